This is an optimization exercise on Yosys and OpenROAD, whose aim is small area, a short achievable clock period and few clock cycles, not a production implementation. Only simulation tests tie the RTL to the original design; equivalence was not proved. Order is by start time. A run may have started before the one above it ended, and the first run may already hold edits. Not every run is shown, and edits may drop behaviour that the tests do not exercise.

==> design/flow/design.v <==
module add2(out, a, b);
	input  [31:0] a, b;
	output [31:0] out;
	assign out = a + b;
endmodule
module ror(out, in);
	parameter N = 1;
	input  [31:0] in;
	output [31:0] out;
	assign out = {in[N-1:0], in[31:N]};
endmodule
module lsigma(out, in);
	parameter SHIFT_BITS  	= 1;
	parameter ROTATE_BITS_0 = 1;
	parameter ROTATE_BITS_1 = 1;
	input  [31:0] in;
	output [31:0] out;
	wire [31:0] net [2:0];	 
	assign net[0] = in >> SHIFT_BITS;
	ror #(ROTATE_BITS_0) u1(net[1], in);
	ror #(ROTATE_BITS_1) u2(net[2], in);
	assign out = net[0] ^ net[1] ^ net[2];
endmodule
module usigma(out, in);
	parameter ROTATE_BITS_0 = 1;
	parameter ROTATE_BITS_1 = 1;
	parameter ROTATE_BITS_2 = 1;
	input  [31:0] in;
	output [31:0] out;
	wire [31:0] net [2:0];	 
	ror #(ROTATE_BITS_0) u0(net[0], in);
	ror #(ROTATE_BITS_1) u1(net[1], in);
	ror #(ROTATE_BITS_2) u2(net[2], in);
	assign out = net[0] ^ net[1] ^ net[2];
endmodule
module choice(out, a, b, c);
	input  [31:0] a, b, c;
	output [31:0] out;
	assign out = (a & b) | (~a & c);
endmodule
module majority(out, a, b, c);
	input  [31:0] a, b, c;
	output [31:0] out;
	assign out = (a & b) | (a & c) | (b & c);
endmodule
module constants(out, addr);
	input  [5:0]  addr;
	output [31:0] out;
	reg [31:0] cnst;
	always @* begin
		case(addr)
			00 : cnst = 32'h 428a2f98;
			01 : cnst = 32'h 71374491;
			02 : cnst = 32'h b5c0fbcf;
			03 : cnst = 32'h e9b5dba5;
			04 : cnst = 32'h 3956c25b;
			05 : cnst = 32'h 59f111f1;
			06 : cnst = 32'h 923f82a4;
			07 : cnst = 32'h ab1c5ed5;
			08 : cnst = 32'h d807aa98;
			09 : cnst = 32'h 12835b01;
			10 : cnst = 32'h 243185be;
			11 : cnst = 32'h 550c7dc3;
			12 : cnst = 32'h 72be5d74;
			13 : cnst = 32'h 80deb1fe;
			14 : cnst = 32'h 9bdc06a7;
			15 : cnst = 32'h c19bf174;
			16 : cnst = 32'h e49b69c1;
			17 : cnst = 32'h efbe4786;
			18 : cnst = 32'h 0fc19dc6;
			19 : cnst = 32'h 240ca1cc;
			20 : cnst = 32'h 2de92c6f;
			21 : cnst = 32'h 4a7484aa;
			22 : cnst = 32'h 5cb0a9dc;
			23 : cnst = 32'h 76f988da;
			24 : cnst = 32'h 983e5152;
			25 : cnst = 32'h a831c66d;
			26 : cnst = 32'h b00327c8;
			27 : cnst = 32'h bf597fc7;
			28 : cnst = 32'h c6e00bf3;
			29 : cnst = 32'h d5a79147;
			30 : cnst = 32'h 06ca6351;
			31 : cnst = 32'h 14292967;
			32 : cnst = 32'h 27b70a85;
			33 : cnst = 32'h 2e1b2138;
			34 : cnst = 32'h 4d2c6dfc;
			35 : cnst = 32'h 53380d13;
			36 : cnst = 32'h 650a7354;
			37 : cnst = 32'h 766a0abb;
			38 : cnst = 32'h 81c2c92e;
			39 : cnst = 32'h 92722c85;
			40 : cnst = 32'h a2bfe8a1;
			41 : cnst = 32'h a81a664b;
			42 : cnst = 32'h c24b8b70;
			43 : cnst = 32'h c76c51a3;
			44 : cnst = 32'h d192e819;
			45 : cnst = 32'h d6990624;
			46 : cnst = 32'h f40e3585;
			47 : cnst = 32'h 106aa070;
			48 : cnst = 32'h 19a4c116;
			49 : cnst = 32'h 1e376c08;
			50 : cnst = 32'h 2748774c;
			51 : cnst = 32'h 34b0bcb5;
			52 : cnst = 32'h 391c0cb3;
			53 : cnst = 32'h 4ed8aa4a;
			54 : cnst = 32'h 5b9cca4f;
			55 : cnst = 32'h 682e6ff3;
			56 : cnst = 32'h 748f82ee;
			57 : cnst = 32'h 78a5636f;
			58 : cnst = 32'h 84c87814;
			59 : cnst = 32'h 8cc70208;
			60 : cnst = 32'h 90befffa;
			61 : cnst = 32'h a4506ceb;
			62 : cnst = 32'h bef9a3f7;
			63 : cnst = 32'h c67178f2;
		endcase
	end
	assign out = cnst;
endmodule
module counter(addr, eoc, clk, soc_n, rd);
	input  clk, soc_n, rd;
	output eoc;
	output [5:0] addr;
	reg  Q0, Q1, Q2, Q3, Q4, Q5, Q6;
	wire dQ0, dQ1, dQ2, dQ3, dQ4, dQ5, dQ6;
	wire wQ0, wQ1, wQ2, wQ3, wQ4, wQ5, wQ6, eoc_n;
	always @(posedge clk) begin
		Q0 <= dQ0;
		Q1 <= dQ1;
		Q2 <= dQ2;
		Q3 <= dQ3;
		Q4 <= dQ4;
		Q5 <= dQ5;
		Q6 <= dQ6;
	end
	assign eoc_n = ~Q6;
	assign wQ0 = eoc_n | rd; 
	assign dQ0 = (wQ0 ^ Q0) & soc_n;
	assign wQ1 = wQ0 & Q0;
	assign dQ1 = (wQ1 ^ Q1) & soc_n;
	assign wQ2 = wQ1 & Q1;
	assign dQ2 = (wQ2 ^ Q2) & soc_n;
	assign wQ3 = wQ2 & Q2 & eoc_n;
	assign dQ3 = (wQ3 ^ Q3) & soc_n;
	assign wQ4 = wQ3 & Q3;
	assign dQ4 = (wQ4 ^ Q4) & soc_n;
	assign wQ5 = wQ4 & Q4;
	assign dQ5 = (wQ5 ^ Q5) & soc_n;
	assign wQ6 = wQ5 & Q5;
	assign dQ6 = (wQ6 ^ Q6) & soc_n;
	assign eoc  = Q6;
	assign addr = {Q5, Q4, Q3, Q2, Q1, Q0};
endmodule
module wvar(H_out, X_out, in, H0, clk, rst_n, soc, eoc);
	input  clk, rst_n, soc, eoc;
	input  [31:0] in, H0;
	output [31:0] H_out, X_out;
	reg  [31:0] A, A0;
	wire [31:0] dA, dA0, add_out;
	always @(posedge clk) begin
		A  <= dA;
		A0 <= dA0;
	end
	add2 u0(add_out, A, A0);
	assign dA0 = (~rst_n) ? H0 : (soc) ? add_out : A0;
	assign dA  = (~rst_n) ? 32'd 0 : (soc) ? add_out : (eoc) ? A : in;
	assign X_out = A;
	assign H_out = add_out;
endmodule
module expansion(out, in, clk, sel);
	input  clk, sel;
	input  [31:0] in;
	output [31:0] out;
	reg  [31:0] mem [0:15];
	wire [31:0] a00, a01, a09, a14;
	wire [31:0] mux_out, add_out, lsigma0_out, lsigma1_out;
	always @(posedge clk) begin
		mem[0]  <=  mem[1]; 
		mem[1]  <=  mem[2]; 
		mem[2]  <=  mem[3];
		mem[3]  <=  mem[4];
		mem[4]  <=  mem[5];
		mem[5]  <=  mem[6];
		mem[6]  <=  mem[7];
		mem[7]  <=  mem[8];
		mem[8]  <=  mem[9];
		mem[9]  <=  mem[10];
		mem[10] <=  mem[11];
		mem[11] <=  mem[12];
		mem[12] <=  mem[13];
		mem[13] <=  mem[14];
		mem[14] <=  mem[15];
		mem[15] <=  mux_out;
	end
	assign a00 = mem[0];
	assign a01 = mem[1];
	assign a09 = mem[9];
	assign a14 = mem[14];
	lsigma #(3,  7,  18) u0(lsigma0_out, a01);
	lsigma #(10, 17, 19) u1(lsigma1_out, a14);
	assign add_out = a00 + lsigma0_out + a09 + lsigma1_out;
	assign mux_out = (sel) ? add_out : in;
	assign out = mux_out;
endmodule
module compression(hash, msg, k, clk, rst_n, soc, eoc);
	localparam Ha_0 = 32'h6a09e667;
	localparam Hb_0 = 32'hbb67ae85;
	localparam Hc_0 = 32'h3c6ef372;
	localparam Hd_0 = 32'ha54ff53a;
	localparam He_0 = 32'h510e527f;
	localparam Hf_0 = 32'h9b05688c;
	localparam Hg_0 = 32'h1f83d9ab;
	localparam Hh_0 = 32'h5be0cd19;
	input  clk, rst_n, soc, eoc;
	input  [31:0]  msg, k;
	output [255:0] hash;
	wire [31:0] A, B, C, D, E, F, G, H;
	wire [31:0] Ha, Hb, Hc, Hd, He, Hf, Hg, Hh;
	wire [31:0] addMsg, addE, addA;
	wire [31:0] us0, us1, maj, ch;
	wvar 	 uA(Ha, A, addA, Ha_0, clk, rst_n, soc, eoc);
	wvar 	 uB(Hb, B,    A, Hb_0, clk, rst_n, soc, eoc);
	wvar 	 uC(Hc, C,    B, Hc_0, clk, rst_n, soc, eoc);
	wvar 	 uD(Hd, D,    C, Hd_0, clk, rst_n, soc, eoc);
	wvar 	 uE(He, E, addE, He_0, clk, rst_n, soc, eoc);
	wvar 	 uF(Hf, F,    E, Hf_0, clk, rst_n, soc, eoc);
	wvar 	 uG(Hg, G,    F, Hg_0, clk, rst_n, soc, eoc);
	wvar 	 uH(Hh, H,    G, Hh_0, clk, rst_n, soc, eoc);
	usigma #(6, 11, 25)  u0(us1, E);
	choice	 u1(ch, E, F, G);
	assign addMsg = msg + k + us1 + ch + H;
	assign addE = addMsg + D;
	usigma #(2, 13, 22)	 u4(us0, A);
	majority u5(maj, A, B, C);
	assign addA = us0 + maj + addMsg;	
	assign hash = {Ha, Hb, Hc, Hd, He, Hf, Hg, Hh};
endmodule
module SHA256(idata, odata, eoc, clk, rst, soc, rd, hash);
	input  clk, rst, soc, rd;
	input  [31:0] idata;
	output  [31:0] odata;
	output eoc;
	wire rst_n, soc_n;
	wire ieoc, ird;
	assign rst_n = ~rst;
	assign soc_n = ~soc;
	assign ird = rd & ieoc;
	wire sel;
	wire [5:0] addr;
	counter u0(addr, ieoc, clk, soc_n, ird);
	assign sel = ieoc | addr[5] | addr[4];
	assign eoc = ieoc;
	wire [31:0] k;
	constants u1(k, addr);
	wire [31:0] msg;
	expansion u2(msg, idata, clk, sel);
	output wire [255:0] hash;
	compression u3(hash, msg, k, clk, rst_n, soc, ieoc);
	wire [2:0]  abc;
	reg  [31:0] mux_out;
	assign abc = {addr[2], addr[1], addr[0]};
	always @(abc, hash) begin
		case(abc)
			0 : mux_out = hash[255:224];
			1 : mux_out = hash[223:192];
			2 : mux_out = hash[191:160];
			3 : mux_out = hash[159:128];
			4 : mux_out = hash[127:96];
			5 : mux_out = hash[95:64];
			6 : mux_out = hash[63:32];
			7 : mux_out = hash[31:0];
		endcase
	end
	assign odata = (ird) ? mux_out : 32'd0;
endmodule
==> design/flow/run.sh <==
#!/bin/bash
# synth_recipe.tcl (not shown) runs the flow's synth.tcl, then flattens the netlist and writes it again
# the make line also repeats each setting of config.mk as NAME=value (left out here)
make -C /OpenROAD-flow-scripts/flow DESIGN_CONFIG=/design/flow/config.mk WORK_HOME=/design/flow/orfs CLKGATE_MAP_FILE= SYNTH_SCRIPT=/design/flow/synth_recipe.tcl finish
==> design/flow/config.mk <==
export PLATFORM = sky130hd
export DESIGN_NAME = SHA256
export DESIGN_NICKNAME = SHA256
export VERILOG_FILES = /design/flow/design.v
export SDC_FILE = /design/flow/constraint.sdc
export NUM_CORES = 4
export LEC_CHECK = 0
export CAP_MARGIN = 20
export CORE_MARGIN = 2
export CORE_UTILIZATION = 40
export SLEW_MARGIN = 20
==> design/flow/constraint.sdc <==
create_clock -name core_clock -period 11.0 [get_ports {clk}]
set_input_delay 2.2000 -clock core_clock [delete_from_list [all_inputs] [get_ports {clk}]]
set_output_delay 2.2000 -clock core_clock [all_outputs]
set_load 0.01 [all_outputs]
==> results of run 1 <==
==> per-stage QoR <==
stage / area, µm² / hold slack (ns) / worst slack (ns)
6_report: 71600 / 0.276 / 0.867
5_1_grt: 71600 / 0.313 / 0.178
4_1_cts: 71600 / 0.285 / 0.875
3_5_place_dp: 67500 / 0.312 / 0.987
3_3_place_gp: 67500 / 0.310 / 0.936
2_1_floorplan: 61900 / 0.310 / 2.21
==> layout make-up <==
type                    count  share of cell area, %
clock buffers             156                   4.57
inverters                 426                   2.25
clock inverters            63                   1.17
repair buffers            471                   6.10
well taps                2044                   3.57
multi-input cells        5184                   52.6
diodes                      7                 0.0244
flip-flops and latches   1063                   29.7
==> layout by cell type, fill, tap and decap left out, drive strengths merged, types with 156 or more instances in the layout <==
cell	count
a211oi	163
a21o	175
a21oi	597
clkbuf	156
clkdlybuf4s50	322
dfxtp	1063
fa	195
ha	394
inv	428
mux2i	226
nand2	594
nor2	636
o21ai	440
xnor2	394
xor2	183
==> logic make-up after synthesis <==
group	after synthesis	synth area share, %
adder cells (fa/ha/maj)	607	14.6
AO/OA/AOI/OAI	1928	19.9
flip-flops	1063	34.4
buffers and inverters	790	4.79
XOR/XNOR	578	8.21
multiplexers	328	5.73
AND/OR/NAND/NOR	1743	12.4
==> path summary, 6_finish.rpt <==
kind / startpoint / to / slack, ns
worst min-delay path: u2.mem[5][17]$_DFF_P_ / u2.mem[4][17]$_DFF_P_ / 0.28
worst max-delay path: u2.mem[14][21]$_DFF_P_ / u3.uA.A[31]$_SDFFE_PP0P_ / 0.87
worst max register to register: u2.mem[14][21]$_DFF_P_ / u3.uA.A[31]$_SDFFE_PP0P_ / 0.87
worst min register to register: u2.mem[5][17]$_DFF_P_ / u2.mem[4][17]$_DFF_P_ / 0.28
==> worst max-delay path, delay by kind of cell, from the launching register on <==
family          cells  cell delay, ns
xor+xnor            6            1.41
flops               1            0.35
compound gates     15            3.91
simple gates        8            1.24
buf+inv             1            0.06
fa+ha+maj           7            3.02
==> metal layers <==
metal | GRT usage [%] | up-vias | part of all wire [%] | routed length, µm
met5 | 0 | - | 0.040 | 109
met4 | 15.9 | 16 | 5.6 | 15500
met3 | 7.60 | 609 | 10 | 28100
met2 | 50.4 | 2983 | 42 | 116000
met1 | 46.3 | 27100 | 42 | 116000
li1 | - | 25000 | - | -
==> key figures, run 1 <==
Worst setup path
  • Crit path max fanout: 5
  • Slowest stage delay, CP: 0.66 ns
  • Worst reg2reg path depth: 37
  • Worst setup EP type: register
  • Critical Path RT: 11.65 ns
  • Worst EP arrival: 10.79 ns
  • Critical-path top delay cell: o21ai_0
  • Crit path kind: reg2reg
  • Startpoint Class: register

Logic synthesis
  • Syn_nets: 7662
  • Asr flop ratio synth: 0%
  • Post-synthesis cell area: 0.0619 mm²
  • Post-synthesis sequential area ratio: 34.4%
  • Synth top area cells: dfxtp_1 (34%), ha_1 (8.0%), fa_1 (6.3%)
  • Synth Instances: 7037
  • Avg Synthesized Cell Area: 8.80 µm²
  • Synth Flop Type: dfxtp_1
  • YS warnings: 10
  • EDFF count, synth: 0
  • Top cells by count, synth: dfxtp_1 (1063), nor2_1 (635), a21oi_1 (595)
  • Share of Yosys cell area claimed by the top area cell type: 34.4%
  • Synth Register Bits: 1063
  • Leading area contributor after synthesis: dfxtp_1
  • Top-count cell post-synth: dfxtp_1
  • Yosys cell types: 101

Finish
  • Max reg flops: 512
  • Fillcell total: 15000
  • Final Core Density: 46.6%
  • Biggest register: u2.mem
  • FF/Latch Area: 0.0213 mm²
  • Synthesis-to-finish area growth: 15.7%
  • Nets: 7889
  • Non-Filler Instances: 9414
  • Share of cells above drive strength 1: 7.23%
  • Multi-input logic area: 0.0377 mm²

Floorplanning
  • Core Area: 0.154 mm²
  • Die area: 0.158 mm²
  • Die W: 397 µm
  • Io pins: 325
  • Die Span Y: 397 µm
  • # rows: 144
  • Starting Density: 40.2%

STA
  • Max Clock Freq: 98.7 MHz
  • Slew @ Worst Pin: 1.26 ns
  • Part of the cycle the worst path needs: 92.1%
  • Post-route minimum period: 10.13 ns
  • Clock skew: 0.0692 ns
  • Max-slew violations: 0
  • Final setup viols: 0
  • Slew HR: 15.9%
  • Setup_tns: 0 ns
  • RSZ-0062 raised after global routing: no
  • Final hold violations: 0

Clock tree
  • # clock sinks: 1063
  • Worst-skew pair later-pin latency: 0.80 ns
  • Clk slew on worst S/H paths: 0.06 ns
  • Hold_buf cts: 0
  • Post-CTS Resized: 0
  • Clk root buf: clkbuf_16
  • H-tree levels: 3
  • CTS tree: built
  • CTS Buf Count: 118
  • Post-CTS Setup Inserts: 0
  • Clk buf depth: 3

Route
  • DR DRC count: 0
  • Number of vias per cell: 5.92
  • Initial DRC Count: 6976
  • Drt pass-1 iters: 8
  • Final wirelength: 276000 µm
  • Total number of vias: 55700
  • Wire per inst: 29.3 µm
  • Post-DRT Antenna Nets: 0

Global routing
  • First-pass GRT wire length: 386000 µm
  • Initial antenna violation count: 12
  • Gr ovfl total: 0
  • Largest net degree at the start of global routing: 164
  • Vias in the first global route: 51800
  • Total Routing Usage GR: 33.9%

Placed design
  • Port bufs: 324
  • Placed cell count: 9188
  • Detail Placement HPWL: 215000 µm
  • RePlAce Congestion: 1.02

Flow run
  • Max-Cap Viols: 0

Worst hold path
  • Class of the worst hold path: reg2reg
  • Hold-critical path depth: 0

Run status
  • Status: no timing/DRC/antenna violations
Testbench counts, summed over its fixed seeds: cycles 19,338.
Power of run 1 is not shown: default switching activity piles up to over one toggle a cycle in this logic, so the estimate is an artifact.
==> run 2: changes to the inputs <==
--- a/design/flow/design.v
+++ b/design/flow/design.v
@@ -240,36 +240,134 @@
 	input  [31:0] idata;
-	output  [31:0] odata;
+	output [31:0] odata;
 	output eoc;
-	wire rst_n, soc_n;
-	wire ieoc, ird;
-	assign rst_n = ~rst;
-	assign soc_n = ~soc;
-	assign ird = rd & ieoc;
-	wire sel;
-	wire [5:0] addr;
-	counter u0(addr, ieoc, clk, soc_n, ird);
-	assign sel = ieoc | addr[5] | addr[4];
-	assign eoc = ieoc;
-	wire [31:0] k;
-	constants u1(k, addr);
-	wire [31:0] msg;
-	expansion u2(msg, idata, clk, sel);
-	output wire [255:0] hash;
-	compression u3(hash, msg, k, clk, rst_n, soc, ieoc);
-	wire [2:0]  abc;
-	reg  [31:0] mux_out;
-	assign abc = {addr[2], addr[1], addr[0]};
-	always @(abc, hash) begin
-		case(abc)
-			0 : mux_out = hash[255:224];
-			1 : mux_out = hash[223:192];
-			2 : mux_out = hash[191:160];
-			3 : mux_out = hash[159:128];
-			4 : mux_out = hash[127:96];
-			5 : mux_out = hash[95:64];
-			6 : mux_out = hash[63:32];
-			7 : mux_out = hash[31:0];
+	output [255:0] hash;
+	localparam [255:0] IV = {32'h6a09e667, 32'hbb67ae85, 32'h3c6ef372, 32'ha54ff53a,
+	                         32'h510e527f, 32'h9b05688c, 32'h1f83d9ab, 32'h5be0cd19};
+	reg        soc_r, rst_r;
+	reg  [6:0] cnt;
+	reg  [2:0] ptr;
+	wire sat    = cnt[6] & cnt[0];                
+	wire active = (|cnt) & ~sat;                   
+	wire last   = cnt[6] & ~cnt[0];                
+	wire ff     = (cnt == 7'd62) | (cnt == 7'd63);  
+	wire load   = (cnt[6:3] == 4'd0) & (cnt[2:0] != 3'd0) & (cnt[2:0] <= 3'd4);  
+	wire wsel   = |cnt[6:4];                       
+	assign eoc = sat;
+	always @(posedge clk) begin
+		soc_r <= soc;
+		rst_r <= rst;
+		if (soc)
+			cnt <= 7'd0;
+		else if (!sat)
+			cnt <= cnt + 7'd1;
+		if (soc)
+			ptr <= 3'd0;
+		else if (rd & sat)
+			ptr <= ptr + 3'd1;
+	end
+	reg  [31:0] w [0:15];
+	wire [31:0] w1 = w[1], w14 = w[14];
+	wire [31:0] ls0 = {w1[6:0], w1[31:7]} ^ {w1[17:0], w1[31:18]} ^ (w1 >> 3);
+	wire [31:0] ls1 = {w14[16:0], w14[31:17]} ^ {w14[18:0], w14[31:19]} ^ (w14 >> 10);
+	wire [31:0] wexp = w[0] + ls0 + w[9] + ls1;
+	integer i;
+	always @(posedge clk) begin
+		for (i = 0; i < 15; i = i + 1)
+			w[i] <= w[i+1];
+		w[15] <= wsel ? wexp : idata;
+	end
+	reg [31:0] k;
+	always @* begin
+		case (cnt[5:0])
+			6'd0 : k = 32'h428a2f98;  6'd1 : k = 32'h71374491;  6'd2 : k = 32'hb5c0fbcf;  6'd3 : k = 32'he9b5dba5;
+			6'd4 : k = 32'h3956c25b;  6'd5 : k = 32'h59f111f1;  6'd6 : k = 32'h923f82a4;  6'd7 : k = 32'hab1c5ed5;
+			6'd8 : k = 32'hd807aa98;  6'd9 : k = 32'h12835b01;  6'd10: k = 32'h243185be;  6'd11: k = 32'h550c7dc3;
+			6'd12: k = 32'h72be5d74;  6'd13: k = 32'h80deb1fe;  6'd14: k = 32'h9bdc06a7;  6'd15: k = 32'hc19bf174;
+			6'd16: k = 32'he49b69c1;  6'd17: k = 32'hefbe4786;  6'd18: k = 32'h0fc19dc6;  6'd19: k = 32'h240ca1cc;
+			6'd20: k = 32'h2de92c6f;  6'd21: k = 32'h4a7484aa;  6'd22: k = 32'h5cb0a9dc;  6'd23: k = 32'h76f988da;
+			6'd24: k = 32'h983e5152;  6'd25: k = 32'ha831c66d;  6'd26: k = 32'hb00327c8;  6'd27: k = 32'hbf597fc7;
+			6'd28: k = 32'hc6e00bf3;  6'd29: k = 32'hd5a79147;  6'd30: k = 32'h06ca6351;  6'd31: k = 32'h14292967;
+			6'd32: k = 32'h27b70a85;  6'd33: k = 32'h2e1b2138;  6'd34: k = 32'h4d2c6dfc;  6'd35: k = 32'h53380d13;
+			6'd36: k = 32'h650a7354;  6'd37: k = 32'h766a0abb;  6'd38: k = 32'h81c2c92e;  6'd39: k = 32'h92722c85;
+			6'd40: k = 32'ha2bfe8a1;  6'd41: k = 32'ha81a664b;  6'd42: k = 32'hc24b8b70;  6'd43: k = 32'hc76c51a3;
+			6'd44: k = 32'hd192e819;  6'd45: k = 32'hd6990624;  6'd46: k = 32'hf40e3585;  6'd47: k = 32'h106aa070;
+			6'd48: k = 32'h19a4c116;  6'd49: k = 32'h1e376c08;  6'd50: k = 32'h2748774c;  6'd51: k = 32'h34b0bcb5;
+			6'd52: k = 32'h391c0cb3;  6'd53: k = 32'h4ed8aa4a;  6'd54: k = 32'h5b9cca4f;  6'd55: k = 32'h682e6ff3;
+			6'd56: k = 32'h748f82ee;  6'd57: k = 32'h78a5636f;  6'd58: k = 32'h84c87814;  6'd59: k = 32'h8cc70208;
+			6'd60: k = 32'h90befffa;  6'd61: k = 32'ha4506ceb;  6'd62: k = 32'hbef9a3f7;  default: k = 32'hc67178f2;
+		endcase
+	end
+	reg  [31:0] A, B, C, D, E, F, G, H;
+	reg  [31:0] hk;
+	always @(posedge clk)
+		hk <= (soc_r ? H : G) + k;
+	reg  [31:0] X0, X1, X2, X3, Y0, Y1, Y2, Y3;
+	wire [31:0] xs = X3 + A;
+	wire [31:0] ys = Y3 + E;
+	always @(posedge clk) begin
+		X0 <= X1;
+		X1 <= X2;
+		X2 <= ff ? xs : X3;
+		X3 <= load ? D : X0;
+		Y0 <= Y1;
+		Y1 <= Y2;
+		Y2 <= ff ? ys : Y3;
+		Y3 <= load ? H : Y0;
+	end
+	wire [31:0] wt  = w[15];
+	wire [31:0] S1  = {E[5:0], E[31:6]} ^ {E[10:0], E[31:11]} ^ {E[24:0], E[31:25]};
+	wire [31:0] S0  = {A[1:0], A[31:2]} ^ {A[12:0], A[31:13]} ^ {A[21:0], A[31:22]};
+	wire [31:0] ch  = (E & F) | (~E & G);
+	wire [31:0] mj  = (A & B) | (A & C) | (B & C);
+	wire [31:0] ga  = last ? X0 : 32'd0;
+	wire [31:0] ge  = last ? Y0 : 32'd0;
+	wire [31:0] a1s = hk ^ wt ^ ga;
+	wire [31:0] a1c = {(hk[30:0] & wt[30:0]) | (hk[30:0] & ga[30:0]) | (wt[30:0] & ga[30:0]), 1'b0};
+	wire [31:0] a2s = ch ^ mj ^ a1s;
+	wire [31:0] a2c = {(ch[30:0] & mj[30:0]) | (ch[30:0] & a1s[30:0]) | (mj[30:0] & a1s[30:0]), 1'b0};
+	wire [31:0] a3s = a1c ^ S1 ^ S0;
+	wire [31:0] a3c = {(a1c[30:0] & S1[30:0]) | (a1c[30:0] & S0[30:0]) | (S1[30:0] & S0[30:0]), 1'b0};
+	wire [31:0] a4s = a2s ^ a2c ^ a3s;
+	wire [31:0] a4c = {(a2s[30:0] & a2c[30:0]) | (a2s[30:0] & a3s[30:0]) | (a2c[30:0] & a3s[30:0]), 1'b0};
+	wire [31:0] a5s = a4s ^ a4c ^ a3c;
+	wire [31:0] a5c = {(a4s[30:0] & a4c[30:0]) | (a4s[30:0] & a3c[30:0]) | (a4c[30:0] & a3c[30:0]), 1'b0};
+	wire [31:0] an  = a5s + a5c;
+	wire [31:0] e1s = hk ^ wt ^ D;
+	wire [31:0] e1c = {(hk[30:0] & wt[30:0]) | (hk[30:0] & D[30:0]) | (wt[30:0] & D[30:0]), 1'b0};
+	wire [31:0] e2s = ge ^ ch ^ S1;
+	wire [31:0] e2c = {(ge[30:0] & ch[30:0]) | (ge[30:0] & S1[30:0]) | (ch[30:0] & S1[30:0]), 1'b0};
+	wire [31:0] e3s = e1s ^ e1c ^ e2s;
+	wire [31:0] e3c = {(e1s[30:0] & e1c[30:0]) | (e1s[30:0] & e2s[30:0]) | (e1c[30:0] & e2s[30:0]), 1'b0};
+	wire [31:0] e4s = e3s ^ e3c ^ e2c;
+	wire [31:0] e4c = {(e3s[30:0] & e3c[30:0]) | (e3s[30:0] & e2c[30:0]) | (e3c[30:0] & e2c[30:0]), 1'b0};
+	wire [31:0] en  = e4s + e4c;
+	always @(posedge clk) begin
+		if (rst_r) begin
+			{A, B, C, D, E, F, G, H} <= IV;
+		end else if (active) begin
+			A <= an;
+			B <= last ? xs : A;
+			C <= last ? X2 : B;
+			D <= last ? X1 : C;
+			E <= en;
+			F <= last ? ys : E;
+			G <= last ? Y2 : F;
+			H <= last ? Y1 : G;
+		end
+	end
+	assign hash = {A, B, C, D, E, F, G, H};
+	reg [31:0] mux_out;
+	always @* begin
+		case (ptr)
+			3'd0: mux_out = A;
+			3'd1: mux_out = B;
+			3'd2: mux_out = C;
+			3'd3: mux_out = D;
+			3'd4: mux_out = E;
+			3'd5: mux_out = F;
+			3'd6: mux_out = G;
+			default: mux_out = H;
 		endcase
 	end
-	assign odata = (ird) ? mux_out : 32'd0;
+	assign odata = mux_out;
 endmodule
==> run 2 against run 1 <==
Effect of this change: via count decreased by 22%; sequential cell count increased by 37; die area decreased by 13%; clock skew decreased by 0.042 ns; first-iteration DRC count decreased by 35%; synthesized cell count decreased by 20%; register-to-register slack improved by 3.4 ns; area after synthesis decreased by 13%; worst hold slack improved by 0.046 ns; critical path type is now reg2out.
==> key figures, run 2 <==
Run status
  • Status: no timing/DRC/antenna violations

Logic synthesis
  • Syn_nets: 6243
  • Synth Instances: 5657
  • Share of Yosys cell area claimed by the top area cell type: 40.8%
  • Synth Flop Type: dfxtp_1
  • Post-synthesis cell area: 0.0540 mm²
  • Top cells by count, synth: dfxtp_1 (1100), nand2_1 (688), inv_1 (447)
  • Leading area contributor after synthesis: dfxtp_1
  • Avg Synthesized Cell Area: 9.55 µm²
  • Asr flop ratio synth: 0%
  • Synth top area cells: dfxtp_1 (41%), fa_1 (13%), ha_1 (4.8%)
  • Synth Register Bits: 1100
  • Yosys cell types: 85
  • EDFF count, synth: 0
  • YS warnings: 2
  • Top-count cell post-synth: dfxtp_1
  • Post-synthesis sequential area ratio: 40.8%

STA
  • Clock skew: 0.0267 ns
  • Final setup viols: 0
  • Setup_tns: 0 ns
  • Max Clock Freq: 143 MHz
  • Final hold violations: 0
  • Slew @ Worst Pin: 1.17 ns
  • Post-route minimum period: 6.99 ns
  • Part of the cycle the worst path needs: 63.5%
  • RSZ-0062 raised after global routing: no
  • Slew HR: 21.7%
  • Max-slew violations: 0

Floorplanning
  • Core Area: 0.134 mm²
  • Die Span Y: 372 µm
  • # rows: 134
  • Die area: 0.138 mm²
  • Starting Density: 40.4%
  • Die W: 372 µm
  • Io pins: 325

Clock tree
  • CTS Buf Count: 115
  • Worst-skew pair later-pin latency: 0.75 ns
  • Post-CTS Resized: 0
  • Clk root buf: clkbuf_16
  • CTS tree: built
  • H-tree levels: 3
  • Post-CTS Setup Inserts: 0
  • Hold_buf cts: 0
  • # clock sinks: 1100
  • Clk slew on worst S/H paths: 0.06 ns
  • Clk buf depth: 3

Global routing
  • Gr ovfl total: 0
  • Vias in the first global route: 42100
  • Largest net degree at the start of global routing: 203
  • First-pass GRT wire length: 303000 µm
  • Initial antenna violation count: 11
  • Total Routing Usage GR: 30.4%

Finish
  • Commonest non-fill, non-tap cells in the layout: dfxtp_1 (1096), nand2_1 (687), inv_1 (446)
  • Synthesis-to-finish area growth: 16.5%
  • Share of cells above drive strength 1: 6.94%
  • Nets: 6428
  • Max reg flops: 512
  • Biggest register: w
  • Final Core Density: 47.1%
  • Commonest non-fill, non-tap cell in the layout: dfxtp_1

Placed design
  • Detail Placement HPWL: 160000 µm
  • RePlAce Congestion: 1.02
  • Port bufs: 324

Route
  • Post-DRT Antenna Nets: 0
  • DR DRC count: 0
  • Initial DRC Count: 4548
  • Final wirelength: 213000 µm
  • Total number of vias: 43600
  • Drt pass-1 iters: 12
  • Number of vias per cell: 5.66
  • Wire per inst: 27.6 µm

Worst setup path
  • Crit path max fanout: 37
  • CP delay by family, top: buffers and inverters
  • Startpoint Class: register
  • FF-to-FF End: A[28]$_SDFFE_PP0P_
  • Critical-path top delay cell: nor2b_2
  • Crit path kind: reg2out
  • Cell mode on critical path: buf_4
  • CP Cell Sequence: inv_1, ha_2, buf_4, nor2b_2, buf_4, a22oi_1, o2111ai_1, o21a_1, clkdlybuf4s50_1
  • Worst setup EP type: output port
  • Slowest stage delay, CP: 0.93 ns
  • RR Startpoint: cnt[0]$_SDFFE_PP0N_
  • Worst reg2reg path depth: 22
  • Crit path buf inv count: 4
  • Worst R2R Setup Slack: 4.22 ns
  • Worst EP arrival: 4.79 ns
  • Critical Path RT: 8.80 ns

Worst hold path
  • Hold worst-path end: w[2][29]$_DFF_P_
  • HP Start: w[3][29]$_DFF_P_
  • Hold-critical path depth: 0
  • Class of the worst hold path: reg2reg

Flow run
  • Max-Cap Viols: 0
## run 2: cell types whose count changed after synthesis, sizes merged, moves of 77 or more
cell	change
o21ai	-158
a21o	-82
a211oi	-128
fa	+146
a21oi	-288
nand2	+94
o311ai	+77
nor2	-240
xnor2	-106
ha	-185
mux2i	-183
## run 2: worst max-delay path by stage
stage	from	endpoint	cells after the start
after floorplan	cnt[6]$_SDFFE_PP0N_	A[28]$_SDFFE_PP0P_	25
after global placement	ptr[2]$_SDFFE_PP0P_	odata[16]	7
after detailed placement	cnt[0]$_SDFFE_PP0N_	A[28]$_SDFFE_PP0P_	22
after CTS	ptr[2]$_SDFFE_PP0P_	odata[16]	7
after global routing	cnt[0]$_SDFFE_PP0N_	A[28]$_SDFFE_PP0P_	22
final	ptr[0]$_SDFFE_PP0P_	odata[13]	9
## run 2: metal layers
layer / wire length (µm) / vias up / track usage [%]
li1: - / 19500 / -
met5: 16 / - / 0
met3: 21400 / 423 / 7.44
met1: 87200 / 21500 / 40.3
met2: 94700 / 2200 / 47.2
met4: 9700 / 2 / 12.5
## run 2: kinds of logic (layout without fill, tap and decap cells)
| logic type | Yosys count | count (layout) | share of synthesized area, % |
|---|---|---|---|
| and+or+nand+nor | 1364 | 1364 | 10.6 |
| AOI/OAI and AO/OA | 1310 | 1310 | 16.4 |
| DFF | 1100 | 1100 | 40.8 |
| buffers and inverters | 787 | 1067 | 5.50 |
| adders and majority gates | 553 | 553 | 17.5 |
| xor gates and xnor gates | 425 | 425 | 6.89 |
| muxes | 118 | 118 | 2.36 |
| other | 0 | 5 | 0 |
## run 2: per-stage QoR
step | cell area [µm²] | setup slack (ns) | std cells | hold WS (ns)
global route | 62900 | 4.00 | 7708 | 0.325
CTS | 62900 | 4.05 | 7705 | 0.325
finish | 63000 | 4.01 | 7710 | 0.322
global placement | 58900 | 4.43 | 7493 | 0.310
floorplan | 54000 | 4.71 | 5657 | 0.310
detailed placement | 58900 | 4.35 | 7493 | 0.312
## run 2: cell type report
type / count / area [µm²]
Sequential cell: 1100 / 22000
Multi-Input combinational cell: 3770 / 29100
Tap cell: 1768 / 2210
Clock buffer: 157 / 3340
Timing Repair Buffer: 405 / 3880
Clock inverter: 55 / 669
Inverter: 450 / 1690
Fill cell: 12600 / 70800
Antenna cell: 5 / 12.5
## run 2: worst register-to-register path: cells and delay by family (launching register included)
family                   cells  cell delay [ns]
adder cells (fa/ha/maj)      6             2.39
AND/OR/NAND/NOR              4             1.33
AO/OA/AOI/OAI                8             1.63
buffers and inverters        3             0.73
flip-flops                   1             0.42
XOR/XNOR                     1             0.16
Testbench counts for the RTL of run 2, summed over its fixed seeds: cycles 19,620.
Power of run 2 is left out for the same reason.
==> run 3: changes to the inputs <==
--- a/design/flow/design.v
+++ b/design/flow/design.v
@@ -1,5 +1,121 @@
-module add2(out, a, b);
-	input  [31:0] a, b;
-	output [31:0] out;
-	assign out = a + b;
+module add32_bk(a, b, s);
+	input [31:0] a, b;
+	output [31:0] s;
+	wire [31:0] p0 = a ^ b;
+	wire [31:0] g0 = a & b;
+	wire g_b0_1 = g0[1] | (p0[1] & g0[0]);
+	wire p_b0_1 = p0[1] & p0[0];
+	wire g_b0_3 = g0[3] | (p0[3] & g0[2]);
+	wire p_b0_3 = p0[3] & p0[2];
+	wire g_b0_5 = g0[5] | (p0[5] & g0[4]);
+	wire p_b0_5 = p0[5] & p0[4];
+	wire g_b0_7 = g0[7] | (p0[7] & g0[6]);
+	wire p_b0_7 = p0[7] & p0[6];
+	wire g_b0_9 = g0[9] | (p0[9] & g0[8]);
+	wire p_b0_9 = p0[9] & p0[8];
+	wire g_b0_11 = g0[11] | (p0[11] & g0[10]);
+	wire p_b0_11 = p0[11] & p0[10];
+	wire g_b0_13 = g0[13] | (p0[13] & g0[12]);
+	wire p_b0_13 = p0[13] & p0[12];
+	wire g_b0_15 = g0[15] | (p0[15] & g0[14]);
+	wire p_b0_15 = p0[15] & p0[14];
+	wire g_b0_17 = g0[17] | (p0[17] & g0[16]);
+	wire p_b0_17 = p0[17] & p0[16];
+	wire g_b0_19 = g0[19] | (p0[19] & g0[18]);
+	wire p_b0_19 = p0[19] & p0[18];
+	wire g_b0_21 = g0[21] | (p0[21] & g0[20]);
+	wire p_b0_21 = p0[21] & p0[20];
+	wire g_b0_23 = g0[23] | (p0[23] & g0[22]);
+	wire p_b0_23 = p0[23] & p0[22];
+	wire g_b0_25 = g0[25] | (p0[25] & g0[24]);
+	wire p_b0_25 = p0[25] & p0[24];
+	wire g_b0_27 = g0[27] | (p0[27] & g0[26]);
+	wire p_b0_27 = p0[27] & p0[26];
+	wire g_b0_29 = g0[29] | (p0[29] & g0[28]);
+	wire p_b0_29 = p0[29] & p0[28];
+	wire g_b0_31 = g0[31] | (p0[31] & g0[30]);
+	wire p_b0_31 = p0[31] & p0[30];
+	wire g_b1_3 = g_b0_3 | (p_b0_3 & g_b0_1);
+	wire p_b1_3 = p_b0_3 & p_b0_1;
+	wire g_b1_7 = g_b0_7 | (p_b0_7 & g_b0_5);
+	wire p_b1_7 = p_b0_7 & p_b0_5;
+	wire g_b1_11 = g_b0_11 | (p_b0_11 & g_b0_9);
+	wire p_b1_11 = p_b0_11 & p_b0_9;
+	wire g_b1_15 = g_b0_15 | (p_b0_15 & g_b0_13);
+	wire p_b1_15 = p_b0_15 & p_b0_13;
+	wire g_b1_19 = g_b0_19 | (p_b0_19 & g_b0_17);
+	wire p_b1_19 = p_b0_19 & p_b0_17;
+	wire g_b1_23 = g_b0_23 | (p_b0_23 & g_b0_21);
+	wire p_b1_23 = p_b0_23 & p_b0_21;
+	wire g_b1_27 = g_b0_27 | (p_b0_27 & g_b0_25);
+	wire p_b1_27 = p_b0_27 & p_b0_25;
+	wire g_b1_31 = g_b0_31 | (p_b0_31 & g_b0_29);
+	wire p_b1_31 = p_b0_31 & p_b0_29;
+	wire g_b2_7 = g_b1_7 | (p_b1_7 & g_b1_3);
+	wire p_b2_7 = p_b1_7 & p_b1_3;
+	wire g_b2_15 = g_b1_15 | (p_b1_15 & g_b1_11);
+	wire p_b2_15 = p_b1_15 & p_b1_11;
+	wire g_b2_23 = g_b1_23 | (p_b1_23 & g_b1_19);
+	wire p_b2_23 = p_b1_23 & p_b1_19;
+	wire g_b2_31 = g_b1_31 | (p_b1_31 & g_b1_27);
+	wire p_b2_31 = p_b1_31 & p_b1_27;
+	wire g_b3_15 = g_b2_15 | (p_b2_15 & g_b2_7);
+	wire p_b3_15 = p_b2_15 & p_b2_7;
+	wire g_b3_31 = g_b2_31 | (p_b2_31 & g_b2_23);
+	wire p_b3_31 = p_b2_31 & p_b2_23;
+	wire g_b4_31 = g_b3_31 | (p_b3_31 & g_b3_15);
+	wire p_b4_31 = p_b3_31 & p_b3_15;
+	wire g_r6_23 = g_b2_23 | (p_b2_23 & g_b3_15);
+	wire p_r6_23 = p_b2_23 & p_b3_15;
+	wire g_r7_11 = g_b1_11 | (p_b1_11 & g_b2_7);
+	wire p_r7_11 = p_b1_11 & p_b2_7;
+	wire g_r7_19 = g_b1_19 | (p_b1_19 & g_b3_15);
+	wire p_r7_19 = p_b1_19 & p_b3_15;
+	wire g_r7_27 = g_b1_27 | (p_b1_27 & g_r6_23);
+	wire p_r7_27 = p_b1_27 & p_r6_23;
+	wire g_r8_5 = g_b0_5 | (p_b0_5 & g_b1_3);
+	wire p_r8_5 = p_b0_5 & p_b1_3;
+	wire g_r8_9 = g_b0_9 | (p_b0_9 & g_b2_7);
+	wire p_r8_9 = p_b0_9 & p_b2_7;
+	wire g_r8_13 = g_b0_13 | (p_b0_13 & g_r7_11);
+	wire p_r8_13 = p_b0_13 & p_r7_11;
+	wire g_r8_17 = g_b0_17 | (p_b0_17 & g_b3_15);
+	wire p_r8_17 = p_b0_17 & p_b3_15;
+	wire g_r8_21 = g_b0_21 | (p_b0_21 & g_r7_19);
+	wire p_r8_21 = p_b0_21 & p_r7_19;
+	wire g_r8_25 = g_b0_25 | (p_b0_25 & g_r6_23);
+	wire p_r8_25 = p_b0_25 & p_r6_23;
+	wire g_r8_29 = g_b0_29 | (p_b0_29 & g_r7_27);
+	wire p_r8_29 = p_b0_29 & p_r7_27;
+	wire g_r9_2 = g0[2] | (p0[2] & g_b0_1);
+	wire p_r9_2 = p0[2] & p_b0_1;
+	wire g_r9_4 = g0[4] | (p0[4] & g_b1_3);
+	wire p_r9_4 = p0[4] & p_b1_3;
+	wire g_r9_6 = g0[6] | (p0[6] & g_r8_5);
+	wire p_r9_6 = p0[6] & p_r8_5;
+	wire g_r9_8 = g0[8] | (p0[8] & g_b2_7);
+	wire p_r9_8 = p0[8] & p_b2_7;
+	wire g_r9_10 = g0[10] | (p0[10] & g_r8_9);
+	wire p_r9_10 = p0[10] & p_r8_9;
+	wire g_r9_12 = g0[12] | (p0[12] & g_r7_11);
+	wire p_r9_12 = p0[12] & p_r7_11;
+	wire g_r9_14 = g0[14] | (p0[14] & g_r8_13);
+	wire p_r9_14 = p0[14] & p_r8_13;
+	wire g_r9_16 = g0[16] | (p0[16] & g_b3_15);
+	wire p_r9_16 = p0[16] & p_b3_15;
+	wire g_r9_18 = g0[18] | (p0[18] & g_r8_17);
+	wire p_r9_18 = p0[18] & p_r8_17;
+	wire g_r9_20 = g0[20] | (p0[20] & g_r7_19);
+	wire p_r9_20 = p0[20] & p_r7_19;
+	wire g_r9_22 = g0[22] | (p0[22] & g_r8_21);
+	wire p_r9_22 = p0[22] & p_r8_21;
+	wire g_r9_24 = g0[24] | (p0[24] & g_r6_23);
+	wire p_r9_24 = p0[24] & p_r6_23;
+	wire g_r9_26 = g0[26] | (p0[26] & g_r8_25);
+	wire p_r9_26 = p0[26] & p_r8_25;
+	wire g_r9_28 = g0[28] | (p0[28] & g_r7_27);
+	wire p_r9_28 = p0[28] & p_r7_27;
+	wire g_r9_30 = g0[30] | (p0[30] & g_r8_29);
+	wire p_r9_30 = p0[30] & p_r8_29;
+	assign s = p0 ^ {g_r9_30, g_r8_29, g_r9_28, g_r7_27, g_r9_26, g_r8_25, g_r9_24, g_r6_23, g_r9_22, g_r8_21, g_r9_20, g_r7_19, g_r9_18, g_r8_17, g_r9_16, g_b3_15, g_r9_14, g_r8_13, g_r9_12, g_r7_11, g_r9_10, g_r8_9, g_r9_8, g_b2_7, g_r9_6, g_r8_5, g_r9_4, g_b1_3, g_r9_2, g_b0_1, g0[0], 1'b0};
 endmodule
@@ -247,6 +363,8 @@
 	reg  [6:0] cnt;
-	reg  [2:0] ptr;
-	wire sat    = cnt[6] & cnt[0];                
-	wire active = (|cnt) & ~sat;                   
-	wire last   = cnt[6] & ~cnt[0];                
+	reg  [2:0] ptr;                               
+	reg        eoc_r;
+	wire sat    = cnt[6] & cnt[1];                
+	wire rnd    = (|cnt) & (~cnt[6] | (cnt[5:0] == 6'd0));  
+	wire last   = cnt[6] & (cnt[5:0] == 6'd0);    
+	wire fin    = cnt[6] & (cnt[5:0] == 6'd1);    
 	wire ff     = (cnt == 7'd62) | (cnt == 7'd63);  
@@ -254,3 +372,3 @@
 	wire wsel   = |cnt[6:4];                       
-	assign eoc = sat;
+	assign eoc = eoc_r;
 	always @(posedge clk) begin
@@ -262,5 +380,6 @@
 			cnt <= cnt + 7'd1;
+		eoc_r <= ~soc & (sat | fin);
 		if (soc)
-			ptr <= 3'd0;
-		else if (rd & sat)
+			ptr <= 3'd1;
+		else if (rd & eoc_r)
 			ptr <= ptr + 3'd1;
@@ -271,3 +390,8 @@
 	wire [31:0] ls1 = {w14[16:0], w14[31:17]} ^ {w14[18:0], w14[31:19]} ^ (w14 >> 10);
-	wire [31:0] wexp = w[0] + ls0 + w[9] + ls1;
+	wire [31:0] x1s = w[0] ^ ls0 ^ w[9];
+	wire [31:0] x1c = {(w[0][30:0] & ls0[30:0]) | (w[0][30:0] & w[9][30:0]) | (ls0[30:0] & w[9][30:0]), 1'b0};
+	wire [31:0] x2s = x1s ^ x1c ^ ls1;
+	wire [31:0] x2c = {(x1s[30:0] & x1c[30:0]) | (x1s[30:0] & ls1[30:0]) | (x1c[30:0] & ls1[30:0]), 1'b0};
+	wire [31:0] wexp;
+	add32_bk uwx(x2s, x2c, wexp);
 	integer i;
@@ -301,7 +425,11 @@
 	reg  [31:0] hk;
+	wire [31:0] hkn;
+	add32_bk uhk(soc_r ? H : G, k, hkn);
 	always @(posedge clk)
-		hk <= (soc_r ? H : G) + k;
+		hk <= hkn;
 	reg  [31:0] X0, X1, X2, X3, Y0, Y1, Y2, Y3;
-	wire [31:0] xs = X3 + A;
-	wire [31:0] ys = Y3 + E;
+	wire [31:0] xs;
+	add32_bk uxs(X3, A, xs);
+	wire [31:0] ys;
+	add32_bk uys(Y3, E, ys);
 	always @(posedge clk) begin
@@ -321,24 +449,18 @@
 	wire [31:0] mj  = (A & B) | (A & C) | (B & C);
-	wire [31:0] ga  = last ? X0 : 32'd0;
-	wire [31:0] ge  = last ? Y0 : 32'd0;
-	wire [31:0] a1s = hk ^ wt ^ ga;
-	wire [31:0] a1c = {(hk[30:0] & wt[30:0]) | (hk[30:0] & ga[30:0]) | (wt[30:0] & ga[30:0]), 1'b0};
-	wire [31:0] a2s = ch ^ mj ^ a1s;
-	wire [31:0] a2c = {(ch[30:0] & mj[30:0]) | (ch[30:0] & a1s[30:0]) | (mj[30:0] & a1s[30:0]), 1'b0};
-	wire [31:0] a3s = a1c ^ S1 ^ S0;
-	wire [31:0] a3c = {(a1c[30:0] & S1[30:0]) | (a1c[30:0] & S0[30:0]) | (S1[30:0] & S0[30:0]), 1'b0};
-	wire [31:0] a4s = a2s ^ a2c ^ a3s;
-	wire [31:0] a4c = {(a2s[30:0] & a2c[30:0]) | (a2s[30:0] & a3s[30:0]) | (a2c[30:0] & a3s[30:0]), 1'b0};
-	wire [31:0] a5s = a4s ^ a4c ^ a3c;
-	wire [31:0] a5c = {(a4s[30:0] & a4c[30:0]) | (a4s[30:0] & a3c[30:0]) | (a4c[30:0] & a3c[30:0]), 1'b0};
-	wire [31:0] an  = a5s + a5c;
+	wire [31:0] a1s = hk ^ wt ^ ch;
+	wire [31:0] a1c = {(hk[30:0] & wt[30:0]) | (hk[30:0] & ch[30:0]) | (wt[30:0] & ch[30:0]), 1'b0};
+	wire [31:0] a2s = mj ^ S1 ^ S0;
+	wire [31:0] a2c = {(mj[30:0] & S1[30:0]) | (mj[30:0] & S0[30:0]) | (S1[30:0] & S0[30:0]), 1'b0};
+	wire [31:0] a3s = a1s ^ a1c ^ a2s;
+	wire [31:0] a3c = {(a1s[30:0] & a1c[30:0]) | (a1s[30:0] & a2s[30:0]) | (a1c[30:0] & a2s[30:0]), 1'b0};
+	wire [31:0] a4s = a3s ^ a3c ^ a2c;
+	wire [31:0] a4c = {(a3s[30:0] & a3c[30:0]) | (a3s[30:0] & a2c[30:0]) | (a3c[30:0] & a2c[30:0]), 1'b0};
+	wire [31:0] an  = a4s + a4c;
 	wire [31:0] e1s = hk ^ wt ^ D;
 	wire [31:0] e1c = {(hk[30:0] & wt[30:0]) | (hk[30:0] & D[30:0]) | (wt[30:0] & D[30:0]), 1'b0};
-	wire [31:0] e2s = ge ^ ch ^ S1;
-	wire [31:0] e2c = {(ge[30:0] & ch[30:0]) | (ge[30:0] & S1[30:0]) | (ch[30:0] & S1[30:0]), 1'b0};
-	wire [31:0] e3s = e1s ^ e1c ^ e2s;
-	wire [31:0] e3c = {(e1s[30:0] & e1c[30:0]) | (e1s[30:0] & e2s[30:0]) | (e1c[30:0] & e2s[30:0]), 1'b0};
-	wire [31:0] e4s = e3s ^ e3c ^ e2c;
-	wire [31:0] e4c = {(e3s[30:0] & e3c[30:0]) | (e3s[30:0] & e2c[30:0]) | (e3c[30:0] & e2c[30:0]), 1'b0};
-	wire [31:0] en  = e4s + e4c;
+	wire [31:0] e2s = e1s ^ e1c ^ ch;
+	wire [31:0] e2c = {(e1s[30:0] & e1c[30:0]) | (e1s[30:0] & ch[30:0]) | (e1c[30:0] & ch[30:0]), 1'b0};
+	wire [31:0] e3s = e2s ^ e2c ^ S1;
+	wire [31:0] e3c = {(e2s[30:0] & e2c[30:0]) | (e2s[30:0] & S1[30:0]) | (e2c[30:0] & S1[30:0]), 1'b0};
+	wire [31:0] en  = e3s + e3c;
 	always @(posedge clk) begin
@@ -346,3 +468,3 @@
 			{A, B, C, D, E, F, G, H} <= IV;
-		end else if (active) begin
+		end else if (rnd) begin
 			A <= an;
@@ -355,2 +477,5 @@
 			H <= last ? Y1 : G;
+		end else if (fin) begin
+			A <= xs;
+			E <= ys;
 		end
@@ -358,3 +483,3 @@
 	assign hash = {A, B, C, D, E, F, G, H};
-	reg [31:0] mux_out;
+	reg [31:0] mux_out, odata_r;
 	always @* begin
@@ -371,3 +496,9 @@
 	end
-	assign odata = mux_out;
+	always @(posedge clk) begin
+		if (fin)
+			odata_r <= xs;
+		else if (rd & eoc_r)
+			odata_r <= mux_out;
+	end
+	assign odata = odata_r;
 endmodule
==> run 3 against run 2 <==
Effect of this change: core utilization fell by 0.33 points; clock skew up 0.048 ns; worst hold slack got worse by 0.035 ns; via count is 5.1% lower; non-clock buffer count increased by 2; setup slack gained 0.70 ns; sequential cell count up 33; wire length is 3.8% lower; fmax increased by 11%; synthesized cell count fell by 4.2%.
==> key figures, run 3 <==
Logic synthesis
  • Share of Yosys cell area claimed by the top area cell type: 40.7%
  • Post-synthesis sequential area ratio: 42.4%
  • Avg Synthesized Cell Area: 10.0 µm²
  • Syn_nets: 6001
  • Top cells by count, synth: dfxtp_1 (1101), nand2_1 (615), inv_1 (459)
  • EDFF count, synth: 32
  • Asr flop ratio synth: 0%
  • Synth Flop Type: dfxtp_1
  • Post-synthesis cell area: 0.0542 mm²
  • YS warnings: 2
  • Synth Register Bits: 1133
  • Leading area contributor after synthesis: dfxtp_1
  • Synth top area cells: dfxtp_1 (41%), fa_1 (13%), ha_1 (4.7%)
  • Yosys cell types: 84
  • Synth Instances: 5422
  • Top-count cell post-synth: dfxtp_1

Clock tree
  • Hold_buf cts: 0
  • CTS tree: built
  • Post-CTS Resized: 0
  • Clk slew on worst S/H paths: 0.09 ns
  • Worst-skew pair later-pin latency: 0.79 ns
  • Clk root buf: clkbuf_16
  • Clk buf depth: 3
  • Post-CTS Setup Inserts: 0
  • # clock sinks: 1133
  • H-tree levels: 3
  • CTS Buf Count: 113

Worst setup path
  • Crit path kind: reg2reg
  • Startpoint Class: register
  • Critical Path RT: 11.62 ns
  • CP delay by family, top: adder cells
  • Stages on the worst setup path: 21
  • CP Cell Sequence: xnor2_1, xnor2_1, inv_1, fa_1, inv_1, fa_1, inv_1, fa_1, inv_1, ha_1, inv_1, fa_1, nand2b_1, a21oi_1, nor2_1, o31ai_2, a211oi_1, nor3_1, o21ai_1, and2_1, o311a_1
  • Worst setup EP type: register
  • Slowest stage delay, CP: 0.73 ns
  • Worst R2R Setup Slack: 4.71 ns
  • Cell mode on critical path: inv_1
  • Crit path buf inv count: 5
  • RR Startpoint: E[26]$_SDFFE_PP0P_
  • Worst setup endpoint: A[30]$_SDFFE_PP1P_
  • Crit path max fanout: 10
  • Worst reg2reg path depth: 21
  • Worst EP arrival: 6.91 ns
  • Critical-path top delay cell: dfxtp_1
  • CP Launch Point: E[26]$_SDFFE_PP0P_
  • FF-to-FF End: A[30]$_SDFFE_PP1P_

Placed design
  • Port bufs: 324
  • Detail Placement HPWL: 154000 µm
  • RePlAce Congestion: 1.02

STA
  • Max-slew violations: 0
  • Max Clock Freq: 159 MHz
  • Slew HR: 24.9%
  • RSZ-0062 raised after global routing: no
  • Clock skew: 0.0749 ns
  • Slew @ Worst Pin: 1.12 ns
  • Hold Slack: 0.287 ns
  • Post-route minimum period: 6.29 ns
  • Final hold violations: 0
  • Setup_tns: 0 ns
  • Part of the cycle the worst path needs: 57.2%
  • Final setup viols: 0

Route
  • Number of vias per cell: 5.54
  • DR DRC count: 0
  • Initial DRC Count: 4258
  • Final wirelength: 205000 µm
  • Drt pass-1 iters: 8
  • Wire per inst: 27.4 µm
  • Total number of vias: 41400
  • Post-DRT Antenna Nets: 0

Floorplanning
  • Die area: 0.138 mm²
  • Starting Density: 40.2%
  • Die W: 372 µm
  • Core Area: 0.135 mm²
  • # rows: 135
  • Die Span Y: 372 µm
  • Io pins: 325

Flow run
  • Max-Cap Viols: 0

Finish
  • Commonest non-fill, non-tap cells in the layout: dfxtp_1 (1098), nand2_1 (614), inv_1 (458)
  • Max reg flops: 512
  • Commonest non-fill, non-tap cell in the layout: dfxtp_1
  • Nets: 6180
  • Share of cells above drive strength 1: 8.79%
  • Synthesis-to-finish area growth: 16.3%
  • Biggest register: w

Global routing
  • Gr ovfl total: 0
  • Vias in the first global route: 40700
  • Initial antenna violation count: 4
  • Largest net degree at the start of global routing: 128
  • Total Routing Usage GR: 29.1%
  • First-pass GRT wire length: 290000 µm

Worst hold path
  • Class of the worst hold path: reg2reg
  • Hold-critical path depth: 0
  • HP Start: w[3][3]$_DFF_P_

Run status
  • Status: no timing/DRC/antenna violations
[run 3: cell type report]
cell class	count	area [µm²]
fillers	12600	71900
clock inverters	55	787
well taps	1781	2230
multi-input cells	3483	28200
diodes	1	2.50
repair buffers	407	3890
flip-flops and latches	1133	23000
inverters	463	1740
clock buffers	157	3180
[run 3: how the worst min path moves through the flow]
stage	slack, ns	end
floorplan	0.31	w[10][0]$_DFF_P_
global placement	0.31	w[6][10]$_DFF_P_
detailed placement	0.31	w[10][11]$_DFF_P_
CTS	0.29	w[2][3]$_DFF_P_
global route	0.32	w[2][3]$_DFF_P_
finish	0.29	w[2][3]$_DFF_P_
[run 3: per-layer routing]
metal / track usage [%] / wire length (µm)
met1: 36.9 / 82800
met2: 47.4 / 95600
met3: 4.71 / 13900
met4: 15.8 / 12700
met5: 0 / 28
[run 3: cell families after synthesis]
| logic type | count (synthesis) | synth area share [%] |
|---|---|---|
| DFF | 1133 | 42.4 |
| AOI/OAI and AO/OA | 1208 | 15.1 |
| muxes | 226 | 4.63 |
| buffers and inverters | 806 | 5.68 |
| xor gates and xnor gates | 379 | 6.12 |
| and+or+nand+nor | 1126 | 8.74 |
| adders and majority gates | 544 | 17.2 |
[run 3: per-stage QoR]
| stage | area (µm²) | util (%) | setup slack [ns] | instances |
|---|---|---|---|---|
| floorplan | 54200 | - | 5.82 | 5422 |
| global placement | 59100 | 43.8 | 4.51 | 7267 |
| detailed placement | 59100 | 43.8 | 4.87 | 7267 |
| CTS | 63000 | 46.7 | 4.91 | 7479 |
| global route | 63000 | 46.7 | 4.40 | 7479 |
| finish | 63100 | 46.7 | 4.71 | 7480 |
Testbench counts for the RTL of run 3, summed over its fixed seeds: cycles 19,902.
Power of run 3 is left out for the same reason.
==> run 4: changes to the inputs <==
--- a/design/flow/design.v
+++ b/design/flow/design.v
@@ -121,2 +121,267 @@
 endmodule
+module add32_ks(a, b, s);
+	input [31:0] a, b;
+	output [31:0] s;
+	wire [31:0] p0 = a ^ b;
+	wire [31:0] g0 = a & b;
+	wire g_k0_31 = g0[31] | (p0[31] & g0[30]);
+	wire p_k0_31 = p0[31] & p0[30];
+	wire g_k0_30 = g0[30] | (p0[30] & g0[29]);
+	wire p_k0_30 = p0[30] & p0[29];
+	wire g_k0_29 = g0[29] | (p0[29] & g0[28]);
+	wire p_k0_29 = p0[29] & p0[28];
+	wire g_k0_28 = g0[28] | (p0[28] & g0[27]);
+	wire p_k0_28 = p0[28] & p0[27];
+	wire g_k0_27 = g0[27] | (p0[27] & g0[26]);
+	wire p_k0_27 = p0[27] & p0[26];
+	wire g_k0_26 = g0[26] | (p0[26] & g0[25]);
+	wire p_k0_26 = p0[26] & p0[25];
+	wire g_k0_25 = g0[25] | (p0[25] & g0[24]);
+	wire p_k0_25 = p0[25] & p0[24];
+	wire g_k0_24 = g0[24] | (p0[24] & g0[23]);
+	wire p_k0_24 = p0[24] & p0[23];
+	wire g_k0_23 = g0[23] | (p0[23] & g0[22]);
+	wire p_k0_23 = p0[23] & p0[22];
+	wire g_k0_22 = g0[22] | (p0[22] & g0[21]);
+	wire p_k0_22 = p0[22] & p0[21];
+	wire g_k0_21 = g0[21] | (p0[21] & g0[20]);
+	wire p_k0_21 = p0[21] & p0[20];
+	wire g_k0_20 = g0[20] | (p0[20] & g0[19]);
+	wire p_k0_20 = p0[20] & p0[19];
+	wire g_k0_19 = g0[19] | (p0[19] & g0[18]);
+	wire p_k0_19 = p0[19] & p0[18];
+	wire g_k0_18 = g0[18] | (p0[18] & g0[17]);
+	wire p_k0_18 = p0[18] & p0[17];
+	wire g_k0_17 = g0[17] | (p0[17] & g0[16]);
+	wire p_k0_17 = p0[17] & p0[16];
+	wire g_k0_16 = g0[16] | (p0[16] & g0[15]);
+	wire p_k0_16 = p0[16] & p0[15];
+	wire g_k0_15 = g0[15] | (p0[15] & g0[14]);
+	wire p_k0_15 = p0[15] & p0[14];
+	wire g_k0_14 = g0[14] | (p0[14] & g0[13]);
+	wire p_k0_14 = p0[14] & p0[13];
+	wire g_k0_13 = g0[13] | (p0[13] & g0[12]);
+	wire p_k0_13 = p0[13] & p0[12];
+	wire g_k0_12 = g0[12] | (p0[12] & g0[11]);
+	wire p_k0_12 = p0[12] & p0[11];
+	wire g_k0_11 = g0[11] | (p0[11] & g0[10]);
+	wire p_k0_11 = p0[11] & p0[10];
+	wire g_k0_10 = g0[10] | (p0[10] & g0[9]);
+	wire p_k0_10 = p0[10] & p0[9];
+	wire g_k0_9 = g0[9] | (p0[9] & g0[8]);
+	wire p_k0_9 = p0[9] & p0[8];
+	wire g_k0_8 = g0[8] | (p0[8] & g0[7]);
+	wire p_k0_8 = p0[8] & p0[7];
+	wire g_k0_7 = g0[7] | (p0[7] & g0[6]);
+	wire p_k0_7 = p0[7] & p0[6];
+	wire g_k0_6 = g0[6] | (p0[6] & g0[5]);
+	wire p_k0_6 = p0[6] & p0[5];
+	wire g_k0_5 = g0[5] | (p0[5] & g0[4]);
+	wire p_k0_5 = p0[5] & p0[4];
+	wire g_k0_4 = g0[4] | (p0[4] & g0[3]);
+	wire p_k0_4 = p0[4] & p0[3];
+	wire g_k0_3 = g0[3] | (p0[3] & g0[2]);
+	wire p_k0_3 = p0[3] & p0[2];
+	wire g_k0_2 = g0[2] | (p0[2] & g0[1]);
+	wire p_k0_2 = p0[2] & p0[1];
+	wire g_k0_1 = g0[1] | (p0[1] & g0[0]);
+	wire p_k0_1 = p0[1] & p0[0];
+	wire g_k1_31 = g_k0_31 | (p_k0_31 & g_k0_29);
+	wire p_k1_31 = p_k0_31 & p_k0_29;
+	wire g_k1_30 = g_k0_30 | (p_k0_30 & g_k0_28);
+	wire p_k1_30 = p_k0_30 & p_k0_28;
+	wire g_k1_29 = g_k0_29 | (p_k0_29 & g_k0_27);
+	wire p_k1_29 = p_k0_29 & p_k0_27;
+	wire g_k1_28 = g_k0_28 | (p_k0_28 & g_k0_26);
+	wire p_k1_28 = p_k0_28 & p_k0_26;
+	wire g_k1_27 = g_k0_27 | (p_k0_27 & g_k0_25);
+	wire p_k1_27 = p_k0_27 & p_k0_25;
+	wire g_k1_26 = g_k0_26 | (p_k0_26 & g_k0_24);
+	wire p_k1_26 = p_k0_26 & p_k0_24;
+	wire g_k1_25 = g_k0_25 | (p_k0_25 & g_k0_23);
+	wire p_k1_25 = p_k0_25 & p_k0_23;
+	wire g_k1_24 = g_k0_24 | (p_k0_24 & g_k0_22);
+	wire p_k1_24 = p_k0_24 & p_k0_22;
+	wire g_k1_23 = g_k0_23 | (p_k0_23 & g_k0_21);
+	wire p_k1_23 = p_k0_23 & p_k0_21;
+	wire g_k1_22 = g_k0_22 | (p_k0_22 & g_k0_20);
+	wire p_k1_22 = p_k0_22 & p_k0_20;
+	wire g_k1_21 = g_k0_21 | (p_k0_21 & g_k0_19);
+	wire p_k1_21 = p_k0_21 & p_k0_19;
+	wire g_k1_20 = g_k0_20 | (p_k0_20 & g_k0_18);
+	wire p_k1_20 = p_k0_20 & p_k0_18;
+	wire g_k1_19 = g_k0_19 | (p_k0_19 & g_k0_17);
+	wire p_k1_19 = p_k0_19 & p_k0_17;
+	wire g_k1_18 = g_k0_18 | (p_k0_18 & g_k0_16);
+	wire p_k1_18 = p_k0_18 & p_k0_16;
+	wire g_k1_17 = g_k0_17 | (p_k0_17 & g_k0_15);
+	wire p_k1_17 = p_k0_17 & p_k0_15;
+	wire g_k1_16 = g_k0_16 | (p_k0_16 & g_k0_14);
+	wire p_k1_16 = p_k0_16 & p_k0_14;
+	wire g_k1_15 = g_k0_15 | (p_k0_15 & g_k0_13);
+	wire p_k1_15 = p_k0_15 & p_k0_13;
+	wire g_k1_14 = g_k0_14 | (p_k0_14 & g_k0_12);
+	wire p_k1_14 = p_k0_14 & p_k0_12;
+	wire g_k1_13 = g_k0_13 | (p_k0_13 & g_k0_11);
+	wire p_k1_13 = p_k0_13 & p_k0_11;
+	wire g_k1_12 = g_k0_12 | (p_k0_12 & g_k0_10);
+	wire p_k1_12 = p_k0_12 & p_k0_10;
+	wire g_k1_11 = g_k0_11 | (p_k0_11 & g_k0_9);
+	wire p_k1_11 = p_k0_11 & p_k0_9;
+	wire g_k1_10 = g_k0_10 | (p_k0_10 & g_k0_8);
+	wire p_k1_10 = p_k0_10 & p_k0_8;
+	wire g_k1_9 = g_k0_9 | (p_k0_9 & g_k0_7);
+	wire p_k1_9 = p_k0_9 & p_k0_7;
+	wire g_k1_8 = g_k0_8 | (p_k0_8 & g_k0_6);
+	wire p_k1_8 = p_k0_8 & p_k0_6;
+	wire g_k1_7 = g_k0_7 | (p_k0_7 & g_k0_5);
+	wire p_k1_7 = p_k0_7 & p_k0_5;
+	wire g_k1_6 = g_k0_6 | (p_k0_6 & g_k0_4);
+	wire p_k1_6 = p_k0_6 & p_k0_4;
+	wire g_k1_5 = g_k0_5 | (p_k0_5 & g_k0_3);
+	wire p_k1_5 = p_k0_5 & p_k0_3;
+	wire g_k1_4 = g_k0_4 | (p_k0_4 & g_k0_2);
+	wire p_k1_4 = p_k0_4 & p_k0_2;
+	wire g_k1_3 = g_k0_3 | (p_k0_3 & g_k0_1);
+	wire p_k1_3 = p_k0_3 & p_k0_1;
+	wire g_k1_2 = g_k0_2 | (p_k0_2 & g0[0]);
+	wire p_k1_2 = p_k0_2 & p0[0];
+	wire g_k2_31 = g_k1_31 | (p_k1_31 & g_k1_27);
+	wire p_k2_31 = p_k1_31 & p_k1_27;
+	wire g_k2_30 = g_k1_30 | (p_k1_30 & g_k1_26);
+	wire p_k2_30 = p_k1_30 & p_k1_26;
+	wire g_k2_29 = g_k1_29 | (p_k1_29 & g_k1_25);
+	wire p_k2_29 = p_k1_29 & p_k1_25;
+	wire g_k2_28 = g_k1_28 | (p_k1_28 & g_k1_24);
+	wire p_k2_28 = p_k1_28 & p_k1_24;
+	wire g_k2_27 = g_k1_27 | (p_k1_27 & g_k1_23);
+	wire p_k2_27 = p_k1_27 & p_k1_23;
+	wire g_k2_26 = g_k1_26 | (p_k1_26 & g_k1_22);
+	wire p_k2_26 = p_k1_26 & p_k1_22;
+	wire g_k2_25 = g_k1_25 | (p_k1_25 & g_k1_21);
+	wire p_k2_25 = p_k1_25 & p_k1_21;
+	wire g_k2_24 = g_k1_24 | (p_k1_24 & g_k1_20);
+	wire p_k2_24 = p_k1_24 & p_k1_20;
+	wire g_k2_23 = g_k1_23 | (p_k1_23 & g_k1_19);
+	wire p_k2_23 = p_k1_23 & p_k1_19;
+	wire g_k2_22 = g_k1_22 | (p_k1_22 & g_k1_18);
+	wire p_k2_22 = p_k1_22 & p_k1_18;
+	wire g_k2_21 = g_k1_21 | (p_k1_21 & g_k1_17);
+	wire p_k2_21 = p_k1_21 & p_k1_17;
+	wire g_k2_20 = g_k1_20 | (p_k1_20 & g_k1_16);
+	wire p_k2_20 = p_k1_20 & p_k1_16;
+	wire g_k2_19 = g_k1_19 | (p_k1_19 & g_k1_15);
+	wire p_k2_19 = p_k1_19 & p_k1_15;
+	wire g_k2_18 = g_k1_18 | (p_k1_18 & g_k1_14);
+	wire p_k2_18 = p_k1_18 & p_k1_14;
+	wire g_k2_17 = g_k1_17 | (p_k1_17 & g_k1_13);
+	wire p_k2_17 = p_k1_17 & p_k1_13;
+	wire g_k2_16 = g_k1_16 | (p_k1_16 & g_k1_12);
+	wire p_k2_16 = p_k1_16 & p_k1_12;
+	wire g_k2_15 = g_k1_15 | (p_k1_15 & g_k1_11);
+	wire p_k2_15 = p_k1_15 & p_k1_11;
+	wire g_k2_14 = g_k1_14 | (p_k1_14 & g_k1_10);
+	wire p_k2_14 = p_k1_14 & p_k1_10;
+	wire g_k2_13 = g_k1_13 | (p_k1_13 & g_k1_9);
+	wire p_k2_13 = p_k1_13 & p_k1_9;
+	wire g_k2_12 = g_k1_12 | (p_k1_12 & g_k1_8);
+	wire p_k2_12 = p_k1_12 & p_k1_8;
+	wire g_k2_11 = g_k1_11 | (p_k1_11 & g_k1_7);
+	wire p_k2_11 = p_k1_11 & p_k1_7;
+	wire g_k2_10 = g_k1_10 | (p_k1_10 & g_k1_6);
+	wire p_k2_10 = p_k1_10 & p_k1_6;
+	wire g_k2_9 = g_k1_9 | (p_k1_9 & g_k1_5);
+	wire p_k2_9 = p_k1_9 & p_k1_5;
+	wire g_k2_8 = g_k1_8 | (p_k1_8 & g_k1_4);
+	wire p_k2_8 = p_k1_8 & p_k1_4;
+	wire g_k2_7 = g_k1_7 | (p_k1_7 & g_k1_3);
+	wire p_k2_7 = p_k1_7 & p_k1_3;
+	wire g_k2_6 = g_k1_6 | (p_k1_6 & g_k1_2);
+	wire p_k2_6 = p_k1_6 & p_k1_2;
+	wire g_k2_5 = g_k1_5 | (p_k1_5 & g_k0_1);
+	wire p_k2_5 = p_k1_5 & p_k0_1;
+	wire g_k2_4 = g_k1_4 | (p_k1_4 & g0[0]);
+	wire p_k2_4 = p_k1_4 & p0[0];
+	wire g_k3_31 = g_k2_31 | (p_k2_31 & g_k2_23);
+	wire p_k3_31 = p_k2_31 & p_k2_23;
+	wire g_k3_30 = g_k2_30 | (p_k2_30 & g_k2_22);
+	wire p_k3_30 = p_k2_30 & p_k2_22;
+	wire g_k3_29 = g_k2_29 | (p_k2_29 & g_k2_21);
+	wire p_k3_29 = p_k2_29 & p_k2_21;
+	wire g_k3_28 = g_k2_28 | (p_k2_28 & g_k2_20);
+	wire p_k3_28 = p_k2_28 & p_k2_20;
+	wire g_k3_27 = g_k2_27 | (p_k2_27 & g_k2_19);
+	wire p_k3_27 = p_k2_27 & p_k2_19;
+	wire g_k3_26 = g_k2_26 | (p_k2_26 & g_k2_18);
+	wire p_k3_26 = p_k2_26 & p_k2_18;
+	wire g_k3_25 = g_k2_25 | (p_k2_25 & g_k2_17);
+	wire p_k3_25 = p_k2_25 & p_k2_17;
+	wire g_k3_24 = g_k2_24 | (p_k2_24 & g_k2_16);
+	wire p_k3_24 = p_k2_24 & p_k2_16;
+	wire g_k3_23 = g_k2_23 | (p_k2_23 & g_k2_15);
+	wire p_k3_23 = p_k2_23 & p_k2_15;
+	wire g_k3_22 = g_k2_22 | (p_k2_22 & g_k2_14);
+	wire p_k3_22 = p_k2_22 & p_k2_14;
+	wire g_k3_21 = g_k2_21 | (p_k2_21 & g_k2_13);
+	wire p_k3_21 = p_k2_21 & p_k2_13;
+	wire g_k3_20 = g_k2_20 | (p_k2_20 & g_k2_12);
+	wire p_k3_20 = p_k2_20 & p_k2_12;
+	wire g_k3_19 = g_k2_19 | (p_k2_19 & g_k2_11);
+	wire p_k3_19 = p_k2_19 & p_k2_11;
+	wire g_k3_18 = g_k2_18 | (p_k2_18 & g_k2_10);
+	wire p_k3_18 = p_k2_18 & p_k2_10;
+	wire g_k3_17 = g_k2_17 | (p_k2_17 & g_k2_9);
+	wire p_k3_17 = p_k2_17 & p_k2_9;
+	wire g_k3_16 = g_k2_16 | (p_k2_16 & g_k2_8);
+	wire p_k3_16 = p_k2_16 & p_k2_8;
+	wire g_k3_15 = g_k2_15 | (p_k2_15 & g_k2_7);
+	wire p_k3_15 = p_k2_15 & p_k2_7;
+	wire g_k3_14 = g_k2_14 | (p_k2_14 & g_k2_6);
+	wire p_k3_14 = p_k2_14 & p_k2_6;
+	wire g_k3_13 = g_k2_13 | (p_k2_13 & g_k2_5);
+	wire p_k3_13 = p_k2_13 & p_k2_5;
+	wire g_k3_12 = g_k2_12 | (p_k2_12 & g_k2_4);
+	wire p_k3_12 = p_k2_12 & p_k2_4;
+	wire g_k3_11 = g_k2_11 | (p_k2_11 & g_k1_3);
+	wire p_k3_11 = p_k2_11 & p_k1_3;
+	wire g_k3_10 = g_k2_10 | (p_k2_10 & g_k1_2);
+	wire p_k3_10 = p_k2_10 & p_k1_2;
+	wire g_k3_9 = g_k2_9 | (p_k2_9 & g_k0_1);
+	wire p_k3_9 = p_k2_9 & p_k0_1;
+	wire g_k3_8 = g_k2_8 | (p_k2_8 & g0[0]);
+	wire p_k3_8 = p_k2_8 & p0[0];
+	wire g_k4_31 = g_k3_31 | (p_k3_31 & g_k3_15);
+	wire p_k4_31 = p_k3_31 & p_k3_15;
+	wire g_k4_30 = g_k3_30 | (p_k3_30 & g_k3_14);
+	wire p_k4_30 = p_k3_30 & p_k3_14;
+	wire g_k4_29 = g_k3_29 | (p_k3_29 & g_k3_13);
+	wire p_k4_29 = p_k3_29 & p_k3_13;
+	wire g_k4_28 = g_k3_28 | (p_k3_28 & g_k3_12);
+	wire p_k4_28 = p_k3_28 & p_k3_12;
+	wire g_k4_27 = g_k3_27 | (p_k3_27 & g_k3_11);
+	wire p_k4_27 = p_k3_27 & p_k3_11;
+	wire g_k4_26 = g_k3_26 | (p_k3_26 & g_k3_10);
+	wire p_k4_26 = p_k3_26 & p_k3_10;
+	wire g_k4_25 = g_k3_25 | (p_k3_25 & g_k3_9);
+	wire p_k4_25 = p_k3_25 & p_k3_9;
+	wire g_k4_24 = g_k3_24 | (p_k3_24 & g_k3_8);
+	wire p_k4_24 = p_k3_24 & p_k3_8;
+	wire g_k4_23 = g_k3_23 | (p_k3_23 & g_k2_7);
+	wire p_k4_23 = p_k3_23 & p_k2_7;
+	wire g_k4_22 = g_k3_22 | (p_k3_22 & g_k2_6);
+	wire p_k4_22 = p_k3_22 & p_k2_6;
+	wire g_k4_21 = g_k3_21 | (p_k3_21 & g_k2_5);
+	wire p_k4_21 = p_k3_21 & p_k2_5;
+	wire g_k4_20 = g_k3_20 | (p_k3_20 & g_k2_4);
+	wire p_k4_20 = p_k3_20 & p_k2_4;
+	wire g_k4_19 = g_k3_19 | (p_k3_19 & g_k1_3);
+	wire p_k4_19 = p_k3_19 & p_k1_3;
+	wire g_k4_18 = g_k3_18 | (p_k3_18 & g_k1_2);
+	wire p_k4_18 = p_k3_18 & p_k1_2;
+	wire g_k4_17 = g_k3_17 | (p_k3_17 & g_k0_1);
+	wire p_k4_17 = p_k3_17 & p_k0_1;
+	wire g_k4_16 = g_k3_16 | (p_k3_16 & g0[0]);
+	wire p_k4_16 = p_k3_16 & p0[0];
+	assign s = p0 ^ {g_k4_30, g_k4_29, g_k4_28, g_k4_27, g_k4_26, g_k4_25, g_k4_24, g_k4_23, g_k4_22, g_k4_21, g_k4_20, g_k4_19, g_k4_18, g_k4_17, g_k4_16, g_k3_15, g_k3_14, g_k3_13, g_k3_12, g_k3_11, g_k3_10, g_k3_9, g_k3_8, g_k2_7, g_k2_6, g_k2_5, g_k2_4, g_k1_3, g_k1_2, g_k0_1, g0[0], 1'b0};
+endmodule
 module ror(out, in);
@@ -361,3 +626,3 @@
 	                         32'h510e527f, 32'h9b05688c, 32'h1f83d9ab, 32'h5be0cd19};
-	reg        soc_r, rst_r;
+	reg        rst_r;
 	reg  [6:0] cnt;
@@ -374,3 +639,2 @@
 	always @(posedge clk) begin
-		soc_r <= soc;
 		rst_r <= rst;
@@ -404,19 +668,19 @@
 	always @* begin
-		case (cnt[5:0])
-			6'd0 : k = 32'h428a2f98;  6'd1 : k = 32'h71374491;  6'd2 : k = 32'hb5c0fbcf;  6'd3 : k = 32'he9b5dba5;
-			6'd4 : k = 32'h3956c25b;  6'd5 : k = 32'h59f111f1;  6'd6 : k = 32'h923f82a4;  6'd7 : k = 32'hab1c5ed5;
-			6'd8 : k = 32'hd807aa98;  6'd9 : k = 32'h12835b01;  6'd10: k = 32'h243185be;  6'd11: k = 32'h550c7dc3;
-			6'd12: k = 32'h72be5d74;  6'd13: k = 32'h80deb1fe;  6'd14: k = 32'h9bdc06a7;  6'd15: k = 32'hc19bf174;
-			6'd16: k = 32'he49b69c1;  6'd17: k = 32'hefbe4786;  6'd18: k = 32'h0fc19dc6;  6'd19: k = 32'h240ca1cc;
-			6'd20: k = 32'h2de92c6f;  6'd21: k = 32'h4a7484aa;  6'd22: k = 32'h5cb0a9dc;  6'd23: k = 32'h76f988da;
-			6'd24: k = 32'h983e5152;  6'd25: k = 32'ha831c66d;  6'd26: k = 32'hb00327c8;  6'd27: k = 32'hbf597fc7;
-			6'd28: k = 32'hc6e00bf3;  6'd29: k = 32'hd5a79147;  6'd30: k = 32'h06ca6351;  6'd31: k = 32'h14292967;
-			6'd32: k = 32'h27b70a85;  6'd33: k = 32'h2e1b2138;  6'd34: k = 32'h4d2c6dfc;  6'd35: k = 32'h53380d13;
-			6'd36: k = 32'h650a7354;  6'd37: k = 32'h766a0abb;  6'd38: k = 32'h81c2c92e;  6'd39: k = 32'h92722c85;
-			6'd40: k = 32'ha2bfe8a1;  6'd41: k = 32'ha81a664b;  6'd42: k = 32'hc24b8b70;  6'd43: k = 32'hc76c51a3;
-			6'd44: k = 32'hd192e819;  6'd45: k = 32'hd6990624;  6'd46: k = 32'hf40e3585;  6'd47: k = 32'h106aa070;
-			6'd48: k = 32'h19a4c116;  6'd49: k = 32'h1e376c08;  6'd50: k = 32'h2748774c;  6'd51: k = 32'h34b0bcb5;
-			6'd52: k = 32'h391c0cb3;  6'd53: k = 32'h4ed8aa4a;  6'd54: k = 32'h5b9cca4f;  6'd55: k = 32'h682e6ff3;
-			6'd56: k = 32'h748f82ee;  6'd57: k = 32'h78a5636f;  6'd58: k = 32'h84c87814;  6'd59: k = 32'h8cc70208;
-			6'd60: k = 32'h90befffa;  6'd61: k = 32'ha4506ceb;  6'd62: k = 32'hbef9a3f7;  default: k = 32'hc67178f2;
+		case (cnt[5:0])             
+			   6'd0: k = 32'hc67178f2;     6'd1: k = 32'h428a2f98;     6'd2: k = 32'h71374491;     6'd3: k = 32'hb5c0fbcf;
+			   6'd4: k = 32'he9b5dba5;     6'd5: k = 32'h3956c25b;     6'd6: k = 32'h59f111f1;     6'd7: k = 32'h923f82a4;
+			   6'd8: k = 32'hab1c5ed5;     6'd9: k = 32'hd807aa98;    6'd10: k = 32'h12835b01;    6'd11: k = 32'h243185be;
+			  6'd12: k = 32'h550c7dc3;    6'd13: k = 32'h72be5d74;    6'd14: k = 32'h80deb1fe;    6'd15: k = 32'h9bdc06a7;
+			  6'd16: k = 32'hc19bf174;    6'd17: k = 32'he49b69c1;    6'd18: k = 32'hefbe4786;    6'd19: k = 32'h0fc19dc6;
+			  6'd20: k = 32'h240ca1cc;    6'd21: k = 32'h2de92c6f;    6'd22: k = 32'h4a7484aa;    6'd23: k = 32'h5cb0a9dc;
+			  6'd24: k = 32'h76f988da;    6'd25: k = 32'h983e5152;    6'd26: k = 32'ha831c66d;    6'd27: k = 32'hb00327c8;
+			  6'd28: k = 32'hbf597fc7;    6'd29: k = 32'hc6e00bf3;    6'd30: k = 32'hd5a79147;    6'd31: k = 32'h06ca6351;
+			  6'd32: k = 32'h14292967;    6'd33: k = 32'h27b70a85;    6'd34: k = 32'h2e1b2138;    6'd35: k = 32'h4d2c6dfc;
+			  6'd36: k = 32'h53380d13;    6'd37: k = 32'h650a7354;    6'd38: k = 32'h766a0abb;    6'd39: k = 32'h81c2c92e;
+			  6'd40: k = 32'h92722c85;    6'd41: k = 32'ha2bfe8a1;    6'd42: k = 32'ha81a664b;    6'd43: k = 32'hc24b8b70;
+			  6'd44: k = 32'hc76c51a3;    6'd45: k = 32'hd192e819;    6'd46: k = 32'hd6990624;    6'd47: k = 32'hf40e3585;
+			  6'd48: k = 32'h106aa070;    6'd49: k = 32'h19a4c116;    6'd50: k = 32'h1e376c08;    6'd51: k = 32'h2748774c;
+			  6'd52: k = 32'h34b0bcb5;    6'd53: k = 32'h391c0cb3;    6'd54: k = 32'h4ed8aa4a;    6'd55: k = 32'h5b9cca4f;
+			  6'd56: k = 32'h682e6ff3;    6'd57: k = 32'h748f82ee;    6'd58: k = 32'h78a5636f;    6'd59: k = 32'h84c87814;
+			  6'd60: k = 32'h8cc70208;    6'd61: k = 32'h90befffa;    6'd62: k = 32'ha4506ceb;  default: k = 32'hbef9a3f7;
 		endcase
@@ -424,7 +688,2 @@
 	reg  [31:0] A, B, C, D, E, F, G, H;
-	reg  [31:0] hk;
-	wire [31:0] hkn;
-	add32_bk uhk(soc_r ? H : G, k, hkn);
-	always @(posedge clk)
-		hk <= hkn;
 	reg  [31:0] X0, X1, X2, X3, Y0, Y1, Y2, Y3;
@@ -449,4 +708,6 @@
 	wire [31:0] mj  = (A & B) | (A & C) | (B & C);
-	wire [31:0] a1s = hk ^ wt ^ ch;
-	wire [31:0] a1c = {(hk[30:0] & wt[30:0]) | (hk[30:0] & ch[30:0]) | (wt[30:0] & ch[30:0]), 1'b0};
+	wire [31:0] t0s = H ^ k ^ wt;
+	wire [31:0] t0c = {(H[30:0] & k[30:0]) | (H[30:0] & wt[30:0]) | (k[30:0] & wt[30:0]), 1'b0};
+	wire [31:0] a1s = t0s ^ t0c ^ ch;
+	wire [31:0] a1c = {(t0s[30:0] & t0c[30:0]) | (t0s[30:0] & ch[30:0]) | (t0c[30:0] & ch[30:0]), 1'b0};
 	wire [31:0] a2s = mj ^ S1 ^ S0;
@@ -457,10 +718,10 @@
 	wire [31:0] a4c = {(a3s[30:0] & a3c[30:0]) | (a3s[30:0] & a2c[30:0]) | (a3c[30:0] & a2c[30:0]), 1'b0};
-	wire [31:0] an  = a4s + a4c;
-	wire [31:0] e1s = hk ^ wt ^ D;
-	wire [31:0] e1c = {(hk[30:0] & wt[30:0]) | (hk[30:0] & D[30:0]) | (wt[30:0] & D[30:0]), 1'b0};
-	wire [31:0] e2s = e1s ^ e1c ^ ch;
-	wire [31:0] e2c = {(e1s[30:0] & e1c[30:0]) | (e1s[30:0] & ch[30:0]) | (e1c[30:0] & ch[30:0]), 1'b0};
-	wire [31:0] e3s = e2s ^ e2c ^ S1;
-	wire [31:0] e3c = {(e2s[30:0] & e2c[30:0]) | (e2s[30:0] & S1[30:0]) | (e2c[30:0] & S1[30:0]), 1'b0};
-	wire [31:0] en  = e3s + e3c;
+	wire [31:0] an; add32_ks uan(a4s, a4c, an);
+	wire [31:0] e1s = D ^ ch ^ S1;
+	wire [31:0] e1c = {(D[30:0] & ch[30:0]) | (D[30:0] & S1[30:0]) | (ch[30:0] & S1[30:0]), 1'b0};
+	wire [31:0] e2s = t0s ^ t0c ^ e1s;
+	wire [31:0] e2c = {(t0s[30:0] & t0c[30:0]) | (t0s[30:0] & e1s[30:0]) | (t0c[30:0] & e1s[30:0]), 1'b0};
+	wire [31:0] e3s = e2s ^ e2c ^ e1c;
+	wire [31:0] e3c = {(e2s[30:0] & e2c[30:0]) | (e2s[30:0] & e1c[30:0]) | (e2c[30:0] & e1c[30:0]), 1'b0};
+	wire [31:0] en; add32_ks uen(e3s, e3c, en);
 	always @(posedge clk) begin
==> design/flow/flow/run.sh (new file) <==
#!/bin/bash
set -euo pipefail
bash standard.sh SETUP_SLACK_MARGIN=6.5 > standard.log 2>&1
==> design/flow/standard.sh (new file) <==
#!/bin/bash
# synth_recipe.tcl (not shown) runs the flow's synth.tcl, then flattens the netlist and writes it again
# the make line also repeats each setting of config.mk as NAME=value (left out here)
make -C /OpenROAD-flow-scripts/flow DESIGN_CONFIG=/design/flow/config.mk WORK_HOME=/design/flow/orfs CLKGATE_MAP_FILE= SYNTH_SCRIPT=/design/flow/synth_recipe.tcl "${@:-finish}"
--- a/design/flow/config.mk
+++ b/design/flow/config.mk
@@ -7,2 +7,3 @@
 export LEC_CHECK = 0
+export ABC_AREA = 1
 export CAP_MARGIN = 20
removed: design/flow/run.sh
==> run 4 against run 3 <==
Effect of this change: setup slack better by 1.6 ns; critical path depth down 3; wire length rose by 20%; clock-buffer cell count increased by 2; first-iteration DRC count grew 34%.
==> key figures, run 4 <==
Floorplanning
  • Core Area: 0.131 mm²
  • Die area: 0.135 mm²
  • Io pins: 325
  • Starting Density: 40.2%
  • # rows: 133
  • Die W: 367 µm
  • Die Span Y: 367 µm

Logic synthesis
  • Synth top area cells: dfxtp_1 (40%), fa_1 (13%), nand2_1 (6.5%)
  • Leading area contributor after synthesis: dfxtp_1
  • YS warnings: 2
  • Yosys cell types: 59
  • Post-synthesis mux area share: 0.0213%
  • Post-synthesis sequential area ratio: 42.3%
  • Top-count cell post-synth: dfxtp_1
  • Largest family of logic cells by synthesized area: adder cells
  • Synth Area in XOR/XNOR: 5.20%
  • Synth Instances: 5919
  • Synth Flop Type: dfxtp_1
  • Avg Synthesized Cell Area: 8.93 µm²
  • Top cells by count, synth: dfxtp_1 (1068), nand2_1 (913), inv_1 (909)
  • Compound-Gate Fraction of Synth Area: 13.8%
  • Asr flop ratio synth: 0%
  • Share of Yosys cell area claimed by the top area cell type: 40.5%
  • Synth Register Bits: 1100
  • EDFF count, synth: 32
  • Syn_nets: 6485
  • Synthesized-area fraction occupied by adder cells: 17.6%
  • Post-synthesis cell area: 0.0528 mm²
  • Post-Synth Simple-Gate Area: 12.3%

Finish
  • Commonest non-fill, non-tap cell in the layout: dfxtp_1
  • Max reg flops: 512
  • Biggest register: w
  • Multi-input logic area: 0.0281 mm²
  • Fillcell total: 12400
  • FF/Latch Area: 0.0226 mm²
  • Nets: 6821
  • Share of cells above drive strength 1: 14.1%
  • Final Core Density: 49.6%
  • Commonest non-fill, non-tap cells in the layout: dfxtp_1 (965), inv_1 (888), nand2_1 (866)
  • Synthesis-to-finish area growth: 23.1%

STA
  • Final hold violations: 0
  • Final setup viols: 0
  • Max Clock Freq: 215 MHz
  • Max-slew violations: 0
  • RSZ-0062 raised after global routing: yes
  • Setup_tns: 0 ns
  • Post-route minimum period: 4.64 ns
  • Clock skew: 0.0809 ns
  • Part of the cycle the worst path needs: 42.2%
  • Slew @ Worst Pin: 1.10 ns
  • Slew HR: 26.4%

Route
  • Final wirelength: 245000 µm
  • Post-DRT Antenna Nets: 0
  • Wire per inst: 30.2 µm
  • Number of vias per cell: 5.64
  • Total number of vias: 45800
  • Initial DRC Count: 5702
  • DR DRC count: 0
  • Drt pass-1 iters: 6

Placed design
  • Detail Placement HPWL: 186000 µm
  • Port bufs: 324
  • RePlAce Congestion: 1.02

Worst hold path
  • Hold worst-path end: w[10][8]$_DFF_P_
  • HP Start: w[11][8]$_DFF_P_
  • Hold-critical path depth: 0
  • Class of the worst hold path: reg2reg

Worst setup path
  • RR Startpoint: H[25]$_SDFFE_PP1P_
  • FF-to-FF End: A[26]$_SDFFE_PP0P_
  • Critical Path RT: 11.62 ns
  • Worst reg2reg path depth: 18
  • Crit path max fanout: 5
  • Worst R2R Setup Slack: 6.36 ns
  • Worst setup EP type: register
  • CP Launch Point: H[25]$_SDFFE_PP1P_
  • Crit path kind: reg2reg
  • Worst EP arrival: 5.26 ns
  • Startpoint Class: register

Global routing
  • First-pass GRT wire length: 336000 µm
  • Largest net degree at the start of global routing: 136
  • Initial antenna violation count: 13
  • Gr ovfl total: 0
  • Total Routing Usage GR: 35.2%
  • Vias in the first global route: 43700

Clock tree
  • Clk buf depth: 3
  • CTS Buf Count: 115
  • Hold_buf cts: 0
  • H-tree levels: 3
  • Worst-skew pair later-pin latency: 0.80 ns
  • Clk root buf: clkbuf_16
  • # clock sinks: 1100
  • Clk slew on worst S/H paths: 0.07 ns
  • CTS tree: built

Run status
  • Status: no timing/DRC/antenna violations

Flow run
  • Max-Cap Viols: 0
## run 4: changes by cell type after synthesis, sizes merged, moves of 91 or more
cell / change
inv: +464
nand2: +305
o21ai: +269
mux2: -186
nand3: +158
clkbuf: -111
a211o: -109
xnor2: -102
a21o: -93
a311oi: -91
## run 4: critical path, stage by stage (launching register included)
cell and delay, ns:
dfxtp_2 0.43, fa_1 0.57, inv_1 0.09, fa_1 0.50, inv_1 0.08, fa_1 0.49
inv_1 0.05, fa_1 0.53, inv_1 0.11, ha_2 0.42, nand2_1 0.16, nor2_2 0.16
inv_1 0.10, nor4_2 0.28, nand2_2 0.10, nand3_1 0.08, nand2_1 0.09, nand3_4 0.16
a21oi_2 0.08
## run 4: metal layers
metal  track usage, %  wire length (µm)  part of all wire [%]
met1             48.2            101000                    41
met2             50.4            101000                    41
met3             10.8             29000                    12
met4             17.1             14000                   5.7
met5                0                81                 0.033
## run 4: repair_timing
item	4_1_cts	5_1_grt
buffers inserted	43	53
gates resized for setup	387	323
pin swaps	30	49
endpoints found under the setup margin	89	63
gates cloned	1	0
## run 4: kinds of logic after synthesis
family          count (synthesis)
mux                             1
buf+inv                      1199
flops                        1100
simple gates                 1558
compound gates               1217
xor+xnor                      314
fa+ha+maj                     530
## run 4: how the worst max path moves through the flow
stage	end	cells after the start	slack (ns)
after CTS	A[26]$_SDFFE_PP0P_	18	6.35
final	A[26]$_SDFFE_PP0P_	18	6.36
after floorplan	A[26]$_SDFFE_PP0P_	22	6.54
after detailed placement	A[26]$_SDFFE_PP0P_	23	4.94
after global placement	A[26]$_SDFFE_PP0P_	23	4.87
after global routing	A[26]$_SDFFE_PP0P_	18	6.29
## run 4: layout make-up
type                       instances  area share, %
antenna                            6         0.0231
clock buffer                     159           4.95
tap                             1755           3.38
clock inverter                    52           1.22
timing repair buffer             490           7.16
sequential                      1100           34.7
inverter                         927           5.41
multi-input combinational       3621           43.1
## run 4: metrics by stage
| step | instances | instance area, µm² | hold WS, ns | worst slack [ns] |
|---|---|---|---|---|
| global route | 8108 | 65100 | 0.275 | 6.29 |
| detailed placement | 7796 | 57700 | 0.312 | 4.94 |
| floorplan | 5919 | 52800 | 0.310 | 6.54 |
| CTS | 8051 | 63400 | 0.261 | 6.35 |
| global placement | 7796 | 57700 | 0.309 | 4.87 |
| finish | 8110 | 65100 | 0.262 | 6.36 |
Testbench counts for the RTL of run 4, summed over its fixed seeds: cycles 19,902.
Power of run 4 is left out for the same reason.
==> run 5: changes to the inputs <==
==> design/flow/run.sh (new file) <==
#!/bin/bash
# synth_recipe.tcl (not shown) runs the flow's synth.tcl, then flattens the netlist and writes it again
# the make line also repeats each setting of config.mk as NAME=value (left out here)
make -C /OpenROAD-flow-scripts/flow DESIGN_CONFIG=/design/flow/config.mk WORK_HOME=/design/flow/orfs CLKGATE_MAP_FILE= SYNTH_SCRIPT=/design/flow/synth_recipe.tcl finish
removed: design/flow/flow/run.sh
removed: design/flow/standard.sh
==> run 5 against run 4 <==
Effect of this change: non-clock buffer count decreased by 96; critical path type unchanged; fmax fell by 27%; setup slack got worse by 1.8 ns; still clean on timing, DRC and antenna; sequential cell count unchanged.
==> key figures, run 5 <==
STA
  • Post-route minimum period: 6.40 ns
  • Clock skew: 0.0776 ns
  • Max Clock Freq: 156 MHz
  • Final setup viols: 0
  • Max-slew violations: 0
  • Part of the cycle the worst path needs: 58.2%
  • Slew HR: 26.7%
  • RSZ-0062 raised after global routing: no
  • Setup_tns: 0 ns
  • Slew @ Worst Pin: 1.09 ns
  • Final hold violations: 0

Logic synthesis
  • Largest family of logic cells by synthesized area: adder cells
  • Share of Yosys cell area claimed by the top area cell type: 40.5%
  • Leading area contributor after synthesis: dfxtp_1
  • Syn_nets: 6485
  • Synth top area cells: dfxtp_1 (40%), fa_1 (13%), nand2_1 (6.5%)
  • Top-count cell post-synth: dfxtp_1
  • Asr flop ratio synth: 0%
  • YS warnings: 2
  • Yosys cell types: 59
  • Post-synthesis mux area share: 0.0213%
  • Post-synthesis cell area: 0.0528 mm²
  • Post-Synth Simple-Gate Area: 12.3%
  • Synth Instances: 5919
  • Synthesized-area fraction occupied by adder cells: 17.6%
  • Avg Synthesized Cell Area: 8.93 µm²
  • Top cells by count, synth: dfxtp_1 (1068), nand2_1 (913), inv_1 (909)
  • EDFF count, synth: 32
  • Synth Flop Type: dfxtp_1
  • Compound-Gate Fraction of Synth Area: 13.8%
  • Synth Register Bits: 1100
  • Synth Area in XOR/XNOR: 5.20%
  • Post-synthesis sequential area ratio: 42.3%

Placed design
  • Detail Placement HPWL: 186000 µm
  • RePlAce Congestion: 1.02
  • Placed cell count: 7796
  • Port bufs: 324

Clock tree
  • Clk root buf: clkbuf_16
  • Worst-skew pair later-pin latency: 0.79 ns
  • H-tree levels: 3
  • Clk buf depth: 3
  • CTS Buf Count: 115
  • Post-CTS Setup Inserts: 0
  • Hold_buf cts: 0
  • # clock sinks: 1100
  • CTS tree: built
  • Post-CTS Resized: 0
  • Clk slew on worst S/H paths: 0.07 ns

Finish
  • Nets: 6724
  • Non-Filler Instances: 8014
  • Biggest register: w
  • Final Core Density: 47.0%
  • Max reg flops: 512
  • Commonest non-fill, non-tap cell in the layout: dfxtp_1
  • Commonest non-fill, non-tap cells in the layout: dfxtp_1 (1067), nand2_1 (910), inv_1 (906)
  • Synthesis-to-finish area growth: 16.9%
  • Share of cells above drive strength 1: 5.29%

Run status
  • Status: no timing/DRC/antenna violations

Route
  • Total number of vias: 45100
  • Initial DRC Count: 5906
  • Number of vias per cell: 5.63
  • Final wirelength: 241000 µm
  • Post-DRT Antenna Nets: 0
  • Drt pass-1 iters: 8
  • Wire per inst: 30.0 µm
  • DR DRC count: 0

Floorplanning
  • Io pins: 325
  • Die area: 0.135 mm²
  • Die Span Y: 367 µm
  • # rows: 133
  • Starting Density: 40.2%
  • Core Area: 0.131 mm²
  • Die W: 367 µm

Flow run
  • Max-Cap Viols: 0

Worst setup path
  • Worst setup EP type: register
  • Critical Path RT: 11.70 ns
  • Crit path kind: reg2reg
  • Startpoint Class: register
  • Crit path max fanout: 7
  • Worst EP arrival: 7.10 ns

Global routing
  • Vias in the first global route: 43100
  • Gr ovfl total: 0
  • First-pass GRT wire length: 333000 µm
  • Largest net degree at the start of global routing: 136
  • Initial antenna violation count: 16
  • Total Routing Usage GR: 34.9%

Worst hold path
  • Class of the worst hold path: reg2reg
## run 5: per-stage QoR
stage,instance area (µm²),worst slack (ns),hold slack (ns)
2_1_floorplan,52800,6.54,0.310
3_3_place_gp,57700,4.87,0.309
3_5_place_dp,57700,4.94,0.312
4_1_cts,61700,4.88,0.261
5_1_grt,61700,4.29,0.274
6_report,61800,4.60,0.262
## run 5: worst max-delay path, stage by stage (launching register included)
cell     delay, ns
dfxtp_1       0.64
inv_1         0.23
o21ai_0       0.18
o21ai_0       0.29
fa_1          0.60
inv_1         0.06
fa_1          0.54
inv_1         0.06
fa_1          0.40
inv_1         0.09
ha_1          0.39
inv_1         0.21
fa_1          0.50
inv_1         0.19
nand3_1       0.09
nand2_1       0.20
nand2_1       0.08
nand2_1       0.13
inv_1         0.06
o21ai_0       0.45
nand2_1       0.19
nand4_1       0.12
nand3_1       0.33
a21oi_1       0.26
## run 5: routing by layer
layer,up-vias,GRT usage [%],part of all wire (%)
met1,22200,47.9,42
met4,10,17.1,5.7
li1,19600,-,-
met5,-,0,0.033
met2,2744,49.7,41
met3,548,10.3,12
## run 5: cells by family after synthesis
| logic type | after synthesis |
|---|---|
| compound gates | 1217 |
| fa+ha+maj | 530 |
| buf+inv | 1199 |
| flops | 1100 |
| simple gates | 1558 |
| mux | 1 |
| xor+xnor | 314 |
## run 5: worst paths after layout
check                                       start                 end  slack (ns)  cells after the start
worst max-delay path            A[1]$_SDFFE_PP1P_  A[26]$_SDFFE_PP0P_        4.60                     23
worst min-delay path             w[11][8]$_DFF_P_    w[10][8]$_DFF_P_        0.26                      0
worst max register to register  A[1]$_SDFFE_PP1P_  A[26]$_SDFFE_PP0P_        4.60                     23
worst min register to register   w[11][8]$_DFF_P_    w[10][8]$_DFF_P_        0.26                      0
## run 5: layout make-up
class | instances | area, µm²
Tap cell | 1755 | 2200
Antenna cell | 7 | 17.5
Fill cell | 12700 | 69500
Multi-Input combinational cell | 3620 | 25900
Timing Repair Buffer | 394 | 3780
Inverter | 927 | 3490
Clock buffer | 159 | 3220
Sequential cell | 1100 | 22300
Clock inverter | 52 | 792
Power of run 5 is left out for the same reason.
==> run 6: changes to the inputs <==
--- a/design/flow/design.v
+++ b/design/flow/design.v
@@ -121,267 +121,2 @@
 endmodule
-module add32_ks(a, b, s);
-	input [31:0] a, b;
-	output [31:0] s;
-	wire [31:0] p0 = a ^ b;
-	wire [31:0] g0 = a & b;
-	wire g_k0_31 = g0[31] | (p0[31] & g0[30]);
-	wire p_k0_31 = p0[31] & p0[30];
-	wire g_k0_30 = g0[30] | (p0[30] & g0[29]);
-	wire p_k0_30 = p0[30] & p0[29];
-	wire g_k0_29 = g0[29] | (p0[29] & g0[28]);
-	wire p_k0_29 = p0[29] & p0[28];
-	wire g_k0_28 = g0[28] | (p0[28] & g0[27]);
-	wire p_k0_28 = p0[28] & p0[27];
-	wire g_k0_27 = g0[27] | (p0[27] & g0[26]);
-	wire p_k0_27 = p0[27] & p0[26];
-	wire g_k0_26 = g0[26] | (p0[26] & g0[25]);
-	wire p_k0_26 = p0[26] & p0[25];
-	wire g_k0_25 = g0[25] | (p0[25] & g0[24]);
-	wire p_k0_25 = p0[25] & p0[24];
-	wire g_k0_24 = g0[24] | (p0[24] & g0[23]);
-	wire p_k0_24 = p0[24] & p0[23];
-	wire g_k0_23 = g0[23] | (p0[23] & g0[22]);
-	wire p_k0_23 = p0[23] & p0[22];
-	wire g_k0_22 = g0[22] | (p0[22] & g0[21]);
-	wire p_k0_22 = p0[22] & p0[21];
-	wire g_k0_21 = g0[21] | (p0[21] & g0[20]);
-	wire p_k0_21 = p0[21] & p0[20];
-	wire g_k0_20 = g0[20] | (p0[20] & g0[19]);
-	wire p_k0_20 = p0[20] & p0[19];
-	wire g_k0_19 = g0[19] | (p0[19] & g0[18]);
-	wire p_k0_19 = p0[19] & p0[18];
-	wire g_k0_18 = g0[18] | (p0[18] & g0[17]);
-	wire p_k0_18 = p0[18] & p0[17];
-	wire g_k0_17 = g0[17] | (p0[17] & g0[16]);
-	wire p_k0_17 = p0[17] & p0[16];
-	wire g_k0_16 = g0[16] | (p0[16] & g0[15]);
-	wire p_k0_16 = p0[16] & p0[15];
-	wire g_k0_15 = g0[15] | (p0[15] & g0[14]);
-	wire p_k0_15 = p0[15] & p0[14];
-	wire g_k0_14 = g0[14] | (p0[14] & g0[13]);
-	wire p_k0_14 = p0[14] & p0[13];
-	wire g_k0_13 = g0[13] | (p0[13] & g0[12]);
-	wire p_k0_13 = p0[13] & p0[12];
-	wire g_k0_12 = g0[12] | (p0[12] & g0[11]);
-	wire p_k0_12 = p0[12] & p0[11];
-	wire g_k0_11 = g0[11] | (p0[11] & g0[10]);
-	wire p_k0_11 = p0[11] & p0[10];
-	wire g_k0_10 = g0[10] | (p0[10] & g0[9]);
-	wire p_k0_10 = p0[10] & p0[9];
-	wire g_k0_9 = g0[9] | (p0[9] & g0[8]);
-	wire p_k0_9 = p0[9] & p0[8];
-	wire g_k0_8 = g0[8] | (p0[8] & g0[7]);
-	wire p_k0_8 = p0[8] & p0[7];
-	wire g_k0_7 = g0[7] | (p0[7] & g0[6]);
-	wire p_k0_7 = p0[7] & p0[6];
-	wire g_k0_6 = g0[6] | (p0[6] & g0[5]);
-	wire p_k0_6 = p0[6] & p0[5];
-	wire g_k0_5 = g0[5] | (p0[5] & g0[4]);
-	wire p_k0_5 = p0[5] & p0[4];
-	wire g_k0_4 = g0[4] | (p0[4] & g0[3]);
-	wire p_k0_4 = p0[4] & p0[3];
-	wire g_k0_3 = g0[3] | (p0[3] & g0[2]);
-	wire p_k0_3 = p0[3] & p0[2];
-	wire g_k0_2 = g0[2] | (p0[2] & g0[1]);
-	wire p_k0_2 = p0[2] & p0[1];
-	wire g_k0_1 = g0[1] | (p0[1] & g0[0]);
-	wire p_k0_1 = p0[1] & p0[0];
-	wire g_k1_31 = g_k0_31 | (p_k0_31 & g_k0_29);
-	wire p_k1_31 = p_k0_31 & p_k0_29;
-	wire g_k1_30 = g_k0_30 | (p_k0_30 & g_k0_28);
-	wire p_k1_30 = p_k0_30 & p_k0_28;
-	wire g_k1_29 = g_k0_29 | (p_k0_29 & g_k0_27);
-	wire p_k1_29 = p_k0_29 & p_k0_27;
-	wire g_k1_28 = g_k0_28 | (p_k0_28 & g_k0_26);
-	wire p_k1_28 = p_k0_28 & p_k0_26;
-	wire g_k1_27 = g_k0_27 | (p_k0_27 & g_k0_25);
-	wire p_k1_27 = p_k0_27 & p_k0_25;
-	wire g_k1_26 = g_k0_26 | (p_k0_26 & g_k0_24);
-	wire p_k1_26 = p_k0_26 & p_k0_24;
-	wire g_k1_25 = g_k0_25 | (p_k0_25 & g_k0_23);
-	wire p_k1_25 = p_k0_25 & p_k0_23;
-	wire g_k1_24 = g_k0_24 | (p_k0_24 & g_k0_22);
-	wire p_k1_24 = p_k0_24 & p_k0_22;
-	wire g_k1_23 = g_k0_23 | (p_k0_23 & g_k0_21);
-	wire p_k1_23 = p_k0_23 & p_k0_21;
-	wire g_k1_22 = g_k0_22 | (p_k0_22 & g_k0_20);
-	wire p_k1_22 = p_k0_22 & p_k0_20;
-	wire g_k1_21 = g_k0_21 | (p_k0_21 & g_k0_19);
-	wire p_k1_21 = p_k0_21 & p_k0_19;
-	wire g_k1_20 = g_k0_20 | (p_k0_20 & g_k0_18);
-	wire p_k1_20 = p_k0_20 & p_k0_18;
-	wire g_k1_19 = g_k0_19 | (p_k0_19 & g_k0_17);
-	wire p_k1_19 = p_k0_19 & p_k0_17;
-	wire g_k1_18 = g_k0_18 | (p_k0_18 & g_k0_16);
-	wire p_k1_18 = p_k0_18 & p_k0_16;
-	wire g_k1_17 = g_k0_17 | (p_k0_17 & g_k0_15);
-	wire p_k1_17 = p_k0_17 & p_k0_15;
-	wire g_k1_16 = g_k0_16 | (p_k0_16 & g_k0_14);
-	wire p_k1_16 = p_k0_16 & p_k0_14;
-	wire g_k1_15 = g_k0_15 | (p_k0_15 & g_k0_13);
-	wire p_k1_15 = p_k0_15 & p_k0_13;
-	wire g_k1_14 = g_k0_14 | (p_k0_14 & g_k0_12);
-	wire p_k1_14 = p_k0_14 & p_k0_12;
-	wire g_k1_13 = g_k0_13 | (p_k0_13 & g_k0_11);
-	wire p_k1_13 = p_k0_13 & p_k0_11;
-	wire g_k1_12 = g_k0_12 | (p_k0_12 & g_k0_10);
-	wire p_k1_12 = p_k0_12 & p_k0_10;
-	wire g_k1_11 = g_k0_11 | (p_k0_11 & g_k0_9);
-	wire p_k1_11 = p_k0_11 & p_k0_9;
-	wire g_k1_10 = g_k0_10 | (p_k0_10 & g_k0_8);
-	wire p_k1_10 = p_k0_10 & p_k0_8;
-	wire g_k1_9 = g_k0_9 | (p_k0_9 & g_k0_7);
-	wire p_k1_9 = p_k0_9 & p_k0_7;
-	wire g_k1_8 = g_k0_8 | (p_k0_8 & g_k0_6);
-	wire p_k1_8 = p_k0_8 & p_k0_6;
-	wire g_k1_7 = g_k0_7 | (p_k0_7 & g_k0_5);
-	wire p_k1_7 = p_k0_7 & p_k0_5;
-	wire g_k1_6 = g_k0_6 | (p_k0_6 & g_k0_4);
-	wire p_k1_6 = p_k0_6 & p_k0_4;
-	wire g_k1_5 = g_k0_5 | (p_k0_5 & g_k0_3);
-	wire p_k1_5 = p_k0_5 & p_k0_3;
-	wire g_k1_4 = g_k0_4 | (p_k0_4 & g_k0_2);
-	wire p_k1_4 = p_k0_4 & p_k0_2;
-	wire g_k1_3 = g_k0_3 | (p_k0_3 & g_k0_1);
-	wire p_k1_3 = p_k0_3 & p_k0_1;
-	wire g_k1_2 = g_k0_2 | (p_k0_2 & g0[0]);
-	wire p_k1_2 = p_k0_2 & p0[0];
-	wire g_k2_31 = g_k1_31 | (p_k1_31 & g_k1_27);
-	wire p_k2_31 = p_k1_31 & p_k1_27;
-	wire g_k2_30 = g_k1_30 | (p_k1_30 & g_k1_26);
-	wire p_k2_30 = p_k1_30 & p_k1_26;
-	wire g_k2_29 = g_k1_29 | (p_k1_29 & g_k1_25);
-	wire p_k2_29 = p_k1_29 & p_k1_25;
-	wire g_k2_28 = g_k1_28 | (p_k1_28 & g_k1_24);
-	wire p_k2_28 = p_k1_28 & p_k1_24;
-	wire g_k2_27 = g_k1_27 | (p_k1_27 & g_k1_23);
-	wire p_k2_27 = p_k1_27 & p_k1_23;
-	wire g_k2_26 = g_k1_26 | (p_k1_26 & g_k1_22);
-	wire p_k2_26 = p_k1_26 & p_k1_22;
-	wire g_k2_25 = g_k1_25 | (p_k1_25 & g_k1_21);
-	wire p_k2_25 = p_k1_25 & p_k1_21;
-	wire g_k2_24 = g_k1_24 | (p_k1_24 & g_k1_20);
-	wire p_k2_24 = p_k1_24 & p_k1_20;
-	wire g_k2_23 = g_k1_23 | (p_k1_23 & g_k1_19);
-	wire p_k2_23 = p_k1_23 & p_k1_19;
-	wire g_k2_22 = g_k1_22 | (p_k1_22 & g_k1_18);
-	wire p_k2_22 = p_k1_22 & p_k1_18;
-	wire g_k2_21 = g_k1_21 | (p_k1_21 & g_k1_17);
-	wire p_k2_21 = p_k1_21 & p_k1_17;
-	wire g_k2_20 = g_k1_20 | (p_k1_20 & g_k1_16);
-	wire p_k2_20 = p_k1_20 & p_k1_16;
-	wire g_k2_19 = g_k1_19 | (p_k1_19 & g_k1_15);
-	wire p_k2_19 = p_k1_19 & p_k1_15;
-	wire g_k2_18 = g_k1_18 | (p_k1_18 & g_k1_14);
-	wire p_k2_18 = p_k1_18 & p_k1_14;
-	wire g_k2_17 = g_k1_17 | (p_k1_17 & g_k1_13);
-	wire p_k2_17 = p_k1_17 & p_k1_13;
-	wire g_k2_16 = g_k1_16 | (p_k1_16 & g_k1_12);
-	wire p_k2_16 = p_k1_16 & p_k1_12;
-	wire g_k2_15 = g_k1_15 | (p_k1_15 & g_k1_11);
-	wire p_k2_15 = p_k1_15 & p_k1_11;
-	wire g_k2_14 = g_k1_14 | (p_k1_14 & g_k1_10);
-	wire p_k2_14 = p_k1_14 & p_k1_10;
-	wire g_k2_13 = g_k1_13 | (p_k1_13 & g_k1_9);
-	wire p_k2_13 = p_k1_13 & p_k1_9;
-	wire g_k2_12 = g_k1_12 | (p_k1_12 & g_k1_8);
-	wire p_k2_12 = p_k1_12 & p_k1_8;
-	wire g_k2_11 = g_k1_11 | (p_k1_11 & g_k1_7);
-	wire p_k2_11 = p_k1_11 & p_k1_7;
-	wire g_k2_10 = g_k1_10 | (p_k1_10 & g_k1_6);
-	wire p_k2_10 = p_k1_10 & p_k1_6;
-	wire g_k2_9 = g_k1_9 | (p_k1_9 & g_k1_5);
-	wire p_k2_9 = p_k1_9 & p_k1_5;
-	wire g_k2_8 = g_k1_8 | (p_k1_8 & g_k1_4);
-	wire p_k2_8 = p_k1_8 & p_k1_4;
-	wire g_k2_7 = g_k1_7 | (p_k1_7 & g_k1_3);
-	wire p_k2_7 = p_k1_7 & p_k1_3;
-	wire g_k2_6 = g_k1_6 | (p_k1_6 & g_k1_2);
-	wire p_k2_6 = p_k1_6 & p_k1_2;
-	wire g_k2_5 = g_k1_5 | (p_k1_5 & g_k0_1);
-	wire p_k2_5 = p_k1_5 & p_k0_1;
-	wire g_k2_4 = g_k1_4 | (p_k1_4 & g0[0]);
-	wire p_k2_4 = p_k1_4 & p0[0];
-	wire g_k3_31 = g_k2_31 | (p_k2_31 & g_k2_23);
-	wire p_k3_31 = p_k2_31 & p_k2_23;
-	wire g_k3_30 = g_k2_30 | (p_k2_30 & g_k2_22);
-	wire p_k3_30 = p_k2_30 & p_k2_22;
-	wire g_k3_29 = g_k2_29 | (p_k2_29 & g_k2_21);
-	wire p_k3_29 = p_k2_29 & p_k2_21;
-	wire g_k3_28 = g_k2_28 | (p_k2_28 & g_k2_20);
-	wire p_k3_28 = p_k2_28 & p_k2_20;
-	wire g_k3_27 = g_k2_27 | (p_k2_27 & g_k2_19);
-	wire p_k3_27 = p_k2_27 & p_k2_19;
-	wire g_k3_26 = g_k2_26 | (p_k2_26 & g_k2_18);
-	wire p_k3_26 = p_k2_26 & p_k2_18;
-	wire g_k3_25 = g_k2_25 | (p_k2_25 & g_k2_17);
-	wire p_k3_25 = p_k2_25 & p_k2_17;
-	wire g_k3_24 = g_k2_24 | (p_k2_24 & g_k2_16);
-	wire p_k3_24 = p_k2_24 & p_k2_16;
-	wire g_k3_23 = g_k2_23 | (p_k2_23 & g_k2_15);
-	wire p_k3_23 = p_k2_23 & p_k2_15;
-	wire g_k3_22 = g_k2_22 | (p_k2_22 & g_k2_14);
-	wire p_k3_22 = p_k2_22 & p_k2_14;
-	wire g_k3_21 = g_k2_21 | (p_k2_21 & g_k2_13);
-	wire p_k3_21 = p_k2_21 & p_k2_13;
-	wire g_k3_20 = g_k2_20 | (p_k2_20 & g_k2_12);
-	wire p_k3_20 = p_k2_20 & p_k2_12;
-	wire g_k3_19 = g_k2_19 | (p_k2_19 & g_k2_11);
-	wire p_k3_19 = p_k2_19 & p_k2_11;
-	wire g_k3_18 = g_k2_18 | (p_k2_18 & g_k2_10);
-	wire p_k3_18 = p_k2_18 & p_k2_10;
-	wire g_k3_17 = g_k2_17 | (p_k2_17 & g_k2_9);
-	wire p_k3_17 = p_k2_17 & p_k2_9;
-	wire g_k3_16 = g_k2_16 | (p_k2_16 & g_k2_8);
-	wire p_k3_16 = p_k2_16 & p_k2_8;
-	wire g_k3_15 = g_k2_15 | (p_k2_15 & g_k2_7);
-	wire p_k3_15 = p_k2_15 & p_k2_7;
-	wire g_k3_14 = g_k2_14 | (p_k2_14 & g_k2_6);
-	wire p_k3_14 = p_k2_14 & p_k2_6;
-	wire g_k3_13 = g_k2_13 | (p_k2_13 & g_k2_5);
-	wire p_k3_13 = p_k2_13 & p_k2_5;
-	wire g_k3_12 = g_k2_12 | (p_k2_12 & g_k2_4);
-	wire p_k3_12 = p_k2_12 & p_k2_4;
-	wire g_k3_11 = g_k2_11 | (p_k2_11 & g_k1_3);
-	wire p_k3_11 = p_k2_11 & p_k1_3;
-	wire g_k3_10 = g_k2_10 | (p_k2_10 & g_k1_2);
-	wire p_k3_10 = p_k2_10 & p_k1_2;
-	wire g_k3_9 = g_k2_9 | (p_k2_9 & g_k0_1);
-	wire p_k3_9 = p_k2_9 & p_k0_1;
-	wire g_k3_8 = g_k2_8 | (p_k2_8 & g0[0]);
-	wire p_k3_8 = p_k2_8 & p0[0];
-	wire g_k4_31 = g_k3_31 | (p_k3_31 & g_k3_15);
-	wire p_k4_31 = p_k3_31 & p_k3_15;
-	wire g_k4_30 = g_k3_30 | (p_k3_30 & g_k3_14);
-	wire p_k4_30 = p_k3_30 & p_k3_14;
-	wire g_k4_29 = g_k3_29 | (p_k3_29 & g_k3_13);
-	wire p_k4_29 = p_k3_29 & p_k3_13;
-	wire g_k4_28 = g_k3_28 | (p_k3_28 & g_k3_12);
-	wire p_k4_28 = p_k3_28 & p_k3_12;
-	wire g_k4_27 = g_k3_27 | (p_k3_27 & g_k3_11);
-	wire p_k4_27 = p_k3_27 & p_k3_11;
-	wire g_k4_26 = g_k3_26 | (p_k3_26 & g_k3_10);
-	wire p_k4_26 = p_k3_26 & p_k3_10;
-	wire g_k4_25 = g_k3_25 | (p_k3_25 & g_k3_9);
-	wire p_k4_25 = p_k3_25 & p_k3_9;
-	wire g_k4_24 = g_k3_24 | (p_k3_24 & g_k3_8);
-	wire p_k4_24 = p_k3_24 & p_k3_8;
-	wire g_k4_23 = g_k3_23 | (p_k3_23 & g_k2_7);
-	wire p_k4_23 = p_k3_23 & p_k2_7;
-	wire g_k4_22 = g_k3_22 | (p_k3_22 & g_k2_6);
-	wire p_k4_22 = p_k3_22 & p_k2_6;
-	wire g_k4_21 = g_k3_21 | (p_k3_21 & g_k2_5);
-	wire p_k4_21 = p_k3_21 & p_k2_5;
-	wire g_k4_20 = g_k3_20 | (p_k3_20 & g_k2_4);
-	wire p_k4_20 = p_k3_20 & p_k2_4;
-	wire g_k4_19 = g_k3_19 | (p_k3_19 & g_k1_3);
-	wire p_k4_19 = p_k3_19 & p_k1_3;
-	wire g_k4_18 = g_k3_18 | (p_k3_18 & g_k1_2);
-	wire p_k4_18 = p_k3_18 & p_k1_2;
-	wire g_k4_17 = g_k3_17 | (p_k3_17 & g_k0_1);
-	wire p_k4_17 = p_k3_17 & p_k0_1;
-	wire g_k4_16 = g_k3_16 | (p_k3_16 & g0[0]);
-	wire p_k4_16 = p_k3_16 & p0[0];
-	assign s = p0 ^ {g_k4_30, g_k4_29, g_k4_28, g_k4_27, g_k4_26, g_k4_25, g_k4_24, g_k4_23, g_k4_22, g_k4_21, g_k4_20, g_k4_19, g_k4_18, g_k4_17, g_k4_16, g_k3_15, g_k3_14, g_k3_13, g_k3_12, g_k3_11, g_k3_10, g_k3_9, g_k3_8, g_k2_7, g_k2_6, g_k2_5, g_k2_4, g_k1_3, g_k1_2, g_k0_1, g0[0], 1'b0};
-endmodule
 module ror(out, in);
@@ -666,21 +401,21 @@
 	end
-	reg [31:0] k;
-	always @* begin
-		case (cnt[5:0])             
-			   6'd0: k = 32'hc67178f2;     6'd1: k = 32'h428a2f98;     6'd2: k = 32'h71374491;     6'd3: k = 32'hb5c0fbcf;
-			   6'd4: k = 32'he9b5dba5;     6'd5: k = 32'h3956c25b;     6'd6: k = 32'h59f111f1;     6'd7: k = 32'h923f82a4;
-			   6'd8: k = 32'hab1c5ed5;     6'd9: k = 32'hd807aa98;    6'd10: k = 32'h12835b01;    6'd11: k = 32'h243185be;
-			  6'd12: k = 32'h550c7dc3;    6'd13: k = 32'h72be5d74;    6'd14: k = 32'h80deb1fe;    6'd15: k = 32'h9bdc06a7;
-			  6'd16: k = 32'hc19bf174;    6'd17: k = 32'he49b69c1;    6'd18: k = 32'hefbe4786;    6'd19: k = 32'h0fc19dc6;
-			  6'd20: k = 32'h240ca1cc;    6'd21: k = 32'h2de92c6f;    6'd22: k = 32'h4a7484aa;    6'd23: k = 32'h5cb0a9dc;
-			  6'd24: k = 32'h76f988da;    6'd25: k = 32'h983e5152;    6'd26: k = 32'ha831c66d;    6'd27: k = 32'hb00327c8;
-			  6'd28: k = 32'hbf597fc7;    6'd29: k = 32'hc6e00bf3;    6'd30: k = 32'hd5a79147;    6'd31: k = 32'h06ca6351;
-			  6'd32: k = 32'h14292967;    6'd33: k = 32'h27b70a85;    6'd34: k = 32'h2e1b2138;    6'd35: k = 32'h4d2c6dfc;
-			  6'd36: k = 32'h53380d13;    6'd37: k = 32'h650a7354;    6'd38: k = 32'h766a0abb;    6'd39: k = 32'h81c2c92e;
-			  6'd40: k = 32'h92722c85;    6'd41: k = 32'ha2bfe8a1;    6'd42: k = 32'ha81a664b;    6'd43: k = 32'hc24b8b70;
-			  6'd44: k = 32'hc76c51a3;    6'd45: k = 32'hd192e819;    6'd46: k = 32'hd6990624;    6'd47: k = 32'hf40e3585;
-			  6'd48: k = 32'h106aa070;    6'd49: k = 32'h19a4c116;    6'd50: k = 32'h1e376c08;    6'd51: k = 32'h2748774c;
-			  6'd52: k = 32'h34b0bcb5;    6'd53: k = 32'h391c0cb3;    6'd54: k = 32'h4ed8aa4a;    6'd55: k = 32'h5b9cca4f;
-			  6'd56: k = 32'h682e6ff3;    6'd57: k = 32'h748f82ee;    6'd58: k = 32'h78a5636f;    6'd59: k = 32'h84c87814;
-			  6'd60: k = 32'h8cc70208;    6'd61: k = 32'h90befffa;    6'd62: k = 32'ha4506ceb;  default: k = 32'hbef9a3f7;
+	reg [31:0] k;                 
+	always @(posedge clk) begin
+		case (cnt[5:0])
+			   6'd0: k <= 32'h428a2f98;     6'd1: k <= 32'h71374491;     6'd2: k <= 32'hb5c0fbcf;     6'd3: k <= 32'he9b5dba5;
+			   6'd4: k <= 32'h3956c25b;     6'd5: k <= 32'h59f111f1;     6'd6: k <= 32'h923f82a4;     6'd7: k <= 32'hab1c5ed5;
+			   6'd8: k <= 32'hd807aa98;     6'd9: k <= 32'h12835b01;    6'd10: k <= 32'h243185be;    6'd11: k <= 32'h550c7dc3;
+			  6'd12: k <= 32'h72be5d74;    6'd13: k <= 32'h80deb1fe;    6'd14: k <= 32'h9bdc06a7;    6'd15: k <= 32'hc19bf174;
+			  6'd16: k <= 32'he49b69c1;    6'd17: k <= 32'hefbe4786;    6'd18: k <= 32'h0fc19dc6;    6'd19: k <= 32'h240ca1cc;
+			  6'd20: k <= 32'h2de92c6f;    6'd21: k <= 32'h4a7484aa;    6'd22: k <= 32'h5cb0a9dc;    6'd23: k <= 32'h76f988da;
+			  6'd24: k <= 32'h983e5152;    6'd25: k <= 32'ha831c66d;    6'd26: k <= 32'hb00327c8;    6'd27: k <= 32'hbf597fc7;
+			  6'd28: k <= 32'hc6e00bf3;    6'd29: k <= 32'hd5a79147;    6'd30: k <= 32'h06ca6351;    6'd31: k <= 32'h14292967;
+			  6'd32: k <= 32'h27b70a85;    6'd33: k <= 32'h2e1b2138;    6'd34: k <= 32'h4d2c6dfc;    6'd35: k <= 32'h53380d13;
+			  6'd36: k <= 32'h650a7354;    6'd37: k <= 32'h766a0abb;    6'd38: k <= 32'h81c2c92e;    6'd39: k <= 32'h92722c85;
+			  6'd40: k <= 32'ha2bfe8a1;    6'd41: k <= 32'ha81a664b;    6'd42: k <= 32'hc24b8b70;    6'd43: k <= 32'hc76c51a3;
+			  6'd44: k <= 32'hd192e819;    6'd45: k <= 32'hd6990624;    6'd46: k <= 32'hf40e3585;    6'd47: k <= 32'h106aa070;
+			  6'd48: k <= 32'h19a4c116;    6'd49: k <= 32'h1e376c08;    6'd50: k <= 32'h2748774c;    6'd51: k <= 32'h34b0bcb5;
+			  6'd52: k <= 32'h391c0cb3;    6'd53: k <= 32'h4ed8aa4a;    6'd54: k <= 32'h5b9cca4f;    6'd55: k <= 32'h682e6ff3;
+			  6'd56: k <= 32'h748f82ee;    6'd57: k <= 32'h78a5636f;    6'd58: k <= 32'h84c87814;    6'd59: k <= 32'h8cc70208;
+			  6'd60: k <= 32'h90befffa;    6'd61: k <= 32'ha4506ceb;    6'd62: k <= 32'hbef9a3f7;  default: k <= 32'hc67178f2;
 		endcase
@@ -718,3 +453,3 @@
 	wire [31:0] a4c = {(a3s[30:0] & a3c[30:0]) | (a3s[30:0] & a2c[30:0]) | (a3c[30:0] & a2c[30:0]), 1'b0};
-	wire [31:0] an; add32_ks uan(a4s, a4c, an);
+	wire [31:0] an; add32_bk uan(a4s, a4c, an);
 	wire [31:0] e1s = D ^ ch ^ S1;
@@ -725,3 +460,3 @@
 	wire [31:0] e3c = {(e2s[30:0] & e2c[30:0]) | (e2s[30:0] & e1c[30:0]) | (e2c[30:0] & e1c[30:0]), 1'b0};
-	wire [31:0] en; add32_ks uen(e3s, e3c, en);
+	wire [31:0] en; add32_bk uen(e3s, e3c, en);
 	always @(posedge clk) begin
==> design/flow/flow/run.sh (new file) <==
#!/bin/bash
set -euo pipefail
bash standard.sh "DONT_USE_CELLS=sky130_fd_sc_hd__probe_p_8 sky130_fd_sc_hd__probec_p_8 sky130_fd_sc_hd__lpflow_bleeder_1 sky130_fd_sc_hd__lpflow_clkbufkapwr_1 sky130_fd_sc_hd__lpflow_clkbufkapwr_16 sky130_fd_sc_hd__lpflow_clkbufkapwr_2 sky130_fd_sc_hd__lpflow_clkbufkapwr_4 sky130_fd_sc_hd__lpflow_clkbufkapwr_8 sky130_fd_sc_hd__lpflow_clkinvkapwr_1 sky130_fd_sc_hd__lpflow_clkinvkapwr_16 sky130_fd_sc_hd__lpflow_clkinvkapwr_2 sky130_fd_sc_hd__lpflow_clkinvkapwr_4 sky130_fd_sc_hd__lpflow_clkinvkapwr_8 sky130_fd_sc_hd__lpflow_decapkapwr_12 sky130_fd_sc_hd__lpflow_decapkapwr_3 sky130_fd_sc_hd__lpflow_decapkapwr_4 sky130_fd_sc_hd__lpflow_decapkapwr_6 sky130_fd_sc_hd__lpflow_decapkapwr_8 sky130_fd_sc_hd__lpflow_inputiso0n_1 sky130_fd_sc_hd__lpflow_inputiso0p_1 sky130_fd_sc_hd__lpflow_inputiso1n_1 sky130_fd_sc_hd__lpflow_inputiso1p_1 sky130_fd_sc_hd__lpflow_inputisolatch_1 sky130_fd_sc_hd__lpflow_isobufsrc_1 sky130_fd_sc_hd__lpflow_isobufsrc_16 sky130_fd_sc_hd__lpflow_isobufsrc_2 sky130_fd_sc_hd__lpflow_isobufsrc_4 sky130_fd_sc_hd__lpflow_isobufsrc_8 sky130_fd_sc_hd__lpflow_isobufsrckapwr_16 sky130_fd_sc_hd__lpflow_lsbuf_lh_hl_isowell_tap_1 sky130_fd_sc_hd__lpflow_lsbuf_lh_hl_isowell_tap_2 sky130_fd_sc_hd__lpflow_lsbuf_lh_hl_isowell_tap_4 sky130_fd_sc_hd__lpflow_lsbuf_lh_isowell_4 sky130_fd_sc_hd__lpflow_lsbuf_lh_isowell_tap_1 sky130_fd_sc_hd__lpflow_lsbuf_lh_isowell_tap_2 sky130_fd_sc_hd__lpflow_lsbuf_lh_isowell_tap_4  sky130_fd_sc_hd__fa_1 sky130_fd_sc_hd__fa_2 sky130_fd_sc_hd__fa_4 sky130_fd_sc_hd__ha_1 sky130_fd_sc_hd__ha_2 sky130_fd_sc_hd__ha_4" SETUP_SLACK_MARGIN=7.0 > standard.log 2>&1
==> design/flow/standard.sh (new file) <==
#!/bin/bash
# synth_recipe.tcl (not shown) runs the flow's synth.tcl, then flattens the netlist and writes it again
# the make line also repeats each setting of config.mk as NAME=value (left out here)
make -C /OpenROAD-flow-scripts/flow DESIGN_CONFIG=/design/flow/config.mk WORK_HOME=/design/flow/orfs CLKGATE_MAP_FILE= SYNTH_SCRIPT=/design/flow/synth_recipe.tcl "${@:-finish}"
removed: design/flow/run.sh
==> run 6 against run 5 <==
Effect of this change: worst hold slack better by 0.025 ns; critical path type is now reg2out; design area up 6.5%; fmax up 60%; wire length decreased by 0.88%; cell count increased by 25%; sequential cell count did not move; critical endpoint is now hash[194].
==> key figures, run 6 <==
Finish
  • Multi-input logic area: 0.0288 mm²
  • Fillcell total: 13800
  • FF/Latch Area: 0.0228 mm²
  • Synthesis-to-finish area growth: 18.3%
  • Max reg flops: 512
  • Commonest non-fill, non-tap cells in the layout: nand2_1 (2480), dfxtp_1 (887), inv_1 (859)
  • Commonest non-fill, non-tap cell in the layout: nand2_1
  • Biggest register: w
  • Share of cells above drive strength 1: 11.5%
  • Nets: 8193

Floorplanning
  • # rows: 136
  • Die W: 377 µm
  • Die area: 0.142 mm²
  • Die Span Y: 377 µm
  • Starting Density: 40.4%
  • Core Area: 0.138 mm²
  • Io pins: 325

Worst setup path
  • Worst reg2reg path depth: 22
  • Worst setup EP type: output port
  • CP Cell Sequence: clkdlybuf4s50_1
  • Crit path max fanout: 3
  • Critical Path RT: 8.80 ns
  • Crit path buf inv count: 1
  • Crit path kind: reg2out
  • CP delay by family, top: buffers and inverters
  • Startpoint Class: register
  • Critical-path top delay cell: clkdlybuf4s50_1
  • Slowest stage delay, CP: 0.66 ns
  • Stages on the worst setup path: 1
  • Worst EP arrival: 1.79 ns

Route
  • Wire per inst: 23.7 µm
  • Final wirelength: 239000 µm
  • Drt pass-1 iters: 6
  • Number of vias per cell: 5.38
  • Initial DRC Count: 5695
  • DR DRC count: 0
  • Total number of vias: 54100
  • Post-DRT Antenna Nets: 0

Placed design
  • Port bufs: 324
  • RePlAce Congestion: 1.01
  • Detail Placement HPWL: 183000 µm

STA
  • Slew HR: 21.6%
  • Slew @ Worst Pin: 1.17 ns
  • Part of the cycle the worst path needs: 36.3%
  • Setup_tns: 0 ns
  • Clock skew: 0.0569 ns
  • Max Clock Freq: 251 MHz
  • Final hold violations: 0
  • RSZ-0062 raised after global routing: yes
  • Max-slew violations: 0
  • Final setup viols: 0
  • Post-route minimum period: 3.99 ns

Logic synthesis
  • Share of Yosys cell area claimed by the top area cell type: 38.5%
  • Synth Instances: 7878
  • Post-synthesis cell area: 0.0556 mm²
  • Avg Synthesized Cell Area: 7.06 µm²
  • Synth Register Bits: 1100
  • Syn_nets: 7914
  • Top cells by count, synth: nand2_1 (2507), dfxtp_1 (1068), inv_1 (881)
  • Synth top area cells: dfxtp_1 (38%), nand2_1 (17%), inv_1 (5.9%)
  • YS warnings: 2
  • Leading area contributor after synthesis: dfxtp_1
  • Yosys cell types: 77
  • Top-count cell post-synth: nand2_1
  • Post-synthesis sequential area ratio: 40.2%
  • Asr flop ratio synth: 0%
  • Synth Flop Type: dfxtp_1
  • EDFF count, synth: 32

Clock tree
  • CTS Buf Count: 116
  • CTS tree: built
  • Hold_buf cts: 0
  • Worst-skew pair later-pin latency: 0.79 ns
  • # clock sinks: 1100
  • Clk slew on worst S/H paths: 0.06 ns
  • Clk buf depth: 3
  • Clk root buf: clkbuf_16
  • H-tree levels: 3

Worst hold path
  • Class of the worst hold path: reg2reg
  • Hold-critical path depth: 0

Global routing
  • Vias in the first global route: 50000
  • First-pass GRT wire length: 337000 µm
  • Gr ovfl total: 0
  • Largest net degree at the start of global routing: 131
  • Total Routing Usage GR: 32.7%
  • Initial antenna violation count: 18

Run status
  • Status: no timing/DRC/antenna violations

Flow run
  • Max-Cap Viols: 0
-- run 6: repair_timing --
action                     in CTS  in global routing
pin swaps                       0                  8
resized for setup             322                195
setup endpoints to repair     357                114
cloned                          0                  0
setup buffers                  33                 25
-- run 6: metal layers --
layer  GRT usage (%)  part of all wire (%)  vias up
met3            5.55                   8.6      597
met4            19.0                   6.9       10
met5               0                 0.024        -
met1            42.6                    41    25200
met2            50.8                    43     2510
li1                -                     -    25800
-- run 6: kinds of logic after synthesis --
| group | after synthesis | synth area share, % |
|---|---|---|
| buffers and inverters | 1224 | 8.85 |
| AO/OA/AOI/OAI | 1395 | 14.7 |
| AND/OR/NAND/NOR | 3613 | 27.0 |
| flip-flops | 1100 | 40.2 |
| multiplexers | 4 | 0.0788 |
| XOR/XNOR | 542 | 9.12 |
-- run 6: metrics by stage --
step / std cells / instance area, µm² / util [%] / hold slack (ns) / setup slack (ns)
CTS: 10000 / 64900 / 47.1 / 0.278 / 7.00
global placement: 9775 / 60200 / 43.8 / 0.310 / 6.26
floorplan: 7878 / 55600 / - / 0.310 / 7.59
detailed placement: 9775 / 60200 / 43.8 / 0.312 / 6.26
global route: 10100 / 65800 / 47.8 / 0.291 / 6.92
finish: 10100 / 65800 / 47.8 / 0.288 / 7.01
-- run 6: final timing paths --
kind | to | slack, ns | start
worst min-delay path | w[11][24]$_DFF_P_ | 0.29 | w[12][24]$_DFF_P_
worst max-delay path | hash[194] | 7.01 | B[2]$_SDFFE_PP1P_
worst max register to register | A[13]$_SDFFE_PP1P_ | 7.18 | E[25]$_SDFFE_PP0P_
worst min register to register | w[11][24]$_DFF_P_ | 0.29 | w[12][24]$_DFF_P_
-- run 6: cell type report --
type	instances	area share [%]
timing repair buffer	439	6.35
clock inverter	57	1.19
multi-input combinational	5554	43.9
tap	1794	3.41
clock buffer	163	4.99
sequential	1100	34.6
antenna	4	0.0152
inverter	946	5.53
Testbench counts for the RTL of run 6, summed over its fixed seeds: cycles 19,902.
Power of run 6 is not shown: the default activity estimate is doubtful for this run.
==> run 7: changes to the inputs <==
--- a/design/flow/config.mk
+++ b/design/flow/config.mk
@@ -11,2 +11,3 @@
 export CORE_UTILIZATION = 40
+export CTS_BUF_LIST = sky130_fd_sc_hd__clkbuf_8
 export SLEW_MARGIN = 20
==> run 7 against run 6 <==
Effect of this change: still clean on timing, DRC and antenna; clock skew up 0.0023 ns; setup slack better by 0.027 ns; clock-buffer cell count up 70; via count grew 1.1%; cell count rose by 1.5%; fmax up 0.67%; global-route usage increased by 0.26 points; design area is 0.30% higher; wire length rose by 0.72%; sequential share of layout area is 0.059 points lower; register-to-register slack lost 0.05 ns.
==> key figures, run 7 <==
Run status
  • Status: no timing/DRC/antenna violations

Floorplanning
  • # rows: 136
  • Die area: 0.142 mm²
  • Io pins: 325
  • Starting Density: 40.4%
  • Die W: 377 µm
  • Core Area: 0.138 mm²
  • Die Span Y: 377 µm

Logic synthesis
  • Synth top area cells: dfxtp_1 (38%), nand2_1 (17%), inv_1 (5.9%)
  • Yosys cell types: 77
  • EDFF count, synth: 32
  • Asr flop ratio synth: 0%
  • Leading area contributor after synthesis: dfxtp_1
  • Post-synthesis sequential area ratio: 40.2%
  • Largest family of logic cells by synthesized area: simple AND/OR/NAND/NOR gates
  • Post-synthesis mux area share: 0.0788%
  • Synth Area in XOR/XNOR: 9.12%
  • Synthesized-area fraction occupied by adder cells: 0%
  • Post-synthesis cell area: 0.0556 mm²
  • Synth Instances: 7878
  • Syn_nets: 7914
  • Compound-Gate Fraction of Synth Area: 14.7%
  • Top-count cell post-synth: nand2_1
  • Share of Yosys cell area claimed by the top area cell type: 38.5%
  • YS warnings: 2
  • Avg Synthesized Cell Area: 7.06 µm²
  • Synth Register Bits: 1100
  • Post-Synth Simple-Gate Area: 27.0%
  • Synth Flop Type: dfxtp_1
  • Top cells by count, synth: nand2_1 (2507), dfxtp_1 (1068), inv_1 (881)

STA
  • Slew @ Worst Pin: 1.18 ns
  • Post-route minimum period: 3.96 ns
  • Setup_tns: 0 ns
  • Slew HR: 21.1%
  • Max-slew violations: 0
  • Max Clock Freq: 252 MHz
  • Final hold violations: 0
  • Final setup viols: 0
  • RSZ-0062 raised after global routing: yes
  • Clock skew: 0.0592 ns
  • Part of the cycle the worst path needs: 36.0%

Route
  • DR DRC count: 0
  • Total number of vias: 54700
  • Wire per inst: 23.5 µm
  • Final wirelength: 240000 µm
  • Drt pass-1 iters: 6
  • Number of vias per cell: 5.36
  • Post-DRT Antenna Nets: 0
  • Initial DRC Count: 5807

Worst setup path
  • Crit path kind: reg2out
  • Critical Path RT: 8.80 ns
  • Startpoint Class: register
  • FF-to-FF End: A[13]$_SDFFE_PP1P_
  • Worst EP arrival: 1.76 ns
  • RR Startpoint: E[11]$_SDFFE_PP0P_
  • Worst setup EP type: output port
  • Crit path max fanout: 2
  • Worst reg2reg path depth: 25
  • Worst R2R Setup Slack: 7.13 ns

Flow run
  • Max-Cap Viols: 0

Global routing
  • Largest net degree at the start of global routing: 131
  • Initial antenna violation count: 32
  • Gr ovfl total: 0
  • Vias in the first global route: 50400
  • First-pass GRT wire length: 340000 µm
  • Total Routing Usage GR: 32.9%

Worst hold path
  • Class of the worst hold path: reg2reg
  • Hold worst-path end: w[9][6]$_DFF_P_
  • Hold-critical path depth: 0
  • HP Start: w[10][6]$_DFF_P_

Finish
  • Commonest non-fill, non-tap cells in the layout: nand2_1 (2478), inv_1 (905), dfxtp_1 (878)
  • Fillcell total: 13800
  • Max reg flops: 512
  • Biggest register: w
  • Commonest non-fill, non-tap cell in the layout: nand2_1
  • Share of cells above drive strength 1: 13.3%
  • Non-Filler Instances: 10200
  • Synthesis-to-finish area growth: 18.6%
  • Nets: 8278

Clock tree
  • Clk slew on worst S/H paths: 0.06 ns
  • Clk buf depth: 3
  • Hold_buf cts: 0
  • CTS tree: built
  • Clk root buf: clkbuf_8
  • Worst-skew pair later-pin latency: 0.98 ns
  • # clock sinks: 1100
  • H-tree levels: 4
  • CTS Buf Count: 182

Placed design
  • Detail Placement HPWL: 183000 µm
  • Placed cell count: 9775
  • RePlAce Congestion: 1.01
  • Port bufs: 324
## run 7: worst max-delay path by stage
stage | startpoint | end | slack [ns]
after detailed placement | cnt[1]$_SDFFE_PP0N_ | E[19]$_SDFFE_PP1P_ | 6.26
after global routing | E[26]$_SDFFE_PP0P_ | A[31]$_SDFFE_PP0P_ | 6.88
after CTS | E[1]$_SDFFE_PP1P_ | hash[97] | 6.88
after global placement | cnt[1]$_SDFFE_PP0N_ | E[19]$_SDFFE_PP1P_ | 6.26
final | E[6]$_SDFFE_PP1P_ | hash[102] | 7.04
after floorplan | rd | odata_r[0]$_DFFE_PP_ | 7.59
## run 7: worst max-delay path: stages (launching register included)
cell,delay (ns)
dfxtp_2,0.33
buf_6,0.13
buf_12,0.13
clkdlybuf4s15_2,0.24
## run 7: what timing repair did
| action | 4_1_cts | 5_1_grt |
|---|---|---|
| pin swaps | 0 | 17 |
| setup endpoints to repair | 457 | 87 |
| gates resized for setup | 655 | 171 |
| setup buffers | 49 | 28 |
## run 7: routing by layer
layer	global-route usage (%)	vias up	routed length, µm
li1	-	26000	-
met1	42.5	25400	99200
met2	50.5	2650	103000
met3	6.19	664	20900
met4	20.7	10	17200
met5	0	-	57
## run 7: final cells by class
type                       count  area (µm²)  share of cell area (%)
timing repair buffer         458        4080                    6.18
clock buffer                 233        3210                    4.86
sequential                  1100       22800                    34.6
multi-input combinational   5554       28900                    43.8
inverter                     946        3630                    5.50
antenna                       13        32.5                  0.0493
tap                         1794        2240                    3.40
clock inverter               106        1100                    1.66
## run 7: through the flow
| step | area, µm² | utilization, % | setup slack (ns) | hold slack [ns] |
|---|---|---|---|---|
| 5_1_grt | 65900 | 47.9 | 6.88 | 0.283 |
| 4_1_cts | 65100 | 47.3 | 6.88 | 0.273 |
| 3_5_place_dp | 60200 | 43.8 | 6.26 | 0.312 |
| 2_1_floorplan | 55600 | - | 7.59 | 0.310 |
| 3_3_place_gp | 60200 | 43.8 | 6.26 | 0.310 |
| 6_report | 66000 | 47.9 | 7.04 | 0.286 |
## run 7: logic make-up (layout without fill, tap and decap cells)
group | Yosys count | count (layout)
compound gates | 1395 | 1395
mux | 4 | 4
xor+xnor | 542 | 542
buf+inv | 1224 | 1743
flops | 1100 | 1100
other cells | 0 | 13
simple gates | 3613 | 3613
Power of run 7 is not shown: the default activity estimate is doubtful for this run.
==> run 8: changes to the inputs <==
==> design/flow/flow/run.sh (replaced) <==
#!/bin/bash
set -euo pipefail
bash standard.sh "DONT_USE_CELLS=sky130_fd_sc_hd__probe_p_8 sky130_fd_sc_hd__probec_p_8 sky130_fd_sc_hd__lpflow_bleeder_1 sky130_fd_sc_hd__lpflow_clkbufkapwr_1 sky130_fd_sc_hd__lpflow_clkbufkapwr_16 sky130_fd_sc_hd__lpflow_clkbufkapwr_2 sky130_fd_sc_hd__lpflow_clkbufkapwr_4 sky130_fd_sc_hd__lpflow_clkbufkapwr_8 sky130_fd_sc_hd__lpflow_clkinvkapwr_1 sky130_fd_sc_hd__lpflow_clkinvkapwr_16 sky130_fd_sc_hd__lpflow_clkinvkapwr_2 sky130_fd_sc_hd__lpflow_clkinvkapwr_4 sky130_fd_sc_hd__lpflow_clkinvkapwr_8 sky130_fd_sc_hd__lpflow_decapkapwr_12 sky130_fd_sc_hd__lpflow_decapkapwr_3 sky130_fd_sc_hd__lpflow_decapkapwr_4 sky130_fd_sc_hd__lpflow_decapkapwr_6 sky130_fd_sc_hd__lpflow_decapkapwr_8 sky130_fd_sc_hd__lpflow_inputiso0n_1 sky130_fd_sc_hd__lpflow_inputiso0p_1 sky130_fd_sc_hd__lpflow_inputiso1n_1 sky130_fd_sc_hd__lpflow_inputiso1p_1 sky130_fd_sc_hd__lpflow_inputisolatch_1 sky130_fd_sc_hd__lpflow_isobufsrc_1 sky130_fd_sc_hd__lpflow_isobufsrc_16 sky130_fd_sc_hd__lpflow_isobufsrc_2 sky130_fd_sc_hd__lpflow_isobufsrc_4 sky130_fd_sc_hd__lpflow_isobufsrc_8 sky130_fd_sc_hd__lpflow_isobufsrckapwr_16 sky130_fd_sc_hd__lpflow_lsbuf_lh_hl_isowell_tap_1 sky130_fd_sc_hd__lpflow_lsbuf_lh_hl_isowell_tap_2 sky130_fd_sc_hd__lpflow_lsbuf_lh_hl_isowell_tap_4 sky130_fd_sc_hd__lpflow_lsbuf_lh_isowell_4 sky130_fd_sc_hd__lpflow_lsbuf_lh_isowell_tap_1 sky130_fd_sc_hd__lpflow_lsbuf_lh_isowell_tap_2 sky130_fd_sc_hd__lpflow_lsbuf_lh_isowell_tap_4  sky130_fd_sc_hd__fa_1 sky130_fd_sc_hd__fa_2 sky130_fd_sc_hd__fa_4 sky130_fd_sc_hd__ha_1 sky130_fd_sc_hd__ha_2 sky130_fd_sc_hd__ha_4" SETUP_SLACK_MARGIN=7.0 "CTS_ARGS=-sink_clustering_enable -repair_clock_nets -dont_use_dummy_load" > standard.log 2>&1
--- a/design/flow/config.mk
+++ b/design/flow/config.mk
@@ -10,4 +10,3 @@
 export CORE_MARGIN = 2
-export CORE_UTILIZATION = 40
-export CTS_BUF_LIST = sky130_fd_sc_hd__clkbuf_8
+export CORE_UTILIZATION = 55
 export SLEW_MARGIN = 20
==> run 8 against run 7 <==
Effect of this change: clock-buffer cell count shrank 125; setup slack lost 0.046 ns; sequential cell count is the same; core utilization grew 15 points; non-clock buffer count shrank 55; via count grew 0.42%; design area shrank 4.1%; critical endpoint is now hash[141]; highest routed layer unchanged.
==> key figures, run 8 <==
Finish
  • Synthesis-to-finish area growth: 13.8%
  • Commonest non-fill, non-tap cells in the layout: nand2_1 (2476), dfxtp_1 (948), inv_1 (866)
  • Commonest non-fill, non-tap cell in the layout: nand2_1
  • Final Core Density: 63.2%
  • Nets: 8149
  • Post-Layout Inst Area: 0.0633 mm²
  • Biggest register: w
  • Share of cells above drive strength 1: 9.35%
  • Max reg flops: 512

Logic synthesis
  • YS warnings: 2
  • Synth Flop Type: dfxtp_1
  • Post-synthesis sequential area ratio: 40.2%
  • Share of Yosys cell area claimed by the top area cell type: 38.5%
  • Synth top area cells: dfxtp_1 (38%), nand2_1 (17%), inv_1 (5.9%)
  • Avg Synthesized Cell Area: 7.06 µm²
  • Yosys cell types: 77
  • Syn_nets: 7914
  • Synth Instances: 7878
  • Post-synthesis cell area: 0.0556 mm²
  • Top cells by count, synth: nand2_1 (2507), dfxtp_1 (1068), inv_1 (881)
  • EDFF count, synth: 32
  • Top-count cell post-synth: nand2_1
  • Asr flop ratio synth: 0%
  • Synth Register Bits: 1100
  • Leading area contributor after synthesis: dfxtp_1

Worst setup path
  • Startpoint Class: register
  • Critical-path top delay cell: clkdlybuf4s50_1
  • CP delay by family, top: buffers and inverters
  • Crit path kind: reg2out
  • CP Cell Sequence: clkdlybuf4s50_1
  • Crit path max fanout: 4
  • Worst setup EP type: output port
  • Critical Path RT: 8.80 ns
  • RR Startpoint: cnt[0]$_SDFFE_PP0N_
  • Crit path buf inv count: 1
  • FF-to-FF End: odata_r[16]$_DFFE_PP_
  • Worst R2R Setup Slack: 7.18 ns
  • Slowest stage delay, CP: 0.61 ns
  • Worst reg2reg path depth: 13
  • Worst EP arrival: 1.81 ns

Placed design
  • Detail Placement HPWL: 168000 µm
  • Pre-CTS WS: 6.51 ns
  • Port bufs: 324
  • RePlAce Congestion: 1.03
  • DP Area: 0.0596 mm²

Floorplanning
  • Starting Density: 55.5%
  • Die area: 0.104 mm²
  • Die W: 322 µm
  • Io pins: 325
  • # rows: 116
  • Die Span Y: 322 µm
  • Core Area: 0.100 mm²

STA
  • Part of the cycle the worst path needs: 36.5%
  • Clock skew: 0.116 ns
  • Slew HR: 18.2%
  • Final setup viols: 0
  • Max Clock Freq: 249 MHz
  • Slew @ Worst Pin: 1.23 ns
  • Post-route minimum period: 4.01 ns
  • Setup ws final: 6.99 ns
  • Final hold violations: 0
  • Setup_tns: 0 ns
  • Max-slew violations: 0
  • RSZ-0062 raised after global routing: yes

Clock tree
  • Clk root buf: clkbuf_16
  • Clk slew on worst S/H paths: 0.06 ns
  • Worst-skew pair later-pin latency: 0.75 ns
  • Hold_buf cts: 0
  • # clock sinks: 1100
  • CTS Buf Count: 108
  • Clk buf depth: 3
  • CTS tree: built
  • H-tree levels: 3

Route
  • Drt pass-1 iters: 7
  • Initial DRC Count: 6172
  • Number of vias per cell: 5.83
  • Total number of vias: 54900
  • Wire per inst: 23.6 µm
  • DR DRC count: 0
  • Post-DRT Antenna Nets: 0
  • Final wirelength: 222000 µm

Run status
  • Status: no timing/DRC/antenna violations

Global routing
  • Gr ovfl total: 0
  • Largest net degree at the start of global routing: 173
  • First-pass GRT wire length: 315000 µm
  • Vias in the first global route: 50200
  • Total Routing Usage GR: 41.3%
  • Initial antenna violation count: 11

Worst hold path
  • Class of the worst hold path: reg2reg
  • Hold-critical path depth: 0
  • HP Start: w[5][23]$_DFF_P_
  • Hold worst-path end: w[4][23]$_DFF_P_

Flow run
  • Max-Cap Viols: 0
## run 8: kinds of logic after synthesis
family / Yosys count / synth area share (%)
simple gates: 3613 / 27.0
xor+xnor: 542 / 9.12
mux: 4 / 0.0788
buf+inv: 1224 / 8.85
flops: 1100 / 40.2
compound gates: 1395 / 14.7
## run 8: cell type report
type | instances | area (µm²)
flip-flops and latches | 1100 | 22600
repair buffers | 403 | 3950
multi-input cells | 5554 | 28700
diodes | 7 | 17.5
fillers | 8948 | 36900
well taps | 1298 | 1620
inverters | 946 | 3610
clock buffers | 108 | 2700
## run 8: through the flow
step / cells / hold slack, ns
floorplan: 7878 / 0.310
global placement: 9273 / 0.310
detailed placement: 9274 / 0.312
CTS: 9388 / 0.271
global route: 9409 / 0.267
finish: 9416 / 0.280
## run 8: how the worst max path moves through the flow
stage / startpoint / to / slack [ns] / cells after the start
3_5_place_dp: cnt[0]$_SDFFE_PP0N_ / odata_r[3]$_DFFE_PP_ / 6.51 / 13
6_report: D[13]$_SDFFE_PP1P_ / hash[141] / 6.99 / 1
5_1_grt: H[3]$_SDFFE_PP1P_ / A[31]$_SDFFE_PP0P_ / 6.93 / 35
4_1_cts: D[19]$_SDFFE_PP1P_ / hash[147] / 7.00 / 1
3_3_place_gp: cnt[4]$_SDFFE_PP0N_ / E[10]$_SDFFE_PP0P_ / 6.58 / 15
2_1_floorplan: rd / odata_r[0]$_DFFE_PP_ / 7.59 / 2
## run 8: what timing repair did
item,4_1_cts,5_1_grt
endpoints found under the setup margin,236,202
cloned,0,1
pin swaps,0,4
buffers inserted,6,20
gates resized for setup,156,147
## run 8: per-layer routing
metal | vias up | GRT usage [%] | share of wire (%)
met2 | 3132 | 63.7 | 43
li1 | 25600 | - | -
met4 | 8 | 27.1 | 7.7
met1 | 25400 | 52.3 | 38
met3 | 791 | 8.71 | 11
met5 | - | 0 | 0.034
Power of run 8 is not shown: the default activity estimate is doubtful for this run.
==> run 9: changes to the inputs <==
==> design/flow/flow/run.sh (replaced) <==
#!/bin/bash
set -euo pipefail
bash standard.sh "DONT_USE_CELLS=sky130_fd_sc_hd__probe_p_8 sky130_fd_sc_hd__probec_p_8 sky130_fd_sc_hd__lpflow_bleeder_1 sky130_fd_sc_hd__lpflow_clkbufkapwr_1 sky130_fd_sc_hd__lpflow_clkbufkapwr_16 sky130_fd_sc_hd__lpflow_clkbufkapwr_2 sky130_fd_sc_hd__lpflow_clkbufkapwr_4 sky130_fd_sc_hd__lpflow_clkbufkapwr_8 sky130_fd_sc_hd__lpflow_clkinvkapwr_1 sky130_fd_sc_hd__lpflow_clkinvkapwr_16 sky130_fd_sc_hd__lpflow_clkinvkapwr_2 sky130_fd_sc_hd__lpflow_clkinvkapwr_4 sky130_fd_sc_hd__lpflow_clkinvkapwr_8 sky130_fd_sc_hd__lpflow_decapkapwr_12 sky130_fd_sc_hd__lpflow_decapkapwr_3 sky130_fd_sc_hd__lpflow_decapkapwr_4 sky130_fd_sc_hd__lpflow_decapkapwr_6 sky130_fd_sc_hd__lpflow_decapkapwr_8 sky130_fd_sc_hd__lpflow_inputiso0n_1 sky130_fd_sc_hd__lpflow_inputiso0p_1 sky130_fd_sc_hd__lpflow_inputiso1n_1 sky130_fd_sc_hd__lpflow_inputiso1p_1 sky130_fd_sc_hd__lpflow_inputisolatch_1 sky130_fd_sc_hd__lpflow_isobufsrc_1 sky130_fd_sc_hd__lpflow_isobufsrc_16 sky130_fd_sc_hd__lpflow_isobufsrc_2 sky130_fd_sc_hd__lpflow_isobufsrc_4 sky130_fd_sc_hd__lpflow_isobufsrc_8 sky130_fd_sc_hd__lpflow_isobufsrckapwr_16 sky130_fd_sc_hd__lpflow_lsbuf_lh_hl_isowell_tap_1 sky130_fd_sc_hd__lpflow_lsbuf_lh_hl_isowell_tap_2 sky130_fd_sc_hd__lpflow_lsbuf_lh_hl_isowell_tap_4 sky130_fd_sc_hd__lpflow_lsbuf_lh_isowell_4 sky130_fd_sc_hd__lpflow_lsbuf_lh_isowell_tap_1 sky130_fd_sc_hd__lpflow_lsbuf_lh_isowell_tap_2 sky130_fd_sc_hd__lpflow_lsbuf_lh_isowell_tap_4  sky130_fd_sc_hd__fa_1 sky130_fd_sc_hd__fa_2 sky130_fd_sc_hd__fa_4 sky130_fd_sc_hd__ha_1 sky130_fd_sc_hd__ha_2 sky130_fd_sc_hd__ha_4" SETUP_SLACK_MARGIN=7.0 "CTS_ARGS=-sink_clustering_enable -repair_clock_nets -dont_use_dummy_load" "BUFFER_PORTS_ARGS=-buffer_cell sky130_fd_sc_hd__buf_2" > standard.log 2>&1
==> run 9 against run 8 <==
Effect of this change: wire length decreased by 1.4%; fmax increased by 2.1%; largest cell class unchanged; clock-buffer cell count rose by 1; still clean; highest routed layer unchanged; via count is 0.61% lower; register-to-register slack got worse by 0.11 ns.
==> key figures, run 9 <==
STA
  • RSZ-0062 raised after global routing: yes
  • Post-route minimum period: 3.93 ns
  • Final setup viols: 0
  • Final hold violations: 0
  • Part of the cycle the worst path needs: 35.7%
  • Setup_tns: 0 ns
  • Hold Slack: 0.281 ns
  • Max Clock Freq: 255 MHz
  • Clock skew: 0.0975 ns
  • Max-slew violations: 0
  • Slew HR: 20.8%
  • Slew @ Worst Pin: 1.19 ns

Clock tree
  • Clk slew on worst S/H paths: 0.06 ns
  • CTS Buf Count: 109
  • # clock sinks: 1100
  • Hold_buf cts: 0
  • CTS tree: built
  • Worst-skew pair later-pin latency: 0.74 ns
  • Clk buf depth: 3
  • H-tree levels: 3
  • Clk root buf: clkbuf_16

Floorplanning
  • Starting Density: 55.5%
  • Die Span Y: 322 µm
  • # rows: 116
  • Die W: 322 µm
  • Io pins: 325
  • Core Area: 0.100 mm²
  • Die area: 0.104 mm²

Finish
  • FF/Latch Area: 0.0226 mm²
  • Max reg flops: 512
  • Multi-input logic area: 0.0288 mm²
  • Nets: 8147
  • Commonest non-fill, non-tap cells in the layout: nand2_1 (2481), dfxtp_1 (971), inv_1 (862)
  • Share of cells above drive strength 1: 13.1%
  • Synthesis-to-finish area growth: 10.8%
  • Fillcell total: 9233
  • Commonest non-fill, non-tap cell in the layout: nand2_1
  • Post-Layout Inst Area: 0.0616 mm²
  • Final Core Density: 61.5%
  • Biggest register: w

Run status
  • Status: no timing/DRC/antenna violations

Logic synthesis
  • Synth Register Bits: 1100
  • Post-synthesis sequential area ratio: 40.2%
  • Share of Yosys cell area claimed by the top area cell type: 38.5%
  • Synth Instances: 7878
  • Post-synthesis cell area: 0.0556 mm²
  • Synth Flop Type: dfxtp_1
  • Syn_nets: 7914
  • Top cells by count, synth: nand2_1 (2507), dfxtp_1 (1068), inv_1 (881)
  • YS warnings: 2
  • Top-count cell post-synth: nand2_1
  • Leading area contributor after synthesis: dfxtp_1
  • EDFF count, synth: 32
  • Synth top area cells: dfxtp_1 (38%), nand2_1 (17%), inv_1 (5.9%)
  • Asr flop ratio synth: 0%
  • Yosys cell types: 77
  • Avg Synthesized Cell Area: 7.06 µm²

Global routing
  • First-pass GRT wire length: 313000 µm
  • Largest net degree at the start of global routing: 153
  • Total Routing Usage GR: 41.0%
  • Vias in the first global route: 49400
  • Initial antenna violation count: 15
  • Gr ovfl total: 0

Placed design
  • Detail Placement HPWL: 167000 µm
  • Port bufs: 324
  • DP Area: 0.0580 mm²
  • RePlAce Congestion: 1.03

Route
  • DR DRC count: 0
  • Total number of vias: 54600
  • Wire per inst: 23.3 µm
  • Initial DRC Count: 6541
  • Drt pass-1 iters: 9
  • Number of vias per cell: 5.80
  • Post-DRT Antenna Nets: 0
  • Final wirelength: 219000 µm

Worst setup path
  • Worst EP arrival: 4.46 ns
  • Critical Path RT: 11.53 ns
  • Worst setup EP type: register
  • Crit path max fanout: 78
  • Crit path kind: reg2reg
  • Startpoint Class: register

Flow run
  • Max-Cap Viols: 0

Worst hold path
  • Class of the worst hold path: reg2reg
==> run 9: cell counts after synthesis <==
Identical to the previous run, type by type.
==> run 9: per-layer routing <==
metal	GRT usage, %	wire length, µm	share of wire (%)	up-vias
li1	-	-	-	25500
met1	52.6	86000	39	25300
met2	61.8	92100	42	3014
met3	9.76	24700	11	720
met4	26.4	16300	7.4	8
met5	0	46	0.021	-
==> run 9: final cells by class <==
type | instances | area share [%]
multi-input cells | 5554 | 46.7
flip-flops and latches | 1100 | 36.6
inverters | 946 | 5.91
clock buffers | 109 | 4.43
repair buffers | 400 | 3.69
well taps | 1298 | 2.64
diodes | 6 | 0.0244
==> run 9: logic make-up (layout without fill, tap and decap cells) <==
logic type                after synthesis  in the layout  share of synthesized area, %
AOI/OAI and AO/OA                    1395           1395                          14.7
xor gates and xnor gates              542            542                          9.12
buffers and inverters                1224           1455                          8.85
DFF                                  1100           1100                          40.2
muxes                                   4              4                        0.0788
other                                   0              6                             0
and+or+nand+nor                      3613           3613                          27.0
==> run 9: through the flow <==
| step | worst slack (ns) | cells |
|---|---|---|
| finish | 7.07 | 9413 |
| global route | 6.90 | 9407 |
| CTS | 6.97 | 9381 |
| detailed placement | 6.26 | 9271 |
| global placement | 6.27 | 9270 |
| floorplan | 7.59 | 7878 |
==> run 9: worst max-delay path, stage by stage (launching register included) <==
cell and delay [ns]:
dfxtp_1 0.29, buf_4 0.25, nor2_2 0.14, buf_4 0.27
inv_2 0.17, nor2_4 0.12, inv_2 0.19, o21ai_4 0.27
buf_6 0.44, buf_6 0.52, buf_8 0.52, o22ai_1 0.17
o21ai_0 0.18, inv_1 0.06
==> run 9: timing repair <==
action,CTS,global route
endpoints found under the setup margin,257,249
resized for setup,47,220
pin swaps,0,8
buffers inserted,1,26
endpoints found under the hold margin,0,0
==> run 9: path summary, 6_finish.rpt <==
check | slack (ns) | startpoint | end | cells after the start
worst max-delay path | 7.07 | cnt[4]$_SDFFE_PP0N_ | A[18]$_SDFFE_PP0P_ | 13
worst max register to register | 7.07 | cnt[4]$_SDFFE_PP0N_ | A[18]$_SDFFE_PP0P_ | 13
worst min-delay path | 0.28 | X1[14]$_DFF_P_ | X0[14]$_DFF_P_ | 0
worst min register to register | 0.28 | X1[14]$_DFF_P_ | X0[14]$_DFF_P_ | 0
Power of run 9 is not shown: the default activity estimate is doubtful for this run.
==> run 10: changes to the inputs <==
==> design/flow/flow/run.sh (replaced) <==
#!/bin/bash
set -euo pipefail
bash standard.sh "DONT_USE_CELLS=sky130_fd_sc_hd__probe_p_8 sky130_fd_sc_hd__probec_p_8 sky130_fd_sc_hd__lpflow_bleeder_1 sky130_fd_sc_hd__lpflow_clkbufkapwr_1 sky130_fd_sc_hd__lpflow_clkbufkapwr_16 sky130_fd_sc_hd__lpflow_clkbufkapwr_2 sky130_fd_sc_hd__lpflow_clkbufkapwr_4 sky130_fd_sc_hd__lpflow_clkbufkapwr_8 sky130_fd_sc_hd__lpflow_clkinvkapwr_1 sky130_fd_sc_hd__lpflow_clkinvkapwr_16 sky130_fd_sc_hd__lpflow_clkinvkapwr_2 sky130_fd_sc_hd__lpflow_clkinvkapwr_4 sky130_fd_sc_hd__lpflow_clkinvkapwr_8 sky130_fd_sc_hd__lpflow_decapkapwr_12 sky130_fd_sc_hd__lpflow_decapkapwr_3 sky130_fd_sc_hd__lpflow_decapkapwr_4 sky130_fd_sc_hd__lpflow_decapkapwr_6 sky130_fd_sc_hd__lpflow_decapkapwr_8 sky130_fd_sc_hd__lpflow_inputiso0n_1 sky130_fd_sc_hd__lpflow_inputiso0p_1 sky130_fd_sc_hd__lpflow_inputiso1n_1 sky130_fd_sc_hd__lpflow_inputiso1p_1 sky130_fd_sc_hd__lpflow_inputisolatch_1 sky130_fd_sc_hd__lpflow_isobufsrc_1 sky130_fd_sc_hd__lpflow_isobufsrc_16 sky130_fd_sc_hd__lpflow_isobufsrc_2 sky130_fd_sc_hd__lpflow_isobufsrc_4 sky130_fd_sc_hd__lpflow_isobufsrc_8 sky130_fd_sc_hd__lpflow_isobufsrckapwr_16 sky130_fd_sc_hd__lpflow_lsbuf_lh_hl_isowell_tap_1 sky130_fd_sc_hd__lpflow_lsbuf_lh_hl_isowell_tap_2 sky130_fd_sc_hd__lpflow_lsbuf_lh_hl_isowell_tap_4 sky130_fd_sc_hd__lpflow_lsbuf_lh_isowell_4 sky130_fd_sc_hd__lpflow_lsbuf_lh_isowell_tap_1 sky130_fd_sc_hd__lpflow_lsbuf_lh_isowell_tap_2 sky130_fd_sc_hd__lpflow_lsbuf_lh_isowell_tap_4  sky130_fd_sc_hd__fa_1 sky130_fd_sc_hd__fa_2 sky130_fd_sc_hd__fa_4 sky130_fd_sc_hd__ha_1 sky130_fd_sc_hd__ha_2 sky130_fd_sc_hd__ha_4" SETUP_SLACK_MARGIN=7.4 "CTS_ARGS=-sink_clustering_enable -repair_clock_nets -dont_use_dummy_load" "BUFFER_PORTS_ARGS=-buffer_cell sky130_fd_sc_hd__buf_2" > standard.log 2>&1
==> run 10 against run 9 <==
Effect of this change: still clean on timing, DRC and antenna; sequential cell count unchanged; first-iteration DRC count rose by 3.3%; worst hold slack barely moved; setup slack gained 0.12 ns; wire length grew 3.4%; global-route usage is 0.28 points higher; design area grew 5.4%; fmax is 3.3% higher; sequential share of layout area down 1.6 points; critical path depth down 10; via count rose by 2.4%; synthesized cell count did not move; highest routed layer unchanged.
==> key figures, run 10 <==
Logic synthesis
  • Asr flop ratio synth: 0%
  • Share of Yosys cell area claimed by the top area cell type: 38.5%
  • Yosys cell types: 77
  • Syn_nets: 7914
  • Top cells by count, synth: nand2_1 (2507), dfxtp_1 (1068), inv_1 (881)
  • EDFF count, synth: 32
  • Post-synthesis sequential area ratio: 40.2%
  • Post-synthesis cell area: 0.0556 mm²
  • Synth top area cells: dfxtp_1 (38%), nand2_1 (17%), inv_1 (5.9%)
  • Synth Instances: 7878
  • Top-count cell post-synth: nand2_1
  • Synth Register Bits: 1100
  • YS warnings: 2
  • Avg Synthesized Cell Area: 7.06 µm²
  • Leading area contributor after synthesis: dfxtp_1
  • Synth Flop Type: dfxtp_1

Finish
  • Share of cells above drive strength 1: 19.2%
  • Commonest non-fill, non-tap cell in the layout: nand2_1
  • Synthesis-to-finish area growth: 16.9%
  • Nets: 8299
  • Commonest non-fill, non-tap cells in the layout: nand2_1 (2337), dfxtp_1 (903), inv_1 (839)
  • Biggest register: w
  • Max reg flops: 512
  • Fillcell total: 8848

Worst setup path
  • Crit path kind: reg2out
  • Worst EP arrival: 1.60 ns
  • Crit path max fanout: 6
  • Startpoint Class: register
  • Critical Path RT: 8.80 ns
  • RR Startpoint: E[4]$_SDFFE_PP1P_
  • CP Launch Point: E[25]$_SDFFE_PP0P_
  • Worst setup EP type: output port

Worst hold path
  • HP Start: X1[14]$_DFF_P_
  • Class of the worst hold path: reg2reg

Global routing
  • First-pass GRT wire length: 316000 µm
  • Initial antenna violation count: 16
  • Total Routing Usage GR: 41.3%
  • Largest net degree at the start of global routing: 153
  • Gr ovfl total: 0
  • Vias in the first global route: 50000

Clock tree
  • Hold_buf cts: 0
  • Worst-skew pair later-pin latency: 0.74 ns
  • # clock sinks: 1100
  • Clk buf depth: 3
  • H-tree levels: 3
  • CTS tree: built
  • CTS Buf Count: 109
  • Clk root buf: clkbuf_16
  • Clk slew on worst S/H paths: 0.07 ns

Floorplanning
  • Die Span Y: 322 µm
  • # rows: 116
  • Core Area: 0.100 mm²
  • Die area: 0.104 mm²
  • Starting Density: 55.5%
  • Die W: 322 µm
  • Io pins: 325

STA
  • RSZ-0062 raised after global routing: yes
  • Final hold violations: 0
  • Final setup viols: 0
  • Post-route minimum period: 3.80 ns
  • Slew @ Worst Pin: 1.18 ns
  • Part of the cycle the worst path needs: 34.6%
  • Setup_tns: 0 ns
  • Max-slew violations: 0
  • Max Clock Freq: 263 MHz
  • Clock skew: 0.102 ns
  • Slew HR: 21.3%

Route
  • Number of vias per cell: 5.84
  • Final wirelength: 227000 µm
  • Total number of vias: 55800
  • DR DRC count: 0
  • Wire per inst: 23.7 µm
  • Initial DRC Count: 6757
  • Drt pass-1 iters: 9
  • Post-DRT Antenna Nets: 0

Run status
  • Status: no timing/DRC/antenna violations

Placed design
  • Port bufs: 324
  • Detail Placement HPWL: 167000 µm
  • RePlAce Congestion: 1.03

Flow run
  • Max-Cap Viols: 0
[run 10: cell counts after synthesis]
No cell type changed its count.
[run 10: final cells by class]
| cell class | instances | area, µm² | share of cell area (%) |
|---|---|---|---|
| multi-input combinational | 5554 | 30400 | 46.8 |
| timing repair buffer | 551 | 3700 | 5.70 |
| tap | 1298 | 1620 | 2.50 |
| inverter | 946 | 3720 | 5.73 |
| antenna | 2 | 5.00 | 0.00770 |
| clock buffer | 109 | 2730 | 4.20 |
| sequential | 1100 | 22800 | 35.1 |
| timing repair inverter | 1 | 11.3 | 0.0173 |
[run 10: cells by family after synthesis]
logic type             synth area share [%]
buffers and inverters                  8.85
multiplexers                         0.0788
flip-flops                             40.2
XOR/XNOR                               9.12
AND/OR/NAND/NOR                        27.0
AO/OA/AOI/OAI                          14.7
[run 10: per-stage QoR]
step	std cells	worst slack (ns)	utilization, %	area (µm²)	hold slack [ns]
floorplan	7878	7.59	-	55600	0.310
global placement	9270	6.27	57.9	57900	0.310
detailed placement	9271	6.26	57.9	58000	0.312
CTS	9415	7.32	61.8	61800	0.273
global route	9559	7.15	64.9	65000	0.289
finish	9561	7.20	64.9	65000	0.281
[run 10: final timing paths]
path,end,slack (ns),cells after the start
max,hash[121],7.20,3
min,X0[14]$_DFF_P_,0.28,0
max reg2reg,E[23]$_SDFFE_PP0P_,7.30,25
min reg2reg,X0[14]$_DFF_P_,0.28,0
[run 10: timing repair]
action | in CTS | in global routing
buffers inserted | 35 | 139
hold endpoints to repair | 0 | 0
pin swaps | 9 | 132
endpoints found under the setup margin | 425 | 285
gates resized for setup | 320 | 540
cloned | 0 | 4
[run 10: worst max-delay path, cell delays in order, from the launching register on]
cell     delay (ns)
dfxtp_4        0.48
buf_4          0.20
buf_4          0.14
buf_2          0.12
[run 10: per-layer routing]
layer	GRT usage (%)	share of wire, %
met1	52.5	38
met3	10.4	12
met5	0	0.034
met2	62.4	42
met4	26.5	7.6
Power of run 10 is not shown: the default activity estimate is doubtful for this run.
==> run 11: changes to the inputs <==
--- a/design/flow/design.v
+++ b/design/flow/design.v
@@ -365,9 +365,5 @@
 	reg        eoc_r;
-	wire sat    = cnt[6] & cnt[1];                
-	wire rnd    = (|cnt) & (~cnt[6] | (cnt[5:0] == 6'd0));  
-	wire last   = cnt[6] & (cnt[5:0] == 6'd0);    
-	wire fin    = cnt[6] & (cnt[5:0] == 6'd1);    
-	wire ff     = (cnt == 7'd62) | (cnt == 7'd63);  
-	wire load   = (cnt[6:3] == 4'd0) & (cnt[2:0] != 3'd0) & (cnt[2:0] <= 3'd4);  
-	wire wsel   = |cnt[6:4];                       
+	reg        rnd, last, fin, ff, load, wsel;
+	wire       sat   = cnt[6] & cnt[1];           
+	wire [6:0] cnt_n = soc ? 7'd0 : sat ? cnt : cnt + 7'd1;
 	assign eoc = eoc_r;
@@ -375,7 +371,10 @@
 		rst_r <= rst;
-		if (soc)
-			cnt <= 7'd0;
-		else if (!sat)
-			cnt <= cnt + 7'd1;
-		eoc_r <= ~soc & (sat | fin);
+		cnt   <= cnt_n;
+		eoc_r <= cnt_n == 7'd66;
+		rnd   <= (cnt_n != 7'd0) & (cnt_n <= 7'd64);         
+		last  <= cnt_n == 7'd64;                              
+		fin   <= cnt_n == 7'd65;                              
+		ff    <= (cnt_n == 7'd62) | (cnt_n == 7'd63);         
+		load  <= (cnt_n != 7'd0) & (cnt_n <= 7'd4);           
+		wsel  <= cnt_n >= 7'd16;                              
 		if (soc)
==> design/flow/flow/run.sh (replaced) <==
#!/bin/bash
set -euo pipefail
# Up to clock tree synthesis, repair_timing aims at a 7.4 ns setup margin;
# after global routing only at 7.0 ns, so that it does not add buffers
# chasing the last tenths of a nanosecond with routed parasitics.
bash standard.sh "DONT_USE_CELLS=sky130_fd_sc_hd__probe_p_8 sky130_fd_sc_hd__probec_p_8 sky130_fd_sc_hd__lpflow_bleeder_1 sky130_fd_sc_hd__lpflow_clkbufkapwr_1 sky130_fd_sc_hd__lpflow_clkbufkapwr_16 sky130_fd_sc_hd__lpflow_clkbufkapwr_2 sky130_fd_sc_hd__lpflow_clkbufkapwr_4 sky130_fd_sc_hd__lpflow_clkbufkapwr_8 sky130_fd_sc_hd__lpflow_clkinvkapwr_1 sky130_fd_sc_hd__lpflow_clkinvkapwr_16 sky130_fd_sc_hd__lpflow_clkinvkapwr_2 sky130_fd_sc_hd__lpflow_clkinvkapwr_4 sky130_fd_sc_hd__lpflow_clkinvkapwr_8 sky130_fd_sc_hd__lpflow_decapkapwr_12 sky130_fd_sc_hd__lpflow_decapkapwr_3 sky130_fd_sc_hd__lpflow_decapkapwr_4 sky130_fd_sc_hd__lpflow_decapkapwr_6 sky130_fd_sc_hd__lpflow_decapkapwr_8 sky130_fd_sc_hd__lpflow_inputiso0n_1 sky130_fd_sc_hd__lpflow_inputiso0p_1 sky130_fd_sc_hd__lpflow_inputiso1n_1 sky130_fd_sc_hd__lpflow_inputiso1p_1 sky130_fd_sc_hd__lpflow_inputisolatch_1 sky130_fd_sc_hd__lpflow_isobufsrc_1 sky130_fd_sc_hd__lpflow_isobufsrc_16 sky130_fd_sc_hd__lpflow_isobufsrc_2 sky130_fd_sc_hd__lpflow_isobufsrc_4 sky130_fd_sc_hd__lpflow_isobufsrc_8 sky130_fd_sc_hd__lpflow_isobufsrckapwr_16 sky130_fd_sc_hd__lpflow_lsbuf_lh_hl_isowell_tap_1 sky130_fd_sc_hd__lpflow_lsbuf_lh_hl_isowell_tap_2 sky130_fd_sc_hd__lpflow_lsbuf_lh_hl_isowell_tap_4 sky130_fd_sc_hd__lpflow_lsbuf_lh_isowell_4 sky130_fd_sc_hd__lpflow_lsbuf_lh_isowell_tap_1 sky130_fd_sc_hd__lpflow_lsbuf_lh_isowell_tap_2 sky130_fd_sc_hd__lpflow_lsbuf_lh_isowell_tap_4  sky130_fd_sc_hd__fa_1 sky130_fd_sc_hd__fa_2 sky130_fd_sc_hd__fa_4 sky130_fd_sc_hd__ha_1 sky130_fd_sc_hd__ha_2 sky130_fd_sc_hd__ha_4" SETUP_SLACK_MARGIN=7.4 "CTS_ARGS=-sink_clustering_enable -repair_clock_nets -dont_use_dummy_load -sink_clustering_size 20 -sink_clustering_max_diameter 100" "BUFFER_PORTS_ARGS=-buffer_cell sky130_fd_sc_hd__buf_2" cts > standard_cts.log 2>&1
bash standard.sh "DONT_USE_CELLS=sky130_fd_sc_hd__probe_p_8 sky130_fd_sc_hd__probec_p_8 sky130_fd_sc_hd__lpflow_bleeder_1 sky130_fd_sc_hd__lpflow_clkbufkapwr_1 sky130_fd_sc_hd__lpflow_clkbufkapwr_16 sky130_fd_sc_hd__lpflow_clkbufkapwr_2 sky130_fd_sc_hd__lpflow_clkbufkapwr_4 sky130_fd_sc_hd__lpflow_clkbufkapwr_8 sky130_fd_sc_hd__lpflow_clkinvkapwr_1 sky130_fd_sc_hd__lpflow_clkinvkapwr_16 sky130_fd_sc_hd__lpflow_clkinvkapwr_2 sky130_fd_sc_hd__lpflow_clkinvkapwr_4 sky130_fd_sc_hd__lpflow_clkinvkapwr_8 sky130_fd_sc_hd__lpflow_decapkapwr_12 sky130_fd_sc_hd__lpflow_decapkapwr_3 sky130_fd_sc_hd__lpflow_decapkapwr_4 sky130_fd_sc_hd__lpflow_decapkapwr_6 sky130_fd_sc_hd__lpflow_decapkapwr_8 sky130_fd_sc_hd__lpflow_inputiso0n_1 sky130_fd_sc_hd__lpflow_inputiso0p_1 sky130_fd_sc_hd__lpflow_inputiso1n_1 sky130_fd_sc_hd__lpflow_inputiso1p_1 sky130_fd_sc_hd__lpflow_inputisolatch_1 sky130_fd_sc_hd__lpflow_isobufsrc_1 sky130_fd_sc_hd__lpflow_isobufsrc_16 sky130_fd_sc_hd__lpflow_isobufsrc_2 sky130_fd_sc_hd__lpflow_isobufsrc_4 sky130_fd_sc_hd__lpflow_isobufsrc_8 sky130_fd_sc_hd__lpflow_isobufsrckapwr_16 sky130_fd_sc_hd__lpflow_lsbuf_lh_hl_isowell_tap_1 sky130_fd_sc_hd__lpflow_lsbuf_lh_hl_isowell_tap_2 sky130_fd_sc_hd__lpflow_lsbuf_lh_hl_isowell_tap_4 sky130_fd_sc_hd__lpflow_lsbuf_lh_isowell_4 sky130_fd_sc_hd__lpflow_lsbuf_lh_isowell_tap_1 sky130_fd_sc_hd__lpflow_lsbuf_lh_isowell_tap_2 sky130_fd_sc_hd__lpflow_lsbuf_lh_isowell_tap_4  sky130_fd_sc_hd__fa_1 sky130_fd_sc_hd__fa_2 sky130_fd_sc_hd__fa_4 sky130_fd_sc_hd__ha_1 sky130_fd_sc_hd__ha_2 sky130_fd_sc_hd__ha_4" SETUP_SLACK_MARGIN=7.0 "CTS_ARGS=-sink_clustering_enable -repair_clock_nets -dont_use_dummy_load -sink_clustering_size 20 -sink_clustering_max_diameter 100" "BUFFER_PORTS_ARGS=-buffer_cell sky130_fd_sc_hd__buf_2" finish > standard_finish.log 2>&1
==> run 11 against run 10 <==
Effect of this change: wire length rose by 2.0%; critical path depth rose by 28; global-route usage rose by 2.0 points; register-to-register slack got worse by 0.07 ns; largest cell class unchanged; still clean; setup slack improved by 0.034 ns; sequential cell count rose by 6; synthesized cell count barely moved.
==> key figures, run 11 <==
Finish
  • Post-Layout Inst Area: 0.0612 mm²
  • Max reg flops: 512
  • Commonest non-fill, non-tap cell in the layout: nand2_1
  • Commonest non-fill, non-tap cells in the layout: nand2_1 (2345), dfxtp_1 (932), inv_1 (922)
  • Synthesis-to-finish area growth: 9.91%
  • Fillcell total: 9190
  • Share of cells above drive strength 1: 13.1%
  • Biggest register: w
  • Nets: 8137

STA
  • Final hold violations: 0
  • Slew HR: 18.2%
  • Setup_tns: 0 ns
  • Slew @ Worst Pin: 1.20 ns
  • Clock skew: 0.0823 ns
  • RSZ-0062 raised after global routing: yes
  • Post-route minimum period: 3.77 ns
  • Final setup viols: 0
  • Max Clock Freq: 265 MHz
  • Max-slew violations: 0
  • Part of the cycle the worst path needs: 34.3%
  • Hold Slack: 0.292 ns

Worst setup path
  • Crit path max fanout: 10
  • Cell mode on critical path: nand2_1
  • CP delay by family, top: simple AND/OR/NAND/NOR gates
  • Startpoint Class: register
  • Crit path kind: reg2reg
  • Worst setup EP type: register
  • Crit path buf inv count: 2
  • Critical Path RT: 11.57 ns
  • Slowest stage delay, CP: 0.48 ns
  • Critical-path top delay cell: dfxtp_4
  • Worst EP arrival: 4.34 ns

Floorplanning
  • Die Span Y: 322 µm
  • Die W: 322 µm
  • Core Area: 0.100 mm²
  • # rows: 116
  • Die area: 0.104 mm²
  • Starting Density: 55.6%
  • Io pins: 325

Clock tree
  • Clk root buf: clkbuf_16
  • # clock sinks: 1106
  • Worst-skew pair later-pin latency: 0.70 ns
  • Clk slew on worst S/H paths: 0.10 ns
  • CTS tree: built
  • H-tree levels: 3
  • Clk buf depth: 3
  • CTS Buf Count: 67

Route
  • Post-DRT Antenna Nets: 0
  • Initial DRC Count: 6757
  • Total number of vias: 54700
  • Final wirelength: 231000 µm
  • Wire per inst: 24.6 µm
  • DR DRC count: 0
  • Number of vias per cell: 5.82
  • Drt pass-1 iters: 10

Logic synthesis
  • Top-count cell post-synth: nand2_1
  • Yosys cell types: 77
  • Synth Instances: 7873
  • Asr flop ratio synth: 0%
  • EDFF count, synth: 32
  • Top cells by count, synth: nand2_1 (2364), dfxtp_1 (1074), inv_1 (940)
  • YS warnings: 2
  • Synth Flop Type: dfxtp_1
  • Synth Register Bits: 1106
  • Synth top area cells: dfxtp_1 (39%), nand2_1 (16%), inv_1 (6.3%)
  • Syn_nets: 7909
  • Post-synthesis cell area: 0.0557 mm²
  • Post-synthesis sequential area ratio: 40.4%
  • Leading area contributor after synthesis: dfxtp_1
  • Share of Yosys cell area claimed by the top area cell type: 38.6%
  • Avg Synthesized Cell Area: 7.07 µm²

Global routing
  • Total Routing Usage GR: 43.3%
  • First-pass GRT wire length: 328000 µm
  • Initial antenna violation count: 7
  • Largest net degree at the start of global routing: 94
  • Gr ovfl total: 0
  • Vias in the first global route: 49300

Placed design
  • RePlAce Congestion: 1.03
  • Port bufs: 324
  • Detail Placement HPWL: 175000 µm
  • DP Area: 0.0580 mm²

Flow run
  • Max-Cap Viols: 0

Run status
  • Status: no timing/DRC/antenna violations

Worst hold path
  • Class of the worst hold path: reg2reg
-- run 11: per-stage QoR --
| stage | worst slack [ns] | cells | util (%) |
|---|---|---|---|
| final | 7.23 | 9400 | 61.1 |
| after global routing | 6.98 | 9397 | 61.1 |
| after CTS | 7.31 | 9387 | 60.9 |
| after detailed placement | 6.39 | 9262 | 57.9 |
| after global placement | 6.41 | 9262 | 57.9 |
| after floorplan | 7.55 | 7873 | - |
-- run 11: routing by layer --
metal	GRT usage, %	up-vias	part of all wire, %
li1	-	25600	-
met1	55.0	25100	38
met2	63.5	3217	41
met3	12.2	774	12
met4	29.9	6	8.5
met5	0	-	0.017
-- run 11: timing repair --
item	in CTS	in global routing
pin swaps	5	3
buffers inserted	58	10
endpoints found under the setup margin	224	3
hold endpoints to repair	0	0
gates cloned	0	0
hold buffers	0	0
gates resized for setup	295	35
-- run 11: layout make-up --
cell class / instances / area (µm²) / area share (%)
tap: 1298 / 1620 / 2.65
inverter: 1006 / 3840 / 6.28
timing repair buffer: 445 / 2650 / 4.34
antenna: 3 / 7.51 / 0.0123
sequential: 1106 / 22800 / 37.3
clock buffer: 67 / 1680 / 2.74
multi-input combinational: 5475 / 28600 / 46.7
-- run 11: logic make-up (layout without fill, tap and decap cells) --
logic type / count (synthesis) / in the layout / synth area share (%)
other cells: 0 / 3 / 0
xor+xnor: 520 / 520 / 8.65
compound gates: 1331 / 1331 / 14.8
mux: 3 / 3 / 0.0584
flops: 1106 / 1106 / 40.4
simple gates: 3620 / 3620 / 26.9
fa+ha+maj: 1 / 1 / 0.0180
buf+inv: 1292 / 1518 / 9.19
-- run 11: final timing paths --
check | startpoint | endpoint | slack [ns] | depth (start not counted)
max | A[4]$_SDFFE_PP0P_ | A[31]$_SDFFE_PP0P_ | 7.23 | 31
min | w[13][17]$_DFF_P_ | w[12][17]$_DFF_P_ | 0.29 | 0
max reg2reg | A[4]$_SDFFE_PP0P_ | A[31]$_SDFFE_PP0P_ | 7.23 | 31
min reg2reg | w[13][17]$_DFF_P_ | w[12][17]$_DFF_P_ | 0.29 | 0
-- run 11: worst register-to-register path: cells and delay by family (launching register included) --
| kind | cells | cell delay [ns] |
|---|---|---|
| compound gates | 1 | 0.39 |
| buf+inv | 2 | 0.18 |
| flops | 1 | 0.48 |
| simple gates | 28 | 2.61 |
Testbench counts for the RTL of run 11, summed over its fixed seeds: cycles 19,902.
Power of run 11 is not shown: the default activity estimate is doubtful for this run.
==> run 12: changes to the inputs <==
==> design/flow/flow/run.sh (replaced) <==
#!/bin/bash
set -euo pipefail
# Up to clock tree synthesis, repair_timing aims at a 7.4 ns setup margin;
# after global routing only at 7.0 ns, so that it does not add buffers
# chasing the last tenths of a nanosecond with routed parasitics.
bash standard.sh "DONT_USE_CELLS=sky130_fd_sc_hd__probe_p_8 sky130_fd_sc_hd__probec_p_8 sky130_fd_sc_hd__lpflow_bleeder_1 sky130_fd_sc_hd__lpflow_clkbufkapwr_1 sky130_fd_sc_hd__lpflow_clkbufkapwr_16 sky130_fd_sc_hd__lpflow_clkbufkapwr_2 sky130_fd_sc_hd__lpflow_clkbufkapwr_4 sky130_fd_sc_hd__lpflow_clkbufkapwr_8 sky130_fd_sc_hd__lpflow_clkinvkapwr_1 sky130_fd_sc_hd__lpflow_clkinvkapwr_16 sky130_fd_sc_hd__lpflow_clkinvkapwr_2 sky130_fd_sc_hd__lpflow_clkinvkapwr_4 sky130_fd_sc_hd__lpflow_clkinvkapwr_8 sky130_fd_sc_hd__lpflow_decapkapwr_12 sky130_fd_sc_hd__lpflow_decapkapwr_3 sky130_fd_sc_hd__lpflow_decapkapwr_4 sky130_fd_sc_hd__lpflow_decapkapwr_6 sky130_fd_sc_hd__lpflow_decapkapwr_8 sky130_fd_sc_hd__lpflow_inputiso0n_1 sky130_fd_sc_hd__lpflow_inputiso0p_1 sky130_fd_sc_hd__lpflow_inputiso1n_1 sky130_fd_sc_hd__lpflow_inputiso1p_1 sky130_fd_sc_hd__lpflow_inputisolatch_1 sky130_fd_sc_hd__lpflow_isobufsrc_1 sky130_fd_sc_hd__lpflow_isobufsrc_16 sky130_fd_sc_hd__lpflow_isobufsrc_2 sky130_fd_sc_hd__lpflow_isobufsrc_4 sky130_fd_sc_hd__lpflow_isobufsrc_8 sky130_fd_sc_hd__lpflow_isobufsrckapwr_16 sky130_fd_sc_hd__lpflow_lsbuf_lh_hl_isowell_tap_1 sky130_fd_sc_hd__lpflow_lsbuf_lh_hl_isowell_tap_2 sky130_fd_sc_hd__lpflow_lsbuf_lh_hl_isowell_tap_4 sky130_fd_sc_hd__lpflow_lsbuf_lh_isowell_4 sky130_fd_sc_hd__lpflow_lsbuf_lh_isowell_tap_1 sky130_fd_sc_hd__lpflow_lsbuf_lh_isowell_tap_2 sky130_fd_sc_hd__lpflow_lsbuf_lh_isowell_tap_4  sky130_fd_sc_hd__fa_1 sky130_fd_sc_hd__fa_2 sky130_fd_sc_hd__fa_4 sky130_fd_sc_hd__ha_1 sky130_fd_sc_hd__ha_2 sky130_fd_sc_hd__ha_4" SETUP_SLACK_MARGIN=7.4 "CTS_ARGS=-sink_clustering_enable -repair_clock_nets -dont_use_dummy_load" "BUFFER_PORTS_ARGS=-buffer_cell sky130_fd_sc_hd__buf_2" cts > standard_cts.log 2>&1
bash standard.sh "DONT_USE_CELLS=sky130_fd_sc_hd__probe_p_8 sky130_fd_sc_hd__probec_p_8 sky130_fd_sc_hd__lpflow_bleeder_1 sky130_fd_sc_hd__lpflow_clkbufkapwr_1 sky130_fd_sc_hd__lpflow_clkbufkapwr_16 sky130_fd_sc_hd__lpflow_clkbufkapwr_2 sky130_fd_sc_hd__lpflow_clkbufkapwr_4 sky130_fd_sc_hd__lpflow_clkbufkapwr_8 sky130_fd_sc_hd__lpflow_clkinvkapwr_1 sky130_fd_sc_hd__lpflow_clkinvkapwr_16 sky130_fd_sc_hd__lpflow_clkinvkapwr_2 sky130_fd_sc_hd__lpflow_clkinvkapwr_4 sky130_fd_sc_hd__lpflow_clkinvkapwr_8 sky130_fd_sc_hd__lpflow_decapkapwr_12 sky130_fd_sc_hd__lpflow_decapkapwr_3 sky130_fd_sc_hd__lpflow_decapkapwr_4 sky130_fd_sc_hd__lpflow_decapkapwr_6 sky130_fd_sc_hd__lpflow_decapkapwr_8 sky130_fd_sc_hd__lpflow_inputiso0n_1 sky130_fd_sc_hd__lpflow_inputiso0p_1 sky130_fd_sc_hd__lpflow_inputiso1n_1 sky130_fd_sc_hd__lpflow_inputiso1p_1 sky130_fd_sc_hd__lpflow_inputisolatch_1 sky130_fd_sc_hd__lpflow_isobufsrc_1 sky130_fd_sc_hd__lpflow_isobufsrc_16 sky130_fd_sc_hd__lpflow_isobufsrc_2 sky130_fd_sc_hd__lpflow_isobufsrc_4 sky130_fd_sc_hd__lpflow_isobufsrc_8 sky130_fd_sc_hd__lpflow_isobufsrckapwr_16 sky130_fd_sc_hd__lpflow_lsbuf_lh_hl_isowell_tap_1 sky130_fd_sc_hd__lpflow_lsbuf_lh_hl_isowell_tap_2 sky130_fd_sc_hd__lpflow_lsbuf_lh_hl_isowell_tap_4 sky130_fd_sc_hd__lpflow_lsbuf_lh_isowell_4 sky130_fd_sc_hd__lpflow_lsbuf_lh_isowell_tap_1 sky130_fd_sc_hd__lpflow_lsbuf_lh_isowell_tap_2 sky130_fd_sc_hd__lpflow_lsbuf_lh_isowell_tap_4  sky130_fd_sc_hd__fa_1 sky130_fd_sc_hd__fa_2 sky130_fd_sc_hd__fa_4 sky130_fd_sc_hd__ha_1 sky130_fd_sc_hd__ha_2 sky130_fd_sc_hd__ha_4" SETUP_SLACK_MARGIN=7.0 "CTS_ARGS=-sink_clustering_enable -repair_clock_nets -dont_use_dummy_load" "BUFFER_PORTS_ARGS=-buffer_cell sky130_fd_sc_hd__buf_2" finish > standard_finish.log 2>&1
==> run 12 against run 11 <==
Effect of this change: still clean; clock-buffer cell count increased by 42; die area unchanged; wire length is 0.68% higher; first-iteration DRC count is 2.7% lower; design area increased by 1.8%; area after synthesis stayed put; global-route usage increased by 0.22 points; cell count up 0.43%.
==> key figures, run 12 <==
Logic synthesis
  • Syn_nets: 7909
  • Top cells by count, synth: nand2_1 (2364), dfxtp_1 (1074), inv_1 (940)
  • Post-synthesis cell area: 0.0557 mm²
  • Avg Synthesized Cell Area: 7.07 µm²
  • Asr flop ratio synth: 0%
  • Synth Area in XOR/XNOR: 8.65%
  • YS warnings: 2
  • Synth Flop Type: dfxtp_1
  • Share of Yosys cell area claimed by the top area cell type: 38.6%
  • Leading area contributor after synthesis: dfxtp_1
  • Post-synthesis sequential area ratio: 40.4%
  • Synth Register Bits: 1106
  • EDFF count, synth: 32
  • Synth top area cells: dfxtp_1 (39%), nand2_1 (16%), inv_1 (6.3%)
  • Yosys cell types: 77
  • Largest family of logic cells by synthesized area: simple AND/OR/NAND/NOR gates
  • Synthesized-area fraction occupied by adder cells: 0.0180%
  • Post-synthesis mux area share: 0.0584%
  • Top-count cell post-synth: nand2_1
  • Post-Synth Simple-Gate Area: 26.9%
  • Compound-Gate Fraction of Synth Area: 14.8%
  • Synth Instances: 7873

Route
  • Initial DRC Count: 6572
  • Final wirelength: 233000 µm
  • Number of vias per cell: 5.83
  • Drt pass-1 iters: 9
  • DR DRC count: 0
  • Wire per inst: 24.6 µm
  • Post-DRT Antenna Nets: 0
  • Total number of vias: 55000

STA
  • Max-slew violations: 0
  • Post-route minimum period: 3.76 ns
  • Clock skew: 0.101 ns
  • Final hold violations: 0
  • Setup_tns: 0 ns
  • Slew HR: 19.1%
  • Final setup viols: 0
  • Slew @ Worst Pin: 1.18 ns
  • Max Clock Freq: 266 MHz
  • RSZ-0062 raised after global routing: yes
  • Part of the cycle the worst path needs: 34.1%

Clock tree
  • Clk root buf: clkbuf_16
  • CTS Buf Count: 109
  • Clk slew on worst S/H paths: 0.06 ns
  • H-tree levels: 3
  • Clk buf depth: 3
  • # clock sinks: 1106
  • Worst-skew pair later-pin latency: 0.74 ns
  • CTS tree: built

Global routing
  • Gr ovfl total: 0
  • Total Routing Usage GR: 43.5%
  • Vias in the first global route: 49900
  • Largest net degree at the start of global routing: 94
  • First-pass GRT wire length: 329000 µm
  • Initial antenna violation count: 6

Worst hold path
  • Class of the worst hold path: reg2reg
  • HP Start: w[7][17]$_DFF_P_
  • Hold worst-path end: w[6][17]$_DFF_P_
  • Hold-critical path depth: 0

Placed design
  • RePlAce Congestion: 1.03
  • Detail Placement HPWL: 175000 µm
  • Port bufs: 324
  • Placed cell count: 9262

Worst setup path
  • Cell mode on critical path: nand2_1
  • Crit path kind: reg2reg
  • Worst EP arrival: 4.27 ns
  • Crit path max fanout: 9
  • RR Startpoint: E[25]$_SDFFE_PP0P_
  • Worst reg2reg path depth: 31
  • Critical Path RT: 11.52 ns
  • Worst R2R Setup Slack: 7.24 ns
  • Worst setup EP type: register
  • FF-to-FF End: A[27]$_SDFFE_PP1P_
  • Startpoint Class: register
  • Critical-path top delay cell: dfxtp_4
  • Slowest stage delay, CP: 0.51 ns

Finish
  • Commonest non-fill, non-tap cells in the layout: nand2_1 (2334), dfxtp_1 (925), inv_1 (921)
  • Synthesis-to-finish area growth: 11.9%
  • Commonest non-fill, non-tap cell in the layout: nand2_1
  • Max reg flops: 512
  • Share of cells above drive strength 1: 13.8%
  • Biggest register: w
  • Non-Filler Instances: 9440
  • Nets: 8174

Floorplanning
  • Io pins: 325
  • # rows: 116
  • Starting Density: 55.6%
  • Core Area: 0.100 mm²
  • Die Span Y: 322 µm
  • Die W: 322 µm
  • Die area: 0.104 mm²

Run status
  • Status: no timing/DRC/antenna violations

Flow run
  • Max-Cap Viols: 0
## run 12: changes by cell type in the layout (fill, tap and decap cells not counted), sizes merged
cell / previous run / this run
diode: 3 / 6
clkbuf: 67 / 109
bufbuf: 0 / 1
buf: 445 / 439
## run 12: critical path, delay by kind of cell (launching register included)
kind                   cells  cell delay (ns)
AND/OR/NAND/NOR           25             2.39
flip-flops                 1             0.51
AO/OA/AOI/OAI              4             0.44
buffers and inverters      2             0.24
## run 12: final cells by class
| cell class | count | area (µm²) |
|---|---|---|
| clock buffers | 109 | 2730 |
| inverters | 1006 | 3840 |
| flip-flops and latches | 1106 | 22800 |
| diodes | 6 | 15.0 |
| multi-input cells | 5475 | 28600 |
| fillers | 8997 | 37900 |
| well taps | 1298 | 1620 |
| repair buffers | 440 | 2640 |
## run 12: per-layer routing
| metal | global-route usage (%) | wire (µm) |
|---|---|---|
| met3 | 12.3 | 28300 |
| met1 | 54.9 | 89200 |
| met5 | 0 | 9 |
| met2 | 64.6 | 96800 |
| met4 | 29.4 | 18300 |
## run 12: logic make-up after synthesis
family,count (synthesis)
buffers and inverters,1292
AO/OA/AOI/OAI,1331
multiplexers,3
XOR/XNOR,520
flip-flops,1106
adder cells (fa/ha/maj),1
AND/OR/NAND/NOR,3620
## run 12: how the worst max path moves through the flow
stage	startpoint	end	slack, ns	cells past startpoint
final	E[25]$_SDFFE_PP0P_	A[27]$_SDFFE_PP1P_	7.24	31
after global routing	B[15]$_SDFFE_PP1P_	A[27]$_SDFFE_PP1P_	6.95	29
after CTS	E[6]$_SDFFE_PP1P_	A[31]$_SDFFE_PP0P_	7.27	27
after detailed placement	E[28]$_SDFFE_PP1P_	E[27]$_SDFFE_PP0P_	6.39	24
after global placement	E[28]$_SDFFE_PP1P_	A[31]$_SDFFE_PP0P_	6.41	31
after floorplan	soc	rnd$_DFF_P_	7.55	9
## run 12: timing repair
item	4_1_cts	5_1_grt
cloned	1	0
setup endpoints to repair	231	9
pin swaps	5	3
setup buffers	54	8
gates resized for setup	291	66
hold buffers	0	0
## run 12: metrics by stage
step	setup WS [ns]	hold WS (ns)	util [%]	area [µm²]
3_3_place_gp	6.41	0.310	57.9	58000
6_report	7.24	0.287	62.2	62300
3_5_place_dp	6.39	0.312	57.9	58000
2_1_floorplan	7.55	0.310	-	55700
4_1_cts	7.27	0.281	61.9	62000
5_1_grt	6.95	0.292	62.2	62300
Power of run 12 is not shown: the default activity estimate is doubtful for this run.
==> run 13: changes to the inputs <==
==> design/flow/flow/run.sh: back to that of run 11 <==
--- a/design/flow/config.mk
+++ b/design/flow/config.mk
@@ -10,3 +10,3 @@
 export CORE_MARGIN = 2
-export CORE_UTILIZATION = 55
+export CORE_UTILIZATION = 65
 export SLEW_MARGIN = 20
==> run 13 against run 12 <==
Effect of this change: the flow now stops in 5_1_grt; area after synthesis unchanged; synthesized cell count did not move.
==> key figures, run 13 <==
Run status
  • Status: stopped before the end
  • Failing step: 5_1_grt
  • Error msg: [ERROR GRT-0232] Routing congestion too high. Check the congestion heatmap in the GUI.

Global routing
  • Total Routing Usage GR: 70.1%
  • Largest net degree at the start of global routing: 98
  • Gr ovfl total: 8

STA
  • Worst setup endpoint GRT: w[15][30]$_DFF_P_/D
  • WEP type: sequential cell input

Logic synthesis
  • EDFF count, synth: 32
  • Yosys cell types: 77
  • Asr flop ratio synth: 0%
  • Leading area contributor after synthesis: dfxtp_1
  • Synth Instances: 7873
  • Post-synthesis sequential area ratio: 40.4%
  • YS warnings: 2
  • Top-count cell post-synth: nand2_1
  • Synth top area cells: dfxtp_1 (39%), nand2_1 (16%), inv_1 (6.3%)
  • Post-synthesis cell area: 0.0557 mm²
  • Top cells by count, synth: nand2_1 (2364), dfxtp_1 (1074), inv_1 (940)
  • Syn_nets: 7909
  • Synth Flop Type: dfxtp_1
  • Share of Yosys cell area claimed by the top area cell type: 38.6%
  • Avg Synthesized Cell Area: 7.07 µm²
  • Synth Register Bits: 1106

Clock tree
  • CTS Buf Count: 67
  • Clk buf depth: 3
  • H-tree levels: 3
  • Clk root buf: clkbuf_16
  • # clock sinks: 1106

Placed design
  • Port bufs: 324
  • RePlAce Congestion: 1.06
  • Detail Placement HPWL: 175000 µm

Floorplanning
  • Starting Density: 65.5%
  • Die Span Y: 297 µm
  • Io pins: 325
  • # rows: 107
  • Die W: 297 µm
-- run 13: cell counts after synthesis --
No cell type changed its count.
-- run 13: stage by stage --
stage | worst slack [ns] | std cells | hold slack, ns | instance area [µm²]
floorplan | 7.55 | 7873 | 0.310 | 55700
global placement | 6.52 | 9109 | 0.310 | 57800
CTS | 7.36 | 9258 | 0.286 | 61600
detailed placement | 6.46 | 9109 | 0.312 | 57800
-- run 13: per-layer routing --
metal  overflow  global-route usage, %
met5          0                   31.7
met3          2                   53.7
met1          0                   73.5
met4          2                   64.3
met2          4                   85.1
-- run 13: cell families after synthesis --
kind of cell / share of synthesized area, %
simple gates: 26.9
compound gates: 14.8
xor+xnor: 8.65
mux: 0.0584
flops: 40.4
buf+inv: 9.19
fa+ha+maj: 0.0180
-- run 13: worst min path at each step --
stage	slack (ns)	cells after the start	from	endpoint
3_5_place_dp	0.31	0	w[11][30]$_DFF_P_	w[10][30]$_DFF_P_
2_1_floorplan	0.31	0	w[11][0]$_DFF_P_	w[10][0]$_DFF_P_
4_1_cts	0.29	0	w[12][28]$_DFF_P_	w[11][28]$_DFF_P_
3_3_place_gp	0.31	0	w[8][21]$_DFF_P_	w[7][21]$_DFF_P_
-- run 13: repair_timing --
| item | 4_1_cts |
|---|---|
| gates resized for setup | 400 |
| hold buffers | 0 |
| endpoints found under the setup margin | 238 |
| pin swaps | 52 |
| setup buffers | 82 |
==> run 14: changes to the inputs <==
==> design/flow/flow/run.sh (replaced) <==
#!/bin/bash
set -euo pipefail
# Up to clock tree synthesis, repair_timing aims at a 7.4 ns setup margin;
# after global routing only at 7.15 ns, so that it does not add buffers
# chasing the last tenths of a nanosecond with routed parasitics.
bash standard.sh "DONT_USE_CELLS=sky130_fd_sc_hd__probe_p_8 sky130_fd_sc_hd__probec_p_8 sky130_fd_sc_hd__lpflow_bleeder_1 sky130_fd_sc_hd__lpflow_clkbufkapwr_1 sky130_fd_sc_hd__lpflow_clkbufkapwr_16 sky130_fd_sc_hd__lpflow_clkbufkapwr_2 sky130_fd_sc_hd__lpflow_clkbufkapwr_4 sky130_fd_sc_hd__lpflow_clkbufkapwr_8 sky130_fd_sc_hd__lpflow_clkinvkapwr_1 sky130_fd_sc_hd__lpflow_clkinvkapwr_16 sky130_fd_sc_hd__lpflow_clkinvkapwr_2 sky130_fd_sc_hd__lpflow_clkinvkapwr_4 sky130_fd_sc_hd__lpflow_clkinvkapwr_8 sky130_fd_sc_hd__lpflow_decapkapwr_12 sky130_fd_sc_hd__lpflow_decapkapwr_3 sky130_fd_sc_hd__lpflow_decapkapwr_4 sky130_fd_sc_hd__lpflow_decapkapwr_6 sky130_fd_sc_hd__lpflow_decapkapwr_8 sky130_fd_sc_hd__lpflow_inputiso0n_1 sky130_fd_sc_hd__lpflow_inputiso0p_1 sky130_fd_sc_hd__lpflow_inputiso1n_1 sky130_fd_sc_hd__lpflow_inputiso1p_1 sky130_fd_sc_hd__lpflow_inputisolatch_1 sky130_fd_sc_hd__lpflow_isobufsrc_1 sky130_fd_sc_hd__lpflow_isobufsrc_16 sky130_fd_sc_hd__lpflow_isobufsrc_2 sky130_fd_sc_hd__lpflow_isobufsrc_4 sky130_fd_sc_hd__lpflow_isobufsrc_8 sky130_fd_sc_hd__lpflow_isobufsrckapwr_16 sky130_fd_sc_hd__lpflow_lsbuf_lh_hl_isowell_tap_1 sky130_fd_sc_hd__lpflow_lsbuf_lh_hl_isowell_tap_2 sky130_fd_sc_hd__lpflow_lsbuf_lh_hl_isowell_tap_4 sky130_fd_sc_hd__lpflow_lsbuf_lh_isowell_4 sky130_fd_sc_hd__lpflow_lsbuf_lh_isowell_tap_1 sky130_fd_sc_hd__lpflow_lsbuf_lh_isowell_tap_2 sky130_fd_sc_hd__lpflow_lsbuf_lh_isowell_tap_4  sky130_fd_sc_hd__fa_1 sky130_fd_sc_hd__fa_2 sky130_fd_sc_hd__fa_4 sky130_fd_sc_hd__ha_1 sky130_fd_sc_hd__ha_2 sky130_fd_sc_hd__ha_4" SETUP_SLACK_MARGIN=7.4 "CTS_ARGS=-sink_clustering_enable -repair_clock_nets -dont_use_dummy_load -sink_clustering_size 20 -sink_clustering_max_diameter 100" "BUFFER_PORTS_ARGS=-buffer_cell sky130_fd_sc_hd__buf_2" cts > standard_cts.log 2>&1
bash standard.sh "DONT_USE_CELLS=sky130_fd_sc_hd__probe_p_8 sky130_fd_sc_hd__probec_p_8 sky130_fd_sc_hd__lpflow_bleeder_1 sky130_fd_sc_hd__lpflow_clkbufkapwr_1 sky130_fd_sc_hd__lpflow_clkbufkapwr_16 sky130_fd_sc_hd__lpflow_clkbufkapwr_2 sky130_fd_sc_hd__lpflow_clkbufkapwr_4 sky130_fd_sc_hd__lpflow_clkbufkapwr_8 sky130_fd_sc_hd__lpflow_clkinvkapwr_1 sky130_fd_sc_hd__lpflow_clkinvkapwr_16 sky130_fd_sc_hd__lpflow_clkinvkapwr_2 sky130_fd_sc_hd__lpflow_clkinvkapwr_4 sky130_fd_sc_hd__lpflow_clkinvkapwr_8 sky130_fd_sc_hd__lpflow_decapkapwr_12 sky130_fd_sc_hd__lpflow_decapkapwr_3 sky130_fd_sc_hd__lpflow_decapkapwr_4 sky130_fd_sc_hd__lpflow_decapkapwr_6 sky130_fd_sc_hd__lpflow_decapkapwr_8 sky130_fd_sc_hd__lpflow_inputiso0n_1 sky130_fd_sc_hd__lpflow_inputiso0p_1 sky130_fd_sc_hd__lpflow_inputiso1n_1 sky130_fd_sc_hd__lpflow_inputiso1p_1 sky130_fd_sc_hd__lpflow_inputisolatch_1 sky130_fd_sc_hd__lpflow_isobufsrc_1 sky130_fd_sc_hd__lpflow_isobufsrc_16 sky130_fd_sc_hd__lpflow_isobufsrc_2 sky130_fd_sc_hd__lpflow_isobufsrc_4 sky130_fd_sc_hd__lpflow_isobufsrc_8 sky130_fd_sc_hd__lpflow_isobufsrckapwr_16 sky130_fd_sc_hd__lpflow_lsbuf_lh_hl_isowell_tap_1 sky130_fd_sc_hd__lpflow_lsbuf_lh_hl_isowell_tap_2 sky130_fd_sc_hd__lpflow_lsbuf_lh_hl_isowell_tap_4 sky130_fd_sc_hd__lpflow_lsbuf_lh_isowell_4 sky130_fd_sc_hd__lpflow_lsbuf_lh_isowell_tap_1 sky130_fd_sc_hd__lpflow_lsbuf_lh_isowell_tap_2 sky130_fd_sc_hd__lpflow_lsbuf_lh_isowell_tap_4  sky130_fd_sc_hd__fa_1 sky130_fd_sc_hd__fa_2 sky130_fd_sc_hd__fa_4 sky130_fd_sc_hd__ha_1 sky130_fd_sc_hd__ha_2 sky130_fd_sc_hd__ha_4" SETUP_SLACK_MARGIN=7.15 "CTS_ARGS=-sink_clustering_enable -repair_clock_nets -dont_use_dummy_load -sink_clustering_size 20 -sink_clustering_max_diameter 100" "BUFFER_PORTS_ARGS=-buffer_cell sky130_fd_sc_hd__buf_2" finish > standard_finish.log 2>&1
--- a/design/flow/config.mk
+++ b/design/flow/config.mk
@@ -10,3 +10,3 @@
 export CORE_MARGIN = 2
-export CORE_UTILIZATION = 65
+export CORE_UTILIZATION = 55
 export SLEW_MARGIN = 20
==> run 14 against run 13 <==
Effect of this change: now clean on timing, DRC and antenna; area after synthesis stayed put; synthesized cell count stayed put.
==> key figures, run 14 <==
Run status
  • Status: no timing/DRC/antenna violations

Route
  • Drt pass-1 iters: 7
  • Post-DRT Antenna Nets: 0
  • Number of vias per cell: 5.81
  • Wire per inst: 24.6 µm
  • Initial DRC Count: 6937
  • Total number of vias: 54900
  • DR DRC count: 0
  • Final wirelength: 232000 µm

Flow run
  • Max-Cap Viols: 0

Placed design
  • RePlAce Congestion: 1.03
  • Port bufs: 324
  • Placed cell count: 9262
  • DP Area: 0.0580 mm²
  • Detail Placement HPWL: 175000 µm
  • Pre-CTS WS: 6.39 ns

Finish
  • Commonest non-fill, non-tap cell in the layout: nand2_1
  • Non-Filler Instances: 9452
  • Share of cells above drive strength 1: 14.8%
  • Post-Layout Inst Area: 0.0620 mm²
  • Nets: 8188
  • Biggest register: w
  • Max reg flops: 512
  • Commonest non-fill, non-tap cells in the layout: nand2_1 (2316), dfxtp_1 (917), inv_1 (915)
  • Fillcell total: 9125
  • Synthesis-to-finish area growth: 11.5%

Floorplanning
  • # rows: 116
  • Die W: 322 µm
  • Die area: 0.104 mm²
  • Die Span Y: 322 µm
  • Starting Density: 55.6%
  • Io pins: 325
  • Core Area: 0.100 mm²

Logic synthesis
  • YS warnings: 2
  • Share of Yosys cell area claimed by the top area cell type: 38.6%
  • Synth Flop Type: dfxtp_1
  • Synth Register Bits: 1106
  • Post-synthesis cell area: 0.0557 mm²
  • Post-synthesis sequential area ratio: 40.4%
  • Avg Synthesized Cell Area: 7.07 µm²
  • Top-count cell post-synth: nand2_1
  • EDFF count, synth: 32
  • Leading area contributor after synthesis: dfxtp_1
  • Syn_nets: 7909
  • Top cells by count, synth: nand2_1 (2364), dfxtp_1 (1074), inv_1 (940)
  • Yosys cell types: 77
  • Asr flop ratio synth: 0%
  • Synth Instances: 7873
  • Synth top area cells: dfxtp_1 (39%), nand2_1 (16%), inv_1 (6.3%)

STA
  • Setup_tns: 0 ns
  • Slew @ Worst Pin: 1.36 ns
  • Final setup viols: 0
  • Post-route minimum period: 3.84 ns
  • RSZ-0062 raised after global routing: yes
  • Clock skew: 0.0835 ns
  • Final hold violations: 0
  • Part of the cycle the worst path needs: 34.9%
  • Slew HR: 6.92%
  • Max-slew violations: 0
  • Setup ws final: 7.16 ns
  • Max Clock Freq: 261 MHz

Global routing
  • First-pass GRT wire length: 328000 µm
  • Total Routing Usage GR: 43.3%
  • Gr ovfl total: 0
  • Initial antenna violation count: 7
  • Vias in the first global route: 49300
  • Largest net degree at the start of global routing: 94

Clock tree
  • CTS Buf Count: 67
  • CTS tree: built
  • Clk slew on worst S/H paths: 0.10 ns
  • # clock sinks: 1106
  • Worst-skew pair later-pin latency: 0.70 ns
  • Hold_buf cts: 0
  • Clk buf depth: 3
  • H-tree levels: 3
  • Clk root buf: clkbuf_16

Worst setup path
  • Crit path kind: reg2reg
  • Startpoint Class: register
  • Crit path max fanout: 18
  • Worst EP arrival: 4.19 ns
  • Worst setup EP type: register
  • Critical Path RT: 11.35 ns

Worst hold path
  • Class of the worst hold path: reg2reg
## run 14: cell counts after synthesis
Identical to the previous run, type by type.
## run 14: kinds of logic after synthesis
kind of cell               count (synthesis)  share of synthesized area, %
muxes                                      3                        0.0584
xor gates and xnor gates                 520                          8.65
DFF                                     1106                          40.4
AOI/OAI and AO/OA                       1331                          14.8
and+or+nand+nor                         3620                          26.9
adders and majority gates                  1                        0.0180
buffers and inverters                   1292                          9.19
## run 14: final cells by class
| type | count | area, µm² | share of cell area, % |
|---|---|---|---|
| multi-input cells | 5475 | 29000 | 46.7 |
| flip-flops and latches | 1106 | 22900 | 36.8 |
| inverters | 1006 | 3860 | 6.23 |
| repair buffers | 496 | 3050 | 4.91 |
| clock buffers | 67 | 1680 | 2.70 |
| well taps | 1298 | 1620 | 2.62 |
| diodes | 4 | 10.0 | 0.0161 |
## run 14: worst paths after layout
kind | start | end | slack (ns) | cells past startpoint
worst max register to register | ptr[0]$_SDFFE_PP1P_ | odata_r[4]$_DFFE_PP_ | 7.16 | 8
worst max-delay path | ptr[0]$_SDFFE_PP1P_ | odata_r[4]$_DFFE_PP_ | 7.16 | 8
worst min-delay path | w[13][17]$_DFF_P_ | w[12][17]$_DFF_P_ | 0.29 | 0
worst min register to register | w[13][17]$_DFF_P_ | w[12][17]$_DFF_P_ | 0.29 | 0
## run 14: per-layer routing
layer  vias to the layer above  routed length [µm]  GRT usage [%]
met5                         -                  65              0
met4                        10               19400           29.9
met3                       749               28800           12.2
met2                      3198               95300           63.5
met1                     25300               88900           55.0
li1                      25600                   -              -
## run 14: stage by stage
step | utilization [%] | hold WS [ns]
5_1_grt | 61.9 | 0.302
3_5_place_dp | 57.9 | 0.312
6_report | 62.0 | 0.285
2_1_floorplan | - | 0.310
4_1_cts | 60.9 | 0.299
3_3_place_gp | 57.9 | 0.310
## run 14: worst max-delay path: stages (launching register included)
cell and delay (ns):
dfxtp_1 0.48, inv_1 0.10, nand2_1 0.11, nor2_1 0.05, buf_4 0.28, clkinv_1 0.61
o221ai_1 0.46, a2111oi_0 1.16, o21ai_0 0.26
## run 14: repair_timing
action	4_1_cts	5_1_grt
endpoints found under the setup margin	224	30
pin swaps	5	15
setup buffers	58	61
resized for setup	295	163
Power of run 14 is not shown: the default activity estimate is doubtful for this run.
==> run 15: changes to the inputs <==
==> design/flow/flow/run.sh: back to that of run 11 <==
--- a/design/flow/config.mk
+++ b/design/flow/config.mk
@@ -10,3 +10,3 @@
 export CORE_MARGIN = 2
-export CORE_UTILIZATION = 55
+export CORE_UTILIZATION = 50
 export SLEW_MARGIN = 20
==> run 15 against run 14 <==
Effect of this change: global-route usage is 4.2 points lower; worst hold slack better by 0.014 ns; area after synthesis stayed put; critical path depth is 1 lower; clock skew is 0.014 ns lower; critical endpoint is now odata_r[20]$_DFFE_PP_; largest cell class unchanged.
==> key figures, run 15 <==
Logic synthesis
  • Post-synthesis cell area: 0.0557 mm²
  • Top-count cell post-synth: nand2_1
  • Share of Yosys cell area claimed by the top area cell type: 38.6%
  • YS warnings: 2
  • Post-synthesis sequential area ratio: 40.4%
  • Synth Register Bits: 1106
  • Asr flop ratio synth: 0%
  • Synth top area cells: dfxtp_1 (39%), nand2_1 (16%), inv_1 (6.3%)
  • Leading area contributor after synthesis: dfxtp_1
  • Top cells by count, synth: nand2_1 (2364), dfxtp_1 (1074), inv_1 (940)
  • Synth Flop Type: dfxtp_1
  • Yosys cell types: 77
  • Avg Synthesized Cell Area: 7.07 µm²
  • Synth Instances: 7873
  • EDFF count, synth: 32
  • Syn_nets: 7909

Placed design
  • Detail Placement HPWL: 176000 µm
  • Port bufs: 324
  • RePlAce Congestion: 1.03

Worst setup path
  • Startpoint Class: register
  • Crit path kind: reg2reg
  • Worst EP arrival: 4.32 ns
  • Worst setup EP type: register
  • Slowest stage delay, CP: 0.70 ns
  • Crit path buf inv count: 3
  • CP Cell Sequence: clkinv_1, nand2_1, buf_4, inv_1, a21oi_1, o211ai_1, o21a_1
  • Critical Path RT: 11.42 ns
  • Crit path max fanout: 25
  • CP delay by family, top: compound AO/OA/AOI/OAI gates
  • Critical-path top delay cell: a21oi_1

STA
  • Part of the cycle the worst path needs: 35.5%
  • Final hold violations: 0
  • Setup_tns: 0 ns
  • Post-route minimum period: 3.90 ns
  • Final setup viols: 0
  • RSZ-0062 raised after global routing: yes
  • Clock skew: 0.0694 ns
  • Slew HR: 25.6%
  • Slew @ Worst Pin: 1.09 ns
  • Max Clock Freq: 256 MHz
  • Max-slew violations: 0

Global routing
  • GR Layer Usage met1: 51.4%
  • GRT met2 Usage: 58.7%
  • M3 GR Usage: 8.97%
  • Vias in the first global route: 47800
  • Gr busiest metal: met2
  • Largest net degree at the start of global routing: 92
  • Initial antenna violation count: 6
  • Total Routing Usage GR: 39.1%
  • First-pass GRT wire length: 323000 µm
  • Gr ovfl total: 0

Flow run
  • Max-Cap Viols: 0

Clock tree
  • Clk slew on worst S/H paths: 0.09 ns
  • Worst-skew pair later-pin latency: 0.68 ns
  • Clk buf depth: 3
  • CTS Buf Count: 67
  • H-tree levels: 3
  • CTS tree: built
  • Clk root buf: clkbuf_16
  • # clock sinks: 1106

Floorplanning
  • Die area: 0.114 mm²
  • Die W: 338 µm
  • Io pins: 325
  • Die Span Y: 338 µm
  • Core Area: 0.111 mm²
  • Starting Density: 50.4%
  • # rows: 122

Route
  • Wire per inst: 24.0 µm
  • Drt pass-1 iters: 7
  • Total number of vias: 53800
  • Post-DRT Antenna Nets: 0
  • Initial DRC Count: 6160
  • DR DRC count: 0
  • Final wirelength: 230000 µm
  • Number of vias per cell: 5.62

Finish
  • Nets: 8114
  • Commonest non-fill, non-tap cell in the layout: nand2_1
  • Max reg flops: 512
  • Fillcell total: 10900
  • Synthesis-to-finish area growth: 9.75%
  • Share of cells above drive strength 1: 12.9%
  • Commonest non-fill, non-tap cells in the layout: nand2_1 (2337), dfxtp_1 (933), inv_1 (923)
  • Biggest register: w

Run status
  • Status: no timing/DRC/antenna violations

Worst hold path
  • Class of the worst hold path: reg2reg
## run 15: cell families after synthesis
| logic type | Yosys count | share of synthesized area (%) |
|---|---|---|
| adder cells (fa/ha/maj) | 1 | 0.0180 |
| flip-flops | 1106 | 40.4 |
| XOR/XNOR | 520 | 8.65 |
| AO/OA/AOI/OAI | 1331 | 14.8 |
| multiplexers | 3 | 0.0584 |
| AND/OR/NAND/NOR | 3620 | 26.9 |
| buffers and inverters | 1292 | 9.19 |
## run 15: per-stage QoR
step / std cells / setup WS [ns] / cell area (µm²) / util, % / hold slack [ns]
after floorplan: 7873 / 7.55 / 55700 / - / 0.310
after global placement: 9451 / 6.57 / 58300 / 52.7 / 0.310
after detailed placement: 9451 / 6.55 / 58300 / 52.7 / 0.312
after CTS: 9560 / 7.37 / 60900 / 55.1 / 0.294
after global routing: 9564 / 6.93 / 61100 / 55.3 / 0.306
final: 9567 / 7.10 / 61100 / 55.3 / 0.300
## run 15: layer usage
metal,vias to the layer above,routed length (µm)
met5,-,29
met4,4,16300
met3,619,24300
met2,2850,96000
met1,24800,93100
li1,25500,-
## run 15: what timing repair did
action / in CTS / in global routing
buffers inserted: 42 / 4
gates resized for setup: 277 / 35
hold endpoints to repair: 0 / 0
hold buffers: 0 / 0
pin swaps: 6 / 0
setup endpoints to repair: 215 / 5
## run 15: path summary, 6_finish.rpt
| check | cells past startpoint | slack, ns | to | startpoint |
|---|---|---|---|---|
| max | 7 | 7.10 | odata_r[20]$_DFFE_PP_ | ptr[2]$_SDFFE_PP0P_ |
| min | 0 | 0.30 | w[11][17]$_DFF_P_ | w[12][17]$_DFF_P_ |
| max reg2reg | 7 | 7.10 | odata_r[20]$_DFFE_PP_ | ptr[2]$_SDFFE_PP0P_ |
| min reg2reg | 0 | 0.30 | w[11][17]$_DFF_P_ | w[12][17]$_DFF_P_ |
## run 15: cell type report
class / count / area (µm²) / share of cell area (%)
inverter: 1006 / 3830 / 6.27
multi-input combinational: 5475 / 28500 / 46.6
sequential: 1106 / 22800 / 37.3
antenna: 3 / 7.51 / 0.0123
timing repair buffer: 422 / 2430 / 3.98
clock buffer: 67 / 1680 / 2.74
tap: 1488 / 1860 / 3.05
Power of run 15 is not shown: the default activity estimate is doubtful for this run.
==> run 16: changes to the inputs <==
==> design/flow/flow/run.sh (replaced) <==
#!/bin/bash
set -euo pipefail
# Up to clock tree synthesis, repair_timing aims at a 7.3 ns setup margin;
# after global routing only at 7.0 ns, so that it does not add buffers
# chasing the last tenths of a nanosecond with routed parasitics.
bash standard.sh "DONT_USE_CELLS=sky130_fd_sc_hd__probe_p_8 sky130_fd_sc_hd__probec_p_8 sky130_fd_sc_hd__lpflow_bleeder_1 sky130_fd_sc_hd__lpflow_clkbufkapwr_1 sky130_fd_sc_hd__lpflow_clkbufkapwr_16 sky130_fd_sc_hd__lpflow_clkbufkapwr_2 sky130_fd_sc_hd__lpflow_clkbufkapwr_4 sky130_fd_sc_hd__lpflow_clkbufkapwr_8 sky130_fd_sc_hd__lpflow_clkinvkapwr_1 sky130_fd_sc_hd__lpflow_clkinvkapwr_16 sky130_fd_sc_hd__lpflow_clkinvkapwr_2 sky130_fd_sc_hd__lpflow_clkinvkapwr_4 sky130_fd_sc_hd__lpflow_clkinvkapwr_8 sky130_fd_sc_hd__lpflow_decapkapwr_12 sky130_fd_sc_hd__lpflow_decapkapwr_3 sky130_fd_sc_hd__lpflow_decapkapwr_4 sky130_fd_sc_hd__lpflow_decapkapwr_6 sky130_fd_sc_hd__lpflow_decapkapwr_8 sky130_fd_sc_hd__lpflow_inputiso0n_1 sky130_fd_sc_hd__lpflow_inputiso0p_1 sky130_fd_sc_hd__lpflow_inputiso1n_1 sky130_fd_sc_hd__lpflow_inputiso1p_1 sky130_fd_sc_hd__lpflow_inputisolatch_1 sky130_fd_sc_hd__lpflow_isobufsrc_1 sky130_fd_sc_hd__lpflow_isobufsrc_16 sky130_fd_sc_hd__lpflow_isobufsrc_2 sky130_fd_sc_hd__lpflow_isobufsrc_4 sky130_fd_sc_hd__lpflow_isobufsrc_8 sky130_fd_sc_hd__lpflow_isobufsrckapwr_16 sky130_fd_sc_hd__lpflow_lsbuf_lh_hl_isowell_tap_1 sky130_fd_sc_hd__lpflow_lsbuf_lh_hl_isowell_tap_2 sky130_fd_sc_hd__lpflow_lsbuf_lh_hl_isowell_tap_4 sky130_fd_sc_hd__lpflow_lsbuf_lh_isowell_4 sky130_fd_sc_hd__lpflow_lsbuf_lh_isowell_tap_1 sky130_fd_sc_hd__lpflow_lsbuf_lh_isowell_tap_2 sky130_fd_sc_hd__lpflow_lsbuf_lh_isowell_tap_4  sky130_fd_sc_hd__fa_1 sky130_fd_sc_hd__fa_2 sky130_fd_sc_hd__fa_4 sky130_fd_sc_hd__ha_1 sky130_fd_sc_hd__ha_2 sky130_fd_sc_hd__ha_4" SETUP_SLACK_MARGIN=7.3 "CTS_ARGS=-sink_clustering_enable -repair_clock_nets -dont_use_dummy_load -sink_clustering_size 20 -sink_clustering_max_diameter 100" "BUFFER_PORTS_ARGS=-buffer_cell sky130_fd_sc_hd__buf_2" cts > standard_cts.log 2>&1
bash standard.sh "DONT_USE_CELLS=sky130_fd_sc_hd__probe_p_8 sky130_fd_sc_hd__probec_p_8 sky130_fd_sc_hd__lpflow_bleeder_1 sky130_fd_sc_hd__lpflow_clkbufkapwr_1 sky130_fd_sc_hd__lpflow_clkbufkapwr_16 sky130_fd_sc_hd__lpflow_clkbufkapwr_2 sky130_fd_sc_hd__lpflow_clkbufkapwr_4 sky130_fd_sc_hd__lpflow_clkbufkapwr_8 sky130_fd_sc_hd__lpflow_clkinvkapwr_1 sky130_fd_sc_hd__lpflow_clkinvkapwr_16 sky130_fd_sc_hd__lpflow_clkinvkapwr_2 sky130_fd_sc_hd__lpflow_clkinvkapwr_4 sky130_fd_sc_hd__lpflow_clkinvkapwr_8 sky130_fd_sc_hd__lpflow_decapkapwr_12 sky130_fd_sc_hd__lpflow_decapkapwr_3 sky130_fd_sc_hd__lpflow_decapkapwr_4 sky130_fd_sc_hd__lpflow_decapkapwr_6 sky130_fd_sc_hd__lpflow_decapkapwr_8 sky130_fd_sc_hd__lpflow_inputiso0n_1 sky130_fd_sc_hd__lpflow_inputiso0p_1 sky130_fd_sc_hd__lpflow_inputiso1n_1 sky130_fd_sc_hd__lpflow_inputiso1p_1 sky130_fd_sc_hd__lpflow_inputisolatch_1 sky130_fd_sc_hd__lpflow_isobufsrc_1 sky130_fd_sc_hd__lpflow_isobufsrc_16 sky130_fd_sc_hd__lpflow_isobufsrc_2 sky130_fd_sc_hd__lpflow_isobufsrc_4 sky130_fd_sc_hd__lpflow_isobufsrc_8 sky130_fd_sc_hd__lpflow_isobufsrckapwr_16 sky130_fd_sc_hd__lpflow_lsbuf_lh_hl_isowell_tap_1 sky130_fd_sc_hd__lpflow_lsbuf_lh_hl_isowell_tap_2 sky130_fd_sc_hd__lpflow_lsbuf_lh_hl_isowell_tap_4 sky130_fd_sc_hd__lpflow_lsbuf_lh_isowell_4 sky130_fd_sc_hd__lpflow_lsbuf_lh_isowell_tap_1 sky130_fd_sc_hd__lpflow_lsbuf_lh_isowell_tap_2 sky130_fd_sc_hd__lpflow_lsbuf_lh_isowell_tap_4  sky130_fd_sc_hd__fa_1 sky130_fd_sc_hd__fa_2 sky130_fd_sc_hd__fa_4 sky130_fd_sc_hd__ha_1 sky130_fd_sc_hd__ha_2 sky130_fd_sc_hd__ha_4" SETUP_SLACK_MARGIN=7.0 "CTS_ARGS=-sink_clustering_enable -repair_clock_nets -dont_use_dummy_load -sink_clustering_size 20 -sink_clustering_max_diameter 100" "BUFFER_PORTS_ARGS=-buffer_cell sky130_fd_sc_hd__buf_2" finish > standard_finish.log 2>&1
--- a/design/flow/config.mk
+++ b/design/flow/config.mk
@@ -10,3 +10,3 @@
 export CORE_MARGIN = 2
-export CORE_UTILIZATION = 50
+export CORE_UTILIZATION = 55
 export SLEW_MARGIN = 20
==> run 16 against run 15 <==
Effect of this change: largest cell class unchanged; design area fell by 0.85%; via count is 1.1% higher; critical path type unchanged; area after synthesis did not move; die area decreased by 9.0%; global-route usage increased by 3.9 points; clock skew increased by 0.013 ns; still clean on timing, DRC and antenna.
==> key figures, run 16 <==
Run status
  • Status: no timing/DRC/antenna violations

Worst setup path
  • Cell mode on critical path: o21ai_0
  • Worst EP arrival: 4.41 ns
  • Worst setup EP type: register
  • Critical-path top delay cell: nor2_1
  • Crit path kind: reg2reg
  • Startpoint Class: register
  • Slowest stage delay, CP: 0.78 ns
  • Crit path max fanout: 16
  • CP Cell Sequence: nand2_1, nor2_1, inv_2, buf_4, o22ai_1, a221oi_1, o2111ai_1, o21ai_0, o21ai_0
  • Critical Path RT: 11.36 ns

Logic synthesis
  • Share of Yosys cell area claimed by the top area cell type: 38.6%
  • Synth Instances: 7873
  • EDFF count, synth: 32
  • Synth top area cells: dfxtp_1 (39%), nand2_1 (16%), inv_1 (6.3%)
  • Yosys cell types: 77
  • Asr flop ratio synth: 0%
  • Leading area contributor after synthesis: dfxtp_1
  • Syn_nets: 7909
  • Synth Flop Type: dfxtp_1
  • YS warnings: 2
  • Top cells by count, synth: nand2_1 (2364), dfxtp_1 (1074), inv_1 (940)
  • Synth Register Bits: 1106
  • Avg Synthesized Cell Area: 7.07 µm²
  • Top-count cell post-synth: nand2_1
  • Post-synthesis cell area: 0.0557 mm²
  • Post-synthesis sequential area ratio: 40.4%

Clock tree
  • Clk buf depth: 3
  • CTS tree: built
  • CTS Buf Count: 67
  • H-tree levels: 3
  • # clock sinks: 1106
  • Hold_buf cts: 0
  • Worst-skew pair later-pin latency: 0.70 ns
  • Clk slew on worst S/H paths: 0.09 ns
  • Clk root buf: clkbuf_16

Finish
  • Max reg flops: 512
  • Commonest non-fill, non-tap cells in the layout: nand2_1 (2348), dfxtp_1 (965), inv_1 (923)
  • Fillcell total: 9243
  • Commonest non-fill, non-tap cell in the layout: nand2_1
  • Share of cells above drive strength 1: 12.1%
  • Nets: 8102
  • Biggest register: w
  • Synthesis-to-finish area growth: 8.81%

Global routing
  • Initial antenna violation count: 7
  • Vias in the first global route: 49000
  • First-pass GRT wire length: 325000 µm
  • Gr ovfl total: 0
  • Largest net degree at the start of global routing: 94
  • Total Routing Usage GR: 43.0%

Floorplanning
  • Die area: 0.104 mm²
  • # rows: 116
  • Core Area: 0.100 mm²
  • Die Span Y: 322 µm
  • Die W: 322 µm
  • Starting Density: 55.6%
  • Io pins: 325

Route
  • DR DRC count: 0
  • Post-DRT Antenna Nets: 0
  • Initial DRC Count: 7001
  • Drt pass-1 iters: 6
  • Final wirelength: 230000 µm
  • Total number of vias: 54400
  • Number of vias per cell: 5.81
  • Wire per inst: 24.5 µm

STA
  • RSZ-0062 raised after global routing: yes
  • Final setup viols: 0
  • Final hold violations: 0
  • Setup_tns: 0 ns
  • Slew @ Worst Pin: 1.23 ns
  • Max Clock Freq: 247 MHz
  • Post-route minimum period: 4.05 ns
  • Clock skew: 0.0825 ns
  • Slew HR: 16.1%
  • Max-slew violations: 0
  • Part of the cycle the worst path needs: 36.8%

Placed design
  • Detail Placement HPWL: 175000 µm
  • Port bufs: 324
  • RePlAce Congestion: 1.03

Worst hold path
  • Class of the worst hold path: reg2reg

Flow run
  • Max-Cap Viols: 0
==> run 16: cell counts after synthesis <==
No cell type changed its count.
==> run 16: layout make-up <==
class	instances	area (µm²)	area share, %
inverters	1006	3830	6.33
well taps	1298	1620	2.68
multi-input cells	5475	28400	46.9
diodes	2	5.00	0.00826
clock buffers	67	1680	2.77
flip-flops and latches	1106	22700	37.5
repair buffers	410	2290	3.78
==> run 16: worst max-delay path, delay by kind of cell, from the launching register on <==
family	cells	cell delay [ns]
AND/OR/NAND/NOR	2	1.09
flip-flops	1	0.47
AO/OA/AOI/OAI	5	1.26
buffers and inverters	2	0.90
==> run 16: metrics by stage <==
step	hold slack (ns)	area [µm²]	utilization, %	cells	setup WS [ns]
detailed placement	0.312	58000	57.9	9262	6.39
global placement	0.310	58000	57.9	9262	6.41
CTS	0.299	60200	60.1	9341	7.27
global route	0.302	60600	60.5	9362	6.96
finish	0.290	60600	60.5	9364	6.95
floorplan	0.310	55700	-	7873	7.55
==> run 16: layer usage <==
metal  share of wire, %  GRT usage, %
met3                 13          12.8
met1                 38          54.5
met5              0.015             0
met2                 41          63.0
met4                8.1          28.8
==> run 16: repair_timing <==
| action | CTS | global route |
|---|---|---|
| resized for setup | 158 | 85 |
| setup endpoints to repair | 178 | 21 |
| setup buffers | 12 | 21 |
| pin swaps | 0 | 3 |
==> run 16: logic make-up after synthesis <==
group	share of synthesized area [%]
AND/OR/NAND/NOR	26.9
adder cells (fa/ha/maj)	0.0180
AO/OA/AOI/OAI	14.8
flip-flops	40.4
buffers and inverters	9.19
XOR/XNOR	8.65
multiplexers	0.0584
==> run 16: path summary, 6_finish.rpt <==
| path | from | to | slack (ns) | depth (start not counted) |
|---|---|---|---|---|
| worst min-delay path | w[13][17]$_DFF_P_ | w[12][17]$_DFF_P_ | 0.29 | 0 |
| worst max-delay path | ptr[0]$_SDFFE_PP1P_ | odata_r[18]$_DFFE_PP_ | 6.95 | 9 |
| worst min register to register | w[13][17]$_DFF_P_ | w[12][17]$_DFF_P_ | 0.29 | 0 |
| worst max register to register | ptr[0]$_SDFFE_PP1P_ | odata_r[18]$_DFFE_PP_ | 6.95 | 9 |
Power of run 16 is not shown: the default activity estimate is doubtful for this run.

## what the ideal ports hide
The results above use ideal ports. As a check the final layouts listed here were re-extracted and re-timed, cells and wires unchanged.
Step 1 sets driving cells, clkbuf_16 on the clock port and buf_2 on the other inputs (assumed; they add their load-dependent delay and slew).
Step 2 also shifts input and output timing later by t, the mid clock arrival at the registers, as if the neighbouring blocks saw the same clock.
Three values: ideal, step 1, step 2; two values: the first two.
| run | t, ns | slack for setup (ns) | worst setup path after step 2 | slew at the worst register clock pin (ns) |
|---|---|---|---|---|
| run 1 | 0.848 | 0.867 / 0.867 / 0.867 | register to register | 0.07 / 0.07 |
| run 2 | 0.824 | 4.011 / 3.932 / 4.221 | register to register | 0.07 / 0.07 |
| run 3 | 0.840 | 4.711 / 4.711 / 4.701 | input to register | 0.09 / 0.09 |
| run 4 | 0.844 | 6.357 / 6.357 / 6.070 | input to register | 0.08 / 0.08 |
| run 5 | 0.843 | 4.601 / 4.601 / 4.601 | register to register | 0.08 / 0.08 |
| run 6 | 0.851 | 7.009 / 6.920 / 6.934 | input to register | 0.08 / 0.08 |
| run 7 | 1.018 | 7.036 / 6.967 / 6.941 | input to register | 0.08 / 0.08 |
| run 8 | 0.774 | 6.990 / 6.912 / 6.841 | input to register | 0.07 / 0.07 |
| run 9 | 0.774 | 7.074 / 7.074 / 7.074 | register to register | 0.07 / 0.07 |
| run 10 | 0.780 | 7.198 / 7.114 / 7.304 | register to register | 0.07 / 0.07 |
| run 11 | 0.741 | 7.231 / 7.231 / 7.199 | input to register | 0.10 / 0.10 |
| run 12 | 0.768 | 7.245 / 7.245 / 7.165 | input to register | 0.07 / 0.07 |
| run 14 | 0.740 | 7.164 / 7.123 / 7.164 | register to register | 0.10 / 0.10 |
| run 15 | 0.732 | 7.100 / 7.100 / 7.100 | register to register | 0.09 / 0.09 |
| run 16 | 0.738 | 6.953 / 6.953 / 6.953 | register to register | 0.09 / 0.09 |
After both steps every run listed still meets setup and hold. For run 4, which loses most, drivers alone change the setup slack by 0.000 ns; drivers and shift together by -0.287 ns.
